This design comes from an exercise in tuning for small area, a short achievable clock period and few clock cycles on the open sky130 flow, not from production work.
Where RTL was checked, it was by simulation tests only, not by an equivalence proof against the original.
Order is by start time. A run may have started before the one above it ended, and the first run may already hold edits.
Not every run is shown, and edits may drop behaviour that the tests do not exercise.
The RTL of run 3 was laid out without a check of its function.

[flow/config.mk]
export PLATFORM = sky130hd
export DESIGN_NAME = CORE
export DESIGN_NICKNAME = CORE
export VERILOG_FILES = /design/flow/design.v
export SDC_FILE = /design/flow/constraint.sdc
export NUM_CORES = 4
export LEC_CHECK = 0
export CAP_MARGIN = 20
export CORE_MARGIN = 2
export CORE_UTILIZATION = 40
export SLEW_MARGIN = 20
[flow/constraint.sdc]
create_clock -name core_clock -period 8.0 [get_ports {clk}]
set_input_delay 1.6000 -clock core_clock [delete_from_list [all_inputs] [get_ports {clk}]]
set_output_delay 1.6000 -clock core_clock [all_outputs]
set_load 0.01 [all_outputs]
[flow/design.v]
module Division(
    clk,
    rst_n,
    in_valid,
    in_data_1,	 
    in_data_2,	 
    out_valid,
    out_data	 
);
parameter	ST_INIT		= 'd0;
parameter	ST_STORE	= 'd1;
parameter	ST_DIVIDE 	= 'd2;
parameter	ST_OUTPUT 	= 'd3;
parameter	BASE = 8'h80;  
input				clk;
input				rst_n;
input				in_valid;
input		[19:0]	in_data_1;
input		[11:0]	in_data_2;
output reg			out_valid;
output reg	[7:0]	out_data;
reg			[1:0]	current_state;
reg			[1:0]	next_state;
reg			[19:0]	dividend;
always @(posedge clk) begin
	if (!rst_n) begin
		dividend <= 'd0;		
	end
	else if (current_state == ST_STORE) begin
		dividend <= in_data_1;
	end
	else if (current_state == ST_INIT) begin
		dividend <= 'd0;
	end
end
reg			[7:0]	current_base;
always @(posedge clk) begin
	if (!rst_n) begin
		current_base <= BASE;
	end
	else if (current_state == ST_DIVIDE) begin
		current_base <= current_base >> 1'b1;
	end
	else if (current_state == ST_INIT) begin
		current_base <= BASE;
	end
end
wire		[19:0]	guess_result = (out_data | current_base) * in_data_2;
always @(posedge clk) begin
	if (!rst_n) begin
		out_data <= 'd0;		
	end
	else if(current_state==ST_DIVIDE && (guess_result<dividend || guess_result==dividend) ) begin  
			out_data <= out_data | current_base;
	end
	else if (current_state == ST_INIT) begin
		out_data <= 'd0;
	end
end
reg					terminate_flag;
always @(posedge clk) begin
	if (!rst_n) begin
		terminate_flag <= 1'b0;
	end
	else if ( current_state==ST_DIVIDE && (current_base=='d0 || guess_result == dividend)  ) begin 
		terminate_flag <= 1'b1;
	end
	else if (current_state == ST_INIT) begin
		terminate_flag <= 1'b0;
	end
end
always @(posedge clk) begin
	if (!rst_n) begin
		out_valid <= 1'b0;
	end
	else if (current_state == ST_OUTPUT) begin
		out_valid <= 1'b1;
	end
	else if (current_state == ST_INIT) begin 
		out_valid <= 1'b0;
	end
end
always @(posedge clk) begin
	if (!rst_n) begin
		current_state <= ST_INIT;
	end
	else begin
		current_state <= next_state;
	end
end
always @(*) begin
	if (!rst_n) begin 
		next_state = 'd0;
	end
	else begin
		case(current_state)
			ST_INIT: begin
				if(in_valid) begin
					next_state = ST_STORE;
				end
				else begin
					next_state = ST_INIT;
				end
			end
			ST_STORE: begin
				if(!in_valid) begin
					next_state = ST_DIVIDE;
				end
				else begin
					next_state = ST_STORE; 
				end
			end
			ST_DIVIDE: begin
				if (terminate_flag) begin
					next_state = ST_OUTPUT;
				end
				else begin
					next_state = ST_DIVIDE;
				end
			end
			ST_OUTPUT: begin
				if (out_valid) begin
					next_state = ST_INIT;
				end
				else begin
					next_state = ST_OUTPUT;
				end
			end 
		endcase	
	end
end
endmodule
module kmeans_ram(
  input             CK,
  input      [6:0]  A,
  input      [15:0] DI,
  output reg [15:0] DO,
  input             WEB
);
reg [15:0] mem [0:127];
always @(posedge CK) begin
  if (!WEB)
    mem[A] <= DI;
  DO <= mem[A];
end
endmodule
module kMeans(
  clk,
  rst_n,
  in_valid,
  in_data,
  out_valid,
  out_data
);
input               clk;
input               rst_n;
input               in_valid;
input       [15:0]  in_data;
output reg          out_valid;
output reg  [15:0]  out_data;
parameter CLUSTER_SIZE  = 'd4,
          DATA_SIZE     = 'd128;
parameter ST_IDLE       = 0,
          ST_INIT_INPUT = 1,
          ST_DATA_INPUT = 2,
          ST_SYNC       = 3, 
          ST_GROUP_ACC  = 4,
          ST_UPDATE     = 5,
          ST_CHECK      = 6, 
          ST_OUTPUT     = 7;
reg     [3:0] current_state,
              next_state;
reg     [19:0] accu_element_x0,
               accu_element_y0,
               accu_element_x1,
               accu_element_y1,
               accu_element_x2,
               accu_element_y2,
               accu_element_x3,
               accu_element_y3;
reg     [11:0] data_num0,
               data_num1,
               data_num2,
               data_num3;
reg     [15:0]  mem_out;
reg             in_valid_div_relay;
always @(posedge clk) begin
  if (!rst_n) 
    in_valid_div_relay <= 1'b0;        
  else if (current_state == ST_UPDATE) 
    in_valid_div_relay <= 1'b1;
  else 
    in_valid_div_relay <= 1'b0;
end
reg             in_valid_div;
always @(posedge clk) begin
  if (!rst_n) 
    in_valid_div <= 1'b0;        
  else if (current_state==ST_UPDATE && !in_valid_div_relay) 
    in_valid_div <= 1'b1;
  else 
    in_valid_div <= 1'b0;
end
wire      [7:0] out_data_wire_x0;
wire            out_valid_div_x0;
reg       [7:0] out_data_x0;
always @(posedge clk) begin
  if (!rst_n) 
    out_data_x0 <= 'd0;        
  else if (current_state== ST_UPDATE && out_valid_div_x0) 
    out_data_x0 <= out_data_wire_x0;
  else if (current_state == ST_CHECK)
    out_data_x0 <= 'd0;
end
reg             out_flag_x0;
always @(posedge clk) begin
  if (!rst_n) 
    out_flag_x0 <= 1'b0;        
  else if (current_state== ST_UPDATE && out_valid_div_x0) 
    out_flag_x0 <= 1'b1;
  else if (current_state == ST_CHECK)
    out_flag_x0 <= 1'b0;
end
Division div_x0(
    .clk        (clk),
    .rst_n      (rst_n),
    .in_valid   (in_valid_div),
    .in_data_1  (accu_element_x0),
    .in_data_2  (data_num0),
    .out_valid  (out_valid_div_x0),
    .out_data   (out_data_wire_x0)
);
wire      [7:0] out_data_wire_y0;
wire            out_valid_div_y0;
reg       [7:0] out_data_y0;
always @(posedge clk) begin
  if (!rst_n) 
    out_data_y0 <= 'd0;        
  else if (current_state== ST_UPDATE && out_valid_div_y0) 
    out_data_y0 <= out_data_wire_y0;
  else if (current_state == ST_CHECK)
    out_data_y0 <= 'd0;
end
reg             out_flag_y0;
always @(posedge clk) begin
  if (!rst_n) 
    out_flag_y0 <= 1'b0;        
  else if (current_state== ST_UPDATE && out_valid_div_y0) 
    out_flag_y0 <= 1'b1;
  else if (current_state == ST_CHECK)
    out_flag_y0 <= 1'b0;
end
Division div_y0(
    .clk        (clk),
    .rst_n      (rst_n),
    .in_valid   (in_valid_div),
    .in_data_1  (accu_element_y0),
    .in_data_2  (data_num0),
    .out_valid  (out_valid_div_y0),
    .out_data   (out_data_wire_y0)
);
wire      [7:0] out_data_wire_x1;
wire            out_valid_div_x1;
reg       [7:0] out_data_x1;
always @(posedge clk) begin
  if (!rst_n) 
    out_data_x1 <= 'd0;        
  else if (current_state== ST_UPDATE && out_valid_div_x1) 
    out_data_x1 <= out_data_wire_x1;
  else if (current_state == ST_CHECK)
    out_data_x1 <= 'd0;
end
reg             out_flag_x1;
always @(posedge clk) begin
  if (!rst_n) 
    out_flag_x1 <= 1'b0;        
  else if (current_state== ST_UPDATE && out_valid_div_x1) 
    out_flag_x1 <= 1'b1;
  else if (current_state == ST_CHECK)
    out_flag_x1 <= 1'b0;
end
Division div_x1(
    .clk        (clk),
    .rst_n      (rst_n),
    .in_valid   (in_valid_div),
    .in_data_1  (accu_element_x1),
    .in_data_2  (data_num1),
    .out_valid  (out_valid_div_x1),
    .out_data   (out_data_wire_x1)
);
wire      [7:0] out_data_wire_y1;
wire            out_valid_div_y1;
reg       [7:0] out_data_y1;
always @(posedge clk) begin
  if (!rst_n) 
    out_data_y1 <= 'd0;        
  else if (current_state== ST_UPDATE && out_valid_div_y1) 
    out_data_y1 <= out_data_wire_y1;
  else if (current_state == ST_CHECK)
    out_data_y1 <= 'd0;
end
reg             out_flag_y1;
always @(posedge clk) begin
  if (!rst_n) 
    out_flag_y1 <= 1'b0;        
  else if (current_state== ST_UPDATE && out_valid_div_y1) 
    out_flag_y1 <= 1'b1;
  else if (current_state == ST_CHECK)
    out_flag_y1 <= 1'b0;
end
Division div_y1(
    .clk        (clk),
    .rst_n      (rst_n),
    .in_valid   (in_valid_div),
    .in_data_1  (accu_element_y1),
    .in_data_2  (data_num1),
    .out_valid  (out_valid_div_y1),
    .out_data   (out_data_wire_y1)
);
wire      [7:0] out_data_wire_x2;
wire            out_valid_div_x2;
reg       [7:0] out_data_x2;
always @(posedge clk) begin
  if (!rst_n) 
    out_data_x2 <= 'd0;        
  else if (current_state== ST_UPDATE && out_valid_div_x2) 
    out_data_x2 <= out_data_wire_x2;
  else if (current_state == ST_CHECK)
    out_data_x2 <= 'd0;
end
reg             out_flag_x2;
always @(posedge clk) begin
  if (!rst_n) 
    out_flag_x2 <= 1'b0;        
  else if (current_state== ST_UPDATE && out_valid_div_x2) 
    out_flag_x2 <= 1'b1;
  else if (current_state == ST_CHECK)
    out_flag_x2 <= 1'b0;
end
Division div_x2(
    .clk        (clk),
    .rst_n      (rst_n),
    .in_valid   (in_valid_div),
    .in_data_1  (accu_element_x2),
    .in_data_2  (data_num2),
    .out_valid  (out_valid_div_x2),
    .out_data   (out_data_wire_x2)
);
wire      [7:0] out_data_wire_y2;
wire            out_valid_div_y2;
reg       [7:0] out_data_y2;
always @(posedge clk) begin
  if (!rst_n) 
    out_data_y2 <= 'd0;        
  else if (current_state== ST_UPDATE && out_valid_div_y2) 
    out_data_y2 <= out_data_wire_y2;
  else if (current_state == ST_CHECK)
    out_data_y2 <= 'd0;
end
reg             out_flag_y2;
always @(posedge clk) begin
  if (!rst_n) 
    out_flag_y2 <= 1'b0;        
  else if (current_state== ST_UPDATE && out_valid_div_y2) 
    out_flag_y2 <= 1'b1;
  else if (current_state == ST_CHECK)
    out_flag_y2 <= 1'b0;
end
Division div_y2(
    .clk        (clk),
    .rst_n      (rst_n),
    .in_valid   (in_valid_div),
    .in_data_1  (accu_element_y2),
    .in_data_2  (data_num2),
    .out_valid  (out_valid_div_y2),
    .out_data   (out_data_wire_y2)
);
wire      [7:0] out_data_wire_x3;
wire            out_valid_div_x3;
reg       [7:0] out_data_x3;
always @(posedge clk) begin
  if (!rst_n) 
    out_data_x3 <= 'd0;        
  else if (current_state== ST_UPDATE && out_valid_div_x3) 
    out_data_x3 <= out_data_wire_x3;
  else if (current_state == ST_CHECK)
    out_data_x3 <= 'd0;
end
reg             out_flag_x3;
always @(posedge clk) begin
  if (!rst_n) 
    out_flag_x3 <= 1'b0;        
  else if (current_state== ST_UPDATE && out_valid_div_x3) 
    out_flag_x3 <= 1'b1;
  else if (current_state == ST_CHECK)
    out_flag_x3 <= 1'b0;
end
Division div_x3(
    .clk        (clk),
    .rst_n      (rst_n),
    .in_valid   (in_valid_div),
    .in_data_1  (accu_element_x3),
    .in_data_2  (data_num3),
    .out_valid  (out_valid_div_x3),
    .out_data   (out_data_wire_x3)
);
wire      [7:0] out_data_wire_y3;
wire            out_valid_div_y3;
reg       [7:0] out_data_y3;
always @(posedge clk) begin
  if (!rst_n) 
    out_data_y3 <= 'd0;        
  else if (current_state== ST_UPDATE && out_valid_div_y3) 
    out_data_y3 <= out_data_wire_y3;
  else if (current_state == ST_CHECK)
    out_data_y3 <= 'd0;
end
reg             out_flag_y3;
always @(posedge clk) begin
  if (!rst_n) 
    out_flag_y3 <= 1'b0;        
  else if (current_state== ST_UPDATE && out_valid_div_y3) 
    out_flag_y3 <= 1'b1;
  else if (current_state == ST_CHECK)
    out_flag_y3 <= 1'b0;
end
Division div_y3(
    .clk        (clk),
    .rst_n      (rst_n),
    .in_valid   (in_valid_div),
    .in_data_1  (accu_element_y3),
    .in_data_2  (data_num3),
    .out_valid  (out_valid_div_y3),
    .out_data   (out_data_wire_y3)
);
reg      [1:0]  init_in_count;
always @(posedge clk) begin
  if (!rst_n) 
    init_in_count <= 'd0;    
  else if (current_state==ST_INIT_INPUT || (current_state==ST_IDLE && in_valid)) 
    init_in_count <= init_in_count + 'd1;
  else
    init_in_count <= 'd0;
end
reg     [15:0]  current_element0;
always @(posedge clk) begin
  if (!rst_n)
    current_element0 <= 'd0;    
  else if (( current_state==ST_INIT_INPUT || (current_state==ST_IDLE && in_valid) ) && init_in_count=='d0)
    current_element0 <= in_data;
  else if (current_state==ST_UPDATE && data_num0!='d0 && out_flag_x0 && out_flag_y0) begin
    current_element0[15:8] <= out_data_x0;
    current_element0[7:0]  <= out_data_y0;
  end
  else if (current_state == ST_IDLE)
    current_element0 <= 'd0;
end
reg     [15:0]  current_element1;
always @(posedge clk) begin
  if (!rst_n)
    current_element1 <= 'd0;    
  else if (( current_state==ST_INIT_INPUT || (current_state==ST_IDLE && in_valid) ) && init_in_count=='d1)
    current_element1 <= in_data;
  else if (current_state==ST_UPDATE && data_num1!='d0 && out_flag_x1 && out_flag_y1) begin
    current_element1[15:8] <= out_data_x1;
    current_element1[7:0]  <= out_data_y1;
  end
  else if (current_state == ST_IDLE)
    current_element1 <= 'd0;
end
reg     [15:0]  current_element2;
always @(posedge clk) begin
  if (!rst_n)
    current_element2 <= 'd0;    
  else if (( current_state==ST_INIT_INPUT || (current_state==ST_IDLE && in_valid) ) && init_in_count=='d2)
    current_element2 <= in_data;
  else if (current_state==ST_UPDATE && data_num2!='d0 && out_flag_x2 && out_flag_y2) begin
    current_element2[15:8] <= out_data_x2;
    current_element2[7:0]  <= out_data_y2;
  end
  else if (current_state == ST_IDLE)
    current_element2 <= 'd0;
end
reg     [15:0]  current_element3;
always @(posedge clk) begin
  if (!rst_n)
    current_element3 <= 'd0;    
  else if (( current_state==ST_INIT_INPUT || (current_state==ST_IDLE && in_valid) ) && init_in_count=='d3)
    current_element3 <= in_data;
  else if (current_state==ST_UPDATE && data_num3!='d0 && out_flag_x3 && out_flag_y3) begin
    current_element3[15:8] <= out_data_x3;
    current_element3[7:0]  <= out_data_y3;
  end
  else if (current_state == ST_IDLE)
    current_element3 <= 'd0;
end
reg     [11:0]   mem_count_in;
always @(posedge clk) begin
  if (!rst_n)
    mem_count_in <= 'd0;    
  else if ( current_state==ST_DATA_INPUT )
    mem_count_in <= mem_count_in + 'd1;
  else
    mem_count_in <= 'd0;
end
reg     [15:0]  mem_din;
always @(posedge clk) begin
  if (!rst_n)
    mem_din <= 'd0;        
  else if ( current_state==ST_DATA_INPUT )
    mem_din <= in_data;
  else
    mem_din <= 'd0;
end
reg             mem_we_b;
always @(posedge clk) begin
  if (!rst_n)
    mem_we_b <= 1'b1;        
  else if ( current_state==ST_DATA_INPUT && in_valid )
    mem_we_b <= 1'b0;
  else if(!in_valid)
    mem_we_b <= 1'b1;
end
reg     dummy_check_count; 
always @(posedge clk) begin
  if (!rst_n) 
    dummy_check_count <= 'd0;    
  else if (current_state == ST_CHECK)
    dummy_check_count <= 'd1;
  else 
    dummy_check_count <= 'd0;
end
reg     sync_done;
always @(posedge clk) begin
  if (!rst_n) 
    sync_done <= 1'b0;
  else if (current_state==ST_CHECK && dummy_check_count=='d1)
    sync_done <= 1'b1;
  else
    sync_done <= 1'b0;
end
reg     [1:0] dummy_sync_count; 
always @(posedge clk) begin
  if (!rst_n) 
    dummy_sync_count <= 'd0;    
  else if (current_state == ST_SYNC)
    dummy_sync_count <= dummy_sync_count + 'd1;
  else 
    dummy_sync_count <= 'd0;
end
reg     input_sync;
always @(posedge clk) begin
  if (!rst_n) 
    input_sync <= 1'b0;
  else if (current_state==ST_SYNC && dummy_sync_count=='d2)
    input_sync <= 1'b1;
  else
    input_sync <= 1'b0;
end
reg     [2:0] group_acc_clus_count;
always @(posedge clk) begin
  if (!rst_n)
    group_acc_clus_count <= 'd0;    
  else if (current_state==ST_GROUP_ACC && group_acc_clus_count<'d4) 
    group_acc_clus_count <= group_acc_clus_count + 'd1;    
  else
    group_acc_clus_count <= 'd0;
end
reg     [12:0] group_acc_element_count;
always @(posedge clk) begin
  if (!rst_n)
    group_acc_element_count <= 'd0;    
  else if (current_state==ST_GROUP_ACC && group_acc_clus_count=='d4) 
    group_acc_element_count <= group_acc_element_count + 'd1;    
  else if (current_state == ST_CHECK)
    group_acc_element_count <= 'd0;
end
reg     [15:0] total_element_relay; 
always @(posedge clk) begin
  if (!rst_n)
    total_element_relay <= 'd0;        
  else if (current_state==ST_GROUP_ACC || (current_state==ST_CHECK && sync_done) || current_state==ST_SYNC) 
    total_element_relay <= mem_out;    
end
reg     [15:0] total_element; 
always @(posedge clk) begin
  if (!rst_n)
    total_element <= 'd0;        
  else if (current_state==ST_GROUP_ACC || (current_state==ST_CHECK && sync_done) || current_state==ST_SYNC) 
    total_element <= total_element_relay;    
end
wire [7:0] delta_x0 = (total_element[15:8]>current_element0[15:8])?
 (total_element[15:8]-current_element0[15:8]):(current_element0[15:8]-total_element[15:8]);
wire [7:0] delta_x1 = (total_element[15:8]>current_element1[15:8])?
 (total_element[15:8]-current_element1[15:8]):(current_element1[15:8]-total_element[15:8]);
wire [7:0] delta_x2 = (total_element[15:8]>current_element2[15:8])?
 (total_element[15:8]-current_element2[15:8]):(current_element2[15:8]-total_element[15:8]);
wire [7:0] delta_x3 = (total_element[15:8]>current_element3[15:8])?
 (total_element[15:8]-current_element3[15:8]):(current_element3[15:8]-total_element[15:8]);
wire [7:0] delta_y0 = (total_element[7:0]>current_element0[7:0])?
 (total_element[7:0]-current_element0[7:0]):(current_element0[7:0]-total_element[7:0]);
wire [7:0] delta_y1 = (total_element[7:0]>current_element1[7:0])?
 (total_element[7:0]-current_element1[7:0]):(current_element1[7:0]-total_element[7:0]);
wire [7:0] delta_y2 = (total_element[7:0]>current_element2[7:0])?
 (total_element[7:0]-current_element2[7:0]):(current_element2[7:0]-total_element[7:0]);
wire [7:0] delta_y3 = (total_element[7:0]>current_element3[7:0])?
 (total_element[7:0]-current_element3[7:0]):(current_element3[7:0]-total_element[7:0]);
reg     [8:0] distance;
always @(*) begin
  case (group_acc_clus_count) 
    'd0: begin
      distance = delta_x0 + delta_y0;
    end
    'd1: begin
      distance = delta_x1 + delta_y1;
    end
    'd2: begin
      distance = delta_x2 + delta_y2;
    end
    'd3: begin
      distance = delta_x3 + delta_y3;
    end
    default: distance = 0;
  endcase
end
reg     [8:0] min_distance;
always @(posedge clk) begin
  if (!rst_n) 
    min_distance <= 'd0;    
  else if (current_state==ST_GROUP_ACC && (group_acc_clus_count==0 || distance<min_distance) && group_acc_clus_count!='d4)
    min_distance <= distance;
end
reg     [1:0] min_idx;
always @(posedge clk) begin
  if (!rst_n) 
    min_idx <= 'd0;    
  else if (current_state==ST_GROUP_ACC && (group_acc_clus_count==0 || distance<min_distance) && group_acc_clus_count!='d4)
    min_idx <= group_acc_clus_count;
end
reg      [11:0]  data_num_wire0;
reg      [11:0]  data_num_wire1;
reg      [11:0]  data_num_wire2;
reg      [11:0]  data_num_wire3;
always @(*) begin
  case (min_idx) 
    'd0: begin
      data_num_wire0 = data_num0 + 'd1;
      data_num_wire1 = data_num1;
      data_num_wire2 = data_num2;
      data_num_wire3 = data_num3;
    end
    'd1: begin
      data_num_wire0 = data_num0;
      data_num_wire1 = data_num1 + 'd1;
      data_num_wire2 = data_num2;
      data_num_wire3 = data_num3;
    end
    'd2: begin
      data_num_wire0 = data_num0;
      data_num_wire1 = data_num1;
      data_num_wire2 = data_num2 + 'd1;
      data_num_wire3 = data_num3;
    end
    'd3: begin
      data_num_wire0 = data_num0;
      data_num_wire1 = data_num1;
      data_num_wire2 = data_num2;
      data_num_wire3 = data_num3 + 'd1;
    end
    default: begin
      data_num_wire0 = data_num0;
      data_num_wire1 = data_num1;
      data_num_wire2 = data_num2;
      data_num_wire3 = data_num3;
    end
  endcase
end
always @(posedge clk) begin
  if (!rst_n)
    data_num0 <= 'd0;    
  else if (current_state==ST_GROUP_ACC && group_acc_clus_count=='d4 && min_idx=='d0) 
    data_num0 <= data_num_wire0;    
  else if (current_state == ST_CHECK)
    data_num0 <= 'd0;
end
always @(posedge clk) begin
  if (!rst_n)
    data_num1 <= 'd0;    
  else if (current_state==ST_GROUP_ACC && group_acc_clus_count=='d4 && min_idx=='d1) 
    data_num1 <= data_num_wire1;    
  else if (current_state == ST_CHECK)
    data_num1 <= 'd0;
end
always @(posedge clk) begin
  if (!rst_n)
    data_num2 <= 'd0;    
  else if (current_state==ST_GROUP_ACC && group_acc_clus_count=='d4 && min_idx=='d2) 
    data_num2 <= data_num_wire2;    
  else if (current_state == ST_CHECK)
    data_num2 <= 'd0;
end
always @(posedge clk) begin
  if (!rst_n)
    data_num3 <= 'd0;    
  else if (current_state==ST_GROUP_ACC && group_acc_clus_count=='d4 && min_idx=='d3) 
    data_num3 <= data_num_wire3;    
  else if (current_state == ST_CHECK)
    data_num3 <= 'd0;
end
reg      [19:0]  accu_element_wirex0;
reg      [19:0]  accu_element_wirex1;
reg      [19:0]  accu_element_wirex2;
reg      [19:0]  accu_element_wirex3;
reg      [19:0]  accu_element_wirey0;
reg      [19:0]  accu_element_wirey1;
reg      [19:0]  accu_element_wirey2;
reg      [19:0]  accu_element_wirey3;
always @(*) begin
  case(min_idx)
    'd0: begin
      accu_element_wirex0 = accu_element_x0 + total_element[15:8];
      accu_element_wirex1 = accu_element_x1;
      accu_element_wirex2 = accu_element_x2;
      accu_element_wirex3 = accu_element_x3;
      accu_element_wirey0 = accu_element_y0 + total_element[7:0];
      accu_element_wirey1 = accu_element_y1;
      accu_element_wirey2 = accu_element_y2;
      accu_element_wirey3 = accu_element_y3;
    end
    'd1: begin
      accu_element_wirex0 = accu_element_x0;
      accu_element_wirex1 = accu_element_x1 + total_element[15:8];
      accu_element_wirex2 = accu_element_x2;
      accu_element_wirex3 = accu_element_x3;
      accu_element_wirey0 = accu_element_y0;
      accu_element_wirey1 = accu_element_y1 + total_element[7:0];
      accu_element_wirey2 = accu_element_y2;
      accu_element_wirey3 = accu_element_y3;
    end
    'd2: begin
      accu_element_wirex0 = accu_element_x0;
      accu_element_wirex1 = accu_element_x1;
      accu_element_wirex2 = accu_element_x2 + total_element[15:8];
      accu_element_wirex3 = accu_element_x3;
      accu_element_wirey0 = accu_element_y0;
      accu_element_wirey1 = accu_element_y1;
      accu_element_wirey2 = accu_element_y2 + total_element[7:0];
      accu_element_wirey3 = accu_element_y3;
    end
    'd3: begin
      accu_element_wirex0 = accu_element_x0;
      accu_element_wirex1 = accu_element_x1;
      accu_element_wirex2 = accu_element_x2;
      accu_element_wirex3 = accu_element_x3 + total_element[15:8];
      accu_element_wirey0 = accu_element_y0;
      accu_element_wirey1 = accu_element_y1;
      accu_element_wirey2 = accu_element_y2;
      accu_element_wirey3 = accu_element_y3 + total_element[7:0];
    end
    default: begin
      accu_element_wirex0 = accu_element_x0;
      accu_element_wirex1 = accu_element_x1;
      accu_element_wirex2 = accu_element_x2;
      accu_element_wirex3 = accu_element_x3;
      accu_element_wirey0 = accu_element_y0;
      accu_element_wirey1 = accu_element_y1;
      accu_element_wirey2 = accu_element_y2;
      accu_element_wirey3 = accu_element_y3;
    end
  endcase
end
always @(posedge clk) begin
  if (!rst_n)
    accu_element_x0 <= 'd0;    
  else if (current_state==ST_GROUP_ACC && group_acc_clus_count=='d4 && min_idx=='d0) 
    accu_element_x0 <= accu_element_wirex0;    
  else if (current_state == ST_CHECK)
    accu_element_x0 <= 'd0;
end
always @(posedge clk) begin
  if (!rst_n)
    accu_element_y0 <= 'd0;    
  else if (current_state==ST_GROUP_ACC && group_acc_clus_count=='d4 && min_idx=='d0) 
    accu_element_y0 <= accu_element_wirey0;    
  else if (current_state == ST_CHECK)
    accu_element_y0 <= 'd0;
end
always @(posedge clk) begin
  if (!rst_n)
    accu_element_x1 <= 'd0;    
  else if (current_state==ST_GROUP_ACC && group_acc_clus_count=='d4 && min_idx=='d1) 
    accu_element_x1 <= accu_element_wirex1;    
  else if (current_state == ST_CHECK)
    accu_element_x1 <= 'd0;
end
always @(posedge clk) begin
  if (!rst_n)
    accu_element_y1 <= 'd0;    
  else if (current_state==ST_GROUP_ACC && group_acc_clus_count=='d4 && min_idx=='d1) 
    accu_element_y1 <= accu_element_wirey1;    
  else if (current_state == ST_CHECK)
    accu_element_y1 <= 'd0;
end
always @(posedge clk) begin
  if (!rst_n)
    accu_element_x2 <= 'd0;    
  else if (current_state==ST_GROUP_ACC && group_acc_clus_count=='d4 && min_idx=='d2) 
    accu_element_x2 <= accu_element_wirex2;    
  else if (current_state == ST_CHECK)
    accu_element_x2 <= 'd0;
end
always @(posedge clk) begin
  if (!rst_n)
    accu_element_y2 <= 'd0;    
  else if (current_state==ST_GROUP_ACC && group_acc_clus_count=='d4 && min_idx=='d2) 
    accu_element_y2 <= accu_element_wirey2;    
  else if (current_state == ST_CHECK)
    accu_element_y2 <= 'd0;
end
always @(posedge clk) begin
  if (!rst_n)
    accu_element_x3 <= 'd0;    
  else if (current_state==ST_GROUP_ACC && group_acc_clus_count=='d4 && min_idx=='d3) 
    accu_element_x3 <= accu_element_wirex3;    
  else if (current_state == ST_CHECK)
    accu_element_x3 <= 'd0;
end
always @(posedge clk) begin
  if (!rst_n)
    accu_element_y3 <= 'd0;    
  else if (current_state==ST_GROUP_ACC && group_acc_clus_count=='d4 && min_idx=='d3) 
    accu_element_y3 <= accu_element_wirey3;    
  else if (current_state == ST_CHECK)
    accu_element_y3 <= 'd0;
end
reg       [15:0]  previous_element0;
always @(posedge clk) begin
  if (!rst_n)
    previous_element0 <= 'd0;    
  else if (current_state==ST_UPDATE && in_valid_div)  
    previous_element0 <= current_element0;
  else if (current_state == ST_IDLE)
    previous_element0 <= 'd0;
end
reg       [15:0]  previous_element1;
always @(posedge clk) begin
  if (!rst_n)
    previous_element1 <= 'd0;    
  else if (current_state==ST_UPDATE && in_valid_div)  
    previous_element1 <= current_element1;
  else if (current_state == ST_IDLE)
    previous_element1 <= 'd0;
end
reg       [15:0]  previous_element2;
always @(posedge clk) begin
  if (!rst_n)
    previous_element2 <= 'd0;    
  else if (current_state==ST_UPDATE && in_valid_div)  
    previous_element2 <= current_element2;
  else if (current_state == ST_IDLE)
    previous_element2 <= 'd0;
end
reg       [15:0]  previous_element3;
always @(posedge clk) begin
  if (!rst_n)
    previous_element3 <= 'd0;    
  else if (current_state==ST_UPDATE && in_valid_div) 
    previous_element3 <= current_element3;
  else if (current_state == ST_IDLE)
    previous_element3 <= 'd0;
end
wire  update_done = out_flag_x0 & out_flag_x1 & out_flag_x2 & out_flag_x3 & out_flag_y0 & out_flag_y1 & out_flag_y2 & out_flag_y3;
always @(posedge clk) begin
  if (!rst_n)
    out_valid <= 1'b0;  
  else if(current_state==ST_OUTPUT)
    out_valid <= 1'b1;
  else
    out_valid <= 1'b0;
end
reg     [1:0]   output_count;
always @(posedge clk) begin
  if (!rst_n)
    output_count <= 'd0;    
  else if (current_state == ST_OUTPUT)
    output_count <= output_count + 'd1;
  else
    output_count <= 'd0;
end
always @(posedge clk) begin
  if (!rst_n) begin
    out_data <= 'd0;    
  end
  else if (current_state == ST_OUTPUT) begin
    case(output_count)
    'd0: begin
      out_data <= current_element0;
    end
    'd1: begin
      out_data <= current_element1;
    end
    'd2: begin
      out_data <= current_element2;
    end
    'd3: begin
      out_data <= current_element3;
    end
    default: out_data <= 'd0;
    endcase
  end
end
 reg        [11:0]  mem_addr;
always @(posedge clk) begin
  if (!rst_n) 
    mem_addr <= 'd0;
  else if ( current_state==ST_DATA_INPUT || (current_state==ST_INIT_INPUT && in_valid) ) 
    mem_addr <= mem_count_in;
  else if (current_state==ST_CHECK || current_state==ST_SYNC)
    mem_addr <= 'd0;
  else if (current_state==ST_GROUP_ACC && group_acc_element_count!=DATA_SIZE)
    mem_addr <= group_acc_element_count + 1;
end
wire      [15:0]  mem_out_net;
always @(posedge clk) begin
  if (!rst_n) 
    mem_out <= 'd0;    
  else  
    mem_out <= mem_out_net;
end
always @(posedge clk) begin
  if (!rst_n) begin
    current_state <= ST_IDLE;    
  end
  else begin
    current_state <= next_state;
  end
end
wire  init_input_done = (init_in_count==3)? 1'b1:1'b0;
wire  element0_status = (previous_element0==current_element0)? 1'b1:1'b0;
wire  element1_status = (previous_element1==current_element1)? 1'b1:1'b0;
wire  element2_status = (previous_element2==current_element2)? 1'b1:1'b0;
wire  element3_status = (previous_element3==current_element3)? 1'b1:1'b0;
wire  check_success   = element0_status & element1_status & element2_status & element3_status; 
wire  output_done     = (output_count=='d3)? 1'b1:1'b0;
always @(*) begin
  case(current_state)
    ST_IDLE: begin
      if(in_valid)
        next_state = ST_INIT_INPUT;
      else
        next_state = ST_IDLE;
    end
    ST_INIT_INPUT: begin
      if(init_input_done)
        next_state = ST_DATA_INPUT;
      else
        next_state = ST_INIT_INPUT;
    end
    ST_DATA_INPUT: begin
      if(!in_valid)
        next_state = ST_SYNC;
      else
        next_state = ST_DATA_INPUT;
    end
    ST_SYNC: begin
      if(input_sync)
        next_state = ST_GROUP_ACC;
      else 
        next_state = ST_SYNC;
    end
    ST_GROUP_ACC: begin
      if ( group_acc_element_count == DATA_SIZE )
        next_state = ST_UPDATE;
      else 
        next_state = ST_GROUP_ACC;
    end
    ST_UPDATE: begin
      if(update_done)
        next_state = ST_CHECK;
      else
        next_state = ST_UPDATE;
    end
    ST_CHECK: begin
      if(!check_success && sync_done) 
        next_state = ST_GROUP_ACC;
      else if(check_success)
        next_state = ST_OUTPUT;
      else
        next_state = ST_CHECK;
    end
    ST_OUTPUT: begin
      if(output_done)
        next_state = ST_IDLE;
      else 
        next_state = ST_OUTPUT;
    end
    default:
      next_state = ST_IDLE;
  endcase
end
kmeans_ram u_kmeans_ram(
  .CK   (clk),
  .A    (mem_addr[6:0]),
  .DI   (mem_din),
  .DO   (mem_out_net),
  .WEB  (mem_we_b)
);
endmodule
module CORE(
  clk,
  rst_n,
  in_valid,
  in_data,
  out_valid,
  out_data
);
input               clk;
input               rst_n;
input               in_valid;
input       [15:0]  in_data;
output              out_valid;
output      [15:0]  out_data;
kMeans n_kMeans(
  .clk        (clk),
  .rst_n      (rst_n),
  .in_valid   (in_valid),
  .in_data    (in_data),
  .out_valid  (out_valid),
  .out_data   (out_data)
);
endmodule 
[flow/run.sh]
#!/bin/bash
# synth_recipe.tcl (not shown) runs the flow's synth.tcl, then flattens the netlist and writes it again
# the make line also repeats each setting of config.mk as NAME=value (left out here)
make -C /OpenROAD-flow-scripts/flow DESIGN_CONFIG=/design/flow/config.mk WORK_HOME=/design/flow/orfs CLKGATE_MAP_FILE= SYNTH_SCRIPT=/design/flow/synth_recipe.tcl finish
==> run summary, run 1 <==
* Outcome: timing/DRC/antenna clean
* All-Layer GR Usage at 22.9%
* Core ar. at 366000 um^2
* Clock latency on the worst-skew pair at 0.96 ns
* Main synth FF type: edfxtp_1
* Synthesized cell area at 147000 um^2
* Total gr overflow at 0
* Gate Count Post-Synth at 12891
* Largest Register: n_kMeans.u_kmeans_ram.mem
* Area of the die at 374000 um^2
* Hold Violations, Final at 0
* Share of post-route cells with drive strength above 1 at 7.85%
* Syn Area/Cell at 11.4 um^2
* CTS root buffer: clkbuf_16
* Dominant cells by area after synthesis: edfxtp_1 42%, dfxtp_1 12%, fa_1 6.9%, ha_1 6.5%, a22oi_1 3.2%
* CTS tree: done
* R2r worst-path depth at 26
* Clock sink total at 2929
* Rows at 222
* Max reg flops at 2048
* Hold WC Path Type: reg2reg
* Min cycle time layout at 7.28 ns
* Sequential-to-total area share from yosys stat at 53.7%
* Yosys top cell area share at 41.7%
* Setup crit start kind: flip-flop
* Die W at 611 um
* Number of nets in the layout at 14164
* Setup TNS Final at 0 ns
* Synth-to-layout area growth at 11.5%
* Synth Warn # at 3
* Hold worst-path end: n_kMeans.in_valid_div$_SDFF_PN0_
* 1st-iter DRT viols at 10309
* Reg clk slew, reported paths at 0.05 ns
* Routed vias at 102664
* Dpl hpwl at 281000 um
* Crit path largest cell delay at 0.50 ns
* RR Endpoint: n_kMeans.div_x2.out_data[3]$_SDFFE_PN0P_
* Final wirelength at 438000 um
* Worst Path Required at 8.79 ns
* Wirelength per Cell at 24.4 um
* Distinct cell type count after synthesis at 96
* Fmax at 0.137 GHz
* Final estimated routing congestion in global placement at 0.916
* Slew Viols, Final at 0
* Vias in the first global route at 99427
* Worst setup path category: reg2reg
* Largest net degree at the start of global routing at 192
* Final Skew at 0.0844 ns
* Final worst path period share at 91.0%
* Fill cell count at 33420
* TritonCTS buffer count at 314
* RSZ-0062 raised after global routing: no
* R2r setup slk at 0.72 ns
* Post-synth EDFFs at 2048
* Crit path max fanout at 9
* IO Port Bufs at 35
* Setup ws final at 0.718 ns
* Worst slew margin at 16.5%
* Starting Density at 40.2%
* Pre-CTS setup slack at 0.647 ns
* Clock buffer depth at 4
* Hold Crit Depth at 1
* Crit path buffers/inverters at 3
* Hold buffers post-CTS at 0
* Setup crit end kind: flip-flop
* Ports at 36
* Residual DRC count at 0
* Cell count along the critical path at 26
* # resized after CTS at 0
* Slew @ Worst Pin at 1.25 ns
* CP max stage cell: fa_1
* Delay-heaviest family, CP: adder cells
* Max cap viols at 0
* Setup violators final at 0
* Critical R2R Launch: n_kMeans.div_x2.current_base[2]$_SDFFE_PN0P_
* First-pass GRT wire length at 650000 um
* Die height at 611 um
* Initial antenna violation count at 32
* DR vias/cell at 5.72
* TritonRoute pass-1 iters at 9
* Final ANT Viol Nets at 0
* CP Data Arrival Time at 8.07 ns
* H-tree levels at 5
* Most frequent CP cell: fa_1
* Leading area contributor after synthesis: edfxtp_1
* Synthesized flop and latch total at 2929
* Post-synth ARST share at 0%
* Hold_sp: n_kMeans.in_valid_div_relay$_SDFF_PN0_
* Setup Fix Bufs, Post-CTS at 0
-- worst reg2reg max path, delay by kind of cell (launching register included) --
| kind | cells | cell delay [ns] |
|---|---|---|
| adder cells (fa/ha/maj) | 6 | 2.53 |
| AND/OR/NAND/NOR | 8 | 1.94 |
| AO/OA/AOI/OAI | 8 | 1.89 |
| flip-flops | 1 | 0.35 |
| buffers and inverters | 3 | 0.34 |
| XOR/XNOR | 1 | 0.13 |
-- cell usage in the layout, fill, tap and decap left out, types with 67 or more instances in the layout --
cell       Yosys  layout
o21ai_0      314     313
buf_4          0     345
a221oi_1     198     198
dfxtp_1      881     856
mux2_2        67      67
nand3_1      425     425
a21oi_1      808     808
nor2_1      1013     982
edfxtp_1    2048    2048
fa_1         508     508
clkbuf_1     521      71
inv_1       1045    1044
and3_1       102     100
nor3_1       243     243
a22oi_1      626     626
nor3b_1       75      75
o21a_1        72      72
xnor2_1      210     210
a311oi_1      68      68
nand4_1      171     171
nor2b_1      596     594
clkbuf_16      0     322
nand2_1      606     601
a31oi_1      178     176
xor2_1       107     107
a21o_1       101     101
mux2i_1       72      72
a22o_1       241     241
ha_1         761     759
-- routing by layer --
layer,global-route usage [%],vias to the layer above,routed length (um)
li1,-,46772,-
met1,30.6,51309,183000
met2,37.4,3781,204000
met3,3.46,788,32800
met4,8.98,14,18100
met5,0,-,87
-- cells by family (layout without fill, tap and decap cells) --
group | after synthesis | count (layout) | share of synthesized area, %
DFF | 2929 | 2929 | 53.7
AOI/OAI and AO/OA | 2888 | 2888 | 13.3
muxes | 166 | 166 | 1.28
adders and majority gates | 1269 | 1269 | 13.4
and+or+nand+nor | 3540 | 3540 | 11.9
xor gates and xnor gates | 317 | 317 | 1.88
other | 0 | 21 | 0
buffers and inverters | 1782 | 2009 | 4.64
-- how the worst max path moves through the flow --
stage | startpoint | end | slack, ns
floorplan | n_kMeans.data_num2[5]$_SDFFE_PN0P_ | n_kMeans.div_y2.out_data[0]$_SDFFE_PN0P_ | 1.32
global placement | n_kMeans.div_x2.current_base[2]$_SDFFE_PN0P_ | n_kMeans.div_x2.out_data[2]$_SDFFE_PN0P_ | 0.75
detailed placement | n_kMeans.data_num0[5]$_SDFFE_PN0P_ | n_kMeans.div_x0.out_data[7]$_SDFFE_PN0P_ | 0.65
CTS | n_kMeans.data_num0[5]$_SDFFE_PN0P_ | n_kMeans.div_x0.out_data[7]$_SDFFE_PN0P_ | 0.61
global route | n_kMeans.div_x2.current_base[2]$_SDFFE_PN0P_ | n_kMeans.div_x2.out_data[2]$_SDFFE_PN0P_ | 0.17
finish | n_kMeans.div_x2.current_base[2]$_SDFFE_PN0P_ | n_kMeans.div_x2.out_data[3]$_SDFFE_PN0P_ | 0.72
-- area by class of cell --
cell class | instances | area, um^2 | share of cell area (%)
multi-input combinational | 8180 | 61800 | 37.6
tap | 4816 | 6030 | 3.66
clock buffer | 410 | 8560 | 5.20
sequential | 2929 | 79200 | 48.2
timing repair buffer | 402 | 3370 | 2.05
antenna | 21 | 52.6 | 0.0320
inverter | 1049 | 3950 | 2.40
clock inverter | 148 | 1530 | 0.930
-- through the flow --
step                      instance area [um^2]  utilization (%)  std cells  hold slack [ns]
after CTS                               164000             44.8      17932            0.376
after detailed placement                154000             42.1      17374            0.368
after global placement                  154000             42.1      17372            0.364
after global routing                    164000             44.9      17942            0.397
final                                   164000             44.9      17955            0.374
after floorplan                         147000                -      12891            0.367
-- synthesized netlist by cell type (20+ instances only) --
library cell / number
a211oi_1: 51
a21o_1: 101
a21oi_1: 808
a221oi_1: 198
a222oi_1: 20
a22o_1: 241
a22oi_1: 626
a311oi_1: 68
a31oi_1: 178
and2_1: 47
and3_1: 102
buf_1: 99
buf_2: 112
clkbuf_1: 521
dfxtp_1: 881
edfxtp_1: 2048
fa_1: 508
ha_1: 761
inv_1: 1045
mux2_2: 67
mux2i_1: 72
nand2_1: 606
nand2b_1: 43
nand3_1: 425
nand4_1: 171
nor2_1: 1013
nor2b_1: 596
nor3_1: 243
nor3b_1: 75
nor4_1: 62
o2111ai_1: 21
o211ai_1: 33
o21a_1: 72
o21ai_0: 314
or2_2: 28
or3_1: 37
xnor2_1: 210
xor2_1: 107
Testbench counts, summed over its fixed seeds: cycles 308,536.
Power of run 1 is not shown: the default activity estimate is doubtful for this run.
==> inputs of run 2 (changes only) <==
==> flow/design.v (replaced) <==
module Division (
  input  [14:0] A,
  input  [7:0]  N,
  output [14:0] Y,
  output        Q
);
wire [7:0] t = A[14:7];
wire [8:0] d = {1'b0, t} - {1'b0, N};
assign Q = ~d[8];
assign Y = {Q ? d[6:0] : t[6:0], A[6:0], Q};
endmodule
module kmeans_ram #(
  parameter P = 4,
  parameter M = 32,
  parameter T = 3
) (
  input               CK,
  input               LOAD,
  input  [15:0]       DI,
  output [16*P-1:0]   HEAD,
  output [16*P-1:0]   TAP
);
reg [16*P*M-1:0] sr;
genvar k;
generate
  for (k = 0; k < P; k = k + 1) begin : g_chain
    wire [15:0] tail = sr[(k*M+M-1)*16 +: 16];
    wire [15:0] prev;
    if (k == 0) begin : g_first
      assign prev = DI;
    end else begin : g_next
      assign prev = sr[((k-1)*M+M-1)*16 +: 16];
    end
    always @(posedge CK)
      sr[k*M*16 +: M*16] <= {sr[k*M*16 +: (M-1)*16], LOAD ? prev : tail};
    assign HEAD[k*16 +: 16] = sr[(k*M)*16 +: 16];
    assign TAP[k*16 +: 16]  = sr[(k*M+T)*16 +: 16];
  end
endgenerate
endmodule
module kMeans #(
  parameter P     = 4,
  parameter DSTEP = 2
) (
  input             clk,
  input             rst_n,
  input             in_valid,
  input      [15:0] in_data,
  output reg        out_valid,
  output reg [15:0] out_data
);
localparam M    = 128 / P;
localparam NDIV = 8 / DSTEP;
localparam ST_IDLE  = 3'd0,
           ST_PASS  = 3'd1,
           ST_DRAIN = 3'd2,
           ST_DIV   = 3'd3,
           ST_OUT   = 3'd4;
reg  [2:0]  state;
reg  [6:0]  pc;       
reg         iv_r;
reg  [15:0] id_r;
reg  [7:0]  wc;
always @(posedge clk) begin
  if (!rst_n) begin
    iv_r <= 1'b0;
    wc   <= 8'd0;
  end else begin
    iv_r <= in_valid;
    wc   <= iv_r ? wc + 8'd1 : 8'd0;
  end
  id_r <= in_data;
end
wire [16*P-1:0] head, tap;
kmeans_ram #(.P(P), .M(M), .T(3)) u_ram (
  .CK   (clk),
  .LOAD (iv_r),
  .DI   (id_r),
  .HEAD (head),
  .TAP  (tap)
);
reg  [7:0]  cx [0:3];
reg  [7:0]  cy [0:3];
reg         p1v;      
always @(posedge clk) begin
  if (!rst_n) p1v <= 1'b0;
  else        p1v <= iv_r && (wc >= 8'd4);
end
wire [P-1:0] v0 = (state == ST_PASS) ? {P{1'b1}} : {{(P-1){1'b0}}, p1v};
reg  [P-1:0] v1, v2, v3;
always @(posedge clk) begin
  if (!rst_n) begin
    v1 <= 0; v2 <= 0; v3 <= 0;
  end else begin
    v1 <= v0; v2 <= v1; v3 <= v2;
  end
end
wire [4*P-1:0] sel3;
genvar k, j;
generate
  for (k = 0; k < P; k = k + 1) begin : g_lane
    wire [7:0] x = head[k*16+8 +: 8];
    wire [7:0] y = head[k*16   +: 8];
    reg  [7:0] ax [0:3];
    reg  [7:0] ay [0:3];
    reg  [8:0] d  [0:3];
    reg  [3:0] sel;
    for (j = 0; j < 4; j = j + 1) begin : g_c
      always @(posedge clk) begin
        ax[j] <= (x > cx[j]) ? x - cx[j] : cx[j] - x;
        ay[j] <= (y > cy[j]) ? y - cy[j] : cy[j] - y;
        d[j]  <= {1'b0, ax[j]} + {1'b0, ay[j]};
      end
    end
    wire le01 = d[0] <= d[1];
    wire le02 = d[0] <= d[2];
    wire le03 = d[0] <= d[3];
    wire le12 = d[1] <= d[2];
    wire le13 = d[1] <= d[3];
    wire le23 = d[2] <= d[3];
    always @(posedge clk) begin
      sel[0] <=  le01 &  le02 &  le03;
      sel[1] <= ~le01 &  le12 &  le13;
      sel[2] <= ~le02 & ~le12 &  le23;
      sel[3] <= ~le03 & ~le13 & ~le23;
    end
    assign sel3[k*4 +: 4] = sel & {4{v3[k]}};
  end
endgenerate
reg  [9:0]  tx [0:3];
reg  [9:0]  ty [0:3];
reg  [3:0]  tn [0:3];
integer kk, jj;
reg  [9:0]  sx, sy;
reg  [3:0]  sn;
always @(posedge clk) begin
  for (jj = 0; jj < 4; jj = jj + 1) begin
    sx = 10'd0; sy = 10'd0; sn = 4'd0;
    for (kk = 0; kk < P; kk = kk + 1) begin
      if (sel3[kk*4+jj]) begin
        sx = sx + tap[kk*16+8 +: 8];
        sy = sy + tap[kk*16 +: 8];
        sn = sn + 4'd1;
      end
    end
    tx[jj] <= sx;
    ty[jj] <= sy;
    tn[jj] <= sn;
  end
end
wire        clr = (state == ST_OUT) || (state == ST_IDLE && iv_r && wc < 8'd4) ||
                  (state == ST_PASS && pc == 7'd0);
wire        div = (state == ST_DIV);
wire        div_last = div && (pc == NDIV - 1);
reg  [14:0] accx [0:3];
reg  [14:0] accy [0:3];
reg  [7:0]  accn [0:3];
wire [14:0] dx_w [0:4*(DSTEP+1)-1];
wire [14:0] dy_w [0:4*(DSTEP+1)-1];
wire [DSTEP-1:0] qx_b [0:3];
wire [DSTEP-1:0] qy_b [0:3];
wire [3:0]  chg_j;
generate
  for (j = 0; j < 4; j = j + 1) begin : g_div
    assign dx_w[j*(DSTEP+1)] = accx[j];
    assign dy_w[j*(DSTEP+1)] = accy[j];
    for (k = 0; k < DSTEP; k = k + 1) begin : g_step
      Division u_dx (.A(dx_w[j*(DSTEP+1)+k]), .N(accn[j]), .Y(dx_w[j*(DSTEP+1)+k+1]), .Q(qx_b[j][DSTEP-1-k]));
      Division u_dy (.A(dy_w[j*(DSTEP+1)+k]), .N(accn[j]), .Y(dy_w[j*(DSTEP+1)+k+1]), .Q(qy_b[j][DSTEP-1-k]));
    end
    wire [14:0] nx = dx_w[j*(DSTEP+1)+DSTEP];
    wire [14:0] ny = dy_w[j*(DSTEP+1)+DSTEP];
    wire [7:0] qx = nx[7:0];
    wire [7:0] qy = ny[7:0];
    wire       nz = (accn[j] != 8'd0);
    reg        dif;
    wire [DSTEP-1:0] cxb = cx[j] >> (8 - DSTEP*(pc[2:0]+1));
    wire [DSTEP-1:0] cyb = cy[j] >> (8 - DSTEP*(pc[2:0]+1));
    wire       dif_now = dif | (qx_b[j] != cxb) | (qy_b[j] != cyb);
    always @(posedge clk) begin
      if (div) dif <= (pc == 7'd0) ? ((qx_b[j] != cxb) | (qy_b[j] != cyb)) : dif_now;
    end
    wire       dif_fin = (pc == 7'd0) ? ((qx_b[j] != cxb) | (qy_b[j] != cyb)) : dif_now;
    assign chg_j[j] = nz & dif_fin;
    always @(posedge clk) begin
      if (clr) begin
        accx[j] <= 15'd0;
        accy[j] <= 15'd0;
        accn[j] <= 8'd0;
      end else if (div) begin
        accx[j] <= nx;
        accy[j] <= ny;
      end else begin
        accx[j] <= accx[j] + tx[j];
        accy[j] <= accy[j] + ty[j];
        accn[j] <= accn[j] + tn[j];
      end
    end
    always @(posedge clk) begin
      if (state == ST_IDLE && iv_r && wc == j) begin
        cx[j] <= id_r[15:8];
        cy[j] <= id_r[7:0];
      end else if (div_last && nz) begin
        cx[j] <= qx;
        cy[j] <= qy;
      end
    end
  end
endgenerate
wire chg = |chg_j;
always @(posedge clk) begin
  if (!rst_n) begin
    state <= ST_IDLE;
    pc    <= 7'd0;
  end else begin
    case (state)
      ST_IDLE: begin
        pc <= 7'd0;
        if (iv_r && wc == 8'd131) begin
          state <= ST_DRAIN;
          pc    <= 7'd4;
        end
      end
      ST_PASS: begin
        pc <= pc + 7'd1;
        if (pc == M - 1) begin
          state <= ST_DRAIN;
          pc    <= 7'd3;
        end
      end
      ST_DRAIN: begin
        pc <= pc - 7'd1;
        if (pc == 7'd0) begin
          state <= ST_DIV;
          pc    <= 7'd0;
        end
      end
      ST_DIV: begin
        pc <= pc + 7'd1;
        if (pc == NDIV - 1) begin
          pc    <= 7'd0;
          state <= chg ? ST_PASS : ST_OUT;
        end
      end
      ST_OUT: begin
        pc <= pc + 7'd1;
        if (pc == 7'd3) begin
          state <= ST_IDLE;
          pc    <= 7'd0;
        end
      end
      default: state <= ST_IDLE;
    endcase
  end
end
always @(posedge clk) begin
  if (!rst_n) out_valid <= 1'b0;
  else        out_valid <= (state == ST_OUT);
end
always @(posedge clk) begin
  if (state == ST_OUT)
    out_data <= {cx[pc[1:0]], cy[pc[1:0]]};
end
endmodule
module CORE(
  clk,
  rst_n,
  in_valid,
  in_data,
  out_valid,
  out_data
);
input               clk;
input               rst_n;
input               in_valid;
input       [15:0]  in_data;
output              out_valid;
output      [15:0]  out_data;
kMeans n_kMeans(
  .clk        (clk),
  .rst_n      (rst_n),
  .in_valid   (in_valid),
  .in_data    (in_data),
  .out_valid  (out_valid),
  .out_data   (out_data)
);
endmodule 
==> run summary, run 2 <==
* Outcome: timing/DRC/antenna clean (unchanged)
* Most frequent CP cell: o21ai_0 (was fa_1)
* Dpl hpwl at 260000 um (was 281000 um)
* Fin cells at 14391 (was 17955)
* Largest regs: n_kMeans.u_ram.sr x2048, n_kMeans.g_lane.d x144
* Mux contribution to synthesized area at 4.24% (was 1.28%)
* Final worst path period share at 70.7% (was 91.0%)
* Post-synth EDFFs at 84 (was 2048)
* Starting Density at 40.1% (was 40.2%)
* Setup TNS Final at 0 ns (unchanged)
* TritonRoute pass-1 iters at 8 (was 9)
* Synth Warn # at 42 (was 3)
* RR Endpoint: n_kMeans.ty[3][9]$_DFF_P_ (was n_kMeans.div_x2.out_data[3]$_SDFFE_PN0P_)
* Share of post-route cells with drive strength above 1 at 8.45% (was 7.85%)
* Synth Area in Compound Gates at 12.1% (was 13.3%)
* Ports at 36 (unchanged)
* Setup crit start kind: flip-flop (unchanged)
* Placed instance area at 117000 um^2 (was 154000 um^2)
* CP Data Arrival Time at 6.38 ns (was 8.07 ns)
* Gate Count Post-Synth at 10130 (was 12891)
* RSZ-0062 raised after global routing: no (unchanged)
* Reg clk slew, reported paths at 0.06 ns (was 0.05 ns)
* Yosys top cell area share at 49.3% (was 41.7%)
* Main synth FF type: dfxtp_1 (was edfxtp_1)
* CTS tree: done (unchanged)
* CP cell instances: and2_1 -> clkinv_1 -> o21ai_0 -> inv_1 -> fa_1 -> nor2b_1 -> o21ai_0 -> a21boi_0 -> o21a_1 -> nor2_1 -> xor2_1 -> o21ai_0 -> ha_1 -> nand2_1 -> o21ai_0 -> a21oi_1 -> nor2_1 -> mux2i_1 -> o22ai_1
* Leading area contributor after synthesis: dfxtp_1 (was edfxtp_1)
* Rows at 194 (was 222)
* Largest net degree at the start of global routing at 75 (was 192)
* Hold Crit Depth at 0 (was 1)
* Slew Viols, Final at 0 (unchanged)
* Core ar. at 279000 um^2 (was 366000 um^2)
* R2r worst-path depth at 19 (was 26)
* Post-synth ARST share at 0% (unchanged)
* Area share of xor/xnor cells in the synthesized design at 5.08% (was 1.88%)
* Area of the die at 284000 um^2 (was 374000 um^2)
* Cell with the most instances after synthesis: dfxtp_1 (was edfxtp_1)
* Dominant cells by area after synthesis: dfxtp_1 49%, ha_1 14%, xnor2_1 3.5%, inv_1 2.9%, a21oi_1 2.7% (was edfxtp_1 42%, dfxtp_1 12%, fa_1 6.9%, ha_1 6.5%, a22oi_1 3.2%)
* Largest Register: n_kMeans.u_ram.sr (was n_kMeans.u_kmeans_ram.mem)
* Synth-to-layout area growth at 13.8% (was 11.5%)
* Final core occ at 45.7% (was 44.9%)
* Final estimated routing congestion in global placement at 0.930 (was 0.916)
* Die height at 533 um (was 611 um)
* Routed vias at 74196 (was 102664)
* Number of nets in the layout at 11832 (was 14164)
* Most common cell after layout, fill and taps aside: dfxtp_1 (was edfxtp_1)
* Final ANT Viol Nets at 0 (unchanged)
* Syn Area/Cell at 11.1 um^2 (was 11.4 um^2)
* Min cycle time layout at 5.66 ns (was 7.28 ns)
* Hold buffers post-CTS at 0 (unchanged)
* Slew @ Worst Pin at 1.30 ns (was 1.25 ns)
* Commonest cells after routing, fill and taps aside: 2753 x dfxtp_1, 1254 x ha_1, 858 x inv_1, 602 x a21oi_1, 477 x nand2_1 (was 2048 x edfxtp_1, 1044 x inv_1, 982 x nor2_1, 856 x dfxtp_1, 808 x a21oi_1)
* Delay-heaviest family, CP: compound AO/OA/AOI/OAI gates (was adder cells)
* Cell area after layout at 127000 um^2 (was 164000 um^2)
* Synth Area in Simple Gates at 7.13% (was 11.9%)
* Initial antenna violation count at 55 (was 32)
* Setup violators final at 0 (unchanged)
* Top post-synthesis cells by count: 2755 x dfxtp_1, 1254 x ha_1, 858 x inv_1 (was 2048 x edfxtp_1, 1045 x inv_1, 1013 x nor2_1)
* Final wirelength at 342000 um (was 438000 um)
* Synthesized flop and latch total at 2839 (was 2929)
* Worst slew margin at 12.8% (was 16.5%)
* Max cap viols at 0 (unchanged)
* Critical R2R Launch: n_kMeans.v3[2]$_SDFF_PN0_ (was n_kMeans.div_x2.current_base[2]$_SDFFE_PN0P_)
* Vias in the first global route at 73298 (was 99427)
* Crit path buffers/inverters at 2 (was 3)
* Synthesized cell area at 112000 um^2 (was 147000 um^2)
* Clock latency on the worst-skew pair at 0.90 ns (was 0.96 ns)
* 1st-iter DRT viols at 5242 (was 10309)
* CP max stage cell: dfxtp_1 (was fa_1)
* Distinct cell type count after synthesis at 88 (was 96)
* CTS root buffer: clkbuf_16 (unchanged)
* Clock buffer depth at 4 (unchanged)
* TritonCTS buffer count at 287 (was 314)
* Total gr overflow at 0 (unchanged)
* Max reg flops at 2048 (unchanged)
* Sequential-to-total area share from yosys stat at 51.5% (was 53.7%)
* First-pass GRT wire length at 491000 um (was 650000 um)
* H-tree levels at 5 (unchanged)
* DR vias/cell at 5.16 (was 5.72)
* All-Layer GR Usage at 23.5% (was 22.9%)
* Largest family of logic cells by synthesized area: adder cells (unchanged)
* Die W at 533 um (was 611 um)
* R2r setup slk at 2.34 ns (was 0.72 ns)
* Crit path largest cell delay at 0.74 ns (was 0.50 ns)
* Wirelength per Cell at 23.8 um (was 24.4 um)
* Residual DRC count at 0 (unchanged)
* Setup Fix Bufs, Post-CTS at 0 (unchanged)
* Hold_sp: n_kMeans.u_ram.sr[1578]$_DFF_P_ (was n_kMeans.in_valid_div_relay$_SDFF_PN0_)
* Synth Area in Adders at 16.4% (was 13.4%)
* Crit path max fanout at 27 (was 9)
* Setup crit end kind: flip-flop (unchanged)
* Hold worst-path end: n_kMeans.u_ram.sr[1594]$_DFF_P_ (was n_kMeans.in_valid_div$_SDFF_PN0_)
* Clock sink total at 2839 (was 2929)
* Worst setup path category: reg2reg (unchanged)
* Hold Violations, Final at 0 (unchanged)
* Final Skew at 0.0850 ns (was 0.0844 ns)
* # resized after CTS at 0 (unchanged)
* IO Port Bufs at 35 (unchanged)
* # placed instances at 13862 (was 17374)
* Hold WC Path Type: reg2reg (unchanged)
* Fmax at 0.177 GHz (was 0.137 GHz)
* Worst Path Required at 8.72 ns (was 8.79 ns)
==> run 2: changes by cell type in the layout (fill, tap and decap cells not counted), sizes merged, moves of 215 or more <==
cell / before / now
a22o: 241 / 4
buf: 368 / 153
nor2b: 596 / 158
xnor2: 210 / 452
fa: 508 / 132
edfxtp: 2048 / 84
ha: 761 / 1254
a22oi: 626 / 33
nor2: 1014 / 404
nand3: 425 / 117
dfxtp: 881 / 2755
==> run 2: cells by family (layout without fill, tap and decap cells) <==
group,after synthesis,after routing
other,1,23
xor gates and xnor gates,650,650
adders and majority gates,1390,1390
muxes,425,425
AOI/OAI and AO/OA,2131,2131
and+or+nand+nor,1650,1650
buffers and inverters,1044,1559
DFF,2839,2839
==> run 2: cell type report <==
| class | count | area (um^2) |
|---|---|---|
| Fill cell | 25477 | 151000 |
| Sequential cell | 2839 | 57700 |
| Multi-Input combinational cell | 6250 | 50400 |
| Clock buffer | 385 | 8150 |
| Tap cell | 3724 | 4660 |
| Inverter | 861 | 3230 |
| Clock inverter | 125 | 1750 |
| Timing Repair Buffer | 188 | 1500 |
| Antenna cell | 19 | 47.5 |
==> run 2: per-stage QoR <==
stage               hold WS (ns)  setup WS, ns
detailed placement         0.312          2.40
global placement           0.309          2.28
CTS                        0.268          2.37
global route               0.287          1.83
floorplan                  0.310          2.95
finish                     0.280          2.34
==> run 2: layer usage <==
metal	GRT usage (%)	up-vias	part of all wire [%]
li1	-	35492	-
met1	30.8	35838	44
met2	37.6	2181	45
met3	2.89	675	5.1
met4	12.7	10	5.8
met5	0	-	0.020
==> run 2: how the worst max path moves through the flow <==
stage,from,endpoint,slack (ns),depth (start not counted)
2_1_floorplan,n_kMeans.accn[1][0]$_SDFFE_PP0N_,n_kMeans.state[0]$_SDFFE_PN0P_,2.95,19
3_3_place_gp,n_kMeans.accn[1][0]$_SDFFE_PP0N_,n_kMeans.state[0]$_SDFFE_PN0P_,2.28,19
3_5_place_dp,n_kMeans.accn[1][0]$_SDFFE_PP0N_,n_kMeans.state[0]$_SDFFE_PN0P_,2.40,19
4_1_cts,n_kMeans.accn[1][0]$_SDFFE_PP0N_,n_kMeans.state[0]$_SDFFE_PN0P_,2.37,19
5_1_grt,n_kMeans.v3[2]$_SDFF_PN0_,n_kMeans.ty[3][9]$_DFF_P_,1.83,19
6_report,n_kMeans.v3[2]$_SDFF_PN0_,n_kMeans.ty[3][9]$_DFF_P_,2.34,19
==> run 2: worst register-to-register path: stages (launching register included) <==
cell	delay (ns)
dfxtp_1	0.74
and2_1	0.54
clkinv_1	0.72
o21ai_0	0.63
inv_1	0.13
fa_1	0.44
nor2b_1	0.12
o21ai_0	0.11
a21boi_0	0.29
o21a_1	0.17
nor2_1	0.05
xor2_1	0.15
o21ai_0	0.11
ha_1	0.39
nand2_1	0.06
o21ai_0	0.28
a21oi_1	0.12
nor2_1	0.17
mux2i_1	0.22
o22ai_1	0.10
Testbench counts for the RTL of run 2, summed over its fixed seeds: cycles 24,944.
Power of run 2 is not shown: the default activity estimate is doubtful for this run.
==> inputs of run 3 (changes only) <==
--- a/flow/design.v
+++ b/flow/design.v
@@ -51,13 +51,14 @@
 );
 localparam M    = 128 / P;
 localparam NDIV = 8 / DSTEP;
+localparam TW   = 8 + $clog2(P);    
 localparam ST_IDLE  = 3'd0,
            ST_PASS  = 3'd1,
            ST_DRAIN = 3'd2,
            ST_DIV   = 3'd3,
            ST_OUT   = 3'd4;
 reg  [2:0]  state;
-reg  [6:0]  pc;       
+reg  [6:0]  pc;
 reg         iv_r;
 reg  [15:0] id_r;
 reg  [7:0]  wc;
@@ -72,7 +73,7 @@
   id_r <= in_data;
 end
 wire [16*P-1:0] head, tap;
-kmeans_ram #(.P(P), .M(M), .T(3)) u_ram (
+kmeans_ram #(.P(P), .M(M), .T(2)) u_ram (
   .CK   (clk),
   .LOAD (iv_r),
   .DI   (id_r),
@@ -81,36 +82,33 @@
 );
 reg  [7:0]  cx [0:3];
 reg  [7:0]  cy [0:3];
-reg         p1v;      
+reg          p1v;
+reg          chg_r;
+wire         run  = (state == ST_PASS) && !(pc == 7'd0 && !chg_r);
 always @(posedge clk) begin
   if (!rst_n) p1v <= 1'b0;
   else        p1v <= iv_r && (wc >= 8'd4);
 end
-wire [P-1:0] v0 = (state == ST_PASS) ? {P{1'b1}} : {{(P-1){1'b0}}, p1v};
-reg  [P-1:0] v1, v2, v3;
-always @(posedge clk) begin
-  if (!rst_n) begin
-    v1 <= 0; v2 <= 0; v3 <= 0;
-  end else begin
-    v1 <= v0; v2 <= v1; v3 <= v2;
-  end
-end
-wire [4*P-1:0] sel3;
+wire [P-1:0] v0 = run ? {P{1'b1}} : {{(P-1){1'b0}}, p1v};
+reg  [P-1:0] v1;
+always @(posedge clk) begin
+  if (!rst_n) v1 <= 0;
+  else        v1 <= v0;
+end
+reg  [4*P-1:0] sel;
 genvar k, j;
 generate
   for (k = 0; k < P; k = k + 1) begin : g_lane
     wire [7:0] x = head[k*16+8 +: 8];
     wire [7:0] y = head[k*16   +: 8];
-    reg  [7:0] ax [0:3];
-    reg  [7:0] ay [0:3];
-    reg  [8:0] d  [0:3];
-    reg  [3:0] sel;
+    reg  [8:0] d [0:3];
     for (j = 0; j < 4; j = j + 1) begin : g_c
-      always @(posedge clk) begin
-        ax[j] <= (x > cx[j]) ? x - cx[j] : cx[j] - x;
-        ay[j] <= (y > cy[j]) ? y - cy[j] : cy[j] - y;
-        d[j]  <= {1'b0, ax[j]} + {1'b0, ay[j]};
-      end
+      wire       cox, coy;
+      wire [7:0] ex, ey;
+      assign {cox, ex} = {1'b0, x} + {1'b0, ~cx[j]};
+      assign {coy, ey} = {1'b0, y} + {1'b0, ~cy[j]};
+      always @(posedge clk)
+        d[j] <= {1'b0, ex ^ {8{~cox}}} + {1'b0, ey ^ {8{~coy}}} + cox + coy;
     end
     wire le01 = d[0] <= d[1];
     wire le02 = d[0] <= d[2];
@@ -119,35 +117,42 @@
     wire le13 = d[1] <= d[3];
     wire le23 = d[2] <= d[3];
     always @(posedge clk) begin
-      sel[0] <=  le01 &  le02 &  le03;
-      sel[1] <= ~le01 &  le12 &  le13;
-      sel[2] <= ~le02 & ~le12 &  le23;
-      sel[3] <= ~le03 & ~le13 & ~le23;
-    end
-    assign sel3[k*4 +: 4] = sel & {4{v3[k]}};
-  end
-endgenerate
-reg  [9:0]  tx [0:3];
-reg  [9:0]  ty [0:3];
-reg  [3:0]  tn [0:3];
-integer kk, jj;
-reg  [9:0]  sx, sy;
-reg  [3:0]  sn;
-always @(posedge clk) begin
-  for (jj = 0; jj < 4; jj = jj + 1) begin
-    sx = 10'd0; sy = 10'd0; sn = 4'd0;
-    for (kk = 0; kk < P; kk = kk + 1) begin
-      if (sel3[kk*4+jj]) begin
-        sx = sx + tap[kk*16+8 +: 8];
-        sy = sy + tap[kk*16 +: 8];
-        sn = sn + 4'd1;
-      end
-    end
-    tx[jj] <= sx;
-    ty[jj] <= sy;
-    tn[jj] <= sn;
-  end
-end
+      if (!rst_n) sel[k*4 +: 4] <= 4'd0;
+      else if (!v1[k]) sel[k*4 +: 4] <= 4'd0;
+      else begin
+        sel[k*4+0] <=  le01 &  le02 &  le03;
+        sel[k*4+1] <= ~le01 &  le12 &  le13;
+        sel[k*4+2] <= ~le02 & ~le12 &  le23;
+        sel[k*4+3] <= ~le03 & ~le13 & ~le23;
+      end
+    end
+  end
+endgenerate
+reg  [TW-1:0] tx [0:3];
+reg  [TW-1:0] ty [0:3];
+reg  [3:0]    tn [0:3];
+generate
+  for (j = 0; j < 4; j = j + 1) begin : g_sum
+    wire [TW-1:0] mx [0:2*P-2];
+    wire [TW-1:0] my [0:2*P-2];
+    wire [3:0]    mn [0:2*P-2];
+    for (k = 0; k < P; k = k + 1) begin : g_leaf
+      assign mx[P-1+k] = {{(TW-8){1'b0}}, tap[k*16+8 +: 8] & {8{sel[k*4+j]}}};
+      assign my[P-1+k] = {{(TW-8){1'b0}}, tap[k*16   +: 8] & {8{sel[k*4+j]}}};
+      assign mn[P-1+k] = {3'd0, sel[k*4+j]};
+    end
+    for (k = 0; k < P-1; k = k + 1) begin : g_node
+      assign mx[k] = mx[2*k+1] + mx[2*k+2];
+      assign my[k] = my[2*k+1] + my[2*k+2];
+      assign mn[k] = mn[2*k+1] + mn[2*k+2];
+    end
+    always @(posedge clk) begin
+      tx[j] <= mx[0];
+      ty[j] <= my[0];
+      tn[j] <= mn[0];
+    end
+  end
+endgenerate
 wire        clr = (state == ST_OUT) || (state == ST_IDLE && iv_r && wc < 8'd4) ||
                   (state == ST_PASS && pc == 7'd0);
 wire        div = (state == ST_DIV);
@@ -170,18 +175,16 @@
     end
     wire [14:0] nx = dx_w[j*(DSTEP+1)+DSTEP];
     wire [14:0] ny = dy_w[j*(DSTEP+1)+DSTEP];
-    wire [7:0] qx = nx[7:0];
-    wire [7:0] qy = ny[7:0];
-    wire       nz = (accn[j] != 8'd0);
-    reg        dif;
+    wire [7:0]  qx = nx[7:0];
+    wire [7:0]  qy = ny[7:0];
+    wire        nz = (accn[j] != 8'd0);
+    reg         dif;
     wire [DSTEP-1:0] cxb = cx[j] >> (8 - DSTEP*(pc[2:0]+1));
     wire [DSTEP-1:0] cyb = cy[j] >> (8 - DSTEP*(pc[2:0]+1));
-    wire       dif_now = dif | (qx_b[j] != cxb) | (qy_b[j] != cyb);
-    always @(posedge clk) begin
-      if (div) dif <= (pc == 7'd0) ? ((qx_b[j] != cxb) | (qy_b[j] != cyb)) : dif_now;
-    end
-    wire       dif_fin = (pc == 7'd0) ? ((qx_b[j] != cxb) | (qy_b[j] != cyb)) : dif_now;
-    assign chg_j[j] = nz & dif_fin;
+    wire        dif_s = (qx_b[j] != cxb) | (qy_b[j] != cyb);
+    always @(posedge clk)
+      if (div) dif <= (pc == 7'd0) ? dif_s : (dif | dif_s);
+    assign chg_j[j] = nz & dif;
     always @(posedge clk) begin
       if (clr) begin
         accx[j] <= 15'd0;
@@ -207,7 +210,12 @@
     end
   end
 endgenerate
-wire chg = |chg_j;
+reg div_d;
+always @(posedge clk) begin
+  if (!rst_n) div_d <= 1'b0;
+  else        div_d <= div_last;
+end
+always @(*) chg_r = |chg_j;
 always @(posedge clk) begin
   if (!rst_n) begin
     state <= ST_IDLE;
@@ -218,14 +226,17 @@
         pc <= 7'd0;
         if (iv_r && wc == 8'd131) begin
           state <= ST_DRAIN;
-          pc    <= 7'd4;
+          pc    <= 7'd3;
         end
       end
       ST_PASS: begin
         pc <= pc + 7'd1;
-        if (pc == M - 1) begin
+        if (pc == 7'd0 && !chg_r) begin
+          state <= ST_OUT;
+          pc    <= 7'd0;
+        end else if (pc == M - 1) begin
           state <= ST_DRAIN;
-          pc    <= 7'd3;
+          pc    <= 7'd2;
         end
       end
       ST_DRAIN: begin
@@ -239,7 +250,7 @@
         pc <= pc + 7'd1;
         if (pc == NDIV - 1) begin
           pc    <= 7'd0;
-          state <= chg ? ST_PASS : ST_OUT;
+          state <= ST_PASS;
         end
       end
       ST_OUT: begin
--- a/flow/config.mk
+++ b/flow/config.mk
@@ -7,5 +7,6 @@
 export LEC_CHECK = 0
 export CAP_MARGIN = 20
 export CORE_MARGIN = 2
-export CORE_UTILIZATION = 40
+export CORE_UTILIZATION = 50
+export SETUP_SLACK_MARGIN = 4.0
 export SLEW_MARGIN = 20
==> run summary, run 3 <==
* Final wirelength at 279000 um (was 342000 um)
* Min cycle time layout at 4.35 ns (was 5.66 ns)
* Worst setup path category: reg2reg (unchanged)
* Yosys top cell area share at 49.5% (was 49.3%)
* Hold Violations, Final at 0 (unchanged)
* Worst Path Required at 8.72 ns (about the same)
* Dpl hpwl at 201000 um (was 260000 um)
* Initial antenna violation count at 28 (was 55)
* Synth-to-layout area growth at 18.2% (was 13.8%)
* Sequential-to-total area share from yosys stat at 52.0% (was 51.5%)
* Most frequent CP cell: buf_12 (was o21ai_0)
* Final worst path period share at 54.3% (was 70.7%)
* Final estimated routing congestion in global placement at 0.989 (was 0.930)
* Crit path max fanout at 2 (was 27)
* RSZ-0062 raised after global routing: yes (was no)
* Distinct cell type count after synthesis at 86 (was 88)
* 1st-iter DRT viols at 5287 (was 5242)
* Largest regs: n_kMeans.u_ram.sr x2048, n_kMeans.g_lane.d x144 (unchanged)
* CP cell instances: buf_12 -> clkinvlp_4 -> buf_12 -> buf_12 -> buf_6 -> buf_6 -> ha_4 -> fa_2 -> a21o_1 -> a21oi_2 -> o21ai_1 -> o211a_1 -> o22ai_4 -> xor2_1 -> ha_1 -> fa_2 -> a21o_1 -> a21oi_2 -> nor2b_1 -> o21a_1 -> o41a_1 -> xor2_1 (was and2_1 -> clkinv_1 -> o21ai_0 -> inv_1 -> fa_1 -> nor2b_1 -> o21ai_0 -> a21boi_0 -> o21a_1 -> nor2_1 -> xor2_1 -> o21ai_0 -> ha_1 -> nand2_1 -> o21ai_0 -> a21oi_1 -> nor2_1 -> mux2i_1 -> o22ai_1)
* Syn Area/Cell at 11.2 um^2 (was 11.1 um^2)
* Total gr overflow at 0 (unchanged)
* Clock sink total at 2575 (was 2839)
* Synth Warn # at 26 (was 42)
* First-pass GRT wire length at 404000 um (was 491000 um)
* Post-synth EDFFs at 84 (unchanged)
* H-tree levels at 4 (was 5)
* Rows at 164 (was 194)
* CTS root buffer: clkbuf_16 (unchanged)
* Post-synth ARST share at 0% (unchanged)
* Dominant cells by area after synthesis: dfxtp_1 50%, ha_1 13%, xnor2_1 4.2%, fa_1 4.1%, edfxtp_1 2.5% (was dfxtp_1 49%, ha_1 14%, xnor2_1 3.5%, inv_1 2.9%, a21oi_1 2.7%)
* Synthesized flop and latch total at 2575 (was 2839)
* Outcome: timing/DRC/antenna clean (unchanged)
* Starting Density at 50.4% (was 40.1%)
* Clock latency on the worst-skew pair at 0.90 ns (about the same)
* Ports at 36 (unchanged)
* CTS tree: done (unchanged)
* Worst slew margin at 18.7% (was 12.8%)
* CP Launch Point: n_kMeans.cx[3][0]$_DFFE_PP_ (was n_kMeans.v3[2]$_SDFF_PN0_)
* TritonCTS buffer count at 240 (was 287)
* Top post-synthesis cells by count: 2491 x dfxtp_1, 1022 x ha_1, 640 x inv_1 (was 2755 x dfxtp_1, 1254 x ha_1, 858 x inv_1)
* Delay-heaviest family, CP: compound AO/OA/AOI/OAI gates (unchanged)
* Largest Register: n_kMeans.u_ram.sr (unchanged)
* Final ANT Viol Nets at 0 (unchanged)
* CP max stage cell: edfxtp_1 (was dfxtp_1)
* Setup TNS Final at 0 ns (unchanged)
* Setup crit start kind: flip-flop (unchanged)
* Vias in the first global route at 64765 (was 73298)
* Setup crit end kind: flip-flop (unchanged)
* Slew @ Worst Pin at 1.22 ns (was 1.30 ns)
* Max reg flops at 2048 (unchanged)
* IO Port Bufs at 35 (unchanged)
* Setup violators final at 0 (unchanged)
* Clock buffer depth at 3 (was 4)
* Fill cell count at 16435 (was 25477)
* Largest net degree at the start of global routing at 141 (was 75)
* Critical R2R Launch: n_kMeans.cx[3][0]$_DFFE_PP_ (was n_kMeans.v3[2]$_SDFF_PN0_)
* Reg clk slew, reported paths at 0.06 ns (about the same)
* Hold WC Path Type: reg2reg (unchanged)
* Commonest cells after routing, fill and taps aside: 2455 x dfxtp_1, 932 x ha_1, 578 x nand2_1, 573 x inv_1, 451 x xnor2_1 (was 2753 x dfxtp_1, 1254 x ha_1, 858 x inv_1, 602 x a21oi_1, 477 x nand2_1)
* All-Layer GR Usage at 26.5% (was 23.5%)
* Core ar. at 200000 um^2 (was 279000 um^2)
* Share of post-route cells with drive strength above 1 at 15.9% (was 8.45%)
* Number of nets in the layout at 10771 (was 11832)
* Routed vias at 67519 (was 74196)
* Max cap viols at 0 (unchanged)
* Main synth FF type: dfxtp_1 (unchanged)
* Wirelength per Cell at 22.5 um (was 23.8 um)
* Most common cell after layout, fill and taps aside: dfxtp_1 (unchanged)
* Area of the die at 205000 um^2 (was 284000 um^2)
* DR vias/cell at 5.45 (was 5.16)
* Crit path buffers/inverters at 6 (was 2)
* Fmax at 0.230 GHz (was 0.177 GHz)
* Die height at 453 um (was 533 um)
* Hold_sp: n_kMeans.u_ram.sr[812]$_DFF_P_ (was n_kMeans.u_ram.sr[1578]$_DFF_P_)
* Gate Count Post-Synth at 8980 (was 10130)
* Synthesized cell area at 101000 um^2 (was 112000 um^2)
* Residual DRC count at 0 (unchanged)
* Slew Viols, Final at 0 (unchanged)
* Die W at 453 um (was 533 um)
* Final Skew at 0.0797 ns (was 0.0850 ns)
* Leading area contributor after synthesis: dfxtp_1 (unchanged)
* Crit path largest cell delay at 0.38 ns (was 0.74 ns)
* CP Data Arrival Time at 5.07 ns (was 6.38 ns)
* Cell with the most instances after synthesis: dfxtp_1 (unchanged)
* TritonRoute pass-1 iters at 16 (was 8)
-- run 3: final cells by class --
type                            count  area [um^2]  area share, %
Antenna cell                       12         30.0         0.0252
Clock buffer                      334         6920           5.81
Clock inverter                    110         1430           1.20
Inverter                          640         2570           2.16
Multi-Input combinational cell   5631        48300           40.6
Sequential cell                  2575        52500           44.1
Tap cell                         2656         3320           2.79
Timing Repair Buffer              434         3970           3.33
-- run 3: path summary, 6_finish.rpt --
check,end,slack (ns),cells past startpoint
setup / recovery,n_kMeans.g_lane[1].d[3][8]$_DFF_P_,3.65,22
hold / removal,n_kMeans.u_ram.sr[828]$_DFF_P_,0.25,0
setup reg to reg,n_kMeans.g_lane[1].d[3][8]$_DFF_P_,3.65,22
hold reg to reg,n_kMeans.u_ram.sr[828]$_DFF_P_,0.25,0
-- run 3: timing repair --
| item | in CTS | in global routing |
|---|---|---|
| resized for setup | 326 | 456 |
| gates cloned | 4 | 3 |
| pin swaps | 112 | 269 |
| hold buffers | 0 | 0 |
| endpoints found under the setup margin | 180 | 139 |
| hold endpoints to repair | 0 | 0 |
| setup buffers | 211 | 144 |
-- run 3: layer usage --
| metal | wire [um] | part of all wire [%] | GRT usage, % | vias up |
|---|---|---|---|---|
| met5 | 41 | 0.015 | 0 | - |
| met4 | 17200 | 6.2 | 13.7 | 6 |
| met3 | 21200 | 7.6 | 5.49 | 636 |
| met2 | 121000 | 43 | 40.9 | 2267 |
| met1 | 119000 | 43 | 35.2 | 32372 |
| li1 | - | - | - | 32238 |
-- run 3: stage by stage --
stage / hold slack (ns) / instances / area [um^2] / utilization (%) / worst slack [ns]
global placement: 0.309 / 11574 / 104000 / 52.1 / 2.73
CTS: 0.226 / 12233 / 116000 / 58.0 / 3.80
floorplan: 0.310 / 8980 / 101000 / - / 4.01
finish: 0.245 / 12392 / 119000 / 59.5 / 3.65
global route: 0.229 / 12380 / 119000 / 59.5 / 3.59
detailed placement: 0.312 / 11574 / 104000 / 52.1 / 2.99
-- run 3: cells by family after synthesis --
logic type               synth area share, %
flip-flops                              52.0
AND/OR/NAND/NOR                         8.90
AO/OA/AOI/OAI                           11.4
adder cells (fa/ha/maj)                 16.8
buffers and inverters                   2.95
XOR/XNOR                                5.80
multiplexers                            2.12
Power of run 3 is not shown: the default activity estimate is doubtful for this run.
==> inputs of run 4 (changes only) <==
--- a/flow/design.v
+++ b/flow/design.v
@@ -51,7 +51,7 @@
 );
 localparam M    = 128 / P;
 localparam NDIV = 8 / DSTEP;
-localparam TW   = 8 + $clog2(P);    
+localparam TW   = (P <= 1) ? 8 : (P <= 2) ? 9 : (P <= 4) ? 10 : (P <= 8) ? 11 : 12;    
 localparam ST_IDLE  = 3'd0,
            ST_PASS  = 3'd1,
            ST_DRAIN = 3'd2,
--- a/flow/config.mk
+++ b/flow/config.mk
@@ -7,6 +7,5 @@
 export LEC_CHECK = 0
 export CAP_MARGIN = 20
 export CORE_MARGIN = 2
-export CORE_UTILIZATION = 50
-export SETUP_SLACK_MARGIN = 4.0
+export CORE_UTILIZATION = 40
 export SLEW_MARGIN = 20
==> run summary, run 4 <==
* Outcome: timing/DRC/antenna clean (unchanged)
* Fmax at 0.198 GHz (was 0.230 GHz)
* Starting Density at 40.1% (was 50.4%)
* Global-route layer with the greatest usage: met2 (unchanged)
* Clock sink total at 2575 (unchanged)
* IO Port Bufs at 35 (unchanged)
* # placed instances at 12269 (was 11574)
* Setup violators final at 0 (unchanged)
* Ports at 36 (unchanged)
* Worst slew margin at 21.8% (was 18.7%)
* Hold WC Path Type: reg2reg (unchanged)
* Main synth FF type: dfxtp_1 (unchanged)
* Post-synth EDFFs at 84 (unchanged)
* Dpl hpwl at 207000 um (was 201000 um)
* DR vias/cell at 5.14 (was 5.45)
* # resized after CTS at 0 (was 326)
* Global Route met2 Usage at 33.0% (was 40.9%)
* Min cycle time layout at 5.06 ns (was 4.35 ns)
* GR Layer Usage met1 at 27.3% (was 35.2%)
* Setup Fix Bufs, Post-CTS at 0 (was 211)
* R2r setup slk at 2.94 ns (was 3.65 ns)
* Hold Violations, Final at 0 (unchanged)
* Synthesized flop and latch total at 2575 (unchanged)
* Reg clk slew, reported paths at 0.06 ns (about the same)
* Area of the die at 256000 um^2 (was 205000 um^2)
* Final ANT Viol Nets at 0 (unchanged)
* Synthesized cell area at 101000 um^2 (unchanged)
* Syn Area/Cell at 11.2 um^2 (unchanged)
* Commonest cells after routing, fill and taps aside: 2490 x dfxtp_1, 1022 x ha_1, 639 x inv_1, 580 x nand2_1, 482 x xnor2_1 (was 2455 x dfxtp_1, 932 x ha_1, 578 x nand2_1, 573 x inv_1, 451 x xnor2_1)
* M3 GR Usage at 4.79% (was 5.49%)
* Most common cell after layout, fill and taps aside: dfxtp_1 (unchanged)
* Die W at 506 um (was 453 um)
* Synth-to-layout area growth at 12.8% (was 18.2%)
* Sequential-to-total area share from yosys stat at 52.0% (unchanged)
* First-pass GRT wire length at 404000 um (about the same)
* Fin cells at 12735 (was 12392)
* Synth Warn # at 26 (unchanged)
* Core ar. at 251000 um^2 (was 200000 um^2)
* Yosys top cell area share at 49.5% (unchanged)
* R2r worst-path depth at 18 (was 22)
* Residual DRC count at 0 (unchanged)
* TritonRoute pass-1 iters at 9 (was 16)
* Share of post-route cells with drive strength above 1 at 7.19% (was 15.9%)
* Clock buffer depth at 3 (unchanged)
* Setup TNS Final at 0 ns (unchanged)
* Max cap viols at 0 (unchanged)
* Rows at 184 (was 164)
* Worst Path Required at 8.75 ns (was 8.72 ns)
* Routed vias at 65487 (was 67519)
* Max reg flops at 2048 (unchanged)
* Initial antenna violation count at 55 (was 28)
* Distinct cell type count after synthesis at 86 (unchanged)
* Total gr overflow at 0 (unchanged)
* Crit path max fanout at 8 (was 2)
* Final estimated routing congestion in global placement at 0.945 (was 0.989)
* Gate Count Post-Synth at 8980 (unchanged)
* Largest Register: n_kMeans.u_ram.sr (unchanged)
* Largest net degree at the start of global routing at 126 (was 141)
* Slew Viols, Final at 0 (unchanged)
* Hold_sp: n_kMeans.u_ram.sr[2029]$_DFF_P_ (was n_kMeans.u_ram.sr[812]$_DFF_P_)
* TritonCTS buffer count at 238 (was 240)
* Slew @ Worst Pin at 1.16 ns (was 1.22 ns)
* Leading area contributor after synthesis: dfxtp_1 (unchanged)
* H-tree levels at 4 (unchanged)
* Top post-synthesis cells by count: 2491 x dfxtp_1, 1022 x ha_1, 640 x inv_1 (unchanged)
* 1st-iter DRT viols at 4656 (was 5287)
* Wirelength per Cell at 21.7 um (was 22.5 um)
* Final worst path period share at 63.3% (was 54.3%)
* Clock latency on the worst-skew pair at 0.91 ns (was 0.90 ns)
* Largest regs: n_kMeans.u_ram.sr x2048, n_kMeans.g_lane.d x144 (unchanged)
* Critical R2R Launch: n_kMeans.cx[3][0]$_DFFE_PP_ (unchanged)
* Worst setup path category: reg2reg (unchanged)
* Final Skew at 0.126 ns (was 0.0797 ns)
* Final wirelength at 276000 um (was 279000 um)
* RR Endpoint: n_kMeans.g_lane[3].d[3][8]$_DFF_P_ (was n_kMeans.g_lane[1].d[3][8]$_DFF_P_)
* CP endpoint: n_kMeans.g_lane[3].d[3][8]$_DFF_P_ (was n_kMeans.g_lane[1].d[3][8]$_DFF_P_)
* CTS root buffer: clkbuf_16 (unchanged)
* Cell with the most instances after synthesis: dfxtp_1 (unchanged)
* WHS at 0.241 ns (was 0.245 ns)
* All-Layer GR Usage at 21.2% (was 26.5%)
* Setup crit end kind: flip-flop (unchanged)
* CP Data Arrival Time at 5.82 ns (was 5.07 ns)
* RSZ-0062 raised after global routing: no (was yes)
* Dominant cells by area after synthesis: dfxtp_1 50%, ha_1 13%, xnor2_1 4.2%, fa_1 4.1%, edfxtp_1 2.5% (unchanged)
* Post-synth ARST share at 0% (unchanged)
* Hold buffers post-CTS at 0 (unchanged)
* Number of nets in the layout at 10410 (was 10771)
* Die height at 506 um (was 453 um)
* CP Launch Point: n_kMeans.cx[3][0]$_DFFE_PP_ (unchanged)
* Vias in the first global route at 64151 (was 64765)
* CTS tree: done (unchanged)
* Setup crit start kind: flip-flop (unchanged)
## run 4: changes by cell type in the layout (fill, tap and decap cells not counted), sizes merged
cell,previous run,this run
a31oi,41,40
a21o,153,151
inv,607,653
diode,12,26
clkinv,69,68
buf,398,45
bufinv,17,23
o22ai,36,35
a21oi,357,356
clkinvlp,57,11
clkbuf,335,325
## run 4: per-stage QoR
stage	setup slack, ns	util (%)	cell area (um^2)
after floorplan	3.85	-	101000
after global placement	2.97	41.9	105000
after detailed placement	2.99	41.9	105000
after CTS	2.97	45.2	114000
after global routing	2.55	45.2	114000
final	2.94	45.3	114000
## run 4: kinds of logic after synthesis
| kind of cell | synth area share [%] |
|---|---|
| mux | 2.12 |
| compound gates | 11.4 |
| xor+xnor | 5.80 |
| fa+ha+maj | 16.8 |
| buf+inv | 2.95 |
| simple gates | 8.90 |
| flops | 52.0 |
## run 4: layer usage
layer  share of wire (%)  wire [um]  vias up
met5               0.029         80        -
met4                 5.7      15600       12
met3                 7.2      19900      560
met2                  44     121000     2088
met1                  43     119000    31324
li1                    -          -    31503
## run 4: worst max-delay path: stages, from the launching register on
cell	delay, ns
edfxtp_1	0.55
inv_1	0.33
ha_1	0.34
fa_1	0.47
a21o_1	0.18
a21oi_1	0.26
o21ai_0	0.16
o211a_1	0.18
o22ai_2	0.43
xor2_1	0.14
ha_1	0.33
inv_1	0.06
fa_1	0.45
nor2b_1	0.11
o21ai_0	0.10
a21boi_0	0.26
o21ai_0	0.17
a21oi_1	0.21
xor2_1	0.16
## run 4: final cells by class
class	instances	area, um^2
Fill cell	23068	137000
Inverter	640	2400
Timing Repair Buffer	80	713
Sequential cell	2575	52400
Antenna cell	26	65.1
Tap cell	3348	4190
Clock buffer	325	6810
Multi-Input combinational cell	5626	45400
Clock inverter	115	1600
## run 4: how the worst min path moves through the flow
stage	to	slack (ns)	depth (start not counted)
after floorplan	n_kMeans.u_ram.sr[1000]$_DFF_P_	0.31	0
after global placement	n_kMeans.u_ram.sr[969]$_DFF_P_	0.31	0
after detailed placement	n_kMeans.u_ram.sr[1061]$_DFF_P_	0.31	0
after CTS	n_kMeans.u_ram.sr[2045]$_DFF_P_	0.22	0
after global routing	n_kMeans.u_ram.sr[344]$_DFF_P_	0.23	0
final	n_kMeans.u_ram.sr[2045]$_DFF_P_	0.24	0
Testbench counts for the RTL of run 4, summed over its fixed seeds: cycles 24,554.
Power of run 4 is not shown: the default activity estimate is doubtful for this run.
==> inputs of run 5 (changes only) <==
==> flow/design.v (replaced) <==
module Division (
  input  [14:0] A,
  input  [7:0]  N,
  input  [9:0]  N3,
  output [14:0] Y,
  output [1:0]  Q
);
wire [9:0]  t  = {1'b0, A[14:6]};            
wire [10:0] d1 = {1'b0, t} - {3'b0, N};
wire [10:0] d2 = {1'b0, t} - {2'b0, N, 1'b0};
wire [10:0] d3 = {1'b0, t} - {1'b0, N3};
wire        ge1 = ~d1[10];
wire        ge2 = ~d2[10];
wire        ge3 = ~d3[10];
assign Q = ge3 ? 2'd3 : ge2 ? 2'd2 : ge1 ? 2'd1 : 2'd0;
wire [6:0]  r = ge3 ? d3[6:0] : ge2 ? d2[6:0] : ge1 ? d1[6:0] : t[6:0];
assign Y = {r, A[5:0], Q};
endmodule
module kmeans_ram #(
  parameter P = 4,
  parameter M = 32,
  parameter T = 3
) (
  input               CK,
  input               LOAD,
  input  [15:0]       DI,
  output [16*P-1:0]   HEAD,
  output [16*P-1:0]   TAP
);
reg [16*P*M-1:0] sr;
genvar k;
generate
  for (k = 0; k < P; k = k + 1) begin : g_chain
    wire [15:0] tail = sr[(k*M+M-1)*16 +: 16];
    wire [15:0] prev;
    if (k == 0) begin : g_first
      assign prev = DI;
    end else begin : g_next
      assign prev = sr[((k-1)*M+M-1)*16 +: 16];
    end
    always @(posedge CK)
      sr[k*M*16 +: M*16] <= {sr[k*M*16 +: (M-1)*16], LOAD ? prev : tail};
    assign HEAD[k*16 +: 16] = sr[(k*M)*16 +: 16];
    assign TAP[k*16 +: 16]  = sr[(k*M+T)*16 +: 16];
  end
endgenerate
endmodule
module kMeans #(
  parameter P = 4
) (
  input             clk,
  input             rst_n,
  input             in_valid,
  input      [15:0] in_data,
  output reg        out_valid,
  output reg [15:0] out_data
);
localparam M  = 128 / P;
localparam TW = (P <= 1) ? 8 : (P <= 2) ? 9 : (P <= 4) ? 10 : (P <= 8) ? 11 : 12;
localparam ST_IDLE  = 3'd0,
           ST_PASS  = 3'd1,
           ST_DRAIN = 3'd2,
           ST_DIV   = 3'd3,
           ST_OUT   = 3'd4;
reg  [2:0]  state;
reg  [6:0]  pc;
reg         iv_r;
reg  [15:0] id_r;
reg  [7:0]  wc;
always @(posedge clk) begin
  if (!rst_n) begin
    iv_r <= 1'b0;
    wc   <= 8'd0;
  end else begin
    iv_r <= in_valid;
    wc   <= iv_r ? wc + 8'd1 : 8'd0;
  end
  id_r <= in_data;
end
wire [16*P-1:0] head, tap;
kmeans_ram #(.P(P), .M(M), .T(3)) u_ram (
  .CK   (clk),
  .LOAD (iv_r),
  .DI   (id_r),
  .HEAD (head),
  .TAP  (tap)
);
reg  [7:0]  cx [0:3];
reg  [7:0]  cy [0:3];
reg          p1v;
wire         chg;
wire         run = (state == ST_PASS) && !(pc == 7'd0 && !chg);
always @(posedge clk) begin
  if (!rst_n) p1v <= 1'b0;
  else        p1v <= iv_r && (wc >= 8'd4);
end
wire [P-1:0] v0 = run ? {P{1'b1}} : {{(P-1){1'b0}}, p1v};
reg  [P-1:0] v1, v2;
always @(posedge clk) begin
  if (!rst_n) begin
    v1 <= 0;
    v2 <= 0;
  end else begin
    v1 <= v0;
    v2 <= v1;
  end
end
reg  [4*P-1:0] sel;
genvar k, j;
generate
  for (k = 0; k < P; k = k + 1) begin : g_lane
    wire [7:0] x = head[k*16+8 +: 8];
    wire [7:0] y = head[k*16   +: 8];
    reg  [7:0] ax [0:3];
    reg  [7:0] ay [0:3];
    reg  [3:0] bx, by;
    reg  [8:0] d  [0:3];
    for (j = 0; j < 4; j = j + 1) begin : g_c
      wire       cox, coy;
      wire [7:0] ex, ey;
      assign {cox, ex} = {1'b0, x} + {1'b0, ~cx[j]};
      assign {coy, ey} = {1'b0, y} + {1'b0, ~cy[j]};
      always @(posedge clk) begin
        ax[j] <= ex ^ {8{~cox}};
        ay[j] <= ey ^ {8{~coy}};
        bx[j] <= cox;
        by[j] <= coy;
        d[j]  <= {1'b0, ax[j]} + {1'b0, ay[j]} + bx[j] + by[j];
      end
    end
    wire le01 = d[0] <= d[1];
    wire le02 = d[0] <= d[2];
    wire le03 = d[0] <= d[3];
    wire le12 = d[1] <= d[2];
    wire le13 = d[1] <= d[3];
    wire le23 = d[2] <= d[3];
    always @(posedge clk) begin
      if (!rst_n || !v2[k]) sel[k*4 +: 4] <= 4'd0;
      else begin
        sel[k*4+0] <=  le01 &  le02 &  le03;
        sel[k*4+1] <= ~le01 &  le12 &  le13;
        sel[k*4+2] <= ~le02 & ~le12 &  le23;
        sel[k*4+3] <= ~le03 & ~le13 & ~le23;
      end
    end
  end
endgenerate
reg  [TW-1:0] tx [0:3];
reg  [TW-1:0] ty [0:3];
reg  [3:0]    tn [0:3];
reg  [4:0]    tn3 [0:3];
integer kk, jj;
generate
  for (j = 0; j < 4; j = j + 1) begin : g_sum
    wire [8*P-1:0] mxv, myv;
    wire [P-1:0]   mnv;
    for (k = 0; k < P; k = k + 1) begin : g_leaf
      assign mxv[k*8 +: 8] = tap[k*16+8 +: 8] & {8{sel[k*4+j]}};
      assign myv[k*8 +: 8] = tap[k*16   +: 8] & {8{sel[k*4+j]}};
      assign mnv[k]        = sel[k*4+j];
    end
    reg [TW-1:0] sumx, sumy;
    reg [3:0]    sumn;
    always @(*) begin
      sumx = {TW{1'b0}};
      sumy = {TW{1'b0}};
      sumn = 4'd0;
      for (kk = 0; kk < P; kk = kk + 1) begin
        sumx = sumx + mxv[kk*8 +: 8];
        sumy = sumy + myv[kk*8 +: 8];
        sumn = sumn + mnv[kk];
      end
    end
    always @(posedge clk) begin
      tx[j]  <= sumx;
      ty[j]  <= sumy;
      tn[j]  <= sumn;
      tn3[j] <= {1'b0, sumn} + {sumn, 1'b0};
    end
  end
endgenerate
wire        clr = (state == ST_OUT) || (state == ST_IDLE && iv_r && wc < 8'd4) ||
                  (state == ST_PASS && pc == 7'd0);
wire        div = (state == ST_DIV);
wire        div_last = div && (pc == 7'd3);
wire [3:0]  chg_j;
generate
  for (j = 0; j < 4; j = j + 1) begin : g_cl
    reg  [14:0] sx, sy;
    reg  [7:0]  n;
    reg  [9:0]  n3;
    wire [14:0] yx, yy;
    wire [1:0]  qx, qy;
    Division u_dx (.A(sx), .N(n), .N3(n3), .Y(yx), .Q(qx));
    Division u_dy (.A(sy), .N(n), .N3(n3), .Y(yy), .Q(qy));
    always @(posedge clk) begin
      if (clr) begin
        sx <= 15'd0;
        sy <= 15'd0;
        n  <= 8'd0;
        n3 <= 10'd0;
      end else if (div) begin
        sx <= yx;
        sy <= yy;
      end else begin
        sx <= sx + tx[j];
        sy <= sy + ty[j];
        n  <= n + tn[j];
        n3 <= n3 + tn3[j];
      end
    end
    reg         dif;
    wire [1:0]  cxb = cx[j] >> (6 - 2*pc[1:0]);
    wire [1:0]  cyb = cy[j] >> (6 - 2*pc[1:0]);
    wire        dif_s = (qx != cxb) | (qy != cyb);
    always @(posedge clk)
      if (div) dif <= (pc == 7'd0) ? dif_s : (dif | dif_s);
    assign chg_j[j] = (n != 8'd0) & dif;
    always @(posedge clk) begin
      if (state == ST_IDLE && iv_r && wc == j) begin
        cx[j] <= id_r[15:8];
        cy[j] <= id_r[7:0];
      end else if (div_last && n != 8'd0) begin
        cx[j] <= yx[7:0];
        cy[j] <= yy[7:0];
      end
    end
  end
endgenerate
assign chg = |chg_j;
always @(posedge clk) begin
  if (!rst_n) begin
    state <= ST_IDLE;
    pc    <= 7'd0;
  end else begin
    case (state)
      ST_IDLE: begin
        pc <= 7'd0;
        if (iv_r && wc == 8'd131) begin
          state <= ST_DRAIN;
          pc    <= 7'd4;
        end
      end
      ST_PASS: begin
        pc <= pc + 7'd1;
        if (pc == 7'd0 && !chg) begin
          state <= ST_OUT;
          pc    <= 7'd0;
        end else if (pc == M - 1) begin
          state <= ST_DRAIN;
          pc    <= 7'd3;
        end
      end
      ST_DRAIN: begin
        pc <= pc - 7'd1;
        if (pc == 7'd0) begin
          state <= ST_DIV;
          pc    <= 7'd0;
        end
      end
      ST_DIV: begin
        pc <= pc + 7'd1;
        if (pc == 7'd3) begin
          pc    <= 7'd0;
          state <= ST_PASS;
        end
      end
      ST_OUT: begin
        pc <= pc + 7'd1;
        if (pc == 7'd3) begin
          state <= ST_IDLE;
          pc    <= 7'd0;
        end
      end
      default: state <= ST_IDLE;
    endcase
  end
end
always @(posedge clk) begin
  if (!rst_n) out_valid <= 1'b0;
  else        out_valid <= (state == ST_OUT);
end
always @(posedge clk) begin
  if (state == ST_OUT)
    out_data <= {cx[pc[1:0]], cy[pc[1:0]]};
end
endmodule
module CORE(
  clk,
  rst_n,
  in_valid,
  in_data,
  out_valid,
  out_data
);
input               clk;
input               rst_n;
input               in_valid;
input       [15:0]  in_data;
output              out_valid;
output      [15:0]  out_data;
kMeans n_kMeans(
  .clk        (clk),
  .rst_n      (rst_n),
  .in_valid   (in_valid),
  .in_data    (in_data),
  .out_valid  (out_valid),
  .out_data   (out_data)
);
endmodule 
--- a/flow/config.mk
+++ b/flow/config.mk
@@ -7,5 +7,8 @@
 export LEC_CHECK = 0
 export CAP_MARGIN = 20
 export CORE_MARGIN = 2
-export CORE_UTILIZATION = 40
+export CORE_UTILIZATION = 55
+export CTS_BUF_LIST = sky130_fd_sc_hd__clkbuf_8
+export CTS_CLUSTER_SIZE = 30
+export SETUP_SLACK_MARGIN = 4.6
 export SLEW_MARGIN = 20
==> run summary, run 5 <==
* 1st-iter DRT viols at 5233 (was 4656)
* Setup crit end kind: flip-flop (unchanged)
* Hold Violations, Final at 0 (unchanged)
* Fill cell count at 16301 (was 23068)
* Synth-to-layout area growth at 12.6% (was 12.8%)
* Clock buffer depth at 4 (was 3)
* Synthesized cell area at 112000 um^2 (was 101000 um^2)
* Final Skew at 0.152 ns (was 0.126 ns)
* Setup crit start kind: flip-flop (unchanged)
* TritonCTS buffer count at 444 (was 238)
* Initial antenna violation count at 45 (was 55)
* Worst Path Required at 8.98 ns (was 8.75 ns)
* Largest regs: n_kMeans.u_ram.sr x2048, n_kMeans.g_lane.d x144 (unchanged)
* Max reg flops at 2048 (unchanged)
* Hold buffers post-CTS at 0 (unchanged)
* Rows at 165 (was 184)
* Crit path max fanout at 5 (was 8)
* Hold WC Path Type: reg2reg (unchanged)
* Max cap viols at 0 (unchanged)
* Clock sink total at 2921 (was 2575)
* Largest Register: n_kMeans.u_ram.sr (unchanged)
* Post-synth ARST share at 0% (unchanged)
* Synth Warn # at 20 (was 26)
* CP max stage cell: fa_1 (was edfxtp_1)
* Min cycle time layout at 3.40 ns (was 5.06 ns)
* Die W at 455 um (was 506 um)
* Routed vias at 71835 (was 65487)
* Most common cell after layout, fill and taps aside: dfxtp_1 (unchanged)
* Gate Count Post-Synth at 9785 (was 8980)
* Final estimated routing congestion in global placement at 0.952 (was 0.945)
* CP cell instances: and2_1 -> ha_1 -> inv_1 -> fa_1 -> fa_1 -> inv_1 -> ha_1 -> fa_2 -> a21o_1 -> a21oi_2 -> o21bai_1 -> a21oi_2 -> nor2b_1 -> o21ai_0 -> nand2b_1 (was inv_1 -> ha_1 -> fa_1 -> a21o_1 -> a21oi_1 -> o21ai_0 -> o211a_1 -> o22ai_2 -> xor2_1 -> ha_1 -> inv_1 -> fa_1 -> nor2b_1 -> o21ai_0 -> a21boi_0 -> o21ai_0 -> a21oi_1 -> xor2_1)
* Worst slew margin at 22.4% (was 21.8%)
* Delay-heaviest family, CP: adder cells (was compound AO/OA/AOI/OAI gates)
* Outcome: timing/DRC/antenna clean (unchanged)
* Dpl hpwl at 222000 um (was 207000 um)
* Dominant cells by area after synthesis: dfxtp_1 51%, ha_1 13%, xnor2_1 4.0%, fa_1 3.5%, a21oi_1 2.7% (was dfxtp_1 50%, ha_1 13%, xnor2_1 4.2%, fa_1 4.1%, edfxtp_1 2.5%)
* Yosys top cell area share at 50.7% (was 49.5%)
* Worst setup path category: reg2reg (unchanged)
* Distinct cell type count after synthesis at 99 (was 86)
* Largest net degree at the start of global routing at 144 (was 126)
* Final wirelength at 300000 um (was 276000 um)
* Residual DRC count at 0 (unchanged)
* H-tree levels at 5 (was 4)
* Final worst path period share at 42.4% (was 63.3%)
* Ports at 36 (unchanged)
* DR vias/cell at 5.42 (was 5.14)
* Share of post-route cells with drive strength above 1 at 10.9% (was 7.19%)
* Leading area contributor after synthesis: dfxtp_1 (unchanged)
* Setup TNS Final at 0 ns (unchanged)
* TritonRoute pass-1 iters at 19 (was 9)
* Reg clk slew, reported paths at 0.07 ns (was 0.06 ns)
* RSZ-0062 raised after global routing: yes (was no)
* Top post-synthesis cells by count: 2837 x dfxtp_1, 1175 x ha_1, 677 x inv_1 (was 2491 x dfxtp_1, 1022 x ha_1, 640 x inv_1)
* First-pass GRT wire length at 437000 um (was 404000 um)
* Wirelength per Cell at 22.6 um (was 21.7 um)
* Syn Area/Cell at 11.5 um^2 (was 11.2 um^2)
* Setup violators final at 0 (unchanged)
* Cell with the most instances after synthesis: dfxtp_1 (unchanged)
* Clock latency on the worst-skew pair at 1.14 ns (was 0.91 ns)
* Slew @ Worst Pin at 1.16 ns (about the same)
* Commonest cells after routing, fill and taps aside: 2814 x dfxtp_1, 1141 x ha_1, 792 x inv_1, 558 x clkbuf_8, 548 x a21oi_1 (was 2490 x dfxtp_1, 1022 x ha_1, 639 x inv_1, 580 x nand2_1, 482 x xnor2_1)
* IO Port Bufs at 35 (unchanged)
* Post-synth EDFFs at 84 (unchanged)
* Core ar. at 202000 um^2 (was 251000 um^2)
* Vias in the first global route at 70363 (was 64151)
* Main synth FF type: dfxtp_1 (unchanged)
* Final ANT Viol Nets at 0 (unchanged)
* All-Layer GR Usage at 28.2% (was 21.2%)
* CTS tree: done (unchanged)
* Starting Density at 55.4% (was 40.1%)
* CTS root buffer: clkbuf_8 (was clkbuf_16)
* Crit path buffers/inverters at 2 (unchanged)
* CP Data Arrival Time at 4.37 ns (was 5.82 ns)
* Fmax at 0.295 GHz (was 0.198 GHz)
* Number of nets in the layout at 11602 (was 10410)
* Crit path largest cell delay at 0.50 ns (was 0.55 ns)
* Synthesized flop and latch total at 2921 (was 2575)
* Sequential-to-total area share from yosys stat at 52.9% (was 52.0%)
* Die height at 455 um (was 506 um)
* Total gr overflow at 0 (unchanged)
* Slew Viols, Final at 0 (unchanged)
* Area of the die at 207000 um^2 (was 256000 um^2)
-- run 5: cell count changes after synthesis, moves of 108 or more --
cell	previous run	this run
a21oi_1	355	595
a21o_1	151	259
ha_1	1022	1175
nand2b_1	57	184
dfxtp_1	2491	2837
o21ai_0	428	316
nand2_1	580	439
-- run 5: path summary, 6_finish.rpt --
kind / from / to / slack [ns] / cells after the start
worst max-delay path: n_kMeans.u_ram.sr[560]$_DFF_P_ / n_kMeans.ty[0][9]$_DFF_P_ / 4.60 / 15
worst max register to register: n_kMeans.u_ram.sr[560]$_DFF_P_ / n_kMeans.ty[0][9]$_DFF_P_ / 4.60 / 15
worst min-delay path: n_kMeans.u_ram.sr[2009]$_DFF_P_ / n_kMeans.u_ram.sr[2025]$_DFF_P_ / 0.24 / 0
worst min register to register: n_kMeans.u_ram.sr[2009]$_DFF_P_ / n_kMeans.u_ram.sr[2025]$_DFF_P_ / 0.24 / 0
-- run 5: what timing repair did --
action                                  4_1_cts  5_1_grt
gates resized for setup                     107      147
endpoints found under the setup margin       66       51
gates cloned                                  0        1
setup buffers                                18       20
pin swaps                                    25       93
-- run 5: metrics by stage --
| step | util (%) | setup slack, ns | area [um^2] | hold WS [ns] | cells |
|---|---|---|---|---|---|
| finish | 62.4 | 4.60 | 126000 | 0.244 | 13244 |
| global route | 62.3 | 4.45 | 126000 | 0.237 | 13224 |
| CTS | 61.9 | 4.45 | 125000 | 0.232 | 13200 |
| detailed placement | 57.1 | 3.98 | 116000 | 0.312 | 12399 |
| global placement | 57.1 | 3.98 | 116000 | 0.309 | 12399 |
| floorplan | - | 4.59 | 112000 | 0.310 | 9785 |
-- run 5: final cells by class --
| type | count | area, um^2 | share of cell area [%] |
|---|---|---|---|
| Sequential cell | 2921 | 59400 | 47.1 |
| Multi-Input combinational cell | 6029 | 50500 | 40.0 |
| Clock buffer | 558 | 7680 | 6.09 |
| Tap cell | 2672 | 3340 | 2.65 |
| Inverter | 705 | 2670 | 2.11 |
| Clock inverter | 225 | 1620 | 1.28 |
| Timing Repair Buffer | 111 | 966 | 0.766 |
| Antenna cell | 23 | 57.6 | 0.0456 |
-- run 5: metal layers --
| layer | track usage [%] | wire, um |
|---|---|---|
| met2 | 44.6 | 133000 |
| met3 | 5.75 | 21200 |
| met1 | 37.4 | 131000 |
| met4 | 12.8 | 14000 |
| met5 | 0 | 18 |
-- run 5: cell families after synthesis --
kind of cell	after synthesis	share of synthesized area (%)
AO/OA/AOI/OAI	1899	11.2
AND/OR/NAND/NOR	1768	8.09
buffers and inverters	835	2.84
adder cells (fa/ha/maj)	1371	16.6
flip-flops	2921	52.9
XOR/XNOR	791	6.18
multiplexers	200	2.13
-- run 5: worst register-to-register path: cells and delay by family (launching register included) --
| family | cells | cell delay [ns] |
|---|---|---|
| buffers and inverters | 2 | 0.10 |
| and+or+nand+nor | 3 | 0.27 |
| DFF | 1 | 0.39 |
| adders and majority gates | 5 | 1.77 |
| AOI/OAI and AO/OA | 5 | 0.80 |
Testbench counts for the RTL of run 5, summed over its fixed seeds: cycles 25,008.
Power of run 5 is not shown: the default activity estimate is doubtful for this run.
==> inputs of run 6 (changes only) <==
==> flow/config.mk (replaced) <==
export PLATFORM = sky130hd
export DESIGN_NAME = CORE
export DESIGN_NICKNAME = CORE
export VERILOG_FILES = /design/flow/design.v
export SDC_FILE = /design/flow/constraint.sdc
export NUM_CORES = 4
export LEC_CHECK = 0
export CAP_MARGIN = 20
export CORE_MARGIN = 2
export CORE_UTILIZATION = 50
export SETUP_SLACK_MARGIN = 5.0
export SLEW_MARGIN = 20
==> run summary, run 6 <==
* Synthesized flop and latch total at 2921 (unchanged)
* Final Skew at 0.0803 ns (was 0.152 ns)
* TritonRoute pass-1 iters at 8 (was 19)
* Final wirelength at 310000 um (was 300000 um)
* DR vias/cell at 5.40 (was 5.42)
* Setup crit start kind: flip-flop (unchanged)
* Hold Violations, Final at 0 (unchanged)
* RSZ-0062 raised after global routing: yes (unchanged)
* Post-synth ARST share at 0% (unchanged)
* Fmax at 0.298 GHz (was 0.295 GHz)
* Slew @ Worst Pin at 1.22 ns (was 1.16 ns)
* Hold Crit Depth at 0 (unchanged)
* Number of nets in the layout at 11603 (was 11602)
* Top post-synthesis cells by count: 2837 x dfxtp_1, 1175 x ha_1, 677 x inv_1 (unchanged)
* All-Layer GR Usage at 26.6% (was 28.2%)
* Critical R2R Launch: n_kMeans.sel[2]$_SDFF_PP0_ (was n_kMeans.u_ram.sr[560]$_DFF_P_)
* Max cap viols at 0 (unchanged)
* Outcome: timing/DRC/antenna clean (unchanged)
* Leading area contributor after synthesis: dfxtp_1 (unchanged)
* Core ar. at 223000 um^2 (was 202000 um^2)
* Sequential-to-total area share from yosys stat at 52.9% (unchanged)
* Most common cell after layout, fill and taps aside: dfxtp_1 (unchanged)
* CP Data Arrival Time at 4.11 ns (was 4.37 ns)
* Hold buffers post-CTS at 0 (unchanged)
* Clock buffer depth at 4 (unchanged)
* Crit path max fanout at 4 (was 5)
* 1st-iter DRT viols at 5157 (was 5233)
* CTS tree: done (unchanged)
* Largest regs: n_kMeans.u_ram.sr x2048, n_kMeans.g_lane.d x144 (unchanged)
* CP cell instances: buf_6 -> and2_4 -> ha_4 -> fa_2 -> a21o_1 -> a21oi_2 -> buf_4 -> xnor2_2 -> fa_1 -> inv_2 -> ha_4 -> o21ai_4 -> a21boi_2 -> o21a_1 -> o21ai_1 -> nand2b_1 -> a21o_1 (was and2_1 -> ha_1 -> inv_1 -> fa_1 -> fa_1 -> inv_1 -> ha_1 -> fa_2 -> a21o_1 -> a21oi_2 -> o21bai_1 -> a21oi_2 -> nor2b_1 -> o21ai_0 -> nand2b_1)
* CTS root buffer: clkbuf_16 (was clkbuf_8)
* H-tree levels at 5 (unchanged)
* Setup crit end kind: flip-flop (unchanged)
* Share of post-route cells with drive strength above 1 at 13.1% (was 10.9%)
* Cell area after layout at 130000 um^2 (was 126000 um^2)
* Syn Area/Cell at 11.5 um^2 (unchanged)
* Wirelength per Cell at 23.1 um (was 22.6 um)
* Die W at 478 um (was 455 um)
* Clock latency on the worst-skew pair at 0.93 ns (was 1.14 ns)
* Final estimated routing congestion in global placement at 0.957 (was 0.952)
* Worst slew margin at 18.5% (was 22.4%)
* Crit path largest cell delay at 0.52 ns (was 0.50 ns)
* First-pass GRT wire length at 449000 um (was 437000 um)
* Total gr overflow at 0 (unchanged)
* Final worst path period share at 41.9% (was 42.4%)
* Hold WC Path Type: reg2reg (unchanged)
* Max reg flops at 2048 (unchanged)
* Routed vias at 72403 (was 71835)
* Final ANT Viol Nets at 0 (unchanged)
* Hold worst-path end: n_kMeans.u_ram.sr[1062]$_DFF_P_ (was n_kMeans.u_ram.sr[2025]$_DFF_P_)
* Clock sink total at 2921 (unchanged)
* Post-synth EDFFs at 84 (unchanged)
* Setup violators final at 0 (unchanged)
* Yosys top cell area share at 50.7% (unchanged)
* Cell with the most instances after synthesis: dfxtp_1 (unchanged)
* Vias in the first global route at 70800 (was 70363)
* Reg clk slew, reported paths at 0.06 ns (was 0.07 ns)
* Synth-to-layout area growth at 16.2% (was 12.6%)
* Distinct cell type count after synthesis at 99 (unchanged)
* Initial antenna violation count at 52 (was 45)
* IO Port Bufs at 35 (unchanged)
* Area of the die at 228000 um^2 (was 207000 um^2)
* Worst setup path category: reg2reg (unchanged)
* R2r worst-path depth at 17 (was 15)
* Starting Density at 50.4% (was 55.4%)
* Hold_sp: n_kMeans.u_ram.sr[1046]$_DFF_P_ (was n_kMeans.u_ram.sr[2009]$_DFF_P_)
* Die height at 478 um (was 455 um)
* Slew Viols, Final at 0 (unchanged)
* Synthesized cell area at 112000 um^2 (unchanged)
* Synth Warn # at 20 (unchanged)
* Largest net degree at the start of global routing at 70 (was 144)
* Commonest cells after routing, fill and taps aside: 2796 x dfxtp_1, 1097 x ha_1, 616 x inv_1, 534 x a21oi_1, 480 x xnor2_1 (was 2814 x dfxtp_1, 1141 x ha_1, 792 x inv_1, 558 x clkbuf_8, 548 x a21oi_1)
* R2r setup slk at 4.65 ns (was 4.60 ns)
* Gate Count Post-Synth at 9785 (unchanged)
* RR Endpoint: n_kMeans.ty[2][9]$_DFF_P_ (was n_kMeans.ty[0][9]$_DFF_P_)
* Min cycle time layout at 3.35 ns (was 3.40 ns)
* Largest Register: n_kMeans.u_ram.sr (unchanged)
* TritonCTS buffer count at 303 (was 444)
* Dpl hpwl at 228000 um (was 222000 um)
* Placed instance area at 117000 um^2 (was 116000 um^2)
* CP max stage cell: fa_1 (unchanged)
* Residual DRC count at 0 (unchanged)
* Main synth FF type: dfxtp_1 (unchanged)
* Ports at 36 (unchanged)
* Setup TNS Final at 0 ns (unchanged)
* Worst Path Required at 8.76 ns (was 8.98 ns)
* Rows at 173 (was 165)
* Dominant cells by area after synthesis: dfxtp_1 51%, ha_1 13%, xnor2_1 4.0%, fa_1 3.5%, a21oi_1 2.7% (unchanged)
==> run 6: cell counts after synthesis <==
No cell type changed its count.
==> run 6: metrics by stage <==
step / hold slack [ns] / util (%) / instances / worst slack (ns)
after floorplan: 0.310 / - / 9785 / 4.85
after detailed placement: 0.312 / 52.4 / 12708 / 4.16
final: 0.279 / 58.5 / 13418 / 4.65
after global routing: 0.280 / 58.5 / 13413 / 4.52
after CTS: 0.271 / 57.8 / 13337 / 4.63
after global placement: 0.309 / 52.4 / 12708 / 4.26
==> run 6: worst max-delay path by stage <==
| stage | start | to | cells after the start |
|---|---|---|---|
| after detailed placement | n_kMeans.pc[1]$_SDFFE_PN0P_ | n_kMeans.g_cl[1].sy[12]$_SDFF_PP0_ | 9 |
| after CTS | n_kMeans.sel[1]$_SDFF_PP0_ | n_kMeans.tx[1][7]$_DFF_P_ | 15 |
| after global placement | n_kMeans.sel[1]$_SDFF_PP0_ | n_kMeans.tx[1][8]$_DFF_P_ | 13 |
| final | n_kMeans.sel[2]$_SDFF_PP0_ | n_kMeans.ty[2][9]$_DFF_P_ | 17 |
| after floorplan | n_kMeans.sel[6]$_SDFF_PP0_ | n_kMeans.ty[2][7]$_DFF_P_ | 16 |
| after global routing | n_kMeans.sel[1]$_SDFF_PP0_ | n_kMeans.tx[1][9]$_DFF_P_ | 17 |
==> run 6: cell type report <==
class                           count  area, um^2
Antenna cell                        8        20.0
Sequential cell                  2921       59400
Clock inverter                    109        1440
Fill cell                       18543       92300
Multi-Input combinational cell   6030       51800
Timing Repair Buffer              252        2270
Clock buffer                      418        8820
Inverter                          705        2720
Tap cell                         2975        3720
==> run 6: cell families (layout without fill, tap and decap cells) <==
group,after synthesis,in the layout,share of synthesized area (%)
AO/OA/AOI/OAI,1899,1899,11.2
adder cells (fa/ha/maj),1371,1371,16.6
flip-flops,2921,2921,52.9
other,0,8,0
buffers and inverters,835,1484,2.84
XOR/XNOR,791,791,6.18
AND/OR/NAND/NOR,1768,1769,8.09
multiplexers,200,200,2.13
==> run 6: worst max-delay path: cells and delay by family (launching register included) <==
kind            cells  cell delay [ns]
fa+ha+maj           4             1.31
compound gates      7             0.98
flops               1             0.36
buf+inv             3             0.32
simple gates        2             0.21
xor+xnor            1             0.06
==> run 6: what timing repair did <==
item | CTS | global route
buffers inserted | 99 | 73
cloned | 3 | 0
setup endpoints to repair | 420 | 281
gates resized for setup | 288 | 174
pin swaps | 155 | 160
==> run 6: metal layers <==
| layer | track usage, % | vias to the layer above | routed length, um |
|---|---|---|---|
| met5 | 0 | - | 27 |
| met4 | 13.6 | 4 | 18300 |
| met2 | 40.9 | 2278 | 135000 |
| met1 | 36.2 | 34854 | 137000 |
| met3 | 4.21 | 696 | 20300 |
| li1 | - | 34571 | - |
Power of run 6 is not shown: the default activity estimate is doubtful for this run.
==> inputs of run 7 (changes only) <==
--- a/flow/config.mk
+++ b/flow/config.mk
@@ -8,5 +8,5 @@
 export CAP_MARGIN = 20
 export CORE_MARGIN = 2
 export CORE_UTILIZATION = 50
-export SETUP_SLACK_MARGIN = 5.0
+export SETUP_SLACK_MARGIN = 4.6
 export SLEW_MARGIN = 20
==> run summary, run 7 <==
* Die height at 478 um (unchanged)
* Dpl hpwl at 225000 um (was 228000 um)
* Vias in the first global route at 69723 (was 70800)
* Main synth FF type: dfxtp_1 (unchanged)
* Total gr overflow at 0 (unchanged)
* Post-synth EDFFs at 84 (unchanged)
* IO Port Bufs at 35 (unchanged)
* CP Data Arrival Time at 4.17 ns (was 4.11 ns)
* Share of post-route cells with drive strength above 1 at 9.17% (was 13.1%)
* Setup TNS Final at 0 ns (unchanged)
* H-tree levels at 5 (unchanged)
* Starting Density at 50.4% (unchanged)
* Hold WC Path Type: reg2reg (unchanged)
* Clock buffer depth at 4 (unchanged)
* Fmax at 0.300 GHz (was 0.298 GHz)
* Core ar. at 223000 um^2 (unchanged)
* Register Area at 59400 um^2 (about the same)
* Worst Path Required at 8.83 ns (was 8.76 ns)
* Commonest cells after routing, fill and taps aside: 2813 x dfxtp_1, 1141 x ha_1, 669 x inv_1, 550 x a21oi_1, 505 x xnor2_1 (was 2796 x dfxtp_1, 1097 x ha_1, 616 x inv_1, 534 x a21oi_1, 480 x xnor2_1)
* Area of the die at 228000 um^2 (unchanged)
* Largest Register: n_kMeans.u_ram.sr (unchanged)
* First-pass GRT wire length at 438000 um (was 449000 um)
* Min cycle time layout at 3.34 ns (was 3.35 ns)
* Multi-input logic area at 50500 um^2 (was 51800 um^2)
* Synth-to-layout area growth at 13.4% (was 16.2%)
* Setup crit end kind: flip-flop (unchanged)
* Most common cell after layout, fill and taps aside: dfxtp_1 (unchanged)
* Final worst path period share at 41.7% (was 41.9%)
* Rows at 173 (unchanged)
* Routed vias at 71215 (was 72403)
* Reg clk slew, reported paths at 0.06 ns (about the same)
* Final ANT Viol Nets at 0 (unchanged)
* Top post-synthesis cells by count: 2837 x dfxtp_1, 1175 x ha_1, 677 x inv_1 (unchanged)
* Crit path buffers/inverters at 3 (unchanged)
* Synthesized flop and latch total at 2921 (unchanged)
* Placed instance area at 116000 um^2 (was 117000 um^2)
* Setup ws final at 4.66 ns (was 4.65 ns)
* Final wirelength at 300000 um (was 310000 um)
* Hold buffers post-CTS at 0 (unchanged)
* TritonCTS buffer count at 302 (was 303)
* CTS tree: done (unchanged)
* WHS at 0.279 ns (about the same)
* Ports at 36 (unchanged)
* Wirelength per Cell at 22.6 um (was 23.1 um)
* Yosys top cell area share at 50.7% (unchanged)
* Residual DRC count at 0 (unchanged)
* Clock sink total at 2921 (unchanged)
* Max reg flops at 2048 (unchanged)
* Sequential-to-total area share from yosys stat at 52.9% (unchanged)
* Slew @ Worst Pin at 1.17 ns (was 1.22 ns)
* Pre-CTS setup slack at 4.02 ns (was 4.16 ns)
* Leading area contributor after synthesis: dfxtp_1 (unchanged)
* RSZ-0062 raised after global routing: yes (unchanged)
* Setup violators final at 0 (unchanged)
* Distinct cell type count after synthesis at 99 (unchanged)
* Dominant cells by area after synthesis: dfxtp_1 51%, ha_1 13%, xnor2_1 4.0%, fa_1 3.5%, a21oi_1 2.7% (unchanged)
* All-Layer GR Usage at 25.8% (was 26.6%)
* 1st-iter DRT viols at 5162 (was 5157)
* Final Skew at 0.0943 ns (was 0.0803 ns)
* Initial antenna violation count at 47 (was 52)
* DR vias/cell at 5.37 (was 5.40)
* Fill cell count at 18667 (was 18543)
* Delay-heaviest family, CP: adder cells (unchanged)
* Final estimated routing congestion in global placement at 0.950 (was 0.957)
* Syn Area/Cell at 11.5 um^2 (unchanged)
* Synth Warn # at 20 (unchanged)
* CTS root buffer: clkbuf_16 (unchanged)
* Hold Violations, Final at 0 (unchanged)
* CP max stage cell: fa_1 (unchanged)
* TritonRoute pass-1 iters at 9 (was 8)
* Die W at 478 um (unchanged)
* Number of nets in the layout at 11466 (was 11603)
* Cell with the most instances after synthesis: dfxtp_1 (unchanged)
* Clock latency on the worst-skew pair at 0.94 ns (was 0.93 ns)
* Post-synth ARST share at 0% (unchanged)
* Worst setup path category: reg2reg (unchanged)
* CP cell instances: buf_12 -> and2_4 -> ha_4 -> fa_2 -> a21o_1 -> a21oi_2 -> buf_4 -> xnor2_1 -> fa_1 -> inv_1 -> ha_1 -> o21ai_2 -> a21boi_2 -> o21a_1 -> o21ai_1 -> nand2b_1 -> a21o_1 (was buf_6 -> and2_4 -> ha_4 -> fa_2 -> a21o_1 -> a21oi_2 -> buf_4 -> xnor2_2 -> fa_1 -> inv_2 -> ha_4 -> o21ai_4 -> a21boi_2 -> o21a_1 -> o21ai_1 -> nand2b_1 -> a21o_1)
* Gate Count Post-Synth at 9785 (unchanged)
* Slew Viols, Final at 0 (unchanged)
* Largest regs: n_kMeans.u_ram.sr x2048, n_kMeans.g_lane.d x144 (unchanged)
* Outcome: timing/DRC/antenna clean (unchanged)
* Synthesized cell area at 112000 um^2 (unchanged)
* Max cap viols at 0 (unchanged)
* Setup crit start kind: flip-flop (unchanged)
* Worst slew margin at 21.7% (was 18.5%)
* Crit path largest cell delay at 0.48 ns (was 0.52 ns)
* Most frequent CP cell: a21o_1
* Cell area after layout at 127000 um^2 (was 130000 um^2)
* Crit path max fanout at 5 (was 4)
* Largest net degree at the start of global routing at 151 (was 70)
==> run 7: area by class of cell <==
class,instances,area share [%]
well taps,2975,2.93
clock inverters,107,1.12
multi-input cells,6029,39.7
diodes,15,0.0295
clock buffers,401,6.62
inverters,705,2.09
repair buffers,117,0.792
flip-flops and latches,2921,46.7
==> run 7: timing repair <==
item | in CTS | in global routing
setup buffers | 22 | 20
setup endpoints to repair | 69 | 63
resized for setup | 81 | 154
pin swaps | 8 | 93
==> run 7: through the flow <==
step / util [%] / std cells
2_1_floorplan: - / 9785
3_3_place_gp: 52.1 / 12705
3_5_place_dp: 52.1 / 12705
4_1_cts: 56.7 / 13235
5_1_grt: 57.1 / 13261
6_report: 57.1 / 13270
==> run 7: layer usage <==
metal	GRT usage (%)	part of all wire, %	vias up
li1	-	-	34264
met1	35.2	45	34151
met2	40.6	44	2182
met3	3.78	6.1	618
met4	11.5	4.9	0
met5	0	0	-
==> run 7: worst paths after layout <==
| check | start | to | slack (ns) | cells past startpoint |
|---|---|---|---|---|
| setup / recovery | n_kMeans.sel[0]$_SDFF_PP0_ | n_kMeans.tx[0][9]$_DFF_P_ | 4.66 | 17 |
| hold / removal | n_kMeans.u_ram.sr[21]$_DFF_P_ | n_kMeans.u_ram.sr[37]$_DFF_P_ | 0.28 | 0 |
| setup reg to reg | n_kMeans.sel[0]$_SDFF_PP0_ | n_kMeans.tx[0][9]$_DFF_P_ | 4.66 | 17 |
| hold reg to reg | n_kMeans.u_ram.sr[21]$_DFF_P_ | n_kMeans.u_ram.sr[37]$_DFF_P_ | 0.28 | 0 |
==> run 7: logic make-up (layout without fill, tap and decap cells) <==
| group | Yosys count | in the layout | synth area share, % |
|---|---|---|---|
| flops | 2921 | 2921 | 52.9 |
| simple gates | 1768 | 1768 | 8.09 |
| compound gates | 1899 | 1899 | 11.2 |
| mux | 200 | 200 | 2.13 |
| fa+ha+maj | 1371 | 1371 | 16.6 |
| other cells | 0 | 15 | 0 |
| buf+inv | 835 | 1330 | 2.84 |
| xor+xnor | 791 | 791 | 6.18 |
Power of run 7 is not shown: the default activity estimate is doubtful for this run.
==> inputs of run 8 (changes only) <==
--- a/flow/design.v
+++ b/flow/design.v
@@ -89,7 +89,8 @@
 reg  [7:0]  cy [0:3];
 reg          p1v;
 wire         chg;
-wire         run = (state == ST_PASS) && !(pc == 7'd0 && !chg);
+wire         fin = (state == ST_PASS) && (pc == 7'd0) && !chg;
+wire         run = (state == ST_PASS) && !fin;
 always @(posedge clk) begin
   if (!rst_n) p1v <= 1'b0;
   else        p1v <= iv_r && (wc >= 8'd4);
@@ -147,35 +148,31 @@
 endgenerate
 reg  [TW-1:0] tx [0:3];
 reg  [TW-1:0] ty [0:3];
-reg  [3:0]    tn [0:3];
-reg  [4:0]    tn3 [0:3];
-integer kk, jj;
 generate
   for (j = 0; j < 4; j = j + 1) begin : g_sum
-    wire [8*P-1:0] mxv, myv;
-    wire [P-1:0]   mnv;
+    wire [TW-1:0] ox [0:P-1];
+    wire [TW-1:0] oy [0:P-1];
     for (k = 0; k < P; k = k + 1) begin : g_leaf
-      assign mxv[k*8 +: 8] = tap[k*16+8 +: 8] & {8{sel[k*4+j]}};
-      assign myv[k*8 +: 8] = tap[k*16   +: 8] & {8{sel[k*4+j]}};
-      assign mnv[k]        = sel[k*4+j];
+      assign ox[k] = {{(TW-8){1'b0}}, tap[k*16+8 +: 8] & {8{sel[k*4+j]}}};
+      assign oy[k] = {{(TW-8){1'b0}}, tap[k*16   +: 8] & {8{sel[k*4+j]}}};
     end
-    reg [TW-1:0] sumx, sumy;
-    reg [3:0]    sumn;
-    always @(*) begin
-      sumx = {TW{1'b0}};
-      sumy = {TW{1'b0}};
-      sumn = 4'd0;
-      for (kk = 0; kk < P; kk = kk + 1) begin
-        sumx = sumx + mxv[kk*8 +: 8];
-        sumy = sumy + myv[kk*8 +: 8];
-        sumn = sumn + mnv[kk];
-      end
+    wire [TW-1:0] rsx [0:P-2];
+    wire [TW-1:0] rcx [0:P-2];
+    wire [TW-1:0] rsy [0:P-2];
+    wire [TW-1:0] rcy [0:P-2];
+    assign rsx[0] = ox[0];
+    assign rcx[0] = ox[1];
+    assign rsy[0] = oy[0];
+    assign rcy[0] = oy[1];
+    for (k = 0; k < P-2; k = k + 1) begin : g_row
+      assign rsx[k+1] = rsx[k] ^ rcx[k] ^ ox[k+2];
+      assign rcx[k+1] = ((rsx[k] & rcx[k]) | (rsx[k] & ox[k+2]) | (rcx[k] & ox[k+2])) << 1;
+      assign rsy[k+1] = rsy[k] ^ rcy[k] ^ oy[k+2];
+      assign rcy[k+1] = ((rsy[k] & rcy[k]) | (rsy[k] & oy[k+2]) | (rcy[k] & oy[k+2])) << 1;
     end
     always @(posedge clk) begin
-      tx[j]  <= sumx;
-      ty[j]  <= sumy;
-      tn[j]  <= sumn;
-      tn3[j] <= {1'b0, sumn} + {sumn, 1'b0};
+      tx[j] <= rsx[P-2] + rcx[P-2];
+      ty[j] <= rsy[P-2] + rcy[P-2];
     end
   end
 endgenerate
@@ -197,18 +194,25 @@
       if (clr) begin
         sx <= 15'd0;
         sy <= 15'd0;
-        n  <= 8'd0;
-        n3 <= 10'd0;
       end else if (div) begin
         sx <= yx;
         sy <= yy;
       end else begin
         sx <= sx + tx[j];
         sy <= sy + ty[j];
-        n  <= n + tn[j];
-        n3 <= n3 + tn3[j];
       end
     end
+    reg [3:0] pn;
+    integer q;
+    always @(*) begin
+      pn = 4'd0;
+      for (q = 0; q < P; q = q + 1) pn = pn + sel[q*4+j];
+    end
+    always @(posedge clk) begin
+      if (clr) n <= 8'd0;
+      else if (!div) n <= n + pn;
+      n3 <= {2'b0, n} + {1'b0, n, 1'b0};
+    end
     reg         dif;
     wire [1:0]  cxb = cx[j] >> (6 - 2*pc[1:0]);
     wire [1:0]  cyb = cy[j] >> (6 - 2*pc[1:0]);
@@ -245,7 +249,7 @@
         pc <= pc + 7'd1;
         if (pc == 7'd0 && !chg) begin
           state <= ST_OUT;
-          pc    <= 7'd0;
+          pc    <= 7'd1;
         end else if (pc == M - 1) begin
           state <= ST_DRAIN;
           pc    <= 7'd3;
@@ -278,10 +282,10 @@
 end
 always @(posedge clk) begin
   if (!rst_n) out_valid <= 1'b0;
-  else        out_valid <= (state == ST_OUT);
+  else        out_valid <= (state == ST_OUT) || fin;
 end
 always @(posedge clk) begin
-  if (state == ST_OUT)
+  if (state == ST_OUT || fin)
     out_data <= {cx[pc[1:0]], cy[pc[1:0]]};
 end
 endmodule
--- a/flow/config.mk
+++ b/flow/config.mk
@@ -8,5 +8,5 @@
 export CAP_MARGIN = 20
 export CORE_MARGIN = 2
 export CORE_UTILIZATION = 50
-export SETUP_SLACK_MARGIN = 4.6
+export SETUP_SLACK_MARGIN = 5.0
 export SLEW_MARGIN = 20
==> run summary, run 8 <==
* Outcome: timing/DRC/antenna clean (unchanged)
* # placed instances at 12234 (was 12705)
* Hold Violations, Final at 0 (unchanged)
* Cell count along the critical path at 13 (was 17)
* Register Area at 58900 um^2 (was 59400 um^2)
* Leading area contributor after synthesis: dfxtp_1 (unchanged)
* CP cell instances: nand2_2 -> fa_1 -> inv_2 -> fa_1 -> ha_4 -> fa_2 -> a21o_1 -> a21oi_2 -> o21bai_1 -> a21oi_2 -> nor2b_1 -> o21ai_1 -> nand2b_1 (was buf_12 -> and2_4 -> ha_4 -> fa_2 -> a21o_1 -> a21oi_2 -> buf_4 -> xnor2_1 -> fa_1 -> inv_1 -> ha_1 -> o21ai_2 -> a21boi_2 -> o21a_1 -> o21ai_1 -> nand2b_1 -> a21o_1)
* Fill cell count at 18024 (was 18667)
* Hold Crit Depth at 0 (unchanged)
* Post-synth EDFFs at 84 (unchanged)
* Fin cells at 12927 (was 13270)
* All-Layer GR Usage at 26.1% (was 25.8%)
* H-tree levels at 5 (unchanged)
* Setup TNS Final at 0 ns (unchanged)
* Setup violators final at 0 (unchanged)
* Initial antenna violation count at 42 (was 47)
* Most common cell after layout, fill and taps aside: dfxtp_1 (unchanged)
* Hold_sp: n_kMeans.u_ram.sr[674]$_DFF_P_ (was n_kMeans.u_ram.sr[21]$_DFF_P_)
* Setup crit start kind: flip-flop (unchanged)
* Fmax at 0.315 GHz (was 0.300 GHz)
* Max cap viols at 0 (unchanged)
* IO Port Bufs at 35 (unchanged)
* Dpl hpwl at 219000 um (was 225000 um)
* Main synth FF type: dfxtp_1 (unchanged)
* Residual DRC count at 0 (unchanged)
* Largest net degree at the start of global routing at 141 (was 151)
* Slew @ Worst Pin at 1.09 ns (was 1.17 ns)
* Crit path max fanout at 5 (unchanged)
* Number of nets in the layout at 11243 (was 11466)
* Setup crit end kind: flip-flop (unchanged)
* R2r worst-path depth at 13 (was 17)
* RSZ-0062 raised after global routing: yes (unchanged)
* Distinct cell type count after synthesis at 93 (was 99)
* Syn Area/Cell at 11.6 um^2 (was 11.5 um^2)
* Worst Path Required at 8.77 ns (was 8.83 ns)
* Die W at 472 um (was 478 um)
* Starting Density at 50.4% (about the same)
* First-pass GRT wire length at 430000 um (was 438000 um)
* Reg clk slew, reported paths at 0.06 ns (about the same)
* Max reg flops at 2048 (unchanged)
* Top post-synthesis cells by count: 2809 x dfxtp_1, 1145 x ha_1, 695 x inv_1 (was 2837 x dfxtp_1, 1175 x ha_1, 677 x inv_1)
* Synth Warn # at 18 (was 20)
* Crit path largest cell delay at 0.51 ns (was 0.48 ns)
* Dominant cells by area after synthesis: dfxtp_1 51%, ha_1 13%, fa_1 4.3%, xnor2_1 3.9%, a21oi_1 2.5% (was dfxtp_1 51%, ha_1 13%, xnor2_1 4.0%, fa_1 3.5%, a21oi_1 2.7%)
* Core ar. at 218000 um^2 (was 223000 um^2)
* R2r setup slk at 4.82 ns (was 4.66 ns)
* CTS tree: done (unchanged)
* CTS root buffer: clkbuf_16 (unchanged)
* Worst setup path category: reg2reg (unchanged)
* Clock buffer depth at 4 (unchanged)
* Crit path buffers/inverters at 1 (was 3)
* Wirelength per Cell at 22.9 um (was 22.6 um)
* Yosys top cell area share at 51.2% (was 50.7%)
* Final worst path period share at 39.7% (was 41.7%)
* Rows at 171 (was 173)
* Hold worst-path end: n_kMeans.u_ram.sr[690]$_DFF_P_ (was n_kMeans.u_ram.sr[37]$_DFF_P_)
* Clock latency on the worst-skew pair at 0.97 ns (was 0.94 ns)
* Final estimated routing congestion in global placement at 0.943 (was 0.950)
* RR Endpoint: n_kMeans.ty[2][9]$_DFF_P_ (was n_kMeans.tx[0][9]$_DFF_P_)
* 1st-iter DRT viols at 5020 (was 5162)
* Clock sink total at 2893 (was 2921)
* Final ANT Viol Nets at 0 (unchanged)
* CP Data Arrival Time at 3.94 ns (was 4.17 ns)
* Commonest cells after routing, fill and taps aside: 2738 x dfxtp_1, 1117 x ha_1, 666 x inv_1, 504 x a21oi_1, 470 x xnor2_1 (was 2813 x dfxtp_1, 1141 x ha_1, 669 x inv_1, 550 x a21oi_1, 505 x xnor2_1)
* Post-synth ARST share at 0% (unchanged)
* Die height at 472 um (was 478 um)
* Synthesized flop and latch total at 2893 (was 2921)
* Total gr overflow at 0 (unchanged)
* Area of the die at 223000 um^2 (was 228000 um^2)
* Hold buffers post-CTS at 0 (unchanged)
* Multi-input logic area at 49300 um^2 (was 50500 um^2)
* Critical R2R Launch: n_kMeans.sel[2]$_SDFF_PP0_ (was n_kMeans.sel[0]$_SDFF_PP0_)
* Final core occ at 58.1% (was 57.1%)
* Slew Viols, Final at 0 (unchanged)
* Sequential-to-total area share from yosys stat at 53.5% (was 52.9%)
* Delay-heaviest family, CP: adder cells (unchanged)
* Share of post-route cells with drive strength above 1 at 12.1% (was 9.17%)
* Ports at 36 (unchanged)
* Largest regs: n_kMeans.u_ram.sr x2048, n_kMeans.g_lane.d x144 (unchanged)
* Final wirelength at 296000 um (was 300000 um)
* Vias in the first global route at 67780 (was 69723)
* Hold WC Path Type: reg2reg (unchanged)
* Synthesized cell area at 110000 um^2 (was 112000 um^2)
* Synth-to-layout area growth at 15.2% (was 13.4%)
* Worst slew margin at 26.7% (was 21.7%)
* TritonRoute pass-1 iters at 12 (was 9)
* Min cycle time layout at 3.18 ns (was 3.34 ns)
* Routed vias at 69120 (was 71215)
* DR vias/cell at 5.35 (was 5.37)
* TritonCTS buffer count at 302 (unchanged)
* Cell with the most instances after synthesis: dfxtp_1 (unchanged)
* Final Skew at 0.100 ns (was 0.0943 ns)
* CP max stage cell: fa_1 (unchanged)
* Gate Count Post-Synth at 9426 (was 9785)
* Largest Register: n_kMeans.u_ram.sr (unchanged)
## run 8: cell count changes in the layout (fill, tap and decap cells not counted), sizes merged, moves of 28 or more
| cell | before | now |
|---|---|---|
| o21ai | 360 | 300 |
| and2 | 187 | 105 |
| a21oi | 596 | 551 |
| buf | 81 | 208 |
| dfxtp | 2837 | 2809 |
| ha | 1175 | 1145 |
| nand2 | 440 | 488 |
| nor2 | 321 | 244 |
| nor2b | 153 | 124 |
| fa | 196 | 236 |
## run 8: area by class of cell
type / count / share of cell area [%]
Multi-Input combinational cell: 5724 / 39.0
Timing Repair Buffer: 227 / 1.59
Clock inverter: 111 / 1.16
Sequential cell: 2893 / 46.6
Tap cell: 2854 / 2.82
Inverter: 695 / 2.10
Clock buffer: 407 / 6.72
Antenna cell: 16 / 0.0317
## run 8: worst max path at each step
| stage | from | end | slack, ns |
|---|---|---|---|
| 2_1_floorplan | n_kMeans.sel[10]$_SDFF_PP0_ | n_kMeans.ty[2][9]$_DFF_P_ | 4.94 |
| 6_report | n_kMeans.sel[2]$_SDFF_PP0_ | n_kMeans.ty[2][9]$_DFF_P_ | 4.82 |
| 4_1_cts | n_kMeans.sel[2]$_SDFF_PP0_ | n_kMeans.ty[2][9]$_DFF_P_ | 4.80 |
| 5_1_grt | n_kMeans.sel[2]$_SDFF_PP0_ | n_kMeans.ty[2][9]$_DFF_P_ | 4.69 |
| 3_3_place_gp | n_kMeans.sel[10]$_SDFF_PP0_ | n_kMeans.tx[2][9]$_DFF_P_ | 4.34 |
| 3_5_place_dp | n_kMeans.sel[10]$_SDFF_PP0_ | n_kMeans.tx[2][9]$_DFF_P_ | 4.29 |
## run 8: repair_timing
action / in CTS / in global routing
endpoints found under the setup margin: 388 / 303
gates cloned: 1 / 1
resized for setup: 263 / 193
pin swaps: 74 / 104
buffers inserted: 93 / 64
## run 8: cells by family (layout without fill, tap and decap cells)
family                     Yosys count  after routing  synth area share (%)
buffers and inverters              810           1440                  2.79
adders and majority gates         1381           1381                  17.4
other                                0             16                     0
DFF                               2893           2893                  53.5
xor gates and xnor gates           758            758                  6.05
muxes                              194            194                  2.11
and+or+nand+nor                   1609           1610                  7.43
AOI/OAI and AO/OA                 1781           1781                  10.7
## run 8: metal layers
| metal | vias up | GRT usage (%) | wire (um) | part of all wire (%) |
|---|---|---|---|---|
| met1 | 33225 | 35.0 | 131000 | 44 |
| met2 | 2090 | 41.0 | 131000 | 44 |
| met3 | 528 | 5.15 | 20900 | 7.1 |
| li1 | 33277 | - | - | - |
| met4 | 0 | 11.1 | 13200 | 4.5 |
| met5 | - | 0 | 0 | 0 |
## run 8: through the flow
step / area [um^2] / hold slack (ns) / setup WS, ns
final: 126000 / 0.226 / 4.82
after global routing: 126000 / 0.228 / 4.69
after global placement: 114000 / 0.310 / 4.34
after floorplan: 110000 / 0.310 / 4.94
after detailed placement: 114000 / 0.312 / 4.29
after CTS: 125000 / 0.223 / 4.80
Testbench counts for the RTL of run 8, summed over its fixed seeds: cycles 24,944.
Power of run 8 is not shown: the default activity estimate is doubtful for this run.
==> inputs of run 9 (changes only) <==
--- a/flow/config.mk
+++ b/flow/config.mk
@@ -7,6 +7,8 @@
 export LEC_CHECK = 0
 export CAP_MARGIN = 20
 export CORE_MARGIN = 2
-export CORE_UTILIZATION = 50
+export CORE_UTILIZATION = 70
+export CTS_CLUSTER_DIAMETER = 100
+export CTS_CLUSTER_SIZE = 18
 export SETUP_SLACK_MARGIN = 5.0
 export SLEW_MARGIN = 20
==> run summary, run 9 <==
* Die W at 400 um (was 472 um)
* Cell with the most instances after synthesis: dfxtp_1 (unchanged)
* Synthesized flop and latch total at 2893 (unchanged)
* Mux contribution to synthesized area at 2.11% (unchanged)
* CTS root buffer: clkbuf_16 (unchanged)
* Synth Area in Simple Gates at 7.43% (unchanged)
* Vias in the first global route at 81264
* Dominant cells by area after synthesis: dfxtp_1 51%, ha_1 13%, fa_1 4.3%, xnor2_1 3.9%, a21oi_1 2.5% (unchanged)
* Clock buffer depth at 3 (was 4)
* Top post-synthesis cells by count: 2809 x dfxtp_1, 1145 x ha_1, 695 x inv_1 (unchanged)
* Synth Warn # at 18 (unchanged)
* Final estimated routing congestion in global placement at 1.03 (was 0.943)
* Leading area contributor after synthesis: dfxtp_1 (unchanged)
* Die height at 400 um (was 472 um)
* Post-synth ARST share at 0% (unchanged)
* First-pass GRT wire length at 565000 um
* TritonCTS buffer count at 179 (was 302)
* IO Port Bufs at 35 (unchanged)
* Sequential-to-total area share from yosys stat at 53.5% (unchanged)
* Error msg: [ERROR GRT-0116] Global routing finished with congestion. Check the congestion regions in the DRC Viewer.
* Yosys top cell area share at 51.2% (unchanged)
* Starting Density at 70.3% (was 50.4%)
* Outcome: aborted with a tool error (was timing/DRC/antenna clean)
* Fail Step: global routing
* Ports at 36 (unchanged)
* Post-synth EDFFs at 84 (unchanged)
* Distinct cell type count after synthesis at 93 (unchanged)
* Largest net degree at the start of global routing at 73
* Hold buffers post-CTS at 0 (unchanged)
* Dpl hpwl at 226000 um (was 219000 um)
* Synth Area in Adders at 17.4% (unchanged)
* Gate Count Post-Synth at 9426 (unchanged)
* Rows at 145 (was 171)
* Main synth FF type: dfxtp_1 (unchanged)
* Clock sink total at 2893 (unchanged)
* Syn Area/Cell at 11.6 um^2 (unchanged)
* Largest family of logic cells by synthesized area: adder cells (unchanged)
* H-tree levels at 4 (was 5)
* Area share of xor/xnor cells in the synthesized design at 6.05% (unchanged)
* Synth Area in Compound Gates at 10.7% (unchanged)
* Total gr overflow at 38
* All-Layer GR Usage at 49.8%
* Synthesized cell area at 110000 um^2 (unchanged)
-- run 9: logic make-up after synthesis --
family                     Yosys count
buffers and inverters              810
xor gates and xnor gates           758
adders and majority gates         1381
muxes                              194
DFF                               2893
AOI/OAI and AO/OA                 1781
and+or+nand+nor                   1609
-- run 9: worst max path at each step --
stage / startpoint / endpoint / cells past startpoint
after floorplan: n_kMeans.sel[10]$_SDFF_PP0_ / n_kMeans.ty[2][9]$_DFF_P_ / 15
after global placement: rst_n / n_kMeans.sel[1]$_SDFF_PP0_ / 5
after detailed placement: n_kMeans.sel[10]$_SDFF_PP0_ / n_kMeans.tx[2][9]$_DFF_P_ / 13
after CTS: n_kMeans.sel[2]$_SDFF_PP0_ / n_kMeans.ty[2][9]$_DFF_P_ / 15
-- run 9: layer usage --
layer / GRT overflow / GRT usage (%)
met5: 1 / 12.8
met2: 14 / 70.7
met3: 1 / 26.7
met4: 20 / 37.2
met1: 2 / 55.4
-- run 9: per-stage QoR --
step | area, um^2 | worst slack [ns] | util (%) | cells | hold WS (ns)
after global placement | 113000 | 4.32 | 72.2 | 11432 | 0.310
after CTS | 119000 | 4.44 | 76.4 | 11748 | 0.249
after floorplan | 110000 | 4.94 | - | 9426 | 0.310
after detailed placement | 113000 | 3.80 | 72.2 | 11432 | 0.312
-- run 9: repair_timing --
item	in CTS
gates cloned	2
buffers inserted	100
setup endpoints to repair	360
resized for setup	311
pin swaps	83
hold endpoints to repair	0
==> inputs of run 10 (changes only) <==
==> flow/config.mk (replaced) <==
export PLATFORM = sky130hd
export DESIGN_NAME = CORE
export DESIGN_NICKNAME = CORE
export VERILOG_FILES = /design/flow/design.v
export SDC_FILE = /design/flow/constraint.sdc
export NUM_CORES = 4
export LEC_CHECK = 0
export ABC_AREA = 1
export CAP_MARGIN = 20
export CORE_MARGIN = 2
export CORE_UTILIZATION = 62
export SETUP_SLACK_MARGIN = 5.0
export SLEW_MARGIN = 20
==> run summary, run 10 <==
* Hold WC Path Type: reg2reg
* Largest family of logic cells by synthesized area: adder cells (unchanged)
* Dpl hpwl at 217000 um (was 226000 um)
* Clock buffer depth at 4 (was 3)
* Core ar. at 180000 um^2
* Setup violators final at 0
* Hold buffers post-CTS at 0 (unchanged)
* Worst setup path category: reg2out
* Cell count along the critical path at 1
* Residual DRC count at 0
* IO Port Bufs at 35 (unchanged)
* Reg clk slew, reported paths at 0.06 ns
* Crit path largest cell delay at 0.61 ns
* RR Endpoint: n_kMeans.g_cl[3].n[7]$_SDFFE_PP0N_
* Hold worst-path end: n_kMeans.u_ram.sr[872]$_DFF_P_
* Routed vias at 76813
* Crit path buffers/inverters at 1
* R2r worst-path depth at 13
* Main synth FF type: dfxtp_1 (unchanged)
* Critical R2R Launch: n_kMeans.sel[3]$_SDFF_PP0_
* Largest regs: n_kMeans.u_ram.sr x2048, n_kMeans.g_lane.d x144
* TritonRoute pass-1 iters at 6
* Final wirelength at 305000 um
* Outcome: timing/DRC/antenna clean (was aborted with a tool error)
* DR vias/cell at 5.49
* TritonCTS buffer count at 293 (was 179)
* Starting Density at 62.2% (was 70.3%)
* Final Skew at 0.0724 ns
* Sequential-to-total area share from yosys stat at 52.4% (was 53.5%)
* CP Data Arrival Time at 1.71 ns
* Gate Count Post-Synth at 11121 (was 9426)
* Share of post-route cells with drive strength above 1 at 8.15%
* Clock latency on the worst-skew pair at 0.92 ns
* Ports at 36 (unchanged)
* Slew Viols, Final at 0
* Max cap viols at 0
* All-Layer GR Usage at 32.6%
* Worst Path Required at 6.40 ns
* Rows at 156 (was 145)
* Synth Area in Adders at 17.0% (was 17.4%)
* Number of nets in the layout at 12816
* CP max stage cell: edfxtp_1
* Commonest cells after routing, fill and taps aside: 2738 x dfxtp_1, 1695 x nand2_1, 1256 x inv_1, 1124 x ha_1, 930 x a21oi_1
* Synth Area in Compound Gates at 8.17% (was 10.7%)
* Synth Area in Simple Gates at 11.4% (was 7.43%)
* Hold Crit Depth at 0
* Delay-heaviest family, CP: flip-flops
* Final estimated routing congestion in global placement at 0.985 (was 1.03)
* Post-synth EDFFs at 84 (unchanged)
* Area share of xor/xnor cells in the synthesized design at 5.77% (was 6.05%)
* Cell with the most instances after synthesis: dfxtp_1 (unchanged)
* Slew @ Worst Pin at 1.13 ns
* Vias in the first global route at 74997
* Wirelength per Cell at 21.8 um
* 1st-iter DRT viols at 6067
* Distinct cell type count after synthesis at 58 (was 93)
* Area of the die at 184000 um^2
* Synthesized cell area at 112000 um^2 (was 110000 um^2)
* Setup crit end kind: output port
* Synthesized flop and latch total at 2893 (unchanged)
* Most common cell after layout, fill and taps aside: dfxtp_1
* Worst slew margin at 24.4%
* Fill cell count at 13383
* Top post-synthesis cells by count: 2809 x dfxtp_1, 1728 x nand2_1, 1271 x inv_1 (was 2809 x dfxtp_1, 1145 x ha_1, 695 x inv_1)
* Hold Violations, Final at 0
* Largest net degree at the start of global routing at 75
* CTS tree: done
* Final worst path period share at 41.4%
* Final ANT Viol Nets at 0
* Initial antenna violation count at 22
* Leading area contributor after synthesis: dfxtp_1 (unchanged)
* Max reg flops at 2048
* Crit path max fanout at 1
* CTS root buffer: clkbuf_16 (unchanged)
* Clock sink total at 2893 (unchanged)
* R2r setup slk at 5.00 ns
* H-tree levels at 5 (was 4)
* Die height at 429 um (was 400 um)
* Setup crit start kind: flip-flop
* Synth-to-layout area growth at 12.3%
* Total gr overflow at 0
* First-pass GRT wire length at 451000 um
* Min cycle time layout at 3.31 ns
* Largest Register: n_kMeans.u_ram.sr
* Post-synth ARST share at 0% (unchanged)
* Hold_sp: n_kMeans.u_ram.sr[856]$_DFF_P_
* Setup TNS Final at 0 ns
* Dominant cells by area after synthesis: dfxtp_1 50%, ha_1 13%, nand2_1 5.8%, xor2_1 4.4%, inv_1 4.3% (was dfxtp_1 51%, ha_1 13%, fa_1 4.3%, xnor2_1 3.9%, a21oi_1 2.5%)
* Mux contribution to synthesized area at 0.161% (was 2.11%)
* CP cell instances: buf_2
* RSZ-0062 raised after global routing: yes
* Syn Area/Cell at 10.1 um^2 (was 11.6 um^2)
* Fmax at 0.302 GHz
* Yosys top cell area share at 50.1% (was 51.2%)
* Synth Warn # at 18 (unchanged)
* Die W at 429 um (was 400 um)
==> run 10: cell types whose count changed after synthesis, moves of 141 or more <==
| cell | change |
|---|---|
| nand2_1 | +1240 |
| nand2b_1 | -170 |
| xnor2_1 | -313 |
| nor2_1 | +216 |
| xor2_1 | +294 |
| a21o_1 | -217 |
| inv_1 | +576 |
| nand3_1 | +307 |
| nand4_1 | +141 |
| a21oi_1 | +395 |
==> run 10: what timing repair did <==
action,CTS,global route
endpoints found under the hold margin,0,0
endpoints found under the setup margin,327,188
pin swaps,11,62
setup buffers,45,62
gates resized for setup,180,137
==> run 10: how the worst max path moves through the flow <==
stage                                       start                                 to  slack (ns)
2_1_floorplan          n_kMeans.sel[9]$_SDFF_PP0_          n_kMeans.tx[1][9]$_DFF_P_        5.01
3_3_place_gp   n_kMeans.g_lane[0].d[1][8]$_DFF_P_         n_kMeans.sel[0]$_SDFF_PP0_        4.02
3_5_place_dp          n_kMeans.pc[0]$_SDFFE_PN0P_  n_kMeans.g_cl[0].sy[6]$_SDFF_PP0_        4.21
4_1_cts            n_kMeans.out_data[6]$_DFFE_PP_                        out_data[6]        4.70
5_1_grt            n_kMeans.out_data[0]$_DFFE_PP_                        out_data[0]        4.69
6_report           n_kMeans.out_data[0]$_DFFE_PP_                        out_data[0]        4.69
==> run 10: kinds of logic after synthesis <==
logic type,Yosys count
simple gates,2983
xor+xnor,739
mux,16
buf+inv,1453
fa+ha+maj,1381
compound gates,1656
flops,2893
==> run 10: stage by stage <==
step	utilization (%)	area, um^2	worst slack (ns)	hold WS [ns]	cells
2_1_floorplan	-	112000	5.01	0.310	11121
3_3_place_gp	63.7	115000	4.02	0.309	13383
3_5_place_dp	63.7	115000	4.21	0.312	13384
4_1_cts	69.3	125000	4.70	0.273	13928
5_1_grt	69.8	126000	4.69	0.285	13990
6_report	69.9	126000	4.69	0.275	13996
==> run 10: layout make-up <==
class                      count  area, um^2  area share (%)
sequential                  2893       58900            46.8
multi-input combinational   6775       48200            38.3
clock inverter               106        1350            1.07
inverter                    1283        4860            3.86
antenna                        6        15.0          0.0119
clock buffer                 393        8250            6.54
tap                         2370        2970            2.35
timing repair buffer         170        1430            1.13
==> run 10: per-layer routing <==
metal / part of all wire, % / routed length, um / GRT usage, % / vias to the layer above
li1: - / - / - / 37115
met1: 41 / 126000 / 41.7 / 36071
met2: 44 / 135000 / 51.0 / 2776
met5: 0.016 / 49 / 0 / -
met3: 7.7 / 23600 / 6.53 / 843
met4: 6.9 / 21200 / 19.9 / 8
Power of run 10 is not shown: the default activity estimate is doubtful for this run.
==> inputs of run 11 (changes only) <==
--- a/flow/config.mk
+++ b/flow/config.mk
@@ -5,9 +5,10 @@
 export SDC_FILE = /design/flow/constraint.sdc
 export NUM_CORES = 4
 export LEC_CHECK = 0
-export ABC_AREA = 1
 export CAP_MARGIN = 20
 export CORE_MARGIN = 2
-export CORE_UTILIZATION = 62
+export CORE_UTILIZATION = 65
+export CTS_CLUSTER_DIAMETER = 120
+export CTS_CLUSTER_SIZE = 22
 export SETUP_SLACK_MARGIN = 5.0
 export SLEW_MARGIN = 20
==> run summary, run 11 <==
* Outcome: timing/DRC/antenna clean (unchanged)
* Most common cell after layout, fill and taps aside: dfxtp_1 (unchanged)
* Crit path buffers/inverters at 1 (unchanged)
* CTS tree: done (unchanged)
* Critical R2R Launch: n_kMeans.u_ram.sr[1081]$_DFF_P_ (was n_kMeans.sel[3]$_SDFF_PP0_)
* Hold Violations, Final at 0 (unchanged)
* DR vias/cell at 5.92 (was 5.49)
* Min cycle time layout at 3.17 ns (was 3.31 ns)
* Initial antenna violation count at 32 (was 22)
* Synth Area in Simple Gates at 7.43% (was 11.4%)
* Fill cell count at 11501 (was 13383)
* IO Port Bufs at 35 (unchanged)
* Syn Area/Cell at 11.6 um^2 (was 10.1 um^2)
* Mux contribution to synthesized area at 2.11% (was 0.161%)
* Synthesized flop and latch total at 2893 (unchanged)
* Max reg flops at 2048 (unchanged)
* Setup crit start kind: flip-flop (unchanged)
* Area share of xor/xnor cells in the synthesized design at 6.05% (was 5.77%)
* Final core occ at 71.6% (was 69.9%)
* Post-synth ARST share at 0% (unchanged)
* Distinct cell type count after synthesis at 93 (was 58)
* Slew @ Worst Pin at 1.12 ns (was 1.13 ns)
* Dpl hpwl at 217000 um (about the same)
* Final Skew at 0.0641 ns (was 0.0724 ns)
* Vias in the first global route at 70244 (was 74997)
* Number of nets in the layout at 11095 (was 12816)
* Hold worst-path end: n_kMeans.u_ram.sr[1058]$_DFF_P_ (was n_kMeans.u_ram.sr[872]$_DFF_P_)
* 1st-iter DRT viols at 6733 (was 6067)
* Clock buffer depth at 3 (was 4)
* Slew Viols, Final at 0 (unchanged)
* Starting Density at 65.5% (was 62.2%)
* Share of post-route cells with drive strength above 1 at 9.41% (was 8.15%)
* R2r setup slk at 4.85 ns (was 5.00 ns)
* Crit path largest cell delay at 0.53 ns (was 0.61 ns)
* Area of the die at 172000 um^2 (was 184000 um^2)
* Final worst path period share at 39.6% (was 41.4%)
* Final estimated routing congestion in global placement at 1.01 (was 0.985)
* TritonCTS buffer count at 150 (was 293)
* Yosys top cell area share at 51.2% (was 50.1%)
* Max cap viols at 0 (unchanged)
* Hold buffers post-CTS at 0 (unchanged)
* Leading area contributor after synthesis: dfxtp_1 (unchanged)
* CTS root buffer: clkbuf_16 (unchanged)
* H-tree levels at 4 (was 5)
* Wirelength per Cell at 25.4 um (was 21.8 um)
* Largest net degree at the start of global routing at 108 (was 75)
* Final wirelength at 303000 um (was 305000 um)
* Routed vias at 70742 (was 76813)
* Final ANT Viol Nets at 0 (unchanged)
* Die height at 415 um (was 429 um)
* Crit path max fanout at 1 (unchanged)
* All-Layer GR Usage at 34.4% (was 32.6%)
* R2r worst-path depth at 13 (unchanged)
* Rows at 150 (was 156)
* Sequential-to-total area share from yosys stat at 53.5% (was 52.4%)
* Ports at 36 (unchanged)
* Clock sink total at 2893 (unchanged)
* Synth Area in Adders at 17.4% (was 17.0%)
* First-pass GRT wire length at 440000 um (was 451000 um)
* Synth Area in Compound Gates at 10.7% (was 8.17%)
* Register Area at 58900 um^2 (about the same)
* Total gr overflow at 0 (unchanged)
* Fmax at 0.316 GHz (was 0.302 GHz)
* Multi-input logic area at 49100 um^2 (was 48200 um^2)
* Post-synth EDFFs at 84 (unchanged)
* RR Endpoint: n_kMeans.tx[1][9]$_DFF_P_ (was n_kMeans.g_cl[3].n[7]$_SDFFE_PP0N_)
* TritonRoute pass-1 iters at 9 (was 6)
* Commonest cells after routing, fill and taps aside: 2734 x dfxtp_1, 1130 x ha_1, 668 x inv_1, 505 x a21oi_1, 472 x xnor2_1 (was 2738 x dfxtp_1, 1695 x nand2_1, 1256 x inv_1, 1124 x ha_1, 930 x a21oi_1)
* CP Data Arrival Time at 1.57 ns (was 1.71 ns)
* CP cell instances: buf_2 (unchanged)
* Worst slew margin at 24.7% (was 24.4%)
* Largest regs: n_kMeans.u_ram.sr x2048, n_kMeans.g_lane.d x144 (unchanged)
* Clock latency on the worst-skew pair at 0.88 ns (was 0.92 ns)
* RSZ-0062 raised after global routing: yes (unchanged)
* Synthesized cell area at 110000 um^2 (was 112000 um^2)
* Cell with the most instances after synthesis: dfxtp_1 (unchanged)
* Die W at 415 um (was 429 um)
* Reg clk slew, reported paths at 0.11 ns (was 0.06 ns)
* Largest Register: n_kMeans.u_ram.sr (unchanged)
* Dominant cells by area after synthesis: dfxtp_1 51%, ha_1 13%, fa_1 4.3%, xnor2_1 3.9%, a21oi_1 2.5% (was dfxtp_1 50%, ha_1 13%, nand2_1 5.8%, xor2_1 4.4%, inv_1 4.3%)
* CP max stage cell: edfxtp_1 (unchanged)
* Setup violators final at 0 (unchanged)
* Core ar. at 167000 um^2 (was 180000 um^2)
* Hold_sp: n_kMeans.u_ram.sr[1042]$_DFF_P_ (was n_kMeans.u_ram.sr[856]$_DFF_P_)
* Gate Count Post-Synth at 9426 (was 11121)
* Setup TNS Final at 0 ns (unchanged)
* Hold Crit Depth at 0 (unchanged)
* Hold WC Path Type: reg2reg (unchanged)
* Worst Path Required at 6.40 ns (about the same)
* Synth Warn # at 18 (unchanged)
* Synth-to-layout area growth at 9.22% (was 12.3%)
* Delay-heaviest family, CP: flip-flops (unchanged)
* Setup crit end kind: output port (unchanged)
* Top post-synthesis cells by count: 2809 x dfxtp_1, 1145 x ha_1, 695 x inv_1 (was 2809 x dfxtp_1, 1728 x nand2_1, 1271 x inv_1)
* Worst setup path category: reg2out (unchanged)
* Residual DRC count at 0 (unchanged)
* Main synth FF type: dfxtp_1 (unchanged)
* Largest family of logic cells by synthesized area: adder cells (unchanged)
run 11: cell count changes in the layout (fill, tap and decap cells not counted), sizes merged, moves of 226 or more:
cell and change:
a21oi -403, clkbuf -226, inv -606, nand2 -1266, nand3 -317, nor2 -226
xnor2 +313, xor2 -294
run 11: metrics by stage:
step | instance area [um^2] | std cells | hold WS, ns | worst slack [ns]
after floorplan | 110000 | 9426 | 0.310 | 4.94
after global placement | 113000 | 11580 | 0.309 | 4.29
after detailed placement | 113000 | 11580 | 0.312 | 4.31
after CTS | 118000 | 11850 | 0.268 | 4.79
after global routing | 120000 | 11932 | 0.276 | 4.74
final | 120000 | 11943 | 0.273 | 4.83
run 11: cells by family after synthesis:
kind of cell | after synthesis
AOI/OAI and AO/OA | 1781
muxes | 194
DFF | 2893
and+or+nand+nor | 1609
xor gates and xnor gates | 758
adders and majority gates | 1381
buffers and inverters | 810
run 11: what timing repair did:
item | 4_1_cts | 5_1_grt
setup endpoints to repair | 378 | 409
cloned | 1 | 2
pin swaps | 79 | 91
resized for setup | 259 | 186
buffers inserted | 84 | 80
run 11: routing by layer:
metal  up-vias  GRT usage [%]  share of wire (%)
li1      32750              -                  -
met1     34104           44.1                 40
met2      2976           54.4                 45
met3       894           7.86                8.9
met4        18           18.3                6.3
met5         -              0              0.044
run 11: worst max-delay path by stage:
| stage | start | end | slack, ns | cells past startpoint |
|---|---|---|---|---|
| 3_3_place_gp | rst_n | n_kMeans.sel[9]$_SDFF_PP0_ | 4.29 | 4 |
| 6_report | n_kMeans.out_data[12]$_DFFE_PP_ | out_data[12] | 4.83 | 1 |
| 4_1_cts | n_kMeans.out_data[12]$_DFFE_PP_ | out_data[12] | 4.79 | 1 |
| 2_1_floorplan | n_kMeans.sel[10]$_SDFF_PP0_ | n_kMeans.ty[2][9]$_DFF_P_ | 4.94 | 15 |
| 5_1_grt | n_kMeans.u_ram.sr[1081]$_DFF_P_ | n_kMeans.tx[1][9]$_DFF_P_ | 4.74 | 13 |
| 3_5_place_dp | rst_n | n_kMeans.sel[9]$_SDFF_PP0_ | 4.31 | 4 |
run 11: area by class of cell:
type                            instances  share of cell area, %
Antenna cell                           11                 0.0230
Clock inverter                         18                  0.384
Clock buffer                          167                   3.21
Timing Repair Buffer                  230                   1.71
Inverter                              695                   2.23
Multi-Input combinational cell       5725                   41.0
Tap cell                             2204                   2.30
Sequential cell                      2893                   49.2
Power of run 11 is not shown: the default activity estimate is doubtful for this run.
==> inputs of run 12 (changes only) <==
--- a/flow/design.v
+++ b/flow/design.v
@@ -25,21 +25,16 @@
   input               LOAD,
   input  [15:0]       DI,
   output [16*P-1:0]   HEAD,
-  output [16*P-1:0]   TAP
+  output [16*P-1:0]   TAP,
+  output [63:0]       FIRST    
 );
-reg [16*P*M-1:0] sr;
+reg [16*128-1:0] sr;
+always @(posedge CK)
+  sr <= {sr[0 +: 127*16], LOAD ? DI : sr[127*16 +: 16]};
+assign FIRST = sr[0 +: 64];
 genvar k;
 generate
-  for (k = 0; k < P; k = k + 1) begin : g_chain
-    wire [15:0] tail = sr[(k*M+M-1)*16 +: 16];
-    wire [15:0] prev;
-    if (k == 0) begin : g_first
-      assign prev = DI;
-    end else begin : g_next
-      assign prev = sr[((k-1)*M+M-1)*16 +: 16];
-    end
-    always @(posedge CK)
-      sr[k*M*16 +: M*16] <= {sr[k*M*16 +: (M-1)*16], LOAD ? prev : tail};
+  for (k = 0; k < P; k = k + 1) begin : g_tap
     assign HEAD[k*16 +: 16] = sr[(k*M)*16 +: 16];
     assign TAP[k*16 +: 16]  = sr[(k*M+T)*16 +: 16];
   end
@@ -64,26 +59,26 @@
            ST_OUT   = 3'd4;
 reg  [2:0]  state;
 reg  [6:0]  pc;
-reg         iv_r;
-reg  [15:0] id_r;
 reg  [7:0]  wc;
+reg         w4;       
 always @(posedge clk) begin
   if (!rst_n) begin
-    iv_r <= 1'b0;
-    wc   <= 8'd0;
+    wc <= 8'd0;
+    w4 <= 1'b0;
   end else begin
-    iv_r <= in_valid;
-    wc   <= iv_r ? wc + 8'd1 : 8'd0;
+    wc <= in_valid ? wc + 8'd1 : 8'd0;
+    w4 <= in_valid && wc == 8'd3;
   end
-  id_r <= in_data;
 end
 wire [16*P-1:0] head, tap;
+wire [63:0]     ring_c;
 kmeans_ram #(.P(P), .M(M), .T(3)) u_ram (
   .CK   (clk),
-  .LOAD (iv_r),
-  .DI   (id_r),
+  .LOAD (in_valid),
+  .DI   (in_data),
   .HEAD (head),
-  .TAP  (tap)
+  .TAP  (tap),
+  .FIRST(ring_c)
 );
 reg  [7:0]  cx [0:3];
 reg  [7:0]  cy [0:3];
@@ -93,7 +88,7 @@
 wire         run = (state == ST_PASS) && !fin;
 always @(posedge clk) begin
   if (!rst_n) p1v <= 1'b0;
-  else        p1v <= iv_r && (wc >= 8'd4);
+  else        p1v <= in_valid && (wc >= 8'd4);
 end
 wire [P-1:0] v0 = run ? {P{1'b1}} : {{(P-1){1'b0}}, p1v};
 reg  [P-1:0] v1, v2;
@@ -176,7 +171,7 @@
     end
   end
 endgenerate
-wire        clr = (state == ST_OUT) || (state == ST_IDLE && iv_r && wc < 8'd4) ||
+wire        clr = (state == ST_OUT) || (state == ST_IDLE && wc != 8'd0 && wc < 8'd4) ||
                   (state == ST_PASS && pc == 7'd0);
 wire        div = (state == ST_DIV);
 wire        div_last = div && (pc == 7'd3);
@@ -221,9 +216,9 @@
       if (div) dif <= (pc == 7'd0) ? dif_s : (dif | dif_s);
     assign chg_j[j] = (n != 8'd0) & dif;
     always @(posedge clk) begin
-      if (state == ST_IDLE && iv_r && wc == j) begin
-        cx[j] <= id_r[15:8];
-        cy[j] <= id_r[7:0];
+      if (w4) begin
+        cx[j] <= ring_c[(3-j)*16+8 +: 8];
+        cy[j] <= ring_c[(3-j)*16   +: 8];
       end else if (div_last && n != 8'd0) begin
         cx[j] <= yx[7:0];
         cy[j] <= yy[7:0];
@@ -240,7 +235,7 @@
     case (state)
       ST_IDLE: begin
         pc <= 7'd0;
-        if (iv_r && wc == 8'd131) begin
+        if (in_valid && wc == 8'd131) begin
           state <= ST_DRAIN;
           pc    <= 7'd4;
         end
@@ -284,10 +279,8 @@
   if (!rst_n) out_valid <= 1'b0;
   else        out_valid <= (state == ST_OUT) || fin;
 end
-always @(posedge clk) begin
-  if (state == ST_OUT || fin)
-    out_data <= {cx[pc[1:0]], cy[pc[1:0]]};
-end
+always @(posedge clk)
+  out_data <= {cx[pc[1:0]], cy[pc[1:0]]};
 endmodule
 module CORE(
   clk,
==> run summary, run 12 <==
* WL met2 at 131000 um (was 136000 um)
* Fmax at 0.296 GHz (was 0.316 GHz)
* Distinct cell type count after synthesis at 91 (was 93)
* Setup crit end kind: flip-flop (was output port)
* First-pass GRT wire length at 424000 um (was 440000 um)
* Residual DRC count at 0 (unchanged)
* Crit path max fanout at 6 (was 1)
* Final worst path period share at 42.2% (was 39.6%)
* Met1 Wirelength at 119000 um (was 121000 um)
* Top layer in use: met5 (unchanged)
* DR vias/cell at 5.91 (was 5.92)
* Number of nets in the layout at 11080 (was 11095)
* Commonest cells after routing, fill and taps aside: 2742 x dfxtp_1, 1123 x ha_1, 649 x inv_1, 501 x xnor2_1, 460 x nand2_1 (was 2734 x dfxtp_1, 1130 x ha_1, 668 x inv_1, 505 x a21oi_1, 472 x xnor2_1)
* CTS tree: done (unchanged)
* Setup crit start kind: flip-flop (unchanged)
* Setup TNS Final at 0 ns (unchanged)
* Leading area contributor after synthesis: dfxtp_1 (unchanged)
* Synthesized cell area at 109000 um^2 (was 110000 um^2)
* Initial antenna violation count at 33 (was 32)
* TritonCTS buffer count at 149 (was 150)
* Clock latency on the worst-skew pair at 0.87 ns (was 0.88 ns)
* Cell with the most instances after synthesis: dfxtp_1 (unchanged)
* Final estimated routing congestion in global placement at 0.974 (was 1.01)
* Reg clk slew, reported paths at 0.09 ns (was 0.11 ns)
* Gate Count Post-Synth at 9408 (was 9426)
* Hold Violations, Final at 0 (unchanged)
* CP max stage cell: fa_1 (was edfxtp_1)
* Largest regs: n_kMeans.u_ram.sr x2048, n_kMeans.g_lane.d x144 (unchanged)
* RSZ-0062 raised after global routing: yes (unchanged)
* Worst Path Required at 8.73 ns (was 6.40 ns)
* Hold WC Path Type: reg2reg (unchanged)
* Die W at 413 um (was 415 um)
* Rows at 150 (unchanged)
* Placed instance area at 112000 um^2 (was 113000 um^2)
* Synth-to-layout area growth at 9.33% (was 9.22%)
* Die height at 413 um (was 415 um)
* Main synth FF type: dfxtp_1 (unchanged)
* Post-synth EDFFs at 68 (was 84)
* Dpl hpwl at 206000 um (was 217000 um)
* Ports at 36 (unchanged)
* IO Port Bufs at 35 (unchanged)
* Final core occ at 71.3% (was 71.6%)
* Share of post-route cells with drive strength above 1 at 8.51% (was 9.41%)
* Final ANT Viol Nets at 0 (unchanged)
* Routed vias at 70576 (was 70742)
* TritonRoute pass-1 iters at 8 (was 9)
* Crit path largest cell delay at 0.59 ns (was 0.53 ns)
* Final Skew at 0.0697 ns (was 0.0641 ns)
* Largest net degree at the start of global routing at 97 (was 108)
* Cell area after layout at 119000 um^2 (was 120000 um^2)
* Area of the die at 171000 um^2 (was 172000 um^2)
* Max reg flops at 2048 (unchanged)
* All-Layer GR Usage at 33.4% (was 34.4%)
* CP cell instances: buf_6 -> buf_6 -> buf_4 -> nand2_1 -> fa_1 -> inv_1 -> fa_1 -> ha_4 -> a21oi_2 -> o21bai_1 -> a21oi_2 -> nor2b_1 -> o21ai_1 -> nand2b_1 (was buf_2)
* Max cap viols at 0 (unchanged)
* CTS root buffer: clkbuf_16 (unchanged)
* Starting Density at 65.2% (was 65.5%)
* Slew @ Worst Pin at 0.957 ns (was 1.12 ns)
* Outcome: timing/DRC/antenna clean (unchanged)
* Most common cell after layout, fill and taps aside: dfxtp_1 (unchanged)
* CP Data Arrival Time at 4.11 ns (was 1.57 ns)
* Core ar. at 167000 um^2 (about the same)
* Yosys top cell area share at 51.7% (was 51.2%)
* H-tree levels at 4 (unchanged)
* Sequential-to-total area share from yosys stat at 53.6% (was 53.5%)
* Min cycle time layout at 3.38 ns (was 3.17 ns)
* Wirelength per Cell at 24.5 um (was 25.4 um)
* Met3 wire length at 24500 um (was 27000 um)
* Synth Warn # at 18 (unchanged)
* Clock buffer depth at 3 (unchanged)
* Post-synth ARST share at 0% (unchanged)
* Synthesized flop and latch total at 2877 (was 2893)
* Top post-synthesis cells by count: 2809 x dfxtp_1, 1143 x ha_1, 677 x inv_1 (was 2809 x dfxtp_1, 1145 x ha_1, 695 x inv_1)
* 1st-iter DRT viols at 6019 (was 6733)
* Final wirelength at 293000 um (was 303000 um)
* Slew Viols, Final at 0 (unchanged)
* Syn Area/Cell at 11.6 um^2 (about the same)
* Worst slew margin at 35.5% (was 24.7%)
* Worst setup path category: reg2reg (was reg2out)
* Setup violators final at 0 (unchanged)
* Total gr overflow at 0 (unchanged)
* Clock sink total at 2877 (was 2893)
* Dominant cells by area after synthesis: dfxtp_1 52%, ha_1 13%, fa_1 4.3%, xnor2_1 4.1%, inv_1 2.3% (was dfxtp_1 51%, ha_1 13%, fa_1 4.3%, xnor2_1 3.9%, a21oi_1 2.5%)
* Largest Register: n_kMeans.u_ram.sr (unchanged)
* Vias in the first global route at 68970 (was 70244)
* Hold buffers post-CTS at 0 (unchanged)
==> run 12: final timing paths <==
path	startpoint	endpoint	slack, ns	depth (start not counted)
setup / recovery	n_kMeans.sel[4]$_SDFF_PP0_	n_kMeans.ty[0][9]$_DFF_P_	4.62	14
hold / removal	n_kMeans.u_ram.sr[1560]$_DFF_P_	n_kMeans.u_ram.sr[1576]$_DFF_P_	0.30	0
setup reg to reg	n_kMeans.sel[4]$_SDFF_PP0_	n_kMeans.ty[0][9]$_DFF_P_	4.62	14
hold reg to reg	n_kMeans.u_ram.sr[1560]$_DFF_P_	n_kMeans.u_ram.sr[1576]$_DFF_P_	0.30	0
==> run 12: layer usage <==
| layer | track usage (%) | vias up |
|---|---|---|
| li1 | - | 32672 |
| met1 | 43.6 | 33883 |
| met2 | 52.5 | 3086 |
| met3 | 6.86 | 925 |
| met4 | 17.6 | 10 |
| met5 | 0 | - |
==> run 12: layout make-up <==
type	instances	area (um^2)
antenna	17	42.5
clock buffer	166	3820
clock inverter	17	382
fill	11599	47800
inverter	678	2620
multi-input combinational	5739	48700
sequential	2877	58400
tap	2204	2760
timing repair buffer	237	2100
==> run 12: worst max-delay path, delay by kind of cell (launching register included) <==
family	cells	cell delay, ns
AO/OA/AOI/OAI	4	0.69
adder cells (fa/ha/maj)	3	1.37
buffers and inverters	4	0.48
flip-flops	1	0.42
AND/OR/NAND/NOR	3	0.28
==> run 12: through the flow <==
stage / hold slack, ns / worst slack (ns) / std cells
3_5_place_dp: 0.312 / 4.05 / 11569
2_1_floorplan: 0.310 / 4.93 / 9408
6_report: 0.297 / 4.62 / 11935
3_3_place_gp: 0.309 / 3.47 / 11567
4_1_cts: 0.310 / 4.78 / 11824
5_1_grt: 0.299 / 4.53 / 11921
==> run 12: cells by family (layout without fill, tap and decap cells) <==
group | Yosys count | after routing | synth area share, %
AO/OA/AOI/OAI | 1790 | 1790 | 10.8
XOR/XNOR | 752 | 752 | 6.06
adder cells (fa/ha/maj) | 1379 | 1379 | 17.5
buffers and inverters | 792 | 1098 | 2.77
flip-flops | 2877 | 2877 | 53.6
multiplexers | 122 | 122 | 1.38
other | 0 | 17 | 0
AND/OR/NAND/NOR | 1696 | 1696 | 7.93
==> run 12: repair_timing <==
item / CTS / global route
endpoints found under the setup margin: 395 / 307
gates resized for setup: 244 / 200
setup buffers: 72 / 94
pin swaps: 54 / 109
Testbench counts for the RTL of run 12, summed over its fixed seeds: cycles 24,880.
Power of run 12 is not shown: the default activity estimate is doubtful for this run.
==> inputs of run 13 (changes only) <==
--- a/flow/config.mk
+++ b/flow/config.mk
@@ -7,8 +7,8 @@
 export LEC_CHECK = 0
 export CAP_MARGIN = 20
 export CORE_MARGIN = 2
-export CORE_UTILIZATION = 65
-export CTS_CLUSTER_DIAMETER = 120
-export CTS_CLUSTER_SIZE = 22
+export CORE_UTILIZATION = 58
+export CTS_CLUSTER_DIAMETER = 110
+export CTS_CLUSTER_SIZE = 20
 export SETUP_SLACK_MARGIN = 5.0
 export SLEW_MARGIN = 20
==> run summary, run 13 <==
* Final ANT Viol Nets at 0 (unchanged)
* CP Launch Point: n_kMeans.u_ram.sr[1073]$_DFF_P_ (was n_kMeans.sel[4]$_SDFF_PP0_)
* Crit path buffers/inverters at 1 (was 4)
* Synthesized cell area at 109000 um^2 (unchanged)
* R2r setup slk at 4.90 ns (was 4.62 ns)
* Slew Viols, Final at 0 (unchanged)
* Rows at 158 (was 150)
* Residual DRC count at 0 (unchanged)
* CP endpoint: n_kMeans.ty[2][9]$_DFF_P_ (was n_kMeans.ty[0][9]$_DFF_P_)
* Leading area contributor after synthesis: dfxtp_1 (unchanged)
* Final worst path period share at 38.7% (was 42.2%)
* Fill cell count at 14479 (was 11599)
* Setup ws final at 4.90 ns (was 4.62 ns)
* Clock latency on the worst-skew pair at 0.90 ns (was 0.87 ns)
* CP Data Arrival Time at 3.83 ns (was 4.11 ns)
* 1st-iter DRT viols at 5457 (was 6019)
* DR vias/cell at 5.59 (was 5.91)
* Dominant cells by area after synthesis: dfxtp_1 52%, ha_1 13%, fa_1 4.3%, xnor2_1 4.1%, inv_1 2.3% (unchanged)
* Wirelength per Cell at 23.0 um (was 24.5 um)
* Critical R2R Launch: n_kMeans.u_ram.sr[1073]$_DFF_P_ (was n_kMeans.sel[4]$_SDFF_PP0_)
* CP max stage cell: fa_1 (unchanged)
* Clock sink total at 2877 (unchanged)
* Reg clk slew, reported paths at 0.08 ns (was 0.09 ns)
* Largest net degree at the start of global routing at 76 (was 97)
* Cell with the most instances after synthesis: dfxtp_1 (unchanged)
* Final estimated routing congestion in global placement at 0.967 (was 0.974)
* Ports at 36 (unchanged)
* Hold Violations, Final at 0 (unchanged)
* All-Layer GR Usage at 28.9% (was 33.4%)
* Largest Register: n_kMeans.u_ram.sr (unchanged)
* R2r worst-path depth at 13 (was 14)
* Fmax at 0.323 GHz (was 0.296 GHz)
* Min cycle time layout at 3.10 ns (was 3.38 ns)
* Setup crit end kind: flip-flop (unchanged)
* Distinct cell type count after synthesis at 91 (unchanged)
* Number of nets in the layout at 11080 (unchanged)
* Hold WC Path Type: reg2reg (unchanged)
* Pre-CTS setup slack at 4.13 ns (was 4.05 ns)
* Routed vias at 68274 (was 70576)
* RSZ-0062 raised after global routing: yes (unchanged)
* Gate Count Post-Synth at 9408 (unchanged)
* TritonCTS buffer count at 162 (was 149)
* Setup crit start kind: flip-flop (unchanged)
* Synth-to-layout area growth at 9.81% (was 9.33%)
* Top post-synthesis cells by count: 2809 x dfxtp_1, 1143 x ha_1, 677 x inv_1 (unchanged)
* Main synth FF type: dfxtp_1 (unchanged)
* Area of the die at 191000 um^2 (was 171000 um^2)
* CP cell instances: nand2_4 -> fa_1 -> inv_2 -> fa_1 -> ha_2 -> fa_2 -> a21o_1 -> a21oi_2 -> o21bai_1 -> a21oi_2 -> nor2b_1 -> o21ai_1 -> nand2b_1 (was buf_6 -> buf_6 -> buf_4 -> nand2_1 -> fa_1 -> inv_1 -> fa_1 -> ha_4 -> a21oi_2 -> o21bai_1 -> a21oi_2 -> nor2b_1 -> o21ai_1 -> nand2b_1)
* Crit path largest cell delay at 0.55 ns (was 0.59 ns)
* CTS tree: done (unchanged)
* Yosys top cell area share at 51.7% (unchanged)
* TritonRoute pass-1 iters at 18 (was 8)
* Dpl hpwl at 205000 um (was 206000 um)
* Synthesized flop and latch total at 2877 (unchanged)
* Final wirelength at 280000 um (was 293000 um)
* Sequential-to-total area share from yosys stat at 53.6% (unchanged)
* Most common cell after layout, fill and taps aside: dfxtp_1 (unchanged)
* Final core occ at 64.3% (was 71.3%)
* Delay-heaviest family, CP: adder cells (unchanged)
* Cell area after layout at 119000 um^2 (about the same)
* Worst Path Required at 8.73 ns (about the same)
* Setup violators final at 0 (unchanged)
* CTS root buffer: clkbuf_16 (unchanged)
* Total gr overflow at 0 (unchanged)
* Commonest cells after routing, fill and taps aside: 2730 x dfxtp_1, 1128 x ha_1, 652 x inv_1, 493 x xnor2_1, 476 x nand2_1 (was 2742 x dfxtp_1, 1123 x ha_1, 649 x inv_1, 501 x xnor2_1, 460 x nand2_1)
* Cell count along the critical path at 13 (was 14)
* Clock buffer depth at 3 (unchanged)
* Share of post-route cells with drive strength above 1 at 8.35% (was 8.51%)
* Synth Warn # at 18 (unchanged)
* H-tree levels at 4 (unchanged)
* Worst slew margin at 19.0% (was 35.5%)
* Worst setup path category: reg2reg (unchanged)
* Placed instance area at 112000 um^2 (about the same)
* Max cap viols at 0 (unchanged)
* Starting Density at 58.5% (was 65.2%)
* Setup TNS Final at 0 ns (unchanged)
* IO Port Bufs at 35 (unchanged)
* Final Skew at 0.0992 ns (was 0.0697 ns)
* Core ar. at 186000 um^2 (was 167000 um^2)
* Max reg flops at 2048 (unchanged)
* Crit path max fanout at 5 (was 6)
* Syn Area/Cell at 11.6 um^2 (unchanged)
* First-pass GRT wire length at 412000 um (was 424000 um)
* Post-synth EDFFs at 68 (unchanged)
* Outcome: timing/DRC/antenna clean (unchanged)
* Vias in the first global route at 66267 (was 68970)
* Die height at 437 um (was 413 um)
* Largest regs: n_kMeans.u_ram.sr x2048, n_kMeans.g_lane.d x144 (unchanged)
* Die W at 437 um (was 413 um)
* Initial antenna violation count at 37 (was 33)
* Post-synth ARST share at 0% (unchanged)
* Slew @ Worst Pin at 1.21 ns (was 0.957 ns)
* Hold buffers post-CTS at 0 (unchanged)
* RR Endpoint: n_kMeans.ty[2][9]$_DFF_P_ (was n_kMeans.ty[0][9]$_DFF_P_)
## run 13: cell families (layout without fill, tap and decap cells)
family | Yosys count | count (layout) | synth area share, %
DFF | 2877 | 2877 | 53.6
AOI/OAI and AO/OA | 1790 | 1790 | 10.8
and+or+nand+nor | 1696 | 1696 | 7.93
adders and majority gates | 1379 | 1379 | 17.5
buffers and inverters | 792 | 1099 | 2.77
xor gates and xnor gates | 752 | 752 | 6.06
muxes | 122 | 122 | 1.38
other | 0 | 14 | 0
## run 13: final cells by class
cell class	instances	area [um^2]	area share [%]
diodes	14	35.0	0.0293
clock buffers	178	4110	3.45
clock inverters	19	439	0.368
inverters	678	2630	2.21
multi-input cells	5739	48500	40.6
flip-flops and latches	2877	58400	48.9
well taps	2480	3100	2.60
repair buffers	224	2140	1.79
## run 13: how the worst min path moves through the flow
stage	from	to	slack, ns	depth (start not counted)
global placement	n_kMeans.u_ram.sr[728]$_DFF_P_	n_kMeans.u_ram.sr[744]$_DFF_P_	0.31	0
CTS	n_kMeans.u_ram.sr[1711]$_DFF_P_	n_kMeans.u_ram.sr[1727]$_DFF_P_	0.27	0
finish	n_kMeans.u_ram.sr[1711]$_DFF_P_	n_kMeans.u_ram.sr[1727]$_DFF_P_	0.28	0
global route	n_kMeans.u_ram.sr[1711]$_DFF_P_	n_kMeans.u_ram.sr[1727]$_DFF_P_	0.29	0
detailed placement	n_kMeans.u_ram.sr[1118]$_DFF_P_	n_kMeans.u_ram.sr[1134]$_DFF_P_	0.31	0
floorplan	n_kMeans.u_ram.sr[984]$_DFF_P_	n_kMeans.u_ram.sr[1000]$_DFF_P_	0.31	0
## run 13: metal layers
metal	GRT usage [%]	wire [um]
met2	45.7	125000
met5	0	70
met1	38.6	120000
met3	5.56	20700
met4	13.0	14900
## run 13: worst reg2reg max path, stage by stage, from the launching register on
cell      delay (ns)
dfxtp_4         0.45
nand2_4         0.07
fa_1            0.55
inv_2           0.04
fa_1            0.46
ha_2            0.20
fa_2            0.34
a21o_1          0.20
a21oi_2         0.14
o21bai_1        0.10
a21oi_2         0.15
nor2b_1         0.06
o21ai_1         0.16
nand2b_1        0.07
## run 13: through the flow
stage               instances  hold slack [ns]
finish                  12209            0.280
detailed placement      11845            0.312
CTS                     12135            0.275
floorplan                9408            0.310
global placement        11845            0.309
global route            12195            0.288
## run 13: timing repair
action                                  4_1_cts  5_1_grt
endpoints found under the setup margin      493      379
resized for setup                           224      176
gates cloned                                  0        0
pin swaps                                    58       83
buffers inserted                             93       60
Power of run 13 is not shown: the default activity estimate is doubtful for this run.
==> inputs of run 14 (changes only) <==
--- a/flow/design.v
+++ b/flow/design.v
@@ -26,7 +26,8 @@
   input  [15:0]       DI,
   output [16*P-1:0]   HEAD,
   output [16*P-1:0]   TAP,
-  output [63:0]       FIRST    
+  output [63:0]       FIRST,   
+  output [16*P-1:0]   TAP2     
 );
 reg [16*128-1:0] sr;
 always @(posedge CK)
@@ -37,6 +38,7 @@
   for (k = 0; k < P; k = k + 1) begin : g_tap
     assign HEAD[k*16 +: 16] = sr[(k*M)*16 +: 16];
     assign TAP[k*16 +: 16]  = sr[(k*M+T)*16 +: 16];
+    assign TAP2[k*16 +: 16] = sr[(k*M+T-1)*16 +: 16];
   end
 endgenerate
 endmodule
@@ -78,7 +80,8 @@
   .DI   (in_data),
   .HEAD (head),
   .TAP  (tap),
-  .FIRST(ring_c)
+  .FIRST(ring_c),
+  .TAP2 (tap2)
 );
 reg  [7:0]  cx [0:3];
 reg  [7:0]  cy [0:3];
@@ -141,33 +144,50 @@
     end
   end
 endgenerate
+localparam NP = P / 2;
+wire [16*P-1:0] tap2;
+reg  [8:0]    px2 [0:NP-1];
+reg  [8:0]    py2 [0:NP-1];
+generate
+  for (k = 0; k < NP; k = k + 1) begin : g_pair
+    always @(posedge clk) begin
+      px2[k] <= {1'b0, tap2[(2*k)*16+8 +: 8]} + {1'b0, tap2[(2*k+1)*16+8 +: 8]};
+      py2[k] <= {1'b0, tap2[(2*k)*16   +: 8]} + {1'b0, tap2[(2*k+1)*16   +: 8]};
+    end
+  end
+endgenerate
 reg  [TW-1:0] tx [0:3];
 reg  [TW-1:0] ty [0:3];
 generate
   for (j = 0; j < 4; j = j + 1) begin : g_sum
-    wire [TW-1:0] ox [0:P-1];
-    wire [TW-1:0] oy [0:P-1];
-    for (k = 0; k < P; k = k + 1) begin : g_leaf
-      assign ox[k] = {{(TW-8){1'b0}}, tap[k*16+8 +: 8] & {8{sel[k*4+j]}}};
-      assign oy[k] = {{(TW-8){1'b0}}, tap[k*16   +: 8] & {8{sel[k*4+j]}}};
-    end
-    wire [TW-1:0] rsx [0:P-2];
-    wire [TW-1:0] rcx [0:P-2];
-    wire [TW-1:0] rsy [0:P-2];
-    wire [TW-1:0] rcy [0:P-2];
-    assign rsx[0] = ox[0];
-    assign rcx[0] = ox[1];
-    assign rsy[0] = oy[0];
-    assign rcy[0] = oy[1];
-    for (k = 0; k < P-2; k = k + 1) begin : g_row
-      assign rsx[k+1] = rsx[k] ^ rcx[k] ^ ox[k+2];
-      assign rcx[k+1] = ((rsx[k] & rcx[k]) | (rsx[k] & ox[k+2]) | (rcx[k] & ox[k+2])) << 1;
-      assign rsy[k+1] = rsy[k] ^ rcy[k] ^ oy[k+2];
-      assign rcy[k+1] = ((rsy[k] & rcy[k]) | (rsy[k] & oy[k+2]) | (rcy[k] & oy[k+2])) << 1;
+    wire [TW-1:0] shx [0:NP-1];
+    wire [TW-1:0] shy [0:NP-1];
+    for (k = 0; k < NP; k = k + 1) begin : g_sh
+      wire s0  = sel[(2*k)*4+j];
+      wire s1  = sel[(2*k+1)*4+j];
+      wire o0  = s0 & ~s1;
+      wire o1  = ~s0 & s1;
+      wire o01 = s0 & s1;
+      wire [8:0] x0 = {1'b0, tap[(2*k)*16+8 +: 8]};
+      wire [8:0] x1 = {1'b0, tap[(2*k+1)*16+8 +: 8]};
+      wire [8:0] y0 = {1'b0, tap[(2*k)*16 +: 8]};
+      wire [8:0] y1 = {1'b0, tap[(2*k+1)*16 +: 8]};
+      assign shx[k] = {{(TW-9){1'b0}}, ({9{o0}} & x0) | ({9{o1}} & x1) | ({9{o01}} & px2[k])};
+      assign shy[k] = {{(TW-9){1'b0}}, ({9{o0}} & y0) | ({9{o1}} & y1) | ({9{o01}} & py2[k])};
+    end
+    reg [TW-1:0] ax_, ay_;
+    integer q2;
+    always @(*) begin
+      ax_ = {TW{1'b0}};
+      ay_ = {TW{1'b0}};
+      for (q2 = 0; q2 < NP; q2 = q2 + 1) begin
+        ax_ = ax_ + shx[q2];
+        ay_ = ay_ + shy[q2];
+      end
     end
     always @(posedge clk) begin
-      tx[j] <= rsx[P-2] + rcx[P-2];
-      ty[j] <= rsy[P-2] + rcy[P-2];
+      tx[j] <= ax_;
+      ty[j] <= ay_;
     end
   end
 endgenerate
--- a/flow/config.mk
+++ b/flow/config.mk
@@ -7,7 +7,7 @@
 export LEC_CHECK = 0
 export CAP_MARGIN = 20
 export CORE_MARGIN = 2
-export CORE_UTILIZATION = 58
+export CORE_UTILIZATION = 62
 export CTS_CLUSTER_DIAMETER = 110
 export CTS_CLUSTER_SIZE = 20
 export SETUP_SLACK_MARGIN = 5.0
==> run summary, run 14 <==
* Outcome: timing/DRC/antenna clean (unchanged)
* Total gr overflow at 0 (unchanged)
* All-Layer GR Usage at 33.5% (was 28.9%)
* 1st-iter DRT viols at 6472 (was 5457)
* Synth Area in Simple Gates at 8.16% (was 7.93%)
* Synth Area in Adders at 15.7% (was 17.5%)
* Setup crit start kind: flip-flop (unchanged)
* Number of nets in the layout at 11043 (was 11080)
* Slew @ Worst Pin at 1.15 ns (was 1.21 ns)
* Clock sink total at 2913 (was 2877)
* Vias in the first global route at 70776 (was 66267)
* Die W at 424 um (was 437 um)
* Hold Violations, Final at 0 (unchanged)
* Most common cell after layout, fill and taps aside: dfxtp_1 (unchanged)
* Gate Count Post-Synth at 9557 (was 9408)
* Initial antenna violation count at 40 (was 37)
* Synthesized flop and latch total at 2913 (was 2877)
* Worst slew margin at 23.4% (was 19.0%)
* Synth-to-layout area growth at 8.55% (was 9.81%)
* Post-synth EDFFs at 68 (unchanged)
* CP Data Arrival Time at 3.72 ns (was 3.83 ns)
* Area share of xor/xnor cells in the synthesized design at 6.33% (was 6.06%)
* Setup crit end kind: flip-flop (unchanged)
* Yosys top cell area share at 52.0% (was 51.7%)
* Largest net degree at the start of global routing at 133 (was 76)
* TritonCTS buffer count at 164 (was 162)
* Dominant cells by area after synthesis: dfxtp_1 52%, ha_1 14%, xnor2_1 4.4%, fa_1 2.2%, a21oi_1 2.2% (was dfxtp_1 52%, ha_1 13%, fa_1 4.3%, xnor2_1 4.1%, inv_1 2.3%)
* Reg clk slew, reported paths at 0.09 ns (was 0.08 ns)
* Starting Density at 62.3% (was 58.5%)
* Distinct cell type count after synthesis at 82 (was 91)
* Routed vias at 71149 (was 68274)
* Largest family of logic cells by synthesized area: adder cells (unchanged)
* TritonRoute pass-1 iters at 11 (was 18)
* Final Skew at 0.0638 ns (was 0.0992 ns)
* Synth Warn # at 20 (was 18)
* Max cap viols at 0 (unchanged)
* Largest Register: n_kMeans.u_ram.sr (unchanged)
* Worst Path Required at 8.70 ns (was 8.73 ns)
* Area of the die at 180000 um^2 (was 191000 um^2)
* Clock buffer depth at 3 (unchanged)
* Top post-synthesis cells by count: 2845 x dfxtp_1, 1183 x ha_1, 549 x inv_1 (was 2809 x dfxtp_1, 1143 x ha_1, 677 x inv_1)
* Commonest cells after routing, fill and taps aside: 2804 x dfxtp_1, 1164 x ha_1, 540 x xnor2_1, 523 x inv_1, 458 x a21oi_1 (was 2730 x dfxtp_1, 1128 x ha_1, 652 x inv_1, 493 x xnor2_1, 476 x nand2_1)
* Fill cell count at 12905 (was 14479)
* Clock latency on the worst-skew pair at 0.89 ns (was 0.90 ns)
* Dpl hpwl at 223000 um (was 205000 um)
* CTS root buffer: clkbuf_16 (unchanged)
* Worst setup path category: reg2reg (unchanged)
* Setup TNS Final at 0 ns (unchanged)
* Largest regs: n_kMeans.u_ram.sr x2048, n_kMeans.g_lane.d x144 (unchanged)
* IO Port Bufs at 35 (unchanged)
* Synth Area in Compound Gates at 11.1% (was 10.8%)
* Sequential-to-total area share from yosys stat at 53.9% (was 53.6%)
* Fmax at 0.331 GHz (was 0.323 GHz)
* Rows at 154 (was 158)
* CTS tree: done (unchanged)
* Cell with the most instances after synthesis: dfxtp_1 (unchanged)
* Synthesized cell area at 109000 um^2 (about the same)
* Slew Viols, Final at 0 (unchanged)
* Core ar. at 176000 um^2 (was 186000 um^2)
* Multi-input logic area at 48500 um^2 (about the same)
* DR vias/cell at 5.87 (was 5.59)
* Mux contribution to synthesized area at 2.30% (was 1.38%)
* Post-synth ARST share at 0% (unchanged)
* Main synth FF type: dfxtp_1 (unchanged)
* Final estimated routing congestion in global placement at 1.01 (was 0.967)
* Residual DRC count at 0 (unchanged)
* Register Area at 59100 um^2 (was 58400 um^2)
* Die height at 424 um (was 437 um)
* Final worst path period share at 37.8% (was 38.7%)
* Wirelength per Cell at 25.3 um (was 23.0 um)
* Ports at 36 (unchanged)
* Leading area contributor after synthesis: dfxtp_1 (unchanged)
* First-pass GRT wire length at 447000 um (was 412000 um)
* Final wirelength at 307000 um (was 280000 um)
* Setup violators final at 0 (unchanged)
* Syn Area/Cell at 11.4 um^2 (was 11.6 um^2)
* RSZ-0062 raised after global routing: yes (unchanged)
* Hold buffers post-CTS at 0 (unchanged)
* Share of post-route cells with drive strength above 1 at 6.58% (was 8.35%)
* Crit path max fanout at 8 (was 5)
* Hold WC Path Type: reg2reg (unchanged)
* Min cycle time layout at 3.02 ns (was 3.10 ns)
* Max reg flops at 2048 (unchanged)
* Final ANT Viol Nets at 0 (unchanged)
* H-tree levels at 4 (unchanged)
[run 14: cell types whose count changed in the layout (fill, tap and decap cells not counted), sizes merged, moves of 41 or more]
cell,delta
and2,-74
or3,+60
nand2,-152
inv,-131
a21o,-62
a222oi,+66
buf,-60
mux2i,+95
fa,-116
a31oi,-41
nor2,+146
o21ai,+70
[run 14: metrics by stage]
stage	util (%)	cell area (um^2)	instances	hold slack (ns)	setup WS, ns
finish	67.6	119000	12111	0.285	4.98
global route	67.6	119000	12096	0.286	4.87
CTS	66.9	118000	12032	0.275	4.99
detailed placement	64.0	112000	11813	0.312	4.05
global placement	64.0	112000	11810	0.309	3.00
floorplan	-	109000	9557	0.310	5.10
[run 14: path summary, 6_finish.rpt]
kind,end,slack [ns],from,cells past startpoint
setup reg to reg,n_kMeans.g_lane[0].ay[0][3]$_DFF_P_,4.98,n_kMeans.cy[0][3]$_DFFE_PP_,8
hold / removal,n_kMeans.u_ram.sr[1353]$_DFF_P_,0.28,n_kMeans.u_ram.sr[1337]$_DFF_P_,0
setup / recovery,n_kMeans.g_lane[0].ay[0][3]$_DFF_P_,4.98,n_kMeans.cy[0][3]$_DFFE_PP_,8
hold reg to reg,n_kMeans.u_ram.sr[1353]$_DFF_P_,0.28,n_kMeans.u_ram.sr[1337]$_DFF_P_,0
[run 14: repair_timing]
action / CTS / global route
setup buffers: 18 / 62
gates resized for setup: 201 / 140
pin swaps: 4 / 17
setup endpoints to repair: 436 / 274
cloned: 0 / 2
[run 14: layout make-up]
class                      count  share of cell area (%)
clock inverter                17                   0.361
clock buffer                 184                    3.53
tap                         2340                    2.46
timing repair buffer         160                    1.20
sequential                  2913                    49.7
inverter                     549                    1.81
antenna                       15                  0.0316
multi-input combinational   5933                    40.9
[run 14: worst max-delay path, cell delays in order (launching register included)]
cell      delay, ns
edfxtp_1       0.52
inv_1          0.72
ha_1           0.40
o21ai_0        0.09
nand2b_1       0.16
a211oi_1       0.31
o21bai_1       0.14
a21o_1         0.33
xor2_1         0.21
[run 14: cell families after synthesis]
logic type	count (synthesis)
simple gates	1752
fa+ha+maj	1303
mux	223
xor+xnor	791
buf+inv	712
flops	2913
compound gates	1863
[run 14: layer usage]
| layer | global-route usage (%) | vias to the layer above | wire, um |
|---|---|---|---|
| met4 | 17.2 | 8 | 17500 |
| met2 | 54.2 | 2709 | 140000 |
| met3 | 5.89 | 711 | 23500 |
| li1 | - | 33507 | - |
| met5 | 0 | - | 48 |
| met1 | 43.3 | 34214 | 125000 |
Testbench counts for the RTL of run 14, summed over its fixed seeds: cycles 24,880.
Power of run 14 is not shown: the default activity estimate is doubtful for this run.
==> inputs of run 15 (changes only) <==
--- a/flow/design.v
+++ b/flow/design.v
@@ -72,7 +72,7 @@
     w4 <= in_valid && wc == 8'd3;
   end
 end
-wire [16*P-1:0] head, tap;
+wire [16*P-1:0] head, tap, tap2;
 wire [63:0]     ring_c;
 kmeans_ram #(.P(P), .M(M), .T(3)) u_ram (
   .CK   (clk),
@@ -145,7 +145,6 @@
   end
 endgenerate
 localparam NP = P / 2;
-wire [16*P-1:0] tap2;
 reg  [8:0]    px2 [0:NP-1];
 reg  [8:0]    py2 [0:NP-1];
 generate
==> run summary, run 15 <==
* Ports at 36 (unchanged)
* IO Port Bufs at 35 (unchanged)
* Area of the die at 180000 um^2 (unchanged)
* Post-synth ARST share at 0% (unchanged)
* CTS tree: done (unchanged)
* Setup TNS Final at 0 ns (unchanged)
* Final worst path period share at 38.4% (was 37.8%)
* Critical R2R Launch: n_kMeans.cx[0][1]$_DFFE_PP_ (was n_kMeans.cy[0][3]$_DFFE_PP_)
* Top layer in use: met5 (unchanged)
* Routed vias at 70819 (was 71149)
* Worst setup path category: reg2reg (unchanged)
* Hold WC Path Type: reg2reg (unchanged)
* Max reg flops at 2048 (unchanged)
* Largest net degree at the start of global routing at 81 (was 133)
* Dominant cells by area after synthesis: dfxtp_1 52%, ha_1 14%, xnor2_1 4.4%, fa_1 2.2%, a21oi_1 2.2% (unchanged)
* CP Launch Point: n_kMeans.cx[0][1]$_DFFE_PP_ (was n_kMeans.cy[0][3]$_DFFE_PP_)
* CP Data Arrival Time at 3.81 ns (was 3.72 ns)
* Max cap viols at 0 (unchanged)
* Yosys top cell area share at 52.0% (unchanged)
* H-tree levels at 4 (unchanged)
* R2r setup slk at 4.93 ns (was 4.98 ns)
* Sequential-to-total area share from yosys stat at 53.9% (unchanged)
* First-pass GRT wire length at 439000 um (was 447000 um)
* Setup crit end kind: flip-flop (unchanged)
* Outcome: timing/DRC/antenna clean (unchanged)
* Synthesized cell area at 109000 um^2 (unchanged)
* Final wirelength at 301000 um (was 307000 um)
* Clock sink total at 2913 (unchanged)
* Cell count along the critical path at 11 (was 8)
* CTS root buffer: clkbuf_16 (unchanged)
* Reg clk slew, reported paths at 0.10 ns (was 0.09 ns)
* Die height at 424 um (unchanged)
* Largest Register: n_kMeans.u_ram.sr (unchanged)
* 1st-iter DRT viols at 6743 (was 6472)
* Setup ws final at 4.93 ns (was 4.98 ns)
* Main synth FF type: dfxtp_1 (unchanged)
* Hold Crit Depth at 0 (unchanged)
* Crit path buffers/inverters at 3 (was 1)
* Worst Path Required at 8.74 ns (was 8.70 ns)
* All-Layer GR Usage at 33.0% (was 33.5%)
* Final ANT Viol Nets at 0 (unchanged)
* TritonRoute pass-1 iters at 12 (was 11)
* Total gr overflow at 0 (unchanged)
* R2r worst-path depth at 11 (was 8)
* Core ar. at 176000 um^2 (unchanged)
* Synthesized flop and latch total at 2913 (unchanged)
* Clock buffer depth at 3 (unchanged)
* CP cell instances: buf_4 -> clkinvlp_4 -> buf_4 -> ha_1 -> a21o_1 -> a21o_1 -> a21oi_1 -> nor2b_1 -> o41ai_1 -> xnor2_1 -> mux2i_1 (was inv_1 -> ha_1 -> o21ai_0 -> nand2b_1 -> a211oi_1 -> o21bai_1 -> a21o_1 -> xor2_1)
* Top post-synthesis cells by count: 2845 x dfxtp_1, 1183 x ha_1, 549 x inv_1 (unchanged)
* Syn Area/Cell at 11.4 um^2 (unchanged)
* Pre-CTS setup slack at 4.18 ns (was 4.05 ns)
* Min cycle time layout at 3.07 ns (was 3.02 ns)
* Distinct cell type count after synthesis at 82 (unchanged)
* Met3 wire length at 23400 um (was 23500 um)
* Number of nets in the layout at 11009 (was 11043)
* Clock latency on the worst-skew pair at 0.90 ns (was 0.89 ns)
* Post-synth EDFFs at 68 (unchanged)
* RSZ-0062 raised after global routing: yes (unchanged)
* Worst slew margin at 20.6% (was 23.4%)
* Hold buffers post-CTS at 0 (unchanged)
* Final estimated routing congestion in global placement at 0.996 (was 1.01)
* Share of post-route cells with drive strength above 1 at 6.23% (was 6.58%)
* Residual DRC count at 0 (unchanged)
* Setup violators final at 0 (unchanged)
* Synth Warn # at 20 (unchanged)
* Crit path largest cell delay at 0.45 ns (was 0.72 ns)
* Starting Density at 62.3% (unchanged)
* Delay-heaviest family, CP: compound AO/OA/AOI/OAI gates (unchanged)
* Cell with the most instances after synthesis: dfxtp_1 (unchanged)
* Initial antenna violation count at 47 (was 40)
* RR Endpoint: n_kMeans.g_lane[1].ax[0][7]$_DFF_P_ (was n_kMeans.g_lane[0].ay[0][3]$_DFF_P_)
* CP endpoint: n_kMeans.g_lane[1].ax[0][7]$_DFF_P_ (was n_kMeans.g_lane[0].ay[0][3]$_DFF_P_)
* WL met2 at 138000 um (was 140000 um)
* Met1 Wirelength at 122000 um (was 125000 um)
* Slew @ Worst Pin at 1.19 ns (was 1.15 ns)
* Largest regs: n_kMeans.u_ram.sr x2048, n_kMeans.g_lane.d x144 (unchanged)
* Final Skew at 0.0779 ns (was 0.0638 ns)
* Dpl hpwl at 218000 um (was 223000 um)
* TritonCTS buffer count at 164 (unchanged)
* Crit path max fanout at 6 (was 8)
* Hold Violations, Final at 0 (unchanged)
* Vias in the first global route at 69768 (was 70776)
* Setup crit start kind: flip-flop (unchanged)
* Leading area contributor after synthesis: dfxtp_1 (unchanged)
* Fmax at 0.326 GHz (was 0.331 GHz)
* Gate Count Post-Synth at 9557 (unchanged)
* Rows at 154 (unchanged)
* Synth-to-layout area growth at 8.34% (was 8.55%)
* CP max stage cell: o41ai_1 (was inv_1)
* Fill cell count at 12888 (was 12905)
* Die W at 424 um (unchanged)
* DR vias/cell at 5.86 (was 5.87)
* Slew Viols, Final at 0 (unchanged)
* Most common cell after layout, fill and taps aside: dfxtp_1 (unchanged)
* Commonest cells after routing, fill and taps aside: 2815 x dfxtp_1, 1168 x ha_1, 543 x xnor2_1, 523 x inv_1, 458 x a21oi_1 (was 2804 x dfxtp_1, 1164 x ha_1, 540 x xnor2_1, 523 x inv_1, 458 x a21oi_1)
* Wirelength per Cell at 24.9 um (was 25.3 um)
-- run 15: how the worst min path moves through the flow --
stage                                                from                              end
after floorplan            n_kMeans.u_ram.sr[984]$_DFF_P_  n_kMeans.u_ram.sr[1000]$_DFF_P_
after global placement    n_kMeans.u_ram.sr[1992]$_DFF_P_  n_kMeans.u_ram.sr[2008]$_DFF_P_
after detailed placement   n_kMeans.u_ram.sr[989]$_DFF_P_  n_kMeans.u_ram.sr[1005]$_DFF_P_
after CTS                  n_kMeans.u_ram.sr[610]$_DFF_P_   n_kMeans.u_ram.sr[626]$_DFF_P_
after global routing       n_kMeans.u_ram.sr[610]$_DFF_P_   n_kMeans.u_ram.sr[626]$_DFF_P_
final                      n_kMeans.u_ram.sr[610]$_DFF_P_   n_kMeans.u_ram.sr[626]$_DFF_P_
-- run 15: timing repair --
action | CTS | global route
cloned | 0 | 1
resized for setup | 193 | 144
pin swaps | 6 | 15
endpoints found under the setup margin | 449 | 380
setup buffers | 23 | 29
-- run 15: logic make-up after synthesis --
family,synth area share (%)
buf+inv,2.46
xor+xnor,6.33
fa+ha+maj,15.7
compound gates,11.1
flops,53.9
mux,2.30
simple gates,8.16
-- run 15: metrics by stage --
stage	utilization (%)	std cells	instance area, um^2	hold slack (ns)
6_report	67.5	12083	119000	0.281
5_1_grt	67.4	12069	119000	0.276
4_1_cts	67.0	12034	118000	0.281
3_5_place_dp	64.0	11808	112000	0.312
3_3_place_gp	63.9	11805	112000	0.309
2_1_floorplan	-	9557	109000	0.310
-- run 15: per-layer routing --
layer | up-vias | global-route usage [%]
met5 | - | 0
met4 | 18 | 17.4
met3 | 722 | 6.96
met2 | 2613 | 53.1
met1 | 34018 | 41.7
li1 | 33448 | -
-- run 15: layout make-up --
| type | count | area [um^2] | area share, % |
|---|---|---|---|
| clock inverters | 20 | 443 | 0.374 |
| well taps | 2340 | 2930 | 2.47 |
| clock buffers | 183 | 4180 | 3.52 |
| inverters | 549 | 2170 | 1.83 |
| diodes | 19 | 47.5 | 0.0401 |
| flip-flops and latches | 2913 | 59100 | 49.8 |
| repair buffers | 127 | 1150 | 0.968 |
| multi-input cells | 5932 | 48600 | 41.0 |
-- run 15: worst reg2reg max path: stages (launching register included) --
cell	delay (ns)
edfxtp_1	0.33
buf_4	0.31
clkinvlp_4	0.33
buf_4	0.23
ha_1	0.30
a21o_1	0.18
a21o_1	0.20
a21oi_1	0.26
nor2b_1	0.11
o41ai_1	0.45
xnor2_1	0.18
mux2i_1	0.08
Testbench counts for the RTL of run 15, summed over its fixed seeds: cycles 24,880.
Power of run 15 is not shown: the default activity estimate is doubtful for this run.
==> inputs of run 16 (changes only) <==
--- a/flow/config.mk
+++ b/flow/config.mk
@@ -7,8 +7,8 @@
 export LEC_CHECK = 0
 export CAP_MARGIN = 20
 export CORE_MARGIN = 2
-export CORE_UTILIZATION = 62
-export CTS_CLUSTER_DIAMETER = 110
-export CTS_CLUSTER_SIZE = 20
+export CORE_UTILIZATION = 60
+export CTS_CLUSTER_DIAMETER = 120
+export CTS_CLUSTER_SIZE = 24
 export SETUP_SLACK_MARGIN = 5.0
 export SLEW_MARGIN = 20
==> run summary, run 16 <==
* Outcome: timing/DRC/antenna clean (unchanged)
* CTS root buffer: clkbuf_16 (unchanged)
* All-Layer GR Usage at 31.2% (was 33.0%)
* R2r worst-path depth at 9 (was 11)
* Max reg flops at 2048 (unchanged)
* Core ar. at 181000 um^2 (was 176000 um^2)
* Commonest cells after routing, fill and taps aside: 2808 x dfxtp_1, 1170 x ha_1, 542 x xnor2_1, 528 x inv_1, 461 x a21oi_1 (was 2815 x dfxtp_1, 1168 x ha_1, 543 x xnor2_1, 523 x inv_1, 458 x a21oi_1)
* Setup crit start kind: flip-flop (unchanged)
* Main synth FF type: dfxtp_1 (unchanged)
* Residual DRC count at 0 (unchanged)
* Largest net degree at the start of global routing at 71 (was 81)
* Synth Warn # at 20 (unchanged)
* Starting Density at 60.5% (was 62.3%)
* Number of nets in the layout at 10975 (was 11009)
* Crit path largest cell delay at 0.63 ns (was 0.45 ns)
* Largest regs: n_kMeans.u_ram.sr x2048, n_kMeans.g_lane.d x144 (unchanged)
* Pre-CTS setup slack at 4.01 ns (was 4.18 ns)
* Global-route layer with the greatest usage: met2 (unchanged)
* First-pass GRT wire length at 430000 um (was 439000 um)
* Cell count along the critical path at 9 (was 11)
* # placed instances at 11837 (was 11808)
* Setup crit end kind: flip-flop (unchanged)
* Initial antenna violation count at 30 (was 47)
* Hold Crit Depth at 0 (unchanged)
* Gate Count Post-Synth at 9557 (unchanged)
* Final ANT Viol Nets at 0 (unchanged)
* CP cell instances: ha_1 -> a21oi_1 -> nor2b_1 -> a311oi_2 -> o22ai_1 -> buf_6 -> or4b_2 -> o311ai_0 -> nand4_1 (was buf_4 -> clkinvlp_4 -> buf_4 -> ha_1 -> a21o_1 -> a21o_1 -> a21oi_1 -> nor2b_1 -> o41ai_1 -> xnor2_1 -> mux2i_1)
* RSZ-0062 raised after global routing: yes (unchanged)
* Most common cell after layout, fill and taps aside: dfxtp_1 (unchanged)
* Crit path max fanout at 21 (was 6)
* Delay-heaviest family, CP: simple AND/OR/NAND/NOR gates (was compound AO/OA/AOI/OAI gates)
* Sequential-to-total area share from yosys stat at 53.9% (unchanged)
* Leading area contributor after synthesis: dfxtp_1 (unchanged)
* Wirelength per Cell at 24.5 um (was 24.9 um)
* Final Skew at 0.0745 ns (was 0.0779 ns)
* Synth-to-layout area growth at 7.59% (was 8.34%)
* Fmax at 0.328 GHz (was 0.326 GHz)
* DR vias/cell at 5.79 (was 5.86)
* Cell with the most instances after synthesis: dfxtp_1 (unchanged)
* CP Data Arrival Time at 3.66 ns (was 3.81 ns)
* Dpl hpwl at 219000 um (was 218000 um)
* Yosys top cell area share at 52.0% (unchanged)
* Area of the die at 186000 um^2 (was 180000 um^2)
* Worst Path Required at 8.61 ns (was 8.74 ns)
* Post-synth ARST share at 0% (unchanged)
* Hold Violations, Final at 0 (unchanged)
* Hold WC Path Type: reg2reg (unchanged)
* Largest Register: n_kMeans.u_ram.sr (unchanged)
* Setup TNS Final at 0 ns (unchanged)
* Hold buffers post-CTS at 0 (unchanged)
* Fin cells at 12069 (was 12083)
* Setup violators final at 0 (unchanged)
* Clock buffer depth at 3 (unchanged)
* Clock sink total at 2913 (unchanged)
* Setup ws final at 4.95 ns (was 4.93 ns)
* Clock latency on the worst-skew pair at 0.86 ns (was 0.90 ns)
* H-tree levels at 4 (unchanged)
* Final core occ at 65.1% (was 67.5%)
* Final wirelength at 295000 um (was 301000 um)
* Register Area at 59100 um^2 (about the same)
* GR Layer Usage met1 at 40.8% (was 41.7%)
* Final estimated routing congestion in global placement at 0.992 (was 0.996)
* Ports at 36 (unchanged)
* Synthesized flop and latch total at 2913 (unchanged)
* Reg clk slew, reported paths at 0.10 ns (about the same)
* CP max stage cell: or4b_2 (was o41ai_1)
* Routed vias at 69835 (was 70819)
* 1st-iter DRT viols at 5992 (was 6743)
* Syn Area/Cell at 11.4 um^2 (unchanged)
* Fill cell count at 13910 (was 12888)
* TritonCTS buffer count at 140 (was 164)
* Distinct cell type count after synthesis at 82 (unchanged)
* Worst setup path category: reg2reg (unchanged)
* Multi-input logic area at 48400 um^2 (was 48600 um^2)
* Die W at 431 um (was 424 um)
* Top post-synthesis cells by count: 2845 x dfxtp_1, 1183 x ha_1, 549 x inv_1 (unchanged)
* Global Route met2 Usage at 49.2% (was 53.1%)
* M3 GR Usage at 5.88% (was 6.96%)
* Vias in the first global route at 68137 (was 69768)
* Total gr overflow at 0 (unchanged)
* Final worst path period share at 38.1% (was 38.4%)
* Dominant cells by area after synthesis: dfxtp_1 52%, ha_1 14%, xnor2_1 4.4%, fa_1 2.2%, a21oi_1 2.2% (unchanged)
* Worst slew margin at 15.8% (was 20.6%)
* Post-synth EDFFs at 68 (unchanged)
* Max cap viols at 0 (unchanged)
* Die height at 431 um (was 424 um)
* TritonRoute pass-1 iters at 13 (was 12)
* IO Port Bufs at 35 (unchanged)
* CTS tree: done (unchanged)
* Synthesized cell area at 109000 um^2 (unchanged)
* Min cycle time layout at 3.05 ns (was 3.07 ns)
* Share of post-route cells with drive strength above 1 at 5.70% (was 6.23%)
* Slew Viols, Final at 0 (unchanged)
* Rows at 156 (was 154)
* Crit path buffers/inverters at 1 (was 3)
* Slew @ Worst Pin at 1.25 ns (was 1.19 ns)
## run 16: changes by cell type in the layout (fill, tap and decap cells not counted), sizes merged
cell           before  now
diode              19   12
clkinv             16   11
buf               109   94
nand3              83   84
clkdlybuf4s50      17   18
bufinv              0    1
inv               526  534
clkbuf            184  158
clkinvlp           27   21
clkdlybuf4s15       0    4
## run 16: what timing repair did
item / 4_1_cts / 5_1_grt
gates cloned: 0 / 1
resized for setup: 182 / 123
endpoints found under the setup margin: 433 / 309
buffers inserted: 18 / 25
pin swaps: 5 / 12
## run 16: layer usage
layer	vias up	part of all wire, %
met2	2345	45
met1	33419	42
met5	-	0.016
li1	33398	-
met4	8	6.0
met3	665	7.1
## run 16: kinds of logic (layout without fill, tap and decap cells)
logic type               count (synthesis)  in the layout  synth area share, %
flip-flops                            2913           2913                 53.9
AO/OA/AOI/OAI                         1863           1863                 11.1
AND/OR/NAND/NOR                       1752           1753                 8.16
adder cells (fa/ha/maj)               1303           1303                 15.7
XOR/XNOR                               791            791                 6.33
buffers and inverters                  712            841                 2.46
multiplexers                           223            223                 2.30
other                                    0             12                    0
## run 16: worst paths after layout
| path | from | to | slack (ns) |
|---|---|---|---|
| setup reg to reg | n_kMeans.g_cl[0].sx[10]$_SDFF_PP0_ | n_kMeans.g_cl[0].dif$_DFFE_PP_ | 4.95 |
| setup / recovery | n_kMeans.g_cl[0].sx[10]$_SDFF_PP0_ | n_kMeans.g_cl[0].dif$_DFFE_PP_ | 4.95 |
| hold / removal | n_kMeans.u_ram.sr[585]$_DFF_P_ | n_kMeans.u_ram.sr[601]$_DFF_P_ | 0.29 |
| hold reg to reg | n_kMeans.u_ram.sr[585]$_DFF_P_ | n_kMeans.u_ram.sr[601]$_DFF_P_ | 0.29 |
## run 16: layout make-up
cell class	count	share of cell area (%)
Sequential cell	2913	50.2
Multi-Input combinational cell	5933	41.1
Clock buffer	158	3.07
Tap cell	2370	2.52
Inverter	549	1.82
Timing Repair Buffer	116	0.886
Clock inverter	18	0.375
Antenna cell	12	0.0255
## run 16: through the flow
| stage | hold slack (ns) | instance area [um^2] |
|---|---|---|
| final | 0.293 | 118000 |
| after detailed placement | 0.312 | 112000 |
| after global routing | 0.287 | 118000 |
| after CTS | 0.281 | 117000 |
| after floorplan | 0.310 | 109000 |
| after global placement | 0.310 | 112000 |
## run 16: worst register-to-register path, stage by stage (launching register included)
cell      delay (ns)
dfxtp_1         0.57
ha_1            0.37
a21oi_1         0.19
nor2b_1         0.09
a311oi_2        0.35
o22ai_1         0.16
buf_6           0.19
or4b_2          0.63
o311ai_0        0.12
nand4_1         0.13
Power of run 16 is not shown: the default activity estimate is doubtful for this run.
==> inputs of run 17 (changes only) <==
--- a/flow/config.mk
+++ b/flow/config.mk
@@ -8,7 +8,7 @@
 export CAP_MARGIN = 20
 export CORE_MARGIN = 2
 export CORE_UTILIZATION = 60
-export CTS_CLUSTER_DIAMETER = 120
-export CTS_CLUSTER_SIZE = 24
+export CTS_CLUSTER_DIAMETER = 130
+export CTS_CLUSTER_SIZE = 27
 export SETUP_SLACK_MARGIN = 5.0
 export SLEW_MARGIN = 20
==> run summary, run 17 <==
* Setup crit start kind: flip-flop (unchanged)
* CTS root buffer: clkbuf_16 (unchanged)
* Area of the die at 186000 um^2 (unchanged)
* Largest family of logic cells by synthesized area: adder cells (unchanged)
* Core ar. at 181000 um^2 (unchanged)
* CP max stage cell: ha_1 (was or4b_2)
* Fmax at 0.332 GHz (was 0.328 GHz)
* All-Layer GR Usage at 31.0% (was 31.2%)
* Residual DRC count at 0 (unchanged)
* Delay-heaviest family, CP: compound AO/OA/AOI/OAI gates (was simple AND/OR/NAND/NOR gates)
* Post-synth EDFFs at 68 (unchanged)
* Distinct cell type count after synthesis at 82 (unchanged)
* Critical R2R Launch: n_kMeans.cx[1][1]$_DFFE_PP_ (was n_kMeans.g_cl[0].sx[10]$_SDFF_PP0_)
* Share of post-route cells with drive strength above 1 at 5.57% (was 5.70%)
* Ports at 36 (unchanged)
* Synthesized cell area at 109000 um^2 (unchanged)
* Worst Path Required at 8.70 ns (was 8.61 ns)
* Setup crit end kind: flip-flop (unchanged)
* Clock latency on the worst-skew pair at 0.90 ns (was 0.86 ns)
* CP Launch Point: n_kMeans.cx[1][1]$_DFFE_PP_ (was n_kMeans.g_cl[0].sx[10]$_SDFF_PP0_)
* IO Port Bufs at 35 (unchanged)
* Vias in the first global route at 67552 (was 68137)
* Final estimated routing congestion in global placement at 0.992 (unchanged)
* Yosys top cell area share at 52.0% (unchanged)
* Final ANT Viol Nets at 0 (unchanged)
* Hold Violations, Final at 0 (unchanged)
* CTS tree: done (unchanged)
* Largest net degree at the start of global routing at 71 (unchanged)
* TritonRoute pass-1 iters at 13 (unchanged)
* Synth-to-layout area growth at 6.89% (was 7.59%)
* Crit path max fanout at 7 (was 21)
* Rows at 156 (unchanged)
* Post-synth ARST share at 0% (unchanged)
* Clock buffer depth at 3 (unchanged)
* Main synth FF type: dfxtp_1 (unchanged)
* Max reg flops at 2048 (unchanged)
* R2r setup slk at 4.99 ns (was 4.95 ns)
* Slew Viols, Final at 0 (unchanged)
* Hold WC Path Type: reg2reg (unchanged)
* Synth Area in Simple Gates at 8.16% (unchanged)
* Sequential-to-total area share from yosys stat at 53.9% (unchanged)
* Crit path largest cell delay at 0.37 ns (was 0.63 ns)
* Synth Warn # at 20 (unchanged)
* H-tree levels at 3 (was 4)
* Min cycle time layout at 3.01 ns (was 3.05 ns)
* Starting Density at 60.5% (unchanged)
* Setup violators final at 0 (unchanged)
* Commonest cells after routing, fill and taps aside: 2800 x dfxtp_1, 1168 x ha_1, 543 x xnor2_1, 527 x inv_1, 461 x a21oi_1 (was 2808 x dfxtp_1, 1170 x ha_1, 542 x xnor2_1, 528 x inv_1, 461 x a21oi_1)
* Area share of xor/xnor cells in the synthesized design at 6.33% (unchanged)
* RSZ-0062 raised after global routing: yes (unchanged)
* CP Data Arrival Time at 3.71 ns (was 3.66 ns)
* Largest regs: n_kMeans.u_ram.sr x2048, n_kMeans.g_lane.d x144 (unchanged)
* Largest Register: n_kMeans.u_ram.sr (unchanged)
* Setup TNS Final at 0 ns (unchanged)
* Clock sink total at 2913 (unchanged)
* RR Endpoint: n_kMeans.g_lane[1].ax[1][7]$_DFF_P_ (was n_kMeans.g_cl[0].dif$_DFFE_PP_)
* Final wirelength at 294000 um (was 295000 um)
* Hold buffers post-CTS at 0 (unchanged)
* Die W at 431 um (unchanged)
* Top post-synthesis cells by count: 2845 x dfxtp_1, 1183 x ha_1, 549 x inv_1 (unchanged)
* Wirelength per Cell at 24.4 um (was 24.5 um)
* Final worst path period share at 37.6% (was 38.1%)
* Cell with the most instances after synthesis: dfxtp_1 (unchanged)
* Total gr overflow at 0 (unchanged)
* Synth Area in Compound Gates at 11.1% (unchanged)
* Setup ws final at 4.99 ns (was 4.95 ns)
* Routed vias at 69664 (was 69835)
* Mux contribution to synthesized area at 2.30% (unchanged)
* Leading area contributor after synthesis: dfxtp_1 (unchanged)
* Max cap viols at 0 (unchanged)
* Final Skew at 0.108 ns (was 0.0745 ns)
* TritonCTS buffer count at 118 (was 140)
* CP endpoint: n_kMeans.g_lane[1].ax[1][7]$_DFF_P_ (was n_kMeans.g_cl[0].dif$_DFFE_PP_)
* DR vias/cell at 5.78 (was 5.79)
* Most common cell after layout, fill and taps aside: dfxtp_1 (unchanged)
* Number of nets in the layout at 10963 (was 10975)
* Crit path buffers/inverters at 2 (was 1)
* CP cell instances: buf_4 -> clkinvlp_4 -> ha_1 -> a21o_1 -> a21o_1 -> a21oi_1 -> nor2b_1 -> o41ai_2 -> a21oi_1 -> mux2i_1 (was ha_1 -> a21oi_1 -> nor2b_1 -> a311oi_2 -> o22ai_1 -> buf_6 -> or4b_2 -> o311ai_0 -> nand4_1)
* Synth Area in Adders at 15.7% (unchanged)
* Syn Area/Cell at 11.4 um^2 (unchanged)
* Initial antenna violation count at 29 (was 30)
* Outcome: timing/DRC/antenna clean (unchanged)
* Reg clk slew, reported paths at 0.11 ns (was 0.10 ns)
* Final core occ at 64.6% (was 65.1%)
* Gate Count Post-Synth at 9557 (unchanged)
* 1st-iter DRT viols at 6093 (was 5992)
* Cell count along the critical path at 10 (was 9)
* Pre-CTS setup slack at 4.01 ns (unchanged)
* First-pass GRT wire length at 426000 um (was 430000 um)
* Dpl hpwl at 219000 um (unchanged)
* Synthesized flop and latch total at 2913 (unchanged)
* Worst slew margin at 21.9% (was 15.8%)
* Worst setup path category: reg2reg (unchanged)
* Die height at 431 um (unchanged)
* R2r worst-path depth at 10 (was 9)
* Fill cell count at 14035 (was 13910)
* Dominant cells by area after synthesis: dfxtp_1 52%, ha_1 14%, xnor2_1 4.4%, fa_1 2.2%, a21oi_1 2.2% (unchanged)
* Slew @ Worst Pin at 1.16 ns (was 1.25 ns)
run 17: layer usage:
| layer | share of wire (%) | vias to the layer above | GRT usage [%] |
|---|---|---|---|
| met3 | 7.8 | 628 | 6.08 |
| met2 | 44 | 2412 | 48.8 |
| met5 | 0.0092 | - | 0 |
| li1 | - | 33341 | - |
| met4 | 6.0 | 4 | 16.2 |
| met1 | 42 | 33279 | 40.4 |
run 17: worst min-delay path by stage:
stage,endpoint,slack (ns),start,cells past startpoint
after floorplan,n_kMeans.u_ram.sr[1000]$_DFF_P_,0.31,n_kMeans.u_ram.sr[984]$_DFF_P_,0
after global placement,n_kMeans.u_ram.sr[1934]$_DFF_P_,0.31,n_kMeans.u_ram.sr[1918]$_DFF_P_,0
after detailed placement,n_kMeans.u_ram.sr[130]$_DFF_P_,0.31,n_kMeans.u_ram.sr[114]$_DFF_P_,0
after CTS,n_kMeans.u_ram.sr[376]$_DFF_P_,0.28,n_kMeans.u_ram.sr[360]$_DFF_P_,0
after global routing,n_kMeans.u_ram.sr[376]$_DFF_P_,0.28,n_kMeans.u_ram.sr[360]$_DFF_P_,0
final,n_kMeans.u_ram.sr[376]$_DFF_P_,0.28,n_kMeans.u_ram.sr[360]$_DFF_P_,0
run 17: logic make-up after synthesis:
logic type	Yosys count
AND/OR/NAND/NOR	1752
AO/OA/AOI/OAI	1863
buffers and inverters	712
flip-flops	2913
multiplexers	223
adder cells (fa/ha/maj)	1303
XOR/XNOR	791
run 17: timing repair:
| action | 4_1_cts | 5_1_grt |
|---|---|---|
| resized for setup | 175 | 131 |
| setup endpoints to repair | 405 | 344 |
| pin swaps | 5 | 12 |
| buffers inserted | 15 | 37 |
| gates cloned | 0 | 2 |
run 17: area by class of cell:
| class | count | area (um^2) | area share [%] |
|---|---|---|---|
| clock inverter | 12 | 225 | 0.193 |
| sequential | 2913 | 59100 | 50.5 |
| inverter | 549 | 2140 | 1.83 |
| multi-input combinational | 5933 | 48400 | 41.4 |
| antenna | 10 | 25.0 | 0.0214 |
| clock buffer | 131 | 3000 | 2.57 |
| tap | 2370 | 2970 | 2.54 |
| timing repair buffer | 126 | 1110 | 0.951 |
run 17: through the flow:
step	instances	cell area, um^2	hold WS, ns
after floorplan	9557	109000	0.310
after global placement	11837	112000	0.310
after detailed placement	11837	112000	0.312
after CTS	11995	116000	0.281
after global routing	12034	117000	0.277
final	12044	117000	0.276
Power of run 17 is not shown: the default activity estimate is doubtful for this run.

## separate check: timing with driven ports
The results above use ideal ports. As a check the final layouts listed here were re-extracted and re-timed, cells and wires unchanged.
Step 1 (the two cells are an assumption about what drives the block):
set clk [get_ports {clk}]
set_driving_cell -lib_cell sky130_fd_sc_hd__clkbuf_16 $clk
set_driving_cell -lib_cell sky130_fd_sc_hd__buf_2 [delete_from_list [all_inputs] $clk]
Step 2 also shifts input and output timing later by t, the mid clock arrival at the registers, as if the neighbouring blocks saw the same clock.
Three values: no drivers, after step 1, after step 2; two values: the first two.
run | shift t [ns] | setup WS [ns] | worst hold slack (ns) | worst setup path at the end | pins driven straight from the clock port
run 1 | 1.016 | 0.718 / 0.718 / 0.718 | 0.374 / 0.374 / 0.374 | register to register | 1
run 2 | 0.947 | 2.341 / 2.341 / 2.341 | 0.280 / 0.280 / 0.280 | register to register | 1
run 3 | 0.949 | 3.652 / 3.652 / 3.652 | 0.245 / 0.245 / 0.245 | register to register | 1
run 4 | 0.934 | 2.937 / 2.937 / 2.937 | 0.241 / 0.241 / 0.241 | register to register | 1
run 5 | 1.140 | 4.605 / 4.605 / 4.385 | 0.244 / 0.244 / 0.244 | input to register | 1
run 6 | 0.978 | 4.650 / 4.650 / 4.503 | 0.279 / 0.279 / 0.279 | input to register | 1
run 7 | 0.990 | 4.662 / 4.578 / 4.369 | 0.279 / 0.279 / 0.279 | input to register | 1
run 8 | 1.005 | 4.825 / 4.825 / 4.227 | 0.226 / 0.226 / 0.226 | input to register | 1
run 10 | 0.982 | 4.686 / 4.594 / 4.315 | 0.275 / 0.275 / 0.275 | input to register | 1
run 11 | 0.936 | 4.833 / 4.743 / 4.340 | 0.273 / 0.273 / 0.273 | input to register | 1
run 12 | 0.919 | 4.623 / 4.623 / 4.160 | 0.297 / 0.297 / 0.297 | input to register | 1
run 13 | 0.935 | 4.901 / 4.901 / 4.071 | 0.280 / 0.280 / 0.280 | input to register | 1
run 14 | 0.943 | 4.978 / 4.978 / 4.261 | 0.285 / 0.285 / 0.285 | input to register | 1
run 15 | 0.955 | 4.929 / 4.910 / 4.013 | 0.281 / 0.281 / 0.281 | input to register | 1
run 16 | 0.916 | 4.949 / 4.949 / 4.258 | 0.293 / 0.293 / 0.293 | input to register | 1
run 17 | 0.939 | 4.990 / 4.961 / 4.273 | 0.276 / 0.276 / 0.276 | input to register | 1
After both steps every run listed still meets setup and hold. The setup slack of run 15, which loses most, moves by -0.019 ns with the drivers and by -0.916 ns with both steps.
